Background: an optimization exercise with open tools, aiming at small area. Do not read the settings as production practice. The RTL was checked by simulation tests, not by an equivalence proof against the original design. Order is by start time. A run may have started before the one above it ended, and the first run may already hold edits. The series may have gaps, and a smaller design here may also do less where the tests do not look. Power figures rest on the tool's default switching activity, not on a simulated workload.

`design/flow/design.v`:
```
`timescale 1ns / 1ps 
module data_scramler( 
    input               clk         ,
    input               ce          ,  
    input               rst_n       , 
    input               Scram_Din   ,  
    input               Scram_En    ,  
    input       [6:0]   Scram_Seed  , 
    input               Scram_Load  , 
    input               Signal_Flag_In,
    output reg          Signal_Flag_Out,
    output reg          Scram_Dout  ,
    output reg          Scram_Vld   
);
    reg     [6:0]   shift_reg;
    always@(posedge clk or negedge rst_n ) begin
        if(!rst_n) begin
            shift_reg <= 0;
            Scram_Dout <= 0;
            Scram_Vld  <= 0; 
        end
        else if (ce) begin if( Scram_Load ) begin 
            shift_reg <= Scram_Seed; 
            Scram_Vld <= 0; 
        end
        else if( Scram_En && ~Signal_Flag_In ) begin
            Scram_Dout <= shift_reg[6] + shift_reg[3] + Scram_Din;  
            Scram_Vld  <= 1; 
            shift_reg <= {shift_reg[5:0],(shift_reg[6]+shift_reg[3])};  
        end
        else if( Scram_En && Signal_Flag_In ) begin
            Scram_Dout <= Scram_Din; 
            Scram_Vld  <= 1; 
        end
        else begin  
            Scram_Vld  <= 0; 
        end
            end
    end
    always@(posedge clk or negedge rst_n ) begin
        if(!rst_n) begin 
            Signal_Flag_Out <= 0;
        end
        else if (ce) begin if( ~Signal_Flag_In ) begin 
            Signal_Flag_Out <= 0; 
        end
        else if(  Signal_Flag_In ) begin 
            Signal_Flag_Out <= 1;
        end 
            end
    end
endmodule   
`timescale 1ns / 1ps 
module data_conv_code( 
    input               clk         ,
    input               ce          ,  
    input               rst_n       , 
    input               Signal_Flag_In, 
    output reg         Signal_Flag_Out,
    input               Conv_Din   ,  
    input               Conv_En    , 
    output reg  [1:0]   Conv_Dout  ,
    output reg          Conv_Vld   
); 
    reg     [5:0]   shift_reg;
    always@(posedge clk or negedge rst_n ) begin
        if(!rst_n) begin
            shift_reg <= 0;
            Conv_Dout <= 0;
            Conv_Vld  <= 0; 
        end
        else if (ce) begin if( Conv_En ) begin
            Conv_Dout[0] <= shift_reg[5] + shift_reg[4] + shift_reg[2] + shift_reg[1] + Conv_Din; 
            Conv_Dout[1] <= shift_reg[5] + shift_reg[2] + shift_reg[1] + shift_reg[0] + Conv_Din; 
            Conv_Vld  <= 1;
            shift_reg <= {shift_reg[4:0],Conv_Din};  
        end
        else begin  
            Conv_Vld  <= 0; 
        end
            end
    end
    always@(posedge clk or negedge rst_n ) begin
        if(!rst_n) begin 
            Signal_Flag_Out <= 0;
        end
        else if (ce) begin if( Signal_Flag_In ) begin 
            Signal_Flag_Out <= 1'b1;
        end
        else if( ~Signal_Flag_In ) begin   
            Signal_Flag_Out <= 1'b0;
        end
            end
    end
endmodule   
`timescale 1ns / 1ps 
module data_puncturing( 
    input               clk            ,
    input               din_ce         , 
    input               cb_ce          , 
    input               rst_n          ,
    input   [3:0]       Rate_Con       ,
    input               Signal_Flag_In ,
    input   [1:0]       Punt_Din       ,  
    input               Punt_En        ,  
    output reg [1:0]    SymbolLen_Con  ,
    output reg          Signal_Flag_Out,
    output reg          Punt_Dout      ,
    output reg          Punt_Vld       
);
    reg [5:0]   Puncture_in;
    reg [5:0]   Puncture_reg1;
    reg [5:0]   Puncture_reg;
    reg [2:0]   Cnt_Index;  
    reg [2:0]   Cnt_Bit; 
    reg [2:0]   Cnt_Bit_Max;
    reg         Cache_Valid;
    reg         Cache_Valid_reg1; 
    reg         Cache_Valid_reg; 
    reg         Signal_Flag1,Signal_Flag2,Signal_Flag3,Signal_Flag4;
    wire [3:0]  RATE_CON ;
    assign      RATE_CON = Signal_Flag_In ? 4'b1101 : Rate_Con;
    always@(posedge clk or negedge rst_n ) begin
        if(!rst_n) begin
            Puncture_in <= 0; 
            Cnt_Index <= 0;
            Cache_Valid <= 0;
        end
        else if (din_ce) begin if( Punt_En ) begin   
            case ( RATE_CON )
			4'b1101,4'b0101,4'b1001: begin
                Puncture_in[1:0] <= Punt_Din;	 
                Cache_Valid <= 1'b1;
                Cnt_Index <= 0;
            end
            4'b1111,4'b0111,4'b1011,4'b0011: begin
                Puncture_in <= {Puncture_in[3:0],Punt_Din};	  
                if(Cnt_Index==2)  begin
                    Cnt_Index <= 0;
                    Cache_Valid <= 1'b1;
                    end
                else  begin
                    Cnt_Index <= Cnt_Index + 1'b1;
                    Cache_Valid <= 1'b0;
                  end
            end
            4'b0001: begin
                Puncture_in <= {Puncture_in[3:0],Punt_Din};			  
                if(Cnt_Index==1) begin
                    Cnt_Index <= 0;
                    Cache_Valid <= 1'b1;
                    end
                else  begin
                    Cnt_Index <= Cnt_Index + 1'b1;
                    Cache_Valid <= 1'b0;
                    end
            end  
            default:;
            endcase
        end 
        else begin
            Cache_Valid <= 1'b0;
        end
            end
    end
    always@(posedge clk or negedge rst_n ) begin
        if(!rst_n) begin
            Signal_Flag1 <= 0;
        end
        else if (din_ce) begin if( ~Signal_Flag_In ) begin
            Signal_Flag1 <= 1'b0;
        end
        else if( Signal_Flag_In ) begin
            Signal_Flag1 <= 1'b1;
        end
            end
    end
    always@(posedge clk or negedge rst_n ) begin
        if(!rst_n) begin
            Signal_Flag2 <= 0; 
            Signal_Flag3 <= 0;
            Signal_Flag4 <= 0;
            Puncture_reg <= 0; 
            Puncture_reg1 <= 0;
            Cache_Valid_reg <= 0;
            Cache_Valid_reg1 <= 0;
        end
        else if (cb_ce) begin  begin 
            Signal_Flag2 <= Signal_Flag1;
            Puncture_reg1 <= Puncture_in;
            Cache_Valid_reg1 <= Cache_Valid;
            Signal_Flag3 <= Signal_Flag2 ;
            Puncture_reg <= Puncture_reg1;
            Cache_Valid_reg <= ~Cache_Valid_reg && Cache_Valid_reg1; 
            Signal_Flag4 <= Signal_Flag3;
        end
            end
    end  
    always@( * ) begin    
        if( Signal_Flag3 || Signal_Flag4 ) begin 
            Cnt_Bit_Max <= 1;
        end
        else  begin 
            case ( RATE_CON )
			4'b1101,4'b0101,4'b1001: begin
                Cnt_Bit_Max <= 1;
            end
            4'b1111,4'b0111,4'b1011,4'b0011: begin
                Cnt_Bit_Max <= 3;
            end
            4'b0001: begin
                Cnt_Bit_Max <= 2;
            end 
            default: Cnt_Bit_Max <= 1;
            endcase
        end  
    end
    always@(posedge clk or negedge rst_n ) begin
        if(!rst_n) begin 
            Cnt_Bit <= 0; 
        end
        else if (cb_ce) begin if( Cnt_Bit>=Cnt_Bit_Max ) begin
            Cnt_Bit <= 1'b0;
        end  
        else if( Cnt_Bit>0 ) begin
            Cnt_Bit <= Cnt_Bit + 1'b1;
        end 
        else if( Cache_Valid_reg ) begin
            Cnt_Bit <= 1'b1;
        end  
            end
    end 
    always@(posedge clk or negedge rst_n ) begin
        if(!rst_n) begin
            Punt_Dout <= 0; 
            Punt_Vld <= 0; 
        end
        else if (cb_ce) begin if( Cache_Valid_reg || (Cnt_Bit>0) )  begin 
            case(Cnt_Bit_Max)
            1:begin
                case ( Cnt_Bit )
                    0: begin
                        Punt_Dout <= Puncture_reg[0];
                        Punt_Vld  <= 1'b1;
                    end
                    1: begin
                        Punt_Dout <= Puncture_reg[1];
                        Punt_Vld  <= 1'b1;
                    end
                default:;
                endcase
            end
            2:begin
                case ( Cnt_Bit )
                    0: begin
                        Punt_Dout <= Puncture_reg[0];
                        Punt_Vld  <= 1'b1;
                    end
                    1: begin
                        Punt_Dout <= Puncture_reg[1];
                        Punt_Vld  <= 1'b1;
                    end
                    2: begin
                        Punt_Dout <= Puncture_reg[2];
                        Punt_Vld  <= 1'b1;
                    end
                default:;
                endcase
            end
            3:begin
                case ( Cnt_Bit )
                    0: begin
                        Punt_Dout <= Puncture_reg[0];
                        Punt_Vld  <= 1'b1;
                    end
                    1: begin
                        Punt_Dout <= Puncture_reg[1];
                        Punt_Vld  <= 1'b1;
                    end
                    2: begin
                        Punt_Dout <= Puncture_reg[2];
                        Punt_Vld  <= 1'b1;
                    end
                    3: begin
                        Punt_Dout <= Puncture_reg[5];
                        Punt_Vld  <= 1'b1;
                    end
                default: Punt_Vld <= 0;
                endcase
            end
            default: Punt_Vld <= 0;
            endcase
        end
        else begin 
            Punt_Vld <= 1'b0;
        end
            end
    end
    always@(posedge clk or negedge rst_n ) begin
        if(!rst_n) begin
            SymbolLen_Con <= 0;   
        end
        else if (cb_ce) begin if( Signal_Flag3 || Signal_Flag4) begin 
            SymbolLen_Con <= 2'b00; 
        end
        else if( Cnt_Bit==0 ) begin 
            case ( RATE_CON )
			4'b1101,4'b1111: begin
                SymbolLen_Con <= 2'b00;   
            end
            4'b0101,4'b0111: begin
                SymbolLen_Con <= 2'b01;    
            end
            4'b1001,4'b1011: begin
                SymbolLen_Con <= 2'b10;   
            end 
            4'b0001,4'b0011: begin
                SymbolLen_Con <= 2'b11;   
            end
            default:SymbolLen_Con <= 2'b00;
            endcase
        end  
            end
    end
    always@(posedge clk or negedge rst_n ) begin
        if(!rst_n) begin
            Signal_Flag_Out <= 0;
        end
        else if (cb_ce) begin if( Signal_Flag3 || Signal_Flag4) begin 
            Signal_Flag_Out <= 1;
        end
        else begin 
            Signal_Flag_Out <= 0;
        end  
            end
    end
endmodule   
`timescale 1ns / 1ps 
module sync_buffer
(
    input           rst_n,
	input			clk,
	input			ce,
	input			wea,
	input [8:0]		addra,
	input    		dina,
	output      	douta,
	input			web,
	input [8:0]		addrb,
	input       	dinb,
	output      	doutb
);
    	integer i;
	reg  [575:0]	int_mem;
	reg  	out_mema;
	reg  	out_memb;
	always @ (posedge clk or negedge rst_n)
		begin
			if (!rst_n)
				int_mem <= 576'b0;
			else if (ce)
				begin
					if (wea)
						int_mem[addra] <= dina;
					if (web)
						int_mem[addrb] <= dinb;
				end
		end
	always @ (posedge clk)
		if (ce) begin
			if (!wea)
				out_mema <= int_mem[addra];
			if (!web)
				out_memb <= int_mem[addrb];
		end
	assign douta = (wea)? 0 : out_mema;
	assign doutb = (web)? 0 : out_memb;
endmodule
`timescale 1ns / 1ps 
module data_interleaver
#(
    parameter   SIGNAL_INTV_TO_QAM_FRE = 4  
)(    
    input               clk             ,
    input               ce              ,   
    input               rst_n           , 
    input               Intv_Din        ,   
    input               Intv_En         , 
    input       [1:0]   Intv_Con        , 
    input               Signal_Flag_In  ,
    output reg  [1:0]   Map_Type        , 
    output reg          Intv_Dout       ,
    output reg          Intv_Vld        
);            
    reg             i;
    reg             wea  ;
    reg     [8:0]   addra; 
    reg             dina ;  
    wire             web  ;
    reg     [8:0]   addrb;  
    wire            doutb;
    reg     [8:0]   Cnt_Index;
    wire            Add_Cnt_Index;
    wire            End_Cnt_Index;
    reg     [8:0]   Cnt_Index_Max;
    reg     [1:0]   Intv_Con1;
    reg         Buf_A_Flag;
    reg         Buf_B_Flag;
    reg  [8:0]  Data_Buf_Len; 
    reg         Signal_Flag_Reg; 
    reg             Back_12Bits;
    reg     [3:0]   Cnt_Bit_12; 
    reg     [8:0]   Cnt_Bit; 
    reg [2:0]   Signal_Interval_Time;
    reg [5:0]   Signal_Bit_Cnt;
    localparam  N_48 =2'b00,
                N_96 =2'b01,
                N_192=2'b10,
                N_288=2'b11;
    always@(posedge clk or negedge rst_n ) begin
        if(!rst_n) begin 
            Cnt_Index   <= 0;        
        end
        else if (ce) begin if( End_Cnt_Index ) begin
            Cnt_Index <= 0;
        end
        else if( Add_Cnt_Index ) begin
            Cnt_Index <= Cnt_Index + 1'b1;
        end
            end
    end
    assign Add_Cnt_Index = Intv_En;
    assign End_Cnt_Index = Add_Cnt_Index &&( Cnt_Index == Cnt_Index_Max-1);
    always@( * ) begin  
        case ( Intv_Con )
		N_48 :  Cnt_Index_Max = 48; 
        N_96 :  Cnt_Index_Max = 96;  
        N_192:  Cnt_Index_Max = 192;  
        N_288:  Cnt_Index_Max = 288;  
        default:Cnt_Index_Max = 48;
        endcase 
    end
    always@(posedge clk or negedge rst_n ) begin
        if(!rst_n) begin 
            wea   <= 0;
            addra <= 0;
            dina  <= 0;     
            i <= 0;
        end
        else if (ce) begin if( Add_Cnt_Index && (i==0) ) begin 
            case(Intv_Con)
            N_48:begin  
                wea   <= 1;
                addra <= Cnt_Index[3:0] + (Cnt_Index[3:0]<<1) + Cnt_Index[8:4] ;  
                dina  <= Intv_Din;   
            end 
            N_96:begin  
                wea   <= 1;
                addra <= (Cnt_Index[3:0]<<1)  + (Cnt_Index[3:0]<<2) + Cnt_Index[8:4] ;  
                dina  <= Intv_Din;   
            end
            N_192:begin  
                wea   <= 1;
                addra <= (Cnt_Index[3:0]<<3)  + (Cnt_Index[3:0]<<2) + Cnt_Index[8:4];  
                dina  <= Intv_Din;  
            end
            N_288:begin  
                wea   <= 1;
                addra <= (Cnt_Index[3:0]<<4)  + (Cnt_Index[3:0]<<1) + Cnt_Index[8:4];  
                dina  <= Intv_Din;  
            end 
            default:;
            endcase
            if(End_Cnt_Index)  i <= 1;
        end 
        else if( Add_Cnt_Index && (i==1) ) begin 
            case(Intv_Con)
            N_48:begin  
                wea   <= 1;
                addra <= Cnt_Index[3:0] + (Cnt_Index[3:0]<<1) + Cnt_Index[8:4] + 288;  
                dina  <= Intv_Din;  
            end
            N_96:begin  
                wea   <= 1;
                addra <= (Cnt_Index[3:0]<<1)  + (Cnt_Index[3:0]<<2) + Cnt_Index[8:4] + 288;  
                dina  <= Intv_Din; 
            end
            N_192:begin  
                wea   <= 1;
                addra <= (Cnt_Index[3:0]<<3)  + (Cnt_Index[3:0]<<2) + Cnt_Index[8:4] + 288;  
                dina  <= Intv_Din;  
            end
            N_288:begin  
                wea   <= 1;
                addra <= (Cnt_Index[3:0]<<4)  + (Cnt_Index[3:0]<<1) + Cnt_Index[8:4] + 288;  
                dina  <= Intv_Din;  
            end 
            default:;
            endcase
            if(End_Cnt_Index)  i <= 0;
        end 
        else begin
            wea <= 0; 
        end
            end
    end
    sync_buffer  spram(
        .rst_n          (rst_n          )  ,
	    .clk            (clk            )  ,
	    .ce             (ce             )  ,
	    .wea            (wea            )  ,
	    .addra          (addra          )  ,
	    .dina           (dina           )  ,
	    .douta          (               )  ,
	    .web            (web           )  ,
	    .addrb          (addrb          )  ,
	    .dinb           (               )  ,
	    .doutb          (doutb          )  
    );
    assign web =1'b0;
    always@(posedge clk or negedge rst_n ) begin
        if(!rst_n) begin 
            Buf_A_Flag   <= 0;       
        end
        else if (ce) begin if( Buf_A_Flag && (Cnt_Bit== Data_Buf_Len-1) ) begin
            Buf_A_Flag <= 0;  
        end
        else if( End_Cnt_Index && (i==0) ) begin
            Buf_A_Flag <= 1; 
        end 
            end
    end
    always@(posedge clk or negedge rst_n ) begin
        if(!rst_n) begin 
            Buf_B_Flag   <= 0;   
        end
        else if (ce) begin if( Buf_B_Flag && (Cnt_Bit== Data_Buf_Len-1)) begin
            Buf_B_Flag <= 0;  
        end
        else if( End_Cnt_Index && (i==1) ) begin
            Buf_B_Flag <= 1; 
        end 
            end
    end
    always@(posedge clk or negedge rst_n ) begin
        if(!rst_n) begin        
            Signal_Flag_Reg <=0;
            Data_Buf_Len <= 0;
        end
        else if (ce) begin if( Signal_Flag_Reg && (Signal_Bit_Cnt>=48-1 )&&(Signal_Interval_Time>=SIGNAL_INTV_TO_QAM_FRE-1 ) ) begin 
            Signal_Flag_Reg <= 0; 
        end
        else if( End_Cnt_Index    ) begin  
            Signal_Flag_Reg <= Signal_Flag_In; 
            Data_Buf_Len <= Cnt_Index_Max;
        end 
            end
    end
    always@(posedge clk or negedge rst_n ) begin
        if(!rst_n) begin 
            Intv_Con1 <= 0;        
        end
        else if (ce) begin if( End_Cnt_Index  ) begin 
            Intv_Con1 <= Intv_Con ; 
        end   
            end
    end 
    always@(posedge clk or negedge rst_n ) begin
        if(!rst_n) begin 
            Signal_Interval_Time <= 0;   
        end
        else if (ce) begin if( Signal_Flag_Reg  ) begin 
             if( (Signal_Interval_Time>=SIGNAL_INTV_TO_QAM_FRE-1 ) )  begin  
                Signal_Interval_Time  <= 0 ;   
            end 
            else begin
                Signal_Interval_Time <= Signal_Interval_Time + 1'b1;   
            end
        end
            end
    end 
    always@(posedge clk or negedge rst_n ) begin
        if(!rst_n) begin 
            Signal_Bit_Cnt <= 0;   
        end
        else if (ce) begin if( Signal_Flag_Reg &&(Signal_Interval_Time>=SIGNAL_INTV_TO_QAM_FRE-1)    ) begin 
             if( Signal_Bit_Cnt>=Data_Buf_Len-1  )  begin  
                Signal_Bit_Cnt  <= 0 ;   
            end 
            else begin
                Signal_Bit_Cnt <= Signal_Bit_Cnt + 1'b1;   
            end
        end
            end
    end 
    always@(posedge clk or negedge rst_n ) begin
        if(!rst_n) begin 
            Cnt_Bit   <= 0;    
            Back_12Bits <= 0;  
            Cnt_Bit_12 <= 0;    
        end
        else if (ce) begin if( Buf_A_Flag || Buf_B_Flag ) begin
            begin 
                if( Cnt_Bit == Data_Buf_Len-1 )
                    Cnt_Bit <= 0; 
                else  
                    Cnt_Bit <= Cnt_Bit + 1'b1; 
            end
            begin 
                if( (Back_12Bits==1)&& Cnt_Bit_12==11) 
                    Back_12Bits <= 1'b0; 
                else if( Cnt_Bit_12==11 )
                    Back_12Bits <=  1'b1;  
                end
            begin
                if( Cnt_Bit_12==11) 
                    Cnt_Bit_12 <= 0; 
                else 
                    Cnt_Bit_12 <= Cnt_Bit_12 + 1'b1; 
            end
        end 
            end
    end 
    reg  Rd_Buf_Vld;
     always@(posedge clk or negedge rst_n ) begin
        if(!rst_n) begin 
            addrb <= 0;   
            Rd_Buf_Vld <= 0;  
        end
        else if (ce) begin if( Buf_A_Flag && ~Signal_Flag_Reg  )  begin 
            Rd_Buf_Vld <= 1'b1; 
            if(Back_12Bits==0) 
                addrb <= Cnt_Bit;
            else if(Back_12Bits==1) begin
                case(Cnt_Bit[1:0])
                2'b00: addrb <= {Cnt_Bit[8:2],2'b10};
                2'b01: addrb <= {Cnt_Bit[8:2],2'b11};
                2'b10: addrb <= {Cnt_Bit[8:2],2'b00};
                2'b11: addrb <= {Cnt_Bit[8:2],2'b01};
                default:;
                endcase
            end
        end 
        else if( Buf_B_Flag && ~Signal_Flag_Reg)  begin 
            Rd_Buf_Vld <= 1'b1;
            if(Back_12Bits==0) 
                addrb <= 288 + Cnt_Bit;
            else if(Back_12Bits==1) begin
                case(Cnt_Bit[1:0])
                2'b00: addrb <= 288 + {Cnt_Bit[8:2],2'b10};
                2'b01: addrb <= 288 + {Cnt_Bit[8:2],2'b11};
                2'b10: addrb <= 288 + {Cnt_Bit[8:2],2'b00};
                2'b11: addrb <= 288 + {Cnt_Bit[8:2],2'b01};
                default:;
                endcase
            end
        end    
        else if( Signal_Flag_Reg && ((Signal_Interval_Time>=SIGNAL_INTV_TO_QAM_FRE-1 )) ) begin 
            addrb <= Signal_Bit_Cnt;   
            Rd_Buf_Vld <= 1; 
        end
        else begin 
            Rd_Buf_Vld <= 0;
        end
            end
    end 
    always@(posedge clk or negedge rst_n ) begin
        if(!rst_n) begin 
            Intv_Dout <= 0;
            Intv_Vld  <= 0;     
        end
        else if (ce) begin if( Rd_Buf_Vld ) begin 
            Intv_Dout <= doutb;
            Intv_Vld  <= 1'b1 ;  
        end  
        else    begin  
            Intv_Vld  <= 1'b0 ;   
        end 
            end
    end 
    always@(posedge clk or negedge rst_n ) begin
        if(!rst_n) begin 
            Map_Type <= 0;        
        end
        else if (ce) begin if((Buf_B_Flag || Buf_A_Flag) &&(Cnt_Bit==0)) begin 
            Map_Type <= Intv_Con1 ; 
        end   
            end
    end 
endmodule   
 `timescale 1ns / 1ps 
module data_maping( 
    input               clk         ,
    input               cb_ce       , 
    input               ce          ,  
    input               rst_n       , 
    input               Tx_Clr      ,
    input  [1:0]        Map_Type    ,
    input               Qam16_Din   ,  
    input               Qam16_En    ,    
    output reg  [7:0]   Qam16_Re    ,
    output reg  [7:0]   Qam16_Im    ,
    output reg          Qam16_Vld   ,
    output reg  [5:0]   Index_Out   
); 
    reg   [5:0]     Map_Bits;
    reg   [5:0]     Map_Bits_Reg;
    reg   [1:0]     Map_Type_Reg;
    reg             Map_Bits_Vld_80M; 
    wire            Map_Vld_80M_20M;
    reg   [2:0]     Cnt_Bits_Max;
    reg   [2:0]     Cnt_Bits;
    wire            Add_Cnt_Bits;
    wire            End_Cnt_Bits;
    reg             Map_Bits_Vld_20M;
    reg   [5:0]     Map_Bits_20M;
    reg   [1:0]     Map_Type_20M;
    always@(posedge clk or negedge rst_n ) begin
        if(!rst_n) begin 
            Cnt_Bits <= 0;  
        end
        else if (cb_ce) begin if( Tx_Clr ) begin
            Cnt_Bits <= 0;
        end
        else if( End_Cnt_Bits ) begin 
            Cnt_Bits <= 0;
        end
        else if( Add_Cnt_Bits ) begin   
            Cnt_Bits <= Cnt_Bits + 1'b1;
        end
            end
    end
    assign Add_Cnt_Bits = Qam16_En;
    assign End_Cnt_Bits = Add_Cnt_Bits &&(Cnt_Bits==Cnt_Bits_Max-1);
    always@( * ) begin
       case(Map_Type)
            2'b00:Cnt_Bits_Max = 1;  
            2'b01:Cnt_Bits_Max = 2;  
            2'b10:Cnt_Bits_Max = 4;  
            2'b11:Cnt_Bits_Max = 6;  
            default:Cnt_Bits_Max =1;
       endcase
    end
    always@(posedge clk or negedge rst_n ) begin
        if(!rst_n) begin 
            Map_Bits <= 0;  
        end
        else if (cb_ce) begin if( Add_Cnt_Bits ) begin 
            case(Map_Type)
            2'b00: 
                case(Cnt_Bits)
                0: Map_Bits[0] <= Qam16_Din;
                default:;
                endcase 
            2'b01:
                case(Cnt_Bits)
                0: Map_Bits[0] <= Qam16_Din;
                1: Map_Bits[1] <= Qam16_Din;
                default:;
                endcase 
            2'b10:
                case(Cnt_Bits)
                0: Map_Bits[0] <= Qam16_Din;
                1: Map_Bits[1] <= Qam16_Din;
                2: Map_Bits[2] <= Qam16_Din;
                3: Map_Bits[3] <= Qam16_Din;
                default:;
                endcase 
            2'b11:
                case(Cnt_Bits)
                0: Map_Bits[0] <= Qam16_Din;
                1: Map_Bits[1] <= Qam16_Din;
                2: Map_Bits[2] <= Qam16_Din;
                3: Map_Bits[3] <= Qam16_Din;
                4: Map_Bits[4] <= Qam16_Din;
                5: Map_Bits[5] <= Qam16_Din;
                default:;
                endcase 
            default:;
            endcase
        end 
            end
    end
    always@(posedge clk or negedge rst_n ) begin
        if(!rst_n) begin 
            Map_Bits_Reg <= 0;  
            Map_Type_Reg <= 0; 
            Map_Bits_Vld_80M <= 0; 
        end
        else if (cb_ce) begin if(  End_Cnt_Bits  ) begin 
            Map_Bits_Reg <= Map_Bits;  
            Map_Type_Reg <= Map_Type;
            Map_Bits_Vld_80M <= 1'b1; 
        end 
        else begin
            Map_Bits_Vld_80M <= 1'b0;
        end
            end
    end
    reg  Map_Bits_Vld_80M1,Map_Bits_Vld_80M2,Map_Bits_Vld_80M3;
    always@(posedge clk or negedge rst_n ) begin
        if(!rst_n) begin  
            Map_Bits_Vld_80M1 <= 0;
            Map_Bits_Vld_80M2 <= 0;
            Map_Bits_Vld_80M3 <= 0;
        end
        else if (cb_ce) begin  begin
            Map_Bits_Vld_80M1 <= Map_Bits_Vld_80M;
            Map_Bits_Vld_80M2 <= Map_Bits_Vld_80M1;
            Map_Bits_Vld_80M3 <= Map_Bits_Vld_80M2;
        end
            end
    end
    assign Map_Vld_80M_20M = Map_Bits_Vld_80M3 || Map_Bits_Vld_80M2 || Map_Bits_Vld_80M1 || Map_Bits_Vld_80M;
    always@(posedge clk or negedge rst_n ) begin
        if(!rst_n) begin 
            Map_Bits_Vld_20M <= 0;
            Map_Bits_20M <= 0;
            Map_Type_20M <= 0;
        end
        else if (ce) begin if(  Map_Vld_80M_20M  ) begin 
            Map_Bits_Vld_20M <= 1'b1;
            Map_Bits_20M <= Map_Bits_Reg;
            Map_Type_20M <= Map_Type_Reg;
        end 
        else begin
            Map_Bits_Vld_20M <= 1'b0;
        end
            end
    end
    always@(posedge clk or negedge rst_n ) begin
        if(!rst_n) begin 
            Qam16_Re  <= 0;
            Qam16_Im  <= 0;
            Qam16_Vld <= 0;
            Index_Out <= 6'b111_111;  
        end
        else if (ce) begin if( Tx_Clr ) begin
            Qam16_Re  <= 0;
            Qam16_Im  <= 0;
            Qam16_Vld <= 0;
            Index_Out <= 6'b111_111;
        end
        else if( Map_Bits_Vld_20M ) begin 
            case(Map_Type_20M) 
                2'b00: begin     
                    case(Map_Bits_20M[0])
                        1'b0: Qam16_Re <= 8'b1100_0000; 
                        1'b1: Qam16_Re <= 8'b0100_0000; 
                    default:Qam16_Re <= 0;
                    endcase
                    Qam16_Im <= 8'b00000000;
                    Qam16_Vld <= 1;
                    Index_Out <= Index_Out + 1;
                end
                2'b01: begin         
                    case(Map_Bits_20M[0])
                        1'b0: Qam16_Re <= 8'b1101_0011;   
                        1'b1: Qam16_Re <= 8'b0010_1101;   
                    default:Qam16_Re <= 0;
                    endcase
                    case(Map_Bits_20M[1])
                        1'b0: Qam16_Im <= 8'b1101_0011;
                        1'b1: Qam16_Im <= 8'b0010_1101; 
                    default: Qam16_Im <= 0;
                    endcase
                    Qam16_Vld <= 1;
                    Index_Out <= Index_Out + 1;
                end
                2'b10: begin        
                    case(Map_Bits_20M[1:0])
                        2'b00: Qam16_Re <= 8'b11000011;  
                        2'b10: Qam16_Re <= 8'b11101100;
                        2'b01: Qam16_Re <= 8'b00111101;
                        2'b11: Qam16_Re <= 8'b00010100;
                    default:Qam16_Re <= 0;
                    endcase
                    case(Map_Bits_20M[3:2])
                        2'b00: Qam16_Im <= 8'b11000011;
                        2'b10: Qam16_Im <= 8'b11101100;
                        2'b01: Qam16_Im <= 8'b00111101;
                        2'b11: Qam16_Im <= 8'b00010100;
                    default: Qam16_Im <= 0;
                    endcase
                    Qam16_Vld <= 1;
                    Index_Out <= Index_Out + 1;
                end
                2'b11: begin     
                    case(Map_Bits_20M[2:0])
                        3'b000: Qam16_Re <= 8'b1011_1011;  
                        3'b001: Qam16_Re <= 8'b1100_1111;  
                        3'b011: Qam16_Re <= 8'b1110_0011;  
                        3'b010: Qam16_Re <= 8'b1111_0111;  
                        3'b110: Qam16_Re <= 8'b0100_0101;  
                        3'b111: Qam16_Re <= 8'b0011_0001; 
                        3'b101: Qam16_Re <= 8'b0001_1101; 
                        3'b100: Qam16_Re <= 8'b0000_1001; 
                    default:Qam16_Re <= 0;
                    endcase
                    case(Map_Bits_20M[5:3])
                        3'b000: Qam16_Im <= 8'b1011_1011;  
                        3'b001: Qam16_Im <= 8'b1100_1111;  
                        3'b011: Qam16_Im <= 8'b1110_0011;  
                        3'b010: Qam16_Im <= 8'b1111_0111;  
                        3'b110: Qam16_Im <= 8'b0100_0101;  
                        3'b111: Qam16_Im <= 8'b0011_0001; 
                        3'b101: Qam16_Im <= 8'b0001_1101; 
                        3'b100: Qam16_Im <= 8'b0000_1001; 
                    default: Qam16_Im <= 0;
                    endcase
                    Qam16_Vld <= 1;
                    Index_Out <= Index_Out + 1;
                end
                default:;
            endcase
        end
        else   begin  
            Qam16_Vld  <= 0;
            Index_Out <= 6'b111_111;
        end 
            end
    end
endmodule   
`timescale 1ns / 1ps 
module spram_128
(
    input           rst_n,
	input			clk,
	input			ce,
	input			wea,
	input [6:0]		addra,
	input [7:0] 	dina,
	output[7:0] 	douta,
	input			web,
	input [6:0]		addrb,
	input [7:0]  	dinb,
	output[7:0] 	doutb
);
    integer i;
	reg [7:0]	int_mem [127:0]; 
	reg  [7:0]	out_mema;
	reg  [7:0]	out_memb;
	always @ (posedge clk)
		if (ce) begin
            if (wea)
				begin
					int_mem[addra] <= dina;
				end
			else
				begin
					out_mema <= int_mem[addra];
				end
		end
	always @ (posedge clk)
		if (ce) begin
			if (web)
				begin
					int_mem[addrb] <= dinb;
				end
			else
				begin
					out_memb <= int_mem[addrb];
				end
		end
	assign douta = (wea)? 8'b0 : out_mema;
	assign doutb = (web)? 8'b0 : out_memb;
endmodule
`timescale 1ns / 1ps 
module data_pilot( 
    input               clk         ,
    input               ce          ,  
    input               rst_n       , 
    input       [7:0]   Pilot_DinRe    ,
    input       [7:0]   Pilot_DinIm    ,
    input               Pilot_En    ,  
    input       [5:0]   Pilot_Index  , 
    input               pilot_start ,   
    output reg  [7:0]   Pilot_DoutRe      ,
    output reg  [7:0]   Pilot_DoutIm      ,
    output reg          Pilot_Vld      
);
    reg             Re_wea   ; 
    reg     [6:0]   Re_addra ; 
    reg     [7:0]   Re_dina  ; 
    reg             Im_wea   ; 
    reg     [6:0]   Im_addra ; 
    reg     [7:0]   Im_dina  ; 
    reg             wen_out  ;
    reg     [6:0]   out_addr ; 
    reg     [7:0]   din_b    ; 
    wire    [7:0]   Im_doutb ; 
    wire    [7:0]   Re_doutb ;
reg  [6:0]   Index_Out ;
    reg Pilot_En1;
    reg Pilot_En2;
    wire wr_done;
    always@(posedge clk  or negedge rst_n ) begin
        if(!rst_n) begin
            Pilot_En1 <= 0; 
            Pilot_En2 <= 0;
        end
        else if (ce) begin  begin 
            Pilot_En1 <= Pilot_En;
            Pilot_En2 <= Pilot_En1;
        end 
            end
    end
    assign wr_done = Pilot_En1 && ~Pilot_En;
    reg     [6:0]   shift_reg;
    wire            scram_out ;
    always@(posedge clk or negedge rst_n ) begin
        if(!rst_n) begin
            shift_reg <= 7'b111_1111; 
        end
        else if (ce) begin if( pilot_start ) begin 
            shift_reg <= 7'b111_1111; 
        end 
        else if( wr_done  ) begin  
            shift_reg <= {shift_reg[5:0],(shift_reg[6]+shift_reg[3])};  
        end 
            end
    end
    assign scram_out = (shift_reg[6]+shift_reg[3]);  
    reg     [6:0]   cnt_symbol;
    reg             insert;
    always@(posedge clk or negedge rst_n ) begin
        if(!rst_n) begin
            Re_addra <= 0; 
            Re_wea <= 0;
            Re_dina <= 0;
        end
        else if (ce) begin if( Pilot_En ) begin  
            Re_addra[6] <= cnt_symbol[0] ? 1 : 0;
            case(Pilot_Index)
                0,1,2,3,4 :						      
                    Re_addra[5:0] <= Pilot_Index+38 ; 					 
                5,6,7,8,9,10,11,12,13,14,15,16,17 :
                    Re_addra[5:0] <= Pilot_Index+39 ;
                18,19,20,21,22,23 : 
                    Re_addra[5:0] <= Pilot_Index+40 ;
                24,25,26,27,28,29 :
                    Re_addra[5:0] <= Pilot_Index-23 ; 
                30,31,32,33,34,35,36,37,38,39,40,41,42 :
                    Re_addra[5:0] <= Pilot_Index-22 ;
                43,44,45,46,47 : 
                    Re_addra[5:0] <= Pilot_Index-21 ;
            default:Re_addra[5:0] <= 0;
            endcase
            Re_dina <= Pilot_DinRe;
            Re_wea <= 1;
        end
        else  if( insert ) begin   
            case(Re_addra[5:0])   
                0  :begin
                    Re_addra[5:0] <= 7;
                    Re_dina <= scram_out ? 8'b11000000 : 8'b01000000;
                    Re_wea <= 1;
                end					 
                7  :begin
                    Re_addra[5:0] <= 21;
                    Re_dina <= scram_out ? 8'b01000000 : 8'b11000000;
                    Re_wea <= 1;
                end
                21 : begin
                    Re_addra[5:0] <= 43;
                    Re_dina <= scram_out ? 8'b11000000 : 8'b01000000;
                    Re_wea <= 1;
                end
                43 :begin
                    Re_addra[5:0] <= 57;
                    Re_dina <= scram_out ? 8'b11000000 : 8'b01000000;
                    Re_wea <= 1;
                end 
                57 :begin
                    Re_addra[5:0] <= 0; 
                    Re_wea <= 0;
                end 
            default: begin 
                    Re_addra[5:0] <= 0;
                    Re_wea <= 0;
            end
            endcase
        end
        else  begin
            Re_addra[6] <= cnt_symbol[0] ? 1 : 0;
            Re_wea <= 0;
            Re_addra[5:0] <= 0;
        end
            end
    end
    always@(posedge clk or negedge rst_n ) begin
        if(!rst_n) begin
            insert <= 1; 
        end
        else if (ce) begin if( Re_addra[5:0]==57 ) begin 
            insert <= 0; 
        end 
        else if( wr_done || pilot_start ) begin   
            insert <= 1;  
        end 
            end
    end
    always@(posedge clk or negedge rst_n ) begin
        if(!rst_n) begin
            cnt_symbol <= 0; 
        end
        else if (ce) begin if( pilot_start ) begin  
            cnt_symbol <= 0; 
        end 
        else if( wr_done ) begin   
            cnt_symbol <= cnt_symbol + 1;  
        end 
            end
    end
    always@(posedge clk or negedge rst_n ) begin
        if(!rst_n) begin
            Im_addra <= 0; 
            Im_wea <= 0;
            Im_dina <= 0;
        end
        else if (ce) begin if( Pilot_En ) begin  
            Im_addra[6] <= cnt_symbol[0] ? 1 : 0;
            case(Pilot_Index)
                0,1,2,3,4 :						      
                    Im_addra[5:0] <= Pilot_Index+38 ; 					 
                5,6,7,8,9,10,11,12,13,14,15,16,17 :
                    Im_addra[5:0] <= Pilot_Index+39 ;
                18,19,20,21,22,23 : 
                    Im_addra[5:0] <= Pilot_Index+40 ;
                24,25,26,27,28,29 :
                    Im_addra[5:0] <= Pilot_Index-23 ; 
                30,31,32,33,34,35,36,37,38,39,40,41,42 :
                    Im_addra[5:0] <= Pilot_Index-22 ;
                43,44,45,46,47 : 
                    Im_addra[5:0] <= Pilot_Index-21 ;
            default:Im_addra[5:0] <= 0;
            endcase
            Im_dina <= Pilot_DinIm;
            Im_wea <= 1;
        end
        else   begin   
            Im_wea <= 0; 
            Im_addra[6] <= cnt_symbol[0] ? 1 : 0; 
            Im_addra[5:0] <= 0;
        end
            end
    end
    reg   initialize ;
    always@(posedge clk or negedge rst_n ) begin
        if(!rst_n) begin
            initialize  <= 1; 
        end
        else if (ce) begin if( out_addr==127 ) begin    
            initialize <= 0 ;
        end 
            end
    end
    reg  rdy,rdy1,rdy2; 
    always@(posedge clk or negedge rst_n ) begin
        if(!rst_n) begin
            rdy  <= 0; 
        end
        else if (ce) begin if( out_addr[5:0]==63  ) begin      
            rdy <= 0;
        end 
        else if( ~Pilot_En &&  Pilot_En2  ) begin     
            rdy <= 1;
        end 
            end
    end
    always@(posedge clk or negedge rst_n ) begin
        if(!rst_n) begin
            wen_out  <= 0;
            out_addr <= 0;
            din_b    <= 0;
        end
        else if (ce) begin if( initialize ) begin    
            out_addr <= out_addr + 1; 
            wen_out <= 1; 
            din_b    <= 0;
        end 
        else if( rdy ) begin
            out_addr <= out_addr + 1; 
            wen_out <= 0;
        end
        else begin
            wen_out <= 0;
        end
            end
    end
    always@(posedge clk or negedge rst_n ) begin
        if(!rst_n) begin
            rdy1  <= 0; 
            rdy2  <= 0; 
        end
        else if (ce) begin  begin    
            rdy1  <= rdy; 
            rdy2  <= rdy1; 
        end 
            end
    end
    always@(posedge clk or negedge rst_n ) begin
        if(!rst_n) begin
            Pilot_DoutRe    <= 0;
            Pilot_DoutIm    <= 0;
            Pilot_Vld <= 0;  
        end
        else if (ce) begin  if( rdy1 ) begin     
            Pilot_DoutRe    <= Re_doutb;
            Pilot_DoutIm    <= Im_doutb;
            Pilot_Vld <= 1;  
        end 
        else 
            Pilot_Vld <= 0; 
            end
    end
    always@(posedge clk or negedge rst_n ) begin
        if(!rst_n) begin 
            Index_Out <= 0;
        end
        else if (ce) begin  if( rdy1 ) begin    
            Index_Out <= Index_Out + 1'b1;
        end 
        else  
            Index_Out <= 0;
            end
    end
    spram_128  spram_Re(
        .rst_n          (rst_n          )  ,
	    .clk            (clk          )  ,
	    .ce             (ce           )  ,
	    .wea            (Re_wea            )  ,
	    .addra          (Re_addra          )  ,
	    .dina           (Re_dina           )  ,
	    .douta          (               )  ,
	    .web            (wen_out              )  ,
	    .addrb          (out_addr          )  ,
	    .dinb           (din_b                )  ,
	    .doutb          (Re_doutb          )  
    );
    spram_128  spram_Im(
        .rst_n          (rst_n          )  ,
	    .clk            (clk          )  ,
	    .ce             (ce           )  ,
	    .wea            (Im_wea            )  ,
	    .addra          (Im_addra          )  ,
	    .dina           (Im_dina           )  ,
	    .douta          (               )  ,
	    .web            (wen_out              )  ,
	    .addrb          (out_addr          )  ,
	    .dinb           (din_b               )  ,
	    .doutb          (Im_doutb          )  
    );
endmodule   
`timescale 1ns / 1ps 
module   OFDM_Data_Modem
    #(
        parameter  SIGNAL_INTV_TO_QAM_FRE = 4
    )(  
    input               clk         , 
    input               rst_n       ,
    input               Tx_Clr      ,
    input [3:0]         Rate_Con    , 
    input               Signal_Flag ,
    input [6:0]         Scram_Seed  ,
    input               Data_Bit    ,
    input               Data_Bit_Vld,
    output[7:0]         Dout_Re     ,
    output[7:0]         Dout_Im     ,
    output              Dout_Vld      
);              
    reg  [3:0]  Phase;
    always@(posedge clk or negedge rst_n ) begin
        if(!rst_n)
            Phase <= 0;
        else if( Phase==11 )
            Phase <= 0;
        else
            Phase <= Phase + 1'b1;
    end
    wire din_ce = (Phase==0) || (Phase==4) || (Phase==8);
    wire cb_ce  = (Phase==0) || (Phase==3) || (Phase==6) || (Phase==9);
    wire sys_ce = (Phase==0);
    wire        Scram_Din   ;
    wire        Scram_En    ;
    wire        Scram_Dout  ;
    wire        Scram_Vld   ;
    wire        Signal_Scram_Out;
    assign Scram_Din = Data_Bit;
    assign Scram_En = Data_Bit_Vld ;
    data_scramler  u_scram(   
        .clk                (clk                ),
        .ce                 (din_ce             ),
        .rst_n              (rst_n              ), 
        .Scram_Din          (Scram_Din          ), 
        .Scram_En           (Scram_En           ), 
        .Scram_Seed         (Scram_Seed         ), 
        .Scram_Load         (Tx_Clr             ), 
        .Signal_Flag_In     (Signal_Flag        ),
        .Signal_Flag_Out    (Signal_Scram_Out   ),    
        .Scram_Dout         (Scram_Dout         ),
        .Scram_Vld          (Scram_Vld          ) 
    );
    wire        Conv_Din   ;
    wire        Conv_En    ;
    wire [1:0]  Conv_Dout  ;
    wire        Conv_Vld   ;
    wire        Signal_Conv_Out;
    assign Conv_Din = Scram_Dout;
    assign Conv_En  = Scram_Vld ;
    data_conv_code u_conv( 
        .clk                (clk                ),
        .ce                 (din_ce             ),  
        .rst_n              (rst_n              ),  
        .Conv_Din           (Conv_Din           ),  
        .Signal_Flag_In     (Signal_Scram_Out   ),
        .Signal_Flag_Out    (Signal_Conv_Out    ),
        .Conv_En            (Conv_En            ), 
        .Conv_Dout          (Conv_Dout          ),
        .Conv_Vld           (Conv_Vld           ) 
    );
    wire [1:0]  Punt_Din ;
    wire        Punt_En  ;
    wire        Punt_Dout;
    wire        Punt_Vld ;
    wire        Signal_Punt_Out;
    wire  [1:0] SymbolLen_Con;
    assign Punt_Din = Conv_Dout ;
    assign Punt_En  = Conv_Vld  ;
    data_puncturing  u_punt( 
        .clk                (clk                ),
        .din_ce             (din_ce             ), 
        .cb_ce              (cb_ce              ),  
        .rst_n              (rst_n              ) , 
        .Rate_Con           (Rate_Con           ),
        .Signal_Flag_In     (Signal_Conv_Out    ),
        .SymbolLen_Con      (SymbolLen_Con      ),
        .Signal_Flag_Out    (Signal_Punt_Out    ),
        .Punt_Din           (Punt_Din           ),  
        .Punt_En            (Punt_En            ),  
        .Punt_Dout          (Punt_Dout          ),
        .Punt_Vld           (Punt_Vld           )
    );
    wire        Intv_Din ;
    wire        Intv_En  ;
    wire        Intv_Dout;
    wire        Intv_Vld ;
    wire [1:0]  Map_Type;
    assign Intv_Din = Punt_Dout;
    assign Intv_En  = Punt_Vld ;
    data_interleaver 
    #(
        .SIGNAL_INTV_TO_QAM_FRE(SIGNAL_INTV_TO_QAM_FRE)
    )
    u_intv( 
        .clk                (clk                ),
        .ce                 (cb_ce              ), 
        .rst_n              (rst_n              ), 
        .Intv_Con           (SymbolLen_Con      ), 
        .Signal_Flag_In     (Signal_Punt_Out    ), 
        .Map_Type           (Map_Type           ), 
        .Intv_Din           (Intv_Din           ), 
        .Intv_En            (Intv_En            ), 
        .Intv_Dout          (Intv_Dout          ), 
        .Intv_Vld           (Intv_Vld           )
    );
    wire        Qam16_Din;
    wire        Qam16_En ;
    wire [7:0]  Qam16_Re ; 
    wire [7:0]  Qam16_Im ; 
    wire        Qam16_Vld; 
    wire [5:0]  Index_Out;
    assign Qam16_Din = Intv_Dout;
    assign Qam16_En  = Intv_Vld ;
    data_maping u_Qam16( 
        .cb_ce              (cb_ce              ), 
        .clk                (clk                ),
        .ce                 (sys_ce             ), 
        .Tx_Clr             (Tx_Clr             ), 
        .rst_n              (rst_n              ), 
        .Map_Type           (Map_Type           ), 
        .Qam16_Din          (Qam16_Din          ), 
        .Qam16_En           (Qam16_En           ), 
        .Index_Out          (Index_Out          ), 
        .Qam16_Re           (Qam16_Re           ), 
        .Qam16_Im           (Qam16_Im           ),
        .Qam16_Vld          (Qam16_Vld          ) 
    );
    wire [7:0]      Pilot_DinRe ;
    wire [7:0]      Pilot_DinIm ;
    wire            Pilot_En    ;
    wire [7:0]      Pilot_DoutRe;
    wire [7:0]      Pilot_DoutIm;
    wire            Pilot_Vld   ; 
    assign Pilot_DinRe = Qam16_Re ;
    assign Pilot_DinIm = Qam16_Im ;
    assign Pilot_En    = Qam16_Vld;
    data_pilot  u_pilot(     
        .clk                (clk                ),
        .ce                 (sys_ce             ), 
        .rst_n              (rst_n              ) , 
        .Pilot_Index        (Index_Out          ) , 
        .Pilot_DinRe        (Pilot_DinRe        ) , 
        .Pilot_DinIm        (Pilot_DinIm        ) , 
        .Pilot_En           (Pilot_En           ) , 
        .pilot_start        (Tx_Clr             ) , 
        .Pilot_DoutRe       (Pilot_DoutRe       ) , 
        .Pilot_DoutIm       (Pilot_DoutIm       ) ,
        .Pilot_Vld          (Pilot_Vld          )   
    );
    assign Dout_Re  = Pilot_DoutRe;
    assign Dout_Im  = Pilot_DoutIm;
    assign Dout_Vld = Pilot_Vld   ;
endmodule          
```
`design/flow/run.sh`:
```
#!/bin/bash
# synth_recipe.tcl (not shown) runs the flow's synth.tcl, then flattens the netlist and writes it again
# the make line also repeats each setting of config.mk as NAME=value (left out here)
make -C /OpenROAD-flow-scripts/flow DESIGN_CONFIG=/design/flow/config.mk WORK_HOME=/design/flow/orfs CLKGATE_MAP_FILE= SYNTH_SCRIPT=/design/flow/synth_recipe.tcl finish
```
`design/flow/config.mk`:
```
export PLATFORM = sky130hd
export DESIGN_NAME = OFDM_Data_Modem
export DESIGN_NICKNAME = OFDM_Data_Modem
export VERILOG_FILES = /design/flow/design.v
export SDC_FILE = /design/flow/constraint.sdc
export NUM_CORES = 4
export LEC_CHECK = 0
export CAP_MARGIN = 20
export CORE_MARGIN = 2
export CORE_UTILIZATION = 40
export SLEW_MARGIN = 20
```
`design/flow/constraint.sdc`:
```
create_clock -name core_clock -period 5.0 [get_ports {clk}]
set_input_delay 1.0000 -clock core_clock [delete_from_list [all_inputs] [get_ports {clk}]]
set_output_delay 1.0000 -clock core_clock [all_outputs]
set_load 0.01 [all_outputs]
```
==> results_dict.tcl, run 1 <==
set metrics [dict create \
    cts_buffers 314 \
    nets 10600 \
    cts.sinks 2823 \
    die_area_um2 333000 \
    hold_ws_ns 0.116 \
    seq_area_um2 81100 \
    clock_skew_ns 0.0733 \
    drt-total-wl_mm 440 \
    fin_util 0.452 \
    ys_types 86 \
    reg_top3 "u_pilot.spram_Im.int_mem (1024), u_pilot.spram_Re.int_mem (1024), u_intv.spram.int_mem (512)" \
    vias_per_cell 6.22 \
    grt.overflow.total 0 \
    worstSkewPairLatency_ns 0.93 \
    synth_seq_cells 2823 \
    synth.area.top_cells "edfxtp_1 47%, dfrtp_1 14%, and2_1 7.9%, a22o_1 3.7%, a22oi_1 3.6%" \
    grt_antenna_before_repair 17 \
    io_pins 34 \
    fin_tns_setup_ns 0 \
    grt_max_degree 136 \
    powerDensity_nw_per_um2 362 \
    rsz0062_at_grt "false" \
    crit_arrival_ns 4.68 \
    async_flop_share 0.269 \
    hold_violations 0 \
    ir_worst_vdd_uv 322 \
    initialDrtViolationCount 13300 \
    area_growth_pct 12.6 \
    syn-num-nets 10800 \
    cts_tree "yes" \
    ant_nets 0 \
    die_h_um 577 \
    drc 0 \
    p_leak_nw 48.0 \
    fillers 29400 \
    multi_input_area_um2 46600 \
    worstSetupStartpointType "register" \
    netlist_area_um2 131000 \
    ys.flop_type "edfxtp_1" \
    postCtsSetupBuffers 0 \
    drt_pass1_iterations 9 \
    avgSynthCellArea_um2 12.2 \
    ys_seq_area_frac 0.617 \
    slew_violations 0 \
    dr_total_vias 94200 \
    cts-resized-gates 0 \
    final_cell_mix "2065 x edfxtp_1, 1656 x and2_1, 828 x nand2_1" \
    worst_slew_pin_slew_ns 1.19 \
    rows 210 \
    fmax_ghz 0.252 \
    worstPathRequired_ns 5.71 \
    fin_crit_sh 0.793 \
    cp-end-kind "register" \
    die_w_um 577 \
    fin_crit_ns 3.96 \
    clkTransAtPathRegs_ns 0.06 \
    wire_per_inst_um 29.1 \
    drive_gt1_frac 0.122 \
    first_global_vias 92900 \
    start_util 0.401 \
    yosys.area.top_type "edfxtp_1" \
    cts_max_path_buffers 4 \
    grtUsageTotal 0.258 \
    cp_max_fo 9 \
    synth-edff-count 2065 \
    cap_violations 0 \
    cts_root_buffer "clkbuf_16" \
    io_buffers 33 \
    yosysTopAreaCellShare 0.473 \
    r2r_slack_ns 1.04 \
    hold_class "primary input to async pin" \
    synthCells 10700 \
    gp_congestion 0.922 \
    layout_commonest_cell "edfxtp_1" \
    grt_pass1_wl_mm 642 \
    maxSlewHeadroom 0.199 \
    h-tree-depth 5 \
    ys_warn_count 9 \
    crit_type "register to register" \
    outcome "no timing/DRC/antenna violations" \
    hold_buffers 0 \
    setup_violations 0 \
    core-area_um2 327000 \
    dp_hpwl_mm 268 \
]
==> metrics by stage <==
step                      power (mW)  area (µm²)  cells  setup WS (ns)
after CTS                       53.6      148000  15100           1.13
after detailed placement        30.2      137000  14600           1.12
after floorplan                 28.3      131000  10700           1.66
after global placement          30.2      137000  14600           1.00
after global routing            54.8      148000  15100          0.879
final                           53.4      148000  15100           1.04
==> metal layers <==
metal  part of all wire  GRT usage  up-vias
met5            0.00032          0        -
met4              0.031     0.0819       20
met3               0.11     0.0615      817
met2               0.45      0.400     5499
met1               0.40      0.356    48000
li1                   -          -    39900
==> final cells by class <==
class	count	share of cell area
clock inverter	150	0.0107
tap	4346	0.0368
clock buffer	413	0.0591
antenna	8	0.000136
multi-input combinational	6886	0.316
sequential	2823	0.549
timing repair buffer	437	0.0269
inverter	76	0.00195
==> Yosys cell counts, types with 179 or more instances <==
cell      count
a22o_1      560
a22oi_1     633
and2_1     1658
and3_1      294
clkbuf_1    815
dfrtp_1     743
edfxtp_1   2065
mux2_2      185
nand2_1     848
nor2_1      534
nor3_1      204
o21ai_0     179
o22ai_1     286
==> final timing paths <==
check                                   startpoint                   endpoint  depth (start not counted)
setup / recovery              u_Qam16.Index_Out[0]        u_pilot.Re_addra[2]                          8
hold / removal                               rst_n  u_intv.spram.int_mem[416]                          1
setup reg to reg              u_Qam16.Index_Out[0]        u_pilot.Re_addra[2]                          8
hold reg to reg            u_scram.Signal_Flag_Out     u_conv.Signal_Flag_Out                          2
max in group asynchronous                    rst_n        u_pilot.out_addr[2]                          2
min in group core_clock    u_scram.Signal_Flag_Out     u_conv.Signal_Flag_Out                          2
==> critical path, cell delays in order, from the launching register on <==
cell      delay, ns
dfstp_2        0.62
inv_1          0.15
ha_1           0.31
nor4_1         0.47
o22ai_1        0.17
a22oi_1        0.67
a21oi_1        0.16
o311ai_0       1.03
o211ai_1       0.21
==> report_power, final <==
| group | internal [mW] | switching [mW] |
|---|---|---|
| Combinational | 1.14 | 3.24 |
| Clock | 13.8 | 9.83 |
| Sequential | 25.1 | 0.413 |
==> kinds of logic after synthesis <==
group,share of synthesized area
simple gates,0.162
flops,0.617
compound gates,0.134
buf+inv,0.0297
mux,0.0427
fa+ha+maj,0.00921
xor+xnor,0.00535
==> run 2, diff against run 1 <==
==> design/flow/design.v (replaced) <==
`timescale 1ns / 1ps 
module data_scramler( 
    input               clk         ,
    input               ce          ,  
    input               rst_n       , 
    input               Scram_Din   ,  
    input               Scram_En    ,  
    input       [6:0]   Scram_Seed  , 
    input               Scram_Load  , 
    input               Signal_Flag_In,
    output reg          Signal_Flag_Out,
    output reg          Scram_Dout  ,
    output reg          Scram_Vld   
);
    reg     [6:0]   shift_reg;
    always@(posedge clk or negedge rst_n ) begin
        if(!rst_n) begin
            shift_reg <= 0;
            Scram_Dout <= 0;
            Scram_Vld  <= 0; 
        end
        else if (ce) begin if( Scram_Load ) begin 
            shift_reg <= Scram_Seed; 
            Scram_Vld <= 0; 
        end
        else if( Scram_En && ~Signal_Flag_In ) begin
            Scram_Dout <= shift_reg[6] + shift_reg[3] + Scram_Din;  
            Scram_Vld  <= 1; 
            shift_reg <= {shift_reg[5:0],(shift_reg[6]+shift_reg[3])};  
        end
        else if( Scram_En && Signal_Flag_In ) begin
            Scram_Dout <= Scram_Din; 
            Scram_Vld  <= 1; 
        end
        else begin  
            Scram_Vld  <= 0; 
        end
            end
    end
    always@(posedge clk or negedge rst_n ) begin
        if(!rst_n) begin 
            Signal_Flag_Out <= 0;
        end
        else if (ce) begin if( ~Signal_Flag_In ) begin 
            Signal_Flag_Out <= 0; 
        end
        else if(  Signal_Flag_In ) begin 
            Signal_Flag_Out <= 1;
        end 
            end
    end
endmodule   
`timescale 1ns / 1ps 
module data_conv_code( 
    input               clk         ,
    input               ce          ,  
    input               rst_n       , 
    input               Signal_Flag_In, 
    output reg         Signal_Flag_Out,
    input               Conv_Din   ,  
    input               Conv_En    , 
    output reg  [1:0]   Conv_Dout  ,
    output reg          Conv_Vld   
); 
    reg     [5:0]   shift_reg;
    always@(posedge clk or negedge rst_n ) begin
        if(!rst_n) begin
            shift_reg <= 0;
            Conv_Dout <= 0;
            Conv_Vld  <= 0; 
        end
        else if (ce) begin if( Conv_En ) begin
            Conv_Dout[0] <= shift_reg[5] + shift_reg[4] + shift_reg[2] + shift_reg[1] + Conv_Din; 
            Conv_Dout[1] <= shift_reg[5] + shift_reg[2] + shift_reg[1] + shift_reg[0] + Conv_Din; 
            Conv_Vld  <= 1;
            shift_reg <= {shift_reg[4:0],Conv_Din};  
        end
        else begin  
            Conv_Vld  <= 0; 
        end
            end
    end
    always@(posedge clk or negedge rst_n ) begin
        if(!rst_n) begin 
            Signal_Flag_Out <= 0;
        end
        else if (ce) begin if( Signal_Flag_In ) begin 
            Signal_Flag_Out <= 1'b1;
        end
        else if( ~Signal_Flag_In ) begin   
            Signal_Flag_Out <= 1'b0;
        end
            end
    end
endmodule   
`timescale 1ns / 1ps 
module data_puncturing( 
    input               clk            ,
    input               din_ce         , 
    input               cb_ce          , 
    input               rst_n          ,
    input   [3:0]       Rate_Con       ,
    input               Signal_Flag_In ,
    input   [1:0]       Punt_Din       ,  
    input               Punt_En        ,  
    output reg [1:0]    SymbolLen_Con  ,
    output reg          Signal_Flag_Out,
    output reg          Punt_Dout      ,
    output reg          Punt_Vld       
);
    reg [5:0]   Puncture_in;
    reg [5:0]   Puncture_reg1;
    reg [5:0]   Puncture_reg;
    reg [2:0]   Cnt_Index;  
    reg [2:0]   Cnt_Bit; 
    reg [2:0]   Cnt_Bit_Max;
    reg         Cache_Valid;
    reg         Cache_Valid_reg1; 
    reg         Cache_Valid_reg; 
    reg         Signal_Flag1,Signal_Flag2,Signal_Flag3,Signal_Flag4;
    wire [3:0]  RATE_CON ;
    assign      RATE_CON = Signal_Flag_In ? 4'b1101 : Rate_Con;
    always@(posedge clk or negedge rst_n ) begin
        if(!rst_n) begin
            Puncture_in <= 0; 
            Cnt_Index <= 0;
            Cache_Valid <= 0;
        end
        else if (din_ce) begin if( Punt_En ) begin   
            case ( RATE_CON )
			4'b1101,4'b0101,4'b1001: begin
                Puncture_in[1:0] <= Punt_Din;	 
                Cache_Valid <= 1'b1;
                Cnt_Index <= 0;
            end
            4'b1111,4'b0111,4'b1011,4'b0011: begin
                Puncture_in <= {Puncture_in[3:0],Punt_Din};	  
                if(Cnt_Index==2)  begin
                    Cnt_Index <= 0;
                    Cache_Valid <= 1'b1;
                    end
                else  begin
                    Cnt_Index <= Cnt_Index + 1'b1;
                    Cache_Valid <= 1'b0;
                  end
            end
            4'b0001: begin
                Puncture_in <= {Puncture_in[3:0],Punt_Din};			  
                if(Cnt_Index==1) begin
                    Cnt_Index <= 0;
                    Cache_Valid <= 1'b1;
                    end
                else  begin
                    Cnt_Index <= Cnt_Index + 1'b1;
                    Cache_Valid <= 1'b0;
                    end
            end  
            default:;
            endcase
        end 
        else begin
            Cache_Valid <= 1'b0;
        end
            end
    end
    always@(posedge clk or negedge rst_n ) begin
        if(!rst_n) begin
            Signal_Flag1 <= 0;
        end
        else if (din_ce) begin if( ~Signal_Flag_In ) begin
            Signal_Flag1 <= 1'b0;
        end
        else if( Signal_Flag_In ) begin
            Signal_Flag1 <= 1'b1;
        end
            end
    end
    always@(posedge clk or negedge rst_n ) begin
        if(!rst_n) begin
            Signal_Flag2 <= 0; 
            Signal_Flag3 <= 0;
            Signal_Flag4 <= 0;
            Puncture_reg <= 0; 
            Puncture_reg1 <= 0;
            Cache_Valid_reg <= 0;
            Cache_Valid_reg1 <= 0;
        end
        else if (cb_ce) begin  begin 
            Signal_Flag2 <= Signal_Flag1;
            Puncture_reg1 <= Puncture_in;
            Cache_Valid_reg1 <= Cache_Valid;
            Signal_Flag3 <= Signal_Flag2 ;
            Puncture_reg <= Puncture_reg1;
            Cache_Valid_reg <= ~Cache_Valid_reg && Cache_Valid_reg1; 
            Signal_Flag4 <= Signal_Flag3;
        end
            end
    end  
    always@( * ) begin    
        if( Signal_Flag3 || Signal_Flag4 ) begin 
            Cnt_Bit_Max <= 1;
        end
        else  begin 
            case ( RATE_CON )
			4'b1101,4'b0101,4'b1001: begin
                Cnt_Bit_Max <= 1;
            end
            4'b1111,4'b0111,4'b1011,4'b0011: begin
                Cnt_Bit_Max <= 3;
            end
            4'b0001: begin
                Cnt_Bit_Max <= 2;
            end 
            default: Cnt_Bit_Max <= 1;
            endcase
        end  
    end
    always@(posedge clk or negedge rst_n ) begin
        if(!rst_n) begin 
            Cnt_Bit <= 0; 
        end
        else if (cb_ce) begin if( Cnt_Bit>=Cnt_Bit_Max ) begin
            Cnt_Bit <= 1'b0;
        end  
        else if( Cnt_Bit>0 ) begin
            Cnt_Bit <= Cnt_Bit + 1'b1;
        end 
        else if( Cache_Valid_reg ) begin
            Cnt_Bit <= 1'b1;
        end  
            end
    end 
    always@(posedge clk or negedge rst_n ) begin
        if(!rst_n) begin
            Punt_Dout <= 0; 
            Punt_Vld <= 0; 
        end
        else if (cb_ce) begin if( Cache_Valid_reg || (Cnt_Bit>0) )  begin 
            case(Cnt_Bit_Max)
            1:begin
                case ( Cnt_Bit )
                    0: begin
                        Punt_Dout <= Puncture_reg[0];
                        Punt_Vld  <= 1'b1;
                    end
                    1: begin
                        Punt_Dout <= Puncture_reg[1];
                        Punt_Vld  <= 1'b1;
                    end
                default:;
                endcase
            end
            2:begin
                case ( Cnt_Bit )
                    0: begin
                        Punt_Dout <= Puncture_reg[0];
                        Punt_Vld  <= 1'b1;
                    end
                    1: begin
                        Punt_Dout <= Puncture_reg[1];
                        Punt_Vld  <= 1'b1;
                    end
                    2: begin
                        Punt_Dout <= Puncture_reg[2];
                        Punt_Vld  <= 1'b1;
                    end
                default:;
                endcase
            end
            3:begin
                case ( Cnt_Bit )
                    0: begin
                        Punt_Dout <= Puncture_reg[0];
                        Punt_Vld  <= 1'b1;
                    end
                    1: begin
                        Punt_Dout <= Puncture_reg[1];
                        Punt_Vld  <= 1'b1;
                    end
                    2: begin
                        Punt_Dout <= Puncture_reg[2];
                        Punt_Vld  <= 1'b1;
                    end
                    3: begin
                        Punt_Dout <= Puncture_reg[5];
                        Punt_Vld  <= 1'b1;
                    end
                default: Punt_Vld <= 0;
                endcase
            end
            default: Punt_Vld <= 0;
            endcase
        end
        else begin 
            Punt_Vld <= 1'b0;
        end
            end
    end
    always@(posedge clk or negedge rst_n ) begin
        if(!rst_n) begin
            SymbolLen_Con <= 0;   
        end
        else if (cb_ce) begin if( Signal_Flag3 || Signal_Flag4) begin 
            SymbolLen_Con <= 2'b00; 
        end
        else if( Cnt_Bit==0 ) begin 
            case ( RATE_CON )
			4'b1101,4'b1111: begin
                SymbolLen_Con <= 2'b00;   
            end
            4'b0101,4'b0111: begin
                SymbolLen_Con <= 2'b01;    
            end
            4'b1001,4'b1011: begin
                SymbolLen_Con <= 2'b10;   
            end 
            4'b0001,4'b0011: begin
                SymbolLen_Con <= 2'b11;   
            end
            default:SymbolLen_Con <= 2'b00;
            endcase
        end  
            end
    end
    always@(posedge clk or negedge rst_n ) begin
        if(!rst_n) begin
            Signal_Flag_Out <= 0;
        end
        else if (cb_ce) begin if( Signal_Flag3 || Signal_Flag4) begin 
            Signal_Flag_Out <= 1;
        end
        else begin 
            Signal_Flag_Out <= 0;
        end  
            end
    end
endmodule   
`timescale 1ns / 1ps
module sync_buffer
(
	input			clk,
	input			ce,
	input			we,        
	input [8:0]		addra,
	input    		dina,
	input [8:0]		addrb,
	output reg     	doutb
);
	reg  	int_mem [0:511];
	always @ (posedge clk)
		if (we)
			int_mem[addra] <= dina;
	always @ (posedge clk)
		if (ce)
			doutb <= int_mem[addrb];
endmodule
`timescale 1ns / 1ps 
module data_interleaver
#(
    parameter   SIGNAL_INTV_TO_QAM_FRE = 4  
)(
    input               clk             ,
    input               ce              ,   
    input               rst_n           ,
    input               Intv_Din        ,
    input               Intv_En         ,
    input       [1:0]   Intv_Con        , 
    input               Signal_Flag_In  ,
    output reg  [1:0]   Map_Type        ,
    output reg          Intv_Dout       ,
    output reg          Intv_Vld
);
    reg             i;
    reg             wea  ;
    reg     [8:0]   addra;
    reg             dina ;
    reg     [8:0]   addrb;
    wire            doutb;
    reg             clr;     
    reg     [8:0]   Cnt_Index;
    wire            Add_Cnt_Index;
    wire            End_Cnt_Index;
    reg     [8:0]   Cnt_Index_Max;
    reg     [1:0]   Intv_Con1;
    reg         Buf_A_Flag;
    reg         Buf_B_Flag;
    reg         Len_Vld;
    reg  [1:0]  Len_Con;
    reg  [8:0]  Len_M1;
    wire        Cnt_Bit_Last;
    reg         Signal_Flag_Reg;
    reg             Back_12Bits;
    reg     [3:0]   Cnt_Bit_12;
    reg     [8:0]   Cnt_Bit;
    reg [2:0]   Signal_Interval_Time;
    reg [5:0]   Signal_Bit_Cnt;
    localparam  N_48 =2'b00,
                N_96 =2'b01,
                N_192=2'b10,
                N_288=2'b11;
    always@( * ) begin
        case ( Len_Con )
        N_48 :  Len_M1 = 47;
        N_96 :  Len_M1 = 95;
        N_192:  Len_M1 = 191;
        default:Len_M1 = 287;
        endcase
    end
    assign Cnt_Bit_Last = Len_Vld && (Cnt_Bit == Len_M1);
    wire   Sig_Bit_Last = Len_Vld && (Signal_Bit_Cnt >= Len_M1);
    always@(posedge clk or negedge rst_n ) begin
        if(!rst_n) begin
            Cnt_Index   <= 0;
        end
        else if (ce) begin if( End_Cnt_Index ) begin
            Cnt_Index <= 0;
        end
        else if( Add_Cnt_Index ) begin
            Cnt_Index <= Cnt_Index + 1'b1;
        end
            end
    end
    assign Add_Cnt_Index = Intv_En;
    assign End_Cnt_Index = Add_Cnt_Index &&( Cnt_Index == Cnt_Index_Max-1);
    always@( * ) begin
        case ( Intv_Con )
        N_48 :  Cnt_Index_Max = 48;
        N_96 :  Cnt_Index_Max = 96;
        N_192:  Cnt_Index_Max = 192;
        default:Cnt_Index_Max = 288;
        endcase
    end
    reg [8:0] wr_addr;
    always@( * ) begin
        case(Intv_Con)
        N_48 : wr_addr = Cnt_Index[3:0] + (Cnt_Index[3:0]<<1) + Cnt_Index[8:4];
        N_96 : wr_addr = (Cnt_Index[3:0]<<1)  + (Cnt_Index[3:0]<<2) + Cnt_Index[8:4];
        N_192: wr_addr = (Cnt_Index[3:0]<<3)  + (Cnt_Index[3:0]<<2) + Cnt_Index[8:4];
        default: wr_addr = (Cnt_Index[3:0]<<4)  + (Cnt_Index[3:0]<<1) + Cnt_Index[8:4];
        endcase
    end
    always@(posedge clk or negedge rst_n ) begin
        if(!rst_n) begin
            clr   <= 1;
            wea   <= 0;
            addra <= 0;
            dina  <= 0;
            i <= 0;
        end
        else if (clr) begin
            addra <= addra + 1'b1;
            if (addra == 9'd511) clr <= 0;
        end
        else if (ce) begin if( Add_Cnt_Index ) begin
            wea   <= 1;
            addra <= i ? wr_addr + 9'd288 : wr_addr;
            dina  <= Intv_Din;
            if(End_Cnt_Index)  i <= ~i;
        end
        else begin
            wea <= 0;
        end
            end
    end
    sync_buffer  spram(
	    .clk            (clk            )  ,
	    .ce             (ce             )  ,
	    .we             (clr | (ce & wea))  ,
	    .addra          (addra          )  ,
	    .dina           (dina           )  ,
	    .addrb          (addrb          )  ,
	    .doutb          (doutb          )
    );
    always@(posedge clk or negedge rst_n ) begin
        if(!rst_n) begin
            Buf_A_Flag   <= 0;
        end
        else if (ce) begin if( Buf_A_Flag && Cnt_Bit_Last ) begin
            Buf_A_Flag <= 0;
        end
        else if( End_Cnt_Index && (i==0) ) begin
            Buf_A_Flag <= 1;
        end
            end
    end
    always@(posedge clk or negedge rst_n ) begin
        if(!rst_n) begin
            Buf_B_Flag   <= 0;
        end
        else if (ce) begin if( Buf_B_Flag && Cnt_Bit_Last ) begin
            Buf_B_Flag <= 0;
        end
        else if( End_Cnt_Index && (i==1) ) begin
            Buf_B_Flag <= 1;
        end
            end
    end
    always@(posedge clk or negedge rst_n ) begin
        if(!rst_n) begin
            Signal_Flag_Reg <=0;
            Len_Vld <= 0;
            Len_Con <= 0;
        end
        else if (ce) begin if( Signal_Flag_Reg && (Signal_Bit_Cnt>=48-1 )&&(Signal_Interval_Time>=SIGNAL_INTV_TO_QAM_FRE-1 ) ) begin
            Signal_Flag_Reg <= 0;
        end
        else if( End_Cnt_Index    ) begin
            Signal_Flag_Reg <= Signal_Flag_In;
            Len_Vld <= 1;
            Len_Con <= Intv_Con;
        end
            end
    end
    always@(posedge clk or negedge rst_n ) begin
        if(!rst_n) begin
            Intv_Con1 <= 0;
        end
        else if (ce) begin if( End_Cnt_Index  ) begin
            Intv_Con1 <= Intv_Con ;
        end
            end
    end
    always@(posedge clk or negedge rst_n ) begin
        if(!rst_n) begin
            Signal_Interval_Time <= 0;
        end
        else if (ce) begin if( Signal_Flag_Reg  ) begin
             if( (Signal_Interval_Time>=SIGNAL_INTV_TO_QAM_FRE-1 ) )  begin
                Signal_Interval_Time  <= 0 ;
            end
            else begin
                Signal_Interval_Time <= Signal_Interval_Time + 1'b1;
            end
        end
            end
    end
    always@(posedge clk or negedge rst_n ) begin
        if(!rst_n) begin
            Signal_Bit_Cnt <= 0;
        end
        else if (ce) begin if( Signal_Flag_Reg &&(Signal_Interval_Time>=SIGNAL_INTV_TO_QAM_FRE-1)    ) begin
             if( Sig_Bit_Last )  begin
                Signal_Bit_Cnt  <= 0 ;
            end
            else begin
                Signal_Bit_Cnt <= Signal_Bit_Cnt + 1'b1;
            end
        end
            end
    end
    always@(posedge clk or negedge rst_n ) begin
        if(!rst_n) begin
            Cnt_Bit   <= 0;
            Back_12Bits <= 0;
            Cnt_Bit_12 <= 0;
        end
        else if (ce) begin if( Buf_A_Flag || Buf_B_Flag ) begin
            begin
                if( Cnt_Bit_Last )
                    Cnt_Bit <= 0;
                else
                    Cnt_Bit <= Cnt_Bit + 1'b1;
            end
            begin
                if( (Back_12Bits==1)&& Cnt_Bit_12==11)
                    Back_12Bits <= 1'b0;
                else if( Cnt_Bit_12==11 )
                    Back_12Bits <=  1'b1;
                end
            begin
                if( Cnt_Bit_12==11)
                    Cnt_Bit_12 <= 0;
                else
                    Cnt_Bit_12 <= Cnt_Bit_12 + 1'b1;
            end
        end
            end
    end
    wire [8:0] rd_bit = Back_12Bits ? {Cnt_Bit[8:2], ~Cnt_Bit[1], Cnt_Bit[0]} : Cnt_Bit;
    reg  Rd_Buf_Vld;
     always@(posedge clk or negedge rst_n ) begin
        if(!rst_n) begin
            addrb <= 0;
            Rd_Buf_Vld <= 0;
        end
        else if (ce) begin if( (Buf_A_Flag || Buf_B_Flag) && ~Signal_Flag_Reg )  begin
            Rd_Buf_Vld <= 1'b1;
            addrb <= Buf_A_Flag ? rd_bit : rd_bit + 9'd288;
        end
        else if( Signal_Flag_Reg && ((Signal_Interval_Time>=SIGNAL_INTV_TO_QAM_FRE-1 )) ) begin
            addrb <= Signal_Bit_Cnt;
            Rd_Buf_Vld <= 1;
        end
        else begin
            Rd_Buf_Vld <= 0;
        end
            end
    end
    always@(posedge clk or negedge rst_n ) begin
        if(!rst_n) begin
            Intv_Dout <= 0;
            Intv_Vld  <= 0;
        end
        else if (ce) begin if( Rd_Buf_Vld ) begin
            Intv_Dout <= doutb;
            Intv_Vld  <= 1'b1 ;
        end
        else    begin
            Intv_Vld  <= 1'b0 ;
        end
            end
    end
    always@(posedge clk or negedge rst_n ) begin
        if(!rst_n) begin
            Map_Type <= 0;
        end
        else if (ce) begin if((Buf_B_Flag || Buf_A_Flag) &&(Cnt_Bit==0)) begin
            Map_Type <= Intv_Con1 ;
        end
            end
    end
endmodule
 `timescale 1ns / 1ps 
module data_maping(
    input               clk         ,
    input               cb_ce       , 
    input               ce          ,  
    input               rst_n       ,
    input               Tx_Clr      ,
    input  [1:0]        Map_Type    ,
    input               Qam16_Din   ,
    input               Qam16_En    ,
    output reg  [6:0]   Qam16_Code  ,
    output reg          Qam16_Vld   ,
    output reg  [5:0]   Index_Out
);
    reg   [5:0]     Map_Bits;
    reg   [6:0]     Map_Code_Reg;
    reg             Map_Bits_Vld_80M;
    wire            Map_Vld_80M_20M;
    reg   [2:0]     Cnt_Bits_Max;
    reg   [2:0]     Cnt_Bits;
    wire            Add_Cnt_Bits;
    wire            End_Cnt_Bits;
    reg             Map_Bits_Vld_20M;
    reg   [6:0]     Map_Code_20M;
    always@(posedge clk or negedge rst_n ) begin
        if(!rst_n) begin
            Cnt_Bits <= 0;
        end
        else if (cb_ce) begin if( Tx_Clr ) begin
            Cnt_Bits <= 0;
        end
        else if( End_Cnt_Bits ) begin
            Cnt_Bits <= 0;
        end
        else if( Add_Cnt_Bits ) begin
            Cnt_Bits <= Cnt_Bits + 1'b1;
        end
            end
    end
    assign Add_Cnt_Bits = Qam16_En;
    assign End_Cnt_Bits = Add_Cnt_Bits &&(Cnt_Bits==Cnt_Bits_Max-1);
    always@( * ) begin
       case(Map_Type)
            2'b00:Cnt_Bits_Max = 1;  
            2'b01:Cnt_Bits_Max = 2;  
            2'b10:Cnt_Bits_Max = 4;  
            default:Cnt_Bits_Max = 6;  
       endcase
    end
    always@(posedge clk or negedge rst_n ) begin
        if(!rst_n) begin
            Map_Bits <= 0;
        end
        else if (cb_ce) begin if( Add_Cnt_Bits && (Cnt_Bits < Cnt_Bits_Max) ) begin
            Map_Bits[Cnt_Bits] <= Qam16_Din;
        end
            end
    end
    wire [6:0] Map_Code;
    assign Map_Code[6]   = (Map_Type == 2'b11);
    assign Map_Code[5]   = (Map_Type == 2'b11) ? Map_Bits[5] : (Map_Type == 2'b10);
    assign Map_Code[4]   = (Map_Type == 2'b11) ? Map_Bits[4] : (Map_Type == 2'b01);
    assign Map_Code[3]   = Map_Type[1] ? Map_Bits[3] : ~Map_Type[0];
    assign Map_Code[2:0] = Map_Bits[2:0];
    always@(posedge clk or negedge rst_n ) begin
        if(!rst_n) begin
            Map_Code_Reg <= 7'b0001000;
            Map_Bits_Vld_80M <= 0;
        end
        else if (cb_ce) begin if(  End_Cnt_Bits  ) begin
            Map_Code_Reg <= Map_Code;
            Map_Bits_Vld_80M <= 1'b1;
        end
        else begin
            Map_Bits_Vld_80M <= 1'b0;
        end
            end
    end
    reg  Map_Bits_Vld_80M1,Map_Bits_Vld_80M2,Map_Bits_Vld_80M3;
    always@(posedge clk or negedge rst_n ) begin
        if(!rst_n) begin
            Map_Bits_Vld_80M1 <= 0;
            Map_Bits_Vld_80M2 <= 0;
            Map_Bits_Vld_80M3 <= 0;
        end
        else if (cb_ce) begin  begin
            Map_Bits_Vld_80M1 <= Map_Bits_Vld_80M;
            Map_Bits_Vld_80M2 <= Map_Bits_Vld_80M1;
            Map_Bits_Vld_80M3 <= Map_Bits_Vld_80M2;
        end
            end
    end
    assign Map_Vld_80M_20M = Map_Bits_Vld_80M3 || Map_Bits_Vld_80M2 || Map_Bits_Vld_80M1 || Map_Bits_Vld_80M;
    always@(posedge clk or negedge rst_n ) begin
        if(!rst_n) begin
            Map_Bits_Vld_20M <= 0;
            Map_Code_20M <= 7'b0001000;
        end
        else if (ce) begin if(  Map_Vld_80M_20M  ) begin
            Map_Bits_Vld_20M <= 1'b1;
            Map_Code_20M <= Map_Code_Reg;
        end
        else begin
            Map_Bits_Vld_20M <= 1'b0;
        end
            end
    end
    always@(posedge clk) begin
        if (ce && !Tx_Clr && Map_Bits_Vld_20M)
            Qam16_Code <= Map_Code_20M;
    end
    always@(posedge clk or negedge rst_n ) begin
        if(!rst_n) begin
            Qam16_Vld <= 0;
            Index_Out <= 6'b111_111;
        end
        else if (ce) begin if( Tx_Clr ) begin
            Qam16_Vld <= 0;
            Index_Out <= 6'b111_111;
        end
        else if( Map_Bits_Vld_20M ) begin
            Qam16_Vld <= 1;
            Index_Out <= Index_Out + 1;
        end
        else   begin
            Qam16_Vld  <= 0;
            Index_Out <= 6'b111_111;
        end
            end
    end
endmodule
`timescale 1ns / 1ps 
module spram_128
(
	input			clk,
	input			ce,
	input			wea,
	input [6:0]		addra,
	input [6:0] 	dina,
	input			web,
	input [6:0]		addrb,
	output reg [6:0] 	doutb
);
	function automatic is_null(input integer a);
		is_null = (a >= 27 && a <= 37);
	endfunction
	function automatic is_pilot(input integer a);
		is_pilot = (a == 7 || a == 21 || a == 43 || a == 57);
	endfunction
	wire [6:0] dw_addr = web ? addrb : addra;
	wire       dw_en   = ce & (web | wea);
	wire [6:0] dw_data = web ? 7'b0 : dina;
	wire [6:0] rd [0:127];
	genvar k;
	generate
		for (k = 0; k < 128; k = k + 1) begin : g_ent
			if (is_null(k % 64)) begin : g_null
				assign rd[k] = 7'b0;
			end else if (is_pilot(k % 64)) begin : g_pilot
				reg pv, ps;
				wire sa = ce & wea & (addra == k);
				wire sb = ce & web & (addrb == k);
				always @ (posedge clk) begin
					if (sa | sb)
						pv <= ~sb;
					if (sa)
						ps <= dina[0];
				end
				assign rd[k] = {3'b000, pv, 2'b00, ps};
			end else begin : g_data
				reg [6:0] d;
				always @ (posedge clk)
					if (dw_en && dw_addr == k)
						d <= dw_data;
				assign rd[k] = d;
			end
		end
	endgenerate
	wire [6:0] lv6 [0:63];
	wire [6:0] lv5 [0:31];
	wire [6:0] lv4 [0:15];
	wire [6:0] lv3 [0:7];
	wire [6:0] lv2 [0:3];
	wire [6:0] lv1 [0:1];
	generate
		for (k = 0; k < 64; k = k + 1) begin : g_l6
			assign lv6[k] = addrb[0] ? rd[2*k+1] : rd[2*k];
		end
		for (k = 0; k < 32; k = k + 1) begin : g_l5
			assign lv5[k] = addrb[1] ? lv6[2*k+1] : lv6[2*k];
		end
		for (k = 0; k < 16; k = k + 1) begin : g_l4
			assign lv4[k] = addrb[2] ? lv5[2*k+1] : lv5[2*k];
		end
		for (k = 0; k < 8; k = k + 1) begin : g_l3
			assign lv3[k] = addrb[3] ? lv4[2*k+1] : lv4[2*k];
		end
		for (k = 0; k < 4; k = k + 1) begin : g_l2
			assign lv2[k] = addrb[4] ? lv3[2*k+1] : lv3[2*k];
		end
		for (k = 0; k < 2; k = k + 1) begin : g_l1
			assign lv1[k] = addrb[5] ? lv2[2*k+1] : lv2[2*k];
		end
	endgenerate
	always @ (posedge clk)
		if (ce)
			doutb <= addrb[6] ? lv1[1] : lv1[0];
endmodule
`timescale 1ns / 1ps 
module data_pilot(
    input               clk         ,
    input               ce          ,  
    input               rst_n       ,
    input       [6:0]   Pilot_Din   ,   
    input               Pilot_En    ,
    input       [5:0]   Pilot_Index  ,
    input               pilot_start ,
    output      [7:0]   Pilot_DoutRe      ,
    output      [7:0]   Pilot_DoutIm      ,
    output reg          Pilot_Vld
);
    reg             Re_wea   ;
    reg     [6:0]   Re_addra ;
    reg     [6:0]   Re_dina  ;
    reg             wen_out  ;
    reg     [6:0]   out_addr ;
    wire    [6:0]   Code_doutb ;
    reg Pilot_En1;
    reg Pilot_En2;
    wire wr_done;
    always@(posedge clk  or negedge rst_n ) begin
        if(!rst_n) begin
            Pilot_En1 <= 0;
            Pilot_En2 <= 0;
        end
        else if (ce) begin  begin
            Pilot_En1 <= Pilot_En;
            Pilot_En2 <= Pilot_En1;
        end
            end
    end
    assign wr_done = Pilot_En1 && ~Pilot_En;
    reg     [6:0]   shift_reg;
    wire            scram_out ;
    always@(posedge clk or negedge rst_n ) begin
        if(!rst_n) begin
            shift_reg <= 7'b111_1111;
        end
        else if (ce) begin if( pilot_start ) begin
            shift_reg <= 7'b111_1111;
        end
        else if( wr_done  ) begin
            shift_reg <= {shift_reg[5:0],(shift_reg[6]+shift_reg[3])};
        end
            end
    end
    assign scram_out = (shift_reg[6]+shift_reg[3]);
    reg             cnt_symbol;    
    reg             insert;
    reg     [5:0]   data_addr;
    always@( * ) begin
        case(Pilot_Index)
            0,1,2,3,4 :
                data_addr = Pilot_Index+38 ;
            5,6,7,8,9,10,11,12,13,14,15,16,17 :
                data_addr = Pilot_Index+39 ;
            18,19,20,21,22,23 :
                data_addr = Pilot_Index+40 ;
            24,25,26,27,28,29 :
                data_addr = Pilot_Index-23 ;
            30,31,32,33,34,35,36,37,38,39,40,41,42 :
                data_addr = Pilot_Index-22 ;
            43,44,45,46,47 :
                data_addr = Pilot_Index-21 ;
        default:data_addr = 0;
        endcase
    end
    always@(posedge clk or negedge rst_n ) begin
        if(!rst_n) begin
            Re_addra <= 0;
            Re_wea <= 0;
        end
        else if (ce) begin if( Pilot_En ) begin
            Re_addra <= {cnt_symbol, data_addr};
            Re_wea <= 1;
        end
        else  if( insert ) begin
            case(Re_addra[5:0])
                0  :begin
                    Re_addra[5:0] <= 7;
                    Re_wea <= 1;
                end
                7  :begin
                    Re_addra[5:0] <= 21;
                    Re_wea <= 1;
                end
                21 : begin
                    Re_addra[5:0] <= 43;
                    Re_wea <= 1;
                end
                43 :begin
                    Re_addra[5:0] <= 57;
                    Re_wea <= 1;
                end
            default: begin
                    Re_addra[5:0] <= 0;
                    Re_wea <= 0;
            end
            endcase
        end
        else  begin
            Re_addra <= {cnt_symbol, 6'd0};
            Re_wea <= 0;
        end
            end
    end
    always@(posedge clk) begin
        if (ce) begin
            if (Pilot_En)
                Re_dina <= Pilot_Din;
            else
                Re_dina <= {6'b000100, (Re_addra[5:0] == 7) ? scram_out : ~scram_out};
        end
    end
    always@(posedge clk or negedge rst_n ) begin
        if(!rst_n) begin
            insert <= 1;
        end
        else if (ce) begin if( Re_addra[5:0]==57 ) begin
            insert <= 0;
        end
        else if( wr_done || pilot_start ) begin
            insert <= 1;
        end
            end
    end
    always@(posedge clk or negedge rst_n ) begin
        if(!rst_n) begin
            cnt_symbol <= 0;
        end
        else if (ce) begin if( pilot_start ) begin
            cnt_symbol <= 0;
        end
        else if( wr_done ) begin
            cnt_symbol <= ~cnt_symbol;
        end
            end
    end
    reg   initialize ;
    always@(posedge clk or negedge rst_n ) begin
        if(!rst_n) begin
            initialize  <= 1;
        end
        else if (ce) begin if( out_addr==127 ) begin
            initialize <= 0 ;
        end
            end
    end
    reg  rdy,rdy1;
    always@(posedge clk or negedge rst_n ) begin
        if(!rst_n) begin
            rdy  <= 0;
        end
        else if (ce) begin if( out_addr[5:0]==63  ) begin
            rdy <= 0;
        end
        else if( ~Pilot_En &&  Pilot_En2  ) begin
            rdy <= 1;
        end
            end
    end
    always@(posedge clk or negedge rst_n ) begin
        if(!rst_n) begin
            wen_out  <= 0;
            out_addr <= 0;
        end
        else if (ce) begin if( initialize ) begin
            out_addr <= out_addr + 1;
            wen_out <= 1;
        end
        else if( rdy ) begin
            out_addr <= out_addr + 1;
            wen_out <= 0;
        end
        else begin
            wen_out <= 0;
        end
            end
    end
    always@(posedge clk or negedge rst_n ) begin
        if(!rst_n) begin
            rdy1  <= 0;
        end
        else if (ce) begin
            rdy1  <= rdy;
        end
    end
    reg [6:0] Dout_Code;
    always@(posedge clk) begin
        if (ce)
            Dout_Code <= Code_doutb;
    end
    always@(posedge clk or negedge rst_n ) begin
        if(!rst_n) begin
            Pilot_Vld <= 0;
        end
        else if (ce) begin
            Pilot_Vld <= rdy1;
        end
    end
    function automatic [7:0] lvl64(input [2:0] b);
        case (b)
            3'b000: lvl64 = 8'b1011_1011;
            3'b001: lvl64 = 8'b1100_1111;
            3'b011: lvl64 = 8'b1110_0011;
            3'b010: lvl64 = 8'b1111_0111;
            3'b110: lvl64 = 8'b0100_0101;
            3'b111: lvl64 = 8'b0011_0001;
            3'b101: lvl64 = 8'b0001_1101;
            default: lvl64 = 8'b0000_1001;
        endcase
    endfunction
    function automatic [7:0] lvl16(input [1:0] b);
        case (b)
            2'b00: lvl16 = 8'b11000011;
            2'b10: lvl16 = 8'b11101100;
            2'b01: lvl16 = 8'b00111101;
            default: lvl16 = 8'b00010100;
        endcase
    endfunction
    reg [7:0] dec_re, dec_im;
    always@( * ) begin
        if (Dout_Code[6]) begin
            dec_re = lvl64(Dout_Code[2:0]);
            dec_im = lvl64(Dout_Code[5:3]);
        end else if (Dout_Code[5]) begin
            dec_re = lvl16(Dout_Code[1:0]);
            dec_im = lvl16(Dout_Code[3:2]);
        end else if (Dout_Code[4]) begin
            dec_re = Dout_Code[0] ? 8'b0010_1101 : 8'b1101_0011;
            dec_im = Dout_Code[1] ? 8'b0010_1101 : 8'b1101_0011;
        end else if (Dout_Code[3]) begin
            dec_re = Dout_Code[0] ? 8'b0100_0000 : 8'b1100_0000;
            dec_im = 8'b0;
        end else begin
            dec_re = 8'b0;
            dec_im = 8'b0;
        end
    end
    assign Pilot_DoutRe = dec_re;
    assign Pilot_DoutIm = dec_im;
    spram_128  spram_code(
	    .clk            (clk          )  ,
	    .ce             (ce           )  ,
	    .wea            (Re_wea       )  ,
	    .addra          (Re_addra     )  ,
	    .dina           (Re_dina      )  ,
	    .web            (wen_out      )  ,
	    .addrb          (out_addr     )  ,
	    .doutb          (Code_doutb   )
    );
endmodule
`timescale 1ns / 1ps 
module   OFDM_Data_Modem
    #(
        parameter  SIGNAL_INTV_TO_QAM_FRE = 4
    )(  
    input               clk         , 
    input               rst_n       ,
    input               Tx_Clr      ,
    input [3:0]         Rate_Con    , 
    input               Signal_Flag ,
    input [6:0]         Scram_Seed  ,
    input               Data_Bit    ,
    input               Data_Bit_Vld,
    output[7:0]         Dout_Re     ,
    output[7:0]         Dout_Im     ,
    output              Dout_Vld      
);              
    reg  [3:0]  Phase;
    always@(posedge clk or negedge rst_n ) begin
        if(!rst_n)
            Phase <= 0;
        else if( Phase==11 )
            Phase <= 0;
        else
            Phase <= Phase + 1'b1;
    end
    wire din_ce = (Phase==0) || (Phase==4) || (Phase==8);
    wire cb_ce  = (Phase==0) || (Phase==3) || (Phase==6) || (Phase==9);
    wire sys_ce = (Phase==0);
    wire        Scram_Din   ;
    wire        Scram_En    ;
    wire        Scram_Dout  ;
    wire        Scram_Vld   ;
    wire        Signal_Scram_Out;
    assign Scram_Din = Data_Bit;
    assign Scram_En = Data_Bit_Vld ;
    data_scramler  u_scram(   
        .clk                (clk                ),
        .ce                 (din_ce             ),
        .rst_n              (rst_n              ), 
        .Scram_Din          (Scram_Din          ), 
        .Scram_En           (Scram_En           ), 
        .Scram_Seed         (Scram_Seed         ), 
        .Scram_Load         (Tx_Clr             ), 
        .Signal_Flag_In     (Signal_Flag        ),
        .Signal_Flag_Out    (Signal_Scram_Out   ),    
        .Scram_Dout         (Scram_Dout         ),
        .Scram_Vld          (Scram_Vld          ) 
    );
    wire        Conv_Din   ;
    wire        Conv_En    ;
    wire [1:0]  Conv_Dout  ;
    wire        Conv_Vld   ;
    wire        Signal_Conv_Out;
    assign Conv_Din = Scram_Dout;
    assign Conv_En  = Scram_Vld ;
    data_conv_code u_conv( 
        .clk                (clk                ),
        .ce                 (din_ce             ),  
        .rst_n              (rst_n              ),  
        .Conv_Din           (Conv_Din           ),  
        .Signal_Flag_In     (Signal_Scram_Out   ),
        .Signal_Flag_Out    (Signal_Conv_Out    ),
        .Conv_En            (Conv_En            ), 
        .Conv_Dout          (Conv_Dout          ),
        .Conv_Vld           (Conv_Vld           ) 
    );
    wire [1:0]  Punt_Din ;
    wire        Punt_En  ;
    wire        Punt_Dout;
    wire        Punt_Vld ;
    wire        Signal_Punt_Out;
    wire  [1:0] SymbolLen_Con;
    assign Punt_Din = Conv_Dout ;
    assign Punt_En  = Conv_Vld  ;
    data_puncturing  u_punt( 
        .clk                (clk                ),
        .din_ce             (din_ce             ), 
        .cb_ce              (cb_ce              ),  
        .rst_n              (rst_n              ) , 
        .Rate_Con           (Rate_Con           ),
        .Signal_Flag_In     (Signal_Conv_Out    ),
        .SymbolLen_Con      (SymbolLen_Con      ),
        .Signal_Flag_Out    (Signal_Punt_Out    ),
        .Punt_Din           (Punt_Din           ),  
        .Punt_En            (Punt_En            ),  
        .Punt_Dout          (Punt_Dout          ),
        .Punt_Vld           (Punt_Vld           )
    );
    wire        Intv_Din ;
    wire        Intv_En  ;
    wire        Intv_Dout;
    wire        Intv_Vld ;
    wire [1:0]  Map_Type;
    assign Intv_Din = Punt_Dout;
    assign Intv_En  = Punt_Vld ;
    data_interleaver 
    #(
        .SIGNAL_INTV_TO_QAM_FRE(SIGNAL_INTV_TO_QAM_FRE)
    )
    u_intv( 
        .clk                (clk                ),
        .ce                 (cb_ce              ), 
        .rst_n              (rst_n              ), 
        .Intv_Con           (SymbolLen_Con      ), 
        .Signal_Flag_In     (Signal_Punt_Out    ), 
        .Map_Type           (Map_Type           ), 
        .Intv_Din           (Intv_Din           ), 
        .Intv_En            (Intv_En            ), 
        .Intv_Dout          (Intv_Dout          ), 
        .Intv_Vld           (Intv_Vld           )
    );
    wire        Qam16_Din;
    wire        Qam16_En ;
    wire [6:0]  Qam16_Code;
    wire        Qam16_Vld;
    wire [5:0]  Index_Out;
    assign Qam16_Din = Intv_Dout;
    assign Qam16_En  = Intv_Vld ;
    data_maping u_Qam16(
        .cb_ce              (cb_ce              ),
        .clk                (clk                ),
        .ce                 (sys_ce             ),
        .Tx_Clr             (Tx_Clr             ),
        .rst_n              (rst_n              ),
        .Map_Type           (Map_Type           ),
        .Qam16_Din          (Qam16_Din          ),
        .Qam16_En           (Qam16_En           ),
        .Index_Out          (Index_Out          ),
        .Qam16_Code         (Qam16_Code         ),
        .Qam16_Vld          (Qam16_Vld          )
    );
    data_pilot  u_pilot(
        .clk                (clk                ),
        .ce                 (sys_ce             ),
        .rst_n              (rst_n              ) ,
        .Pilot_Index        (Index_Out          ) ,
        .Pilot_Din          (Qam16_Code         ) ,
        .Pilot_En           (Qam16_Vld          ) ,
        .pilot_start        (Tx_Clr             ) ,
        .Pilot_DoutRe       (Dout_Re            ) ,
        .Pilot_DoutIm       (Dout_Im            ) ,
        .Pilot_Vld          (Dout_Vld           )
    );
endmodule          
==> run 2 against run 1 <==
Against the previous run: setup slack worse by 0.23 ns; largest power group unchanged; power down 50%; clock power is 54% lower; non-clock buffer count decreased by 328; clock skew is 0.047 ns lower; fmax down 5.5%; core utilization shrank 0.27 points; synthesized cell count down 60%.
==> results_dict.tcl, run 2 <==
set metrics [dict create \
    hold_class "primary input to async pin" \
    first_global_vias 35800 \
    drt-total-wl_mm 149 \
    p_leak_nw 24.0 \
    power.switching_mw 6.07 \
    synth-edff-count 1243 \
    cts_tree "yes" \
    yosys.area.top_type "edfxtp_1" \
    fin_crit_ns 4.20 \
    crit_path_start "u_pilot.Dout_Code[3]" \
    netlist_area_um2 62500 \
    vias_per_cell 5.56 \
    synth_most_common_cell "edfxtp_1" \
    die_h_um 399 \
    fillers 13700 \
    worstSkewPairLatency_ns 0.78 \
    p_int_mw 20.4 \
    area_growth_pct 11.9 \
    synthCells 4254 \
    syn-num-nets 4376 \
    clock_skew_ns 0.0267 \
    cts-resized-gates 0 \
    io_pins 34 \
    outcome "no timing/DRC/antenna violations" \
    avgSynthCellArea_um2 14.7 \
    n_antenna_cell 0 \
    comb_power_share 0.066 \
    switching_share 0.229 \
    hold_ws_ns 0.112 \
    ys.flop_type "edfxtp_1" \
    io_buffers 33 \
    worst_slew_pin_slew_ns 1.17 \
    r2r_slack_ns 0.91 \
    grt.overflow.total 0 \
    initialDrtViolationCount 3555 \
    hold_violations 0 \
    grt_antenna_before_repair 1 \
    clkTransAtPathRegs_ns 0.06 \
    synth.area.top_cells "edfxtp_1 60%, mux4_2 11%, dfrtp_1 6.8%, nor2_1 4.6%, nand2_1 2.1%" \
    cp-end-kind "primary output" \
    drt_pass1_iterations 5 \
    drive_gt1_frac 0.159 \
    final_cell_mix "1243 x edfxtp_1, 770 x nor2_1, 335 x nand2_1" \
    async_flop_share 0.131 \
    hold_buffers 0 \
    ant_nets 0 \
    seqPwrFrac 0.524 \
    worstSetupStartpointType "register" \
    ys_top_cells_by_count "1243 x edfxtp_1, 770 x nor2_1, 349 x nand2_1, 301 x mux4_2, 186 x clkbuf_1" \
    rr_startpoint "u_intv.Cnt_Index[2]" \
    pwr-share-clk 0.410 \
    maxSlewHeadroom 0.218 \
    cp_max_fo 8 \
    fin_tns_setup_ns 0 \
    die_area_um2 159000 \
    crit_arrival_ns 3.20 \
    postCtsSetupBuffers 0 \
    regMostFlops "u_pilot.spram_code.g_ent.genblk1.g_data.d" \
    yosysTopAreaCellShare 0.597 \
    ys_warn_count 9 \
    fmax_ghz 0.238 \
    dp_hpwl_mm 88.9 \
    dr_total_vias 35800 \
    start_util 0.401 \
    gp_congestion 0.850 \
    worstPathRequired_ns 4.00 \
    nets 4370 \
    cts_buffers 149 \
    largest_register_ffs 686 \
    reg_top3 "u_pilot.spram_code.g_ent.genblk1.g_data.d (686), u_intv.spram.int_mem (512)" \
    grtUsageTotal 0.188 \
    wire_per_inst_um 23.2 \
    synth_seq_cells 1431 \
    drc 0 \
    powerDensity_nw_per_um2 379 \
    die_w_um 399 \
    layout_commonest_cell "edfxtp_1" \
    core-area_um2 156000 \
    ys_types 80 \
    setup_violations 0 \
    crit_type "register to primary output" \
    grt_pass1_wl_mm 226 \
    rows 145 \
    slew_violations 0 \
    ir_worst_vdd_uv 391 \
    ys_seq_area_frac 0.673 \
    cts_root_buffer "clkbuf_16" \
    cap_violations 0 \
    h-tree-depth 4 \
    rsz0062_at_grt "false" \
    fin_crit_sh 0.839 \
    cts.sinks 1431 \
    cts_max_path_buffers 3 \
    grt_max_degree 180 \
]
[run 2: cell types whose count changed in the layout (fill, tap and decap cells not counted), moves of 247 or more]
cell | before | now
a22o_1 | 560 | 19
a22oi_1 | 632 | 29
and2_1 | 1656 | 15
and3_1 | 293 | 10
buf_4 | 355 | 59
dfrtp_1 | 720 | 163
edfxtp_1 | 2065 | 1243
nand2_1 | 828 | 335
nor2_1 | 523 | 770
o22ai_1 | 282 | 26
[run 2: per-layer routing]
layer	up-vias	GRT usage	wire, µm
li1	16000	-	-
met1	18500	0.265	65000
met2	1149	0.295	70400
met3	203	0.0395	10400
met4	2	0.0532	3370
met5	-	0	19
[run 2: cells by family after synthesis]
group,Yosys count,synth area share
flip-flops,1431,0.673
AND/OR/NAND/NOR,1342,0.0892
AO/OA/AOI/OAI,536,0.0541
multiplexers,434,0.131
buffers and inverters,341,0.0224
adder cells (fa/ha/maj),105,0.0217
XOR/XNOR,65,0.00911
[run 2: power by group through the flow]
stage	combinational (mW)	clock, mW	sequential, mW
after floorplan	0.938	0	14.4
after global placement	1.71	0	14.1
after detailed placement	1.74	0	14.1
after CTS	1.75	11.1	13.9
after global routing	1.97	11.5	13.9
final	1.75	10.9	13.9
[run 2: worst paths after layout]
kind	to	cells after the start
worst min-delay path	u_intv.addra[2]	1
worst min register to register	u_Qam16.Qam16_Code[6]	0
worst max register to register	u_intv.addra[6]	16
worst max-delay path	Dout_Im[1]	8
min in group core_clock	u_Qam16.Qam16_Code[6]	0
max in group asynchronous	u_intv.dina	2
[run 2: worst max-delay path, cell delays in order (launching register included)]
cell             delay (ns)
edfxtp_1               0.53
inv_1                  0.27
ha_1                   0.26
nor4_1                 0.06
o21ai_0                0.32
nand2_1                0.09
nor3_1                 0.23
or2_2                  0.14
clkdlybuf4s50_1        0.52
[run 2: final cells by class]
type                       count  area (µm²)  area share
clock buffer                 197        4030      0.0577
clock inverter                76         709      0.0101
inverter                      75         282     0.00403
multi-input combinational   2482       19200       0.274
sequential                  1431       42100       0.602
tap                         2058        2570      0.0368
timing repair buffer         109        1110      0.0159
[run 2: metrics by stage]
step	area (µm²)	utilization	power, mW	setup WS [ns]	std cells
final	69900	0.449	26.5	0.805	6428
after global routing	69900	0.449	27.4	0.497	6428
after CTS	69800	0.449	26.7	0.591	6425
after detailed placement	65100	0.418	15.9	0.950	6152
after global placement	65100	0.418	15.8	0.901	6151
after floorplan	62500	-	15.4	0.719	4254
==> run 3, diff against run 2 <==
--- a/design/flow/design.v
+++ b/design/flow/design.v
@@ -341,4 +341,7 @@
 	input			clk,
-	input			ce,
-	input			we,        
+	input			rst_n,
+	input			ce,        
+	input [1:0]		ph3,
+	input			clr,
+	input			wea,
 	input [8:0]		addra,
@@ -348,9 +351,45 @@
 );
-	reg  	int_mem [0:511];
+	reg			sw;
+	reg [8:0]	sa;
+	reg			sd;
+	always @ (posedge clk or negedge rst_n)
+		if (!rst_n)
+			sw <= 1'b0;
+		else if (ph3 == 2'd2)
+			sw <= wea | clr;
 	always @ (posedge clk)
-		if (we)
-			int_mem[addra] <= dina;
+		if (ph3 == 2'd2) begin
+			sa <= clr ? {2'b11, addra[6:0]} : addra;
+			sd <= dina & ~clr;
+		end
+	wire plain_w = (sa[8:7] == 2'b11);
+	wire fire    = sw & (plain_w ? (ph3 == 2'd0) : (sa[8:7] == 2'd2 - ph3));
+	wire		ring_d = sd & ~clr;
+	wire [127:0] ring_p0;
+	wire [127:0] plain_q;
+	genvar r;
+	generate
+		for (r = 0; r < 128; r = r + 1) begin : g_ring
+			reg [2:0]	q;    
+			reg			p;    
+			wire sel = fire & (sa[6:0] == r);
+			always @ (posedge clk) begin
+				q <= {q[1:0], (clr | (sel & ~plain_w)) ? ring_d : q[2]};
+				if (sel & plain_w)
+					p <= sd;
+			end
+			assign ring_p0[r] = q[0];
+			assign plain_q[r] = p;
+		end
+	endgenerate
+	wire [1:0]	rj = addrb[8:7];
+	wire		x  = ring_p0[addrb[6:0]];
+	reg			rd_hold;
+	always @ (posedge clk)
+		if ((rj == 2'd1 && ph3 == 2'd2) || (rj == 2'd2 && ph3 == 2'd1))
+			rd_hold <= x;
 	always @ (posedge clk)
 		if (ce)
-			doutb <= int_mem[addrb];
+			doutb <= (rj == 2'd3) ? plain_q[addrb[6:0]] :
+			         (rj == 2'd0) ? x : rd_hold;
 endmodule
@@ -363,2 +402,3 @@
     input               ce              ,   
+    input       [1:0]   ph3             ,   
     input               rst_n           ,
@@ -450,4 +490,6 @@
         else if (clr) begin
-            addra <= addra + 1'b1;
-            if (addra == 9'd511) clr <= 0;
+            if (ce) begin
+                addra[7:0] <= addra[7:0] + 1'b1;
+                if (addra[7:0] == 8'd255) clr <= 0;
+            end
         end
@@ -466,4 +508,7 @@
 	    .clk            (clk            )  ,
+	    .rst_n          (rst_n          )  ,
 	    .ce             (ce             )  ,
-	    .we             (clr | (ce & wea))  ,
+	    .ph3            (ph3            )  ,
+	    .clr            (clr            )  ,
+	    .wea            (wea            )  ,
 	    .addra          (addra          )  ,
@@ -757,5 +802,9 @@
 	input			clk,
+	input			rst_n,
 	input			ce,
+	input [1:0]		ph3,       
+	input [1:0]		ph4,       
 	input			wea,
-	input [6:0]		addra,
+	input			wh,
+	input [5:0]		wa,
 	input [6:0] 	dina,
@@ -765,24 +814,17 @@
 );
-	function automatic is_null(input integer a);
-		is_null = (a >= 27 && a <= 37);
-	endfunction
-	function automatic is_pilot(input integer a);
-		is_pilot = (a == 7 || a == 21 || a == 43 || a == 57);
-	endfunction
-	wire [6:0] dw_addr = web ? addrb : addra;
-	wire       dw_en   = ce & (web | wea);
-	wire [6:0] dw_data = web ? 7'b0 : dina;
-	wire [6:0] rd [0:127];
-	genvar k;
+	localparam [5:0] A0 = 6'd48, P7 = 6'd49, P21 = 6'd50, P43 = 6'd51, P57 = 6'd52;
+	wire [6:0]	pl_code [0:7];
+	wire [6:0]	a0_code [0:1];
+	genvar h, p;
 	generate
-		for (k = 0; k < 128; k = k + 1) begin : g_ent
-			if (is_null(k % 64)) begin : g_null
-				assign rd[k] = 7'b0;
-			end else if (is_pilot(k % 64)) begin : g_pilot
+		for (h = 0; h < 2; h = h + 1) begin : g_half
+			for (p = 0; p < 4; p = p + 1) begin : g_pil
+				localparam [5:0] PA = (p == 0) ? 6'd7 : (p == 1) ? 6'd21 : (p == 2) ? 6'd43 : 6'd57;
+				localparam [6:0] PADDR = 64 * h + PA;
 				reg pv, ps;
-				wire sa = ce & wea & (addra == k);
-				wire sb = ce & web & (addrb == k);
+				wire sa = ce & wea & (wh == h) & (wa == P7 + p);
+				wire sb = ce & web & (addrb == PADDR);
 				always @ (posedge clk) begin
 					if (sa | sb)
-						pv <= ~sb;
+						pv <= sa;
 					if (sa)
@@ -790,41 +832,110 @@
 				end
-				assign rd[k] = {3'b000, pv, 2'b00, ps};
-			end else begin : g_data
-				reg [6:0] d;
-				always @ (posedge clk)
-					if (dw_en && dw_addr == k)
-						d <= dw_data;
-				assign rd[k] = d;
+				assign pl_code[4*h+p] = {3'b000, pv, 2'b00, ps};
 			end
+			localparam [6:0] A0ADDR = 64 * h;
+			reg [6:0] a0;
+			wire e0 = ce & (web ? (addrb == A0ADDR) : (wea & (wh == h) & (wa == A0)));
+			always @ (posedge clk)
+				if (e0)
+					a0 <= web ? 7'b0 : dina;
+			assign a0_code[h] = a0;
 		end
 	endgenerate
-	wire [6:0] lv6 [0:63];
-	wire [6:0] lv5 [0:31];
-	wire [6:0] lv4 [0:15];
-	wire [6:0] lv3 [0:7];
-	wire [6:0] lv2 [0:3];
-	wire [6:0] lv1 [0:1];
-	generate
-		for (k = 0; k < 64; k = k + 1) begin : g_l6
-			assign lv6[k] = addrb[0] ? rd[2*k+1] : rd[2*k];
-		end
-		for (k = 0; k < 32; k = k + 1) begin : g_l5
-			assign lv5[k] = addrb[1] ? lv6[2*k+1] : lv6[2*k];
-		end
-		for (k = 0; k < 16; k = k + 1) begin : g_l4
-			assign lv4[k] = addrb[2] ? lv5[2*k+1] : lv5[2*k];
-		end
-		for (k = 0; k < 8; k = k + 1) begin : g_l3
-			assign lv3[k] = addrb[3] ? lv4[2*k+1] : lv4[2*k];
-		end
-		for (k = 0; k < 4; k = k + 1) begin : g_l2
-			assign lv2[k] = addrb[4] ? lv3[2*k+1] : lv3[2*k];
+	reg			sw;
+	reg			sh;
+	reg [5:0]	sn;
+	reg [6:0]	sd;
+	wire		ph11 = (ph3 == 2'd2) & (ph4 == 2'd3);
+	always @ (posedge clk or negedge rst_n)
+		if (!rst_n)
+			sw <= 1'b0;
+		else if (ph11)
+			sw <= wea & (wa < 6'd48);
+	always @ (posedge clk)
+		if (ph11) begin
+			sh <= wh;
+			sn <= wa;
+			sd <= dina;
 		end
-		for (k = 0; k < 2; k = k + 1) begin : g_l1
-			assign lv1[k] = addrb[5] ? lv2[2*k+1] : lv2[2*k];
+	wire		fire   = sw & (ph3 == 2'd2 - sn[5:4]) & (ph4 == ~sn[1:0]);
+	wire [6:0]	ring_d = web ? 7'b0 : sd;
+	wire [6:0]	ring_p0 [0:7];
+	genvar r;
+	generate
+		for (r = 0; r < 8; r = r + 1) begin : g_ring
+			localparam [2:0] RID = r;    
+			reg [83:0] q;    
+			wire sel = web | (fire & ({sh, sn[3:2]} == RID));
+			always @ (posedge clk)
+				q <= {q[76:0], sel ? ring_d : q[83:77]};
+			assign ring_p0[r] = q[6:0];
 		end
 	endgenerate
+	reg [5:0]	rd_idx;
+	always @ (*) begin
+		case (addrb[5:0])
+			6'd1: rd_idx = 6'd24;
+			6'd2: rd_idx = 6'd25;
+			6'd3: rd_idx = 6'd26;
+			6'd4: rd_idx = 6'd27;
+			6'd5: rd_idx = 6'd28;
+			6'd6: rd_idx = 6'd29;
+			6'd8: rd_idx = 6'd30;
+			6'd9: rd_idx = 6'd31;
+			6'd10: rd_idx = 6'd32;
+			6'd11: rd_idx = 6'd33;
+			6'd12: rd_idx = 6'd34;
+			6'd13: rd_idx = 6'd35;
+			6'd14: rd_idx = 6'd36;
+			6'd15: rd_idx = 6'd37;
+			6'd16: rd_idx = 6'd38;
+			6'd17: rd_idx = 6'd39;
+			6'd18: rd_idx = 6'd40;
+			6'd19: rd_idx = 6'd41;
+			6'd20: rd_idx = 6'd42;
+			6'd22: rd_idx = 6'd43;
+			6'd23: rd_idx = 6'd44;
+			6'd24: rd_idx = 6'd45;
+			6'd25: rd_idx = 6'd46;
+			6'd26: rd_idx = 6'd47;
+			6'd38: rd_idx = 6'd0;
+			6'd39: rd_idx = 6'd1;
+			6'd40: rd_idx = 6'd2;
+			6'd41: rd_idx = 6'd3;
+			6'd42: rd_idx = 6'd4;
+			6'd44: rd_idx = 6'd5;
+			6'd45: rd_idx = 6'd6;
+			6'd46: rd_idx = 6'd7;
+			6'd47: rd_idx = 6'd8;
+			6'd48: rd_idx = 6'd9;
+			6'd49: rd_idx = 6'd10;
+			6'd50: rd_idx = 6'd11;
+			6'd51: rd_idx = 6'd12;
+			6'd52: rd_idx = 6'd13;
+			6'd53: rd_idx = 6'd14;
+			6'd54: rd_idx = 6'd15;
+			6'd55: rd_idx = 6'd16;
+			6'd56: rd_idx = 6'd17;
+			6'd58: rd_idx = 6'd18;
+			6'd59: rd_idx = 6'd19;
+			6'd60: rd_idx = 6'd20;
+			6'd61: rd_idx = 6'd21;
+			6'd62: rd_idx = 6'd22;
+			6'd63: rd_idx = 6'd23;
+			default: rd_idx = 6'd63;
+		endcase
+	end
+	wire		rd_data = (rd_idx != 6'd63);
+	wire		rd_pil  = (addrb[5:0] == 6'd7) | (addrb[5:0] == 6'd21) | (addrb[5:0] == 6'd43) | (addrb[5:0] == 6'd57);
+	wire [1:0]	rd_pn   = (addrb[5:0] == 6'd7) ? 2'd0 : (addrb[5:0] == 6'd21) ? 2'd1 : (addrb[5:0] == 6'd43) ? 2'd2 : 2'd3;
+	wire [6:0]	x = ring_p0[{addrb[6], rd_idx[3:2]}];
+	reg  [6:0]	rd_hold;
+	always @ (posedge clk)
+		if ((ph3 == 2'd3 - rd_idx[5:4] || (rd_idx[5:4] == 2'd0 && ph3 == 2'd0)) && (ph4 == 2'd0 - rd_idx[1:0]))
+			rd_hold <= x;
 	always @ (posedge clk)
 		if (ce)
-			doutb <= addrb[6] ? lv1[1] : lv1[0];
+			doutb <= rd_data ? ((rd_idx[5:4] == 2'd0 && rd_idx[1:0] == 2'd0) ? x : rd_hold) :
+			         rd_pil  ? pl_code[{addrb[6], rd_pn}] :
+			         (addrb[5:0] == 6'd0) ? a0_code[addrb[6]] : 7'b0;
 endmodule
@@ -834,2 +945,4 @@
     input               ce          ,  
+    input       [1:0]   ph3         ,  
+    input       [1:0]   ph4         ,  
     input               rst_n       ,
@@ -844,3 +957,2 @@
     reg             Re_wea   ;
-    reg     [6:0]   Re_addra ;
     reg     [6:0]   Re_dina  ;
@@ -881,23 +993,9 @@
     reg             insert;
-    reg     [5:0]   data_addr;
-    always@( * ) begin
-        case(Pilot_Index)
-            0,1,2,3,4 :
-                data_addr = Pilot_Index+38 ;
-            5,6,7,8,9,10,11,12,13,14,15,16,17 :
-                data_addr = Pilot_Index+39 ;
-            18,19,20,21,22,23 :
-                data_addr = Pilot_Index+40 ;
-            24,25,26,27,28,29 :
-                data_addr = Pilot_Index-23 ;
-            30,31,32,33,34,35,36,37,38,39,40,41,42 :
-                data_addr = Pilot_Index-22 ;
-            43,44,45,46,47 :
-                data_addr = Pilot_Index-21 ;
-        default:data_addr = 0;
-        endcase
-    end
+    localparam [5:0] A0 = 6'd48, P7 = 6'd49, P21 = 6'd50, P43 = 6'd51, P57 = 6'd52;
+    reg             Re_h;
+    reg     [5:0]   Re_a;
     always@(posedge clk or negedge rst_n ) begin
         if(!rst_n) begin
-            Re_addra <= 0;
+            Re_h <= 0;
+            Re_a <= A0;
             Re_wea <= 0;
@@ -905,3 +1003,4 @@
         else if (ce) begin if( Pilot_En ) begin
-            Re_addra <= {cnt_symbol, data_addr};
+            Re_h <= cnt_symbol;
+            Re_a <= (Pilot_Index < 6'd48) ? Pilot_Index : A0;
             Re_wea <= 1;
@@ -909,17 +1008,17 @@
         else  if( insert ) begin
-            case(Re_addra[5:0])
-                0  :begin
-                    Re_addra[5:0] <= 7;
+            case(Re_a)
+                A0  :begin
+                    Re_a <= P7;
                     Re_wea <= 1;
                 end
-                7  :begin
-                    Re_addra[5:0] <= 21;
+                P7  :begin
+                    Re_a <= P21;
                     Re_wea <= 1;
                 end
-                21 : begin
-                    Re_addra[5:0] <= 43;
+                P21 : begin
+                    Re_a <= P43;
                     Re_wea <= 1;
                 end
-                43 :begin
-                    Re_addra[5:0] <= 57;
+                P43 :begin
+                    Re_a <= P57;
                     Re_wea <= 1;
@@ -927,3 +1026,3 @@
             default: begin
-                    Re_addra[5:0] <= 0;
+                    Re_a <= A0;
                     Re_wea <= 0;
@@ -933,3 +1032,4 @@
         else  begin
-            Re_addra <= {cnt_symbol, 6'd0};
+            Re_h <= cnt_symbol;
+            Re_a <= A0;
             Re_wea <= 0;
@@ -943,3 +1043,3 @@
             else
-                Re_dina <= {6'b000100, (Re_addra[5:0] == 7) ? scram_out : ~scram_out};
+                Re_dina <= {6'b000100, (Re_a == P7) ? scram_out : ~scram_out};
         end
@@ -950,3 +1050,3 @@
         end
-        else if (ce) begin if( Re_addra[5:0]==57 ) begin
+        else if (ce) begin if( Re_a==P57 ) begin
             insert <= 0;
@@ -1075,5 +1175,9 @@
 	    .clk            (clk          )  ,
+	    .rst_n          (rst_n        )  ,
 	    .ce             (ce           )  ,
+	    .ph3            (ph3          )  ,
+	    .ph4            (ph4          )  ,
 	    .wea            (Re_wea       )  ,
-	    .addra          (Re_addra     )  ,
+	    .wh             (Re_h         )  ,
+	    .wa             (Re_a         )  ,
 	    .dina           (Re_dina      )  ,
@@ -1101,14 +1205,17 @@
 );              
-    reg  [3:0]  Phase;
+    reg  [1:0]  P3;
+    reg  [1:0]  P4;
     always@(posedge clk or negedge rst_n ) begin
-        if(!rst_n)
-            Phase <= 0;
-        else if( Phase==11 )
-            Phase <= 0;
-        else
-            Phase <= Phase + 1'b1;
-    end
-    wire din_ce = (Phase==0) || (Phase==4) || (Phase==8);
-    wire cb_ce  = (Phase==0) || (Phase==3) || (Phase==6) || (Phase==9);
-    wire sys_ce = (Phase==0);
+        if(!rst_n) begin
+            P3 <= 0;
+            P4 <= 0;
+        end
+        else begin
+            P3 <= (P3 == 2) ? 2'd0 : P3 + 1'b1;
+            P4 <= P4 + 1'b1;
+        end
+    end
+    wire din_ce = (P4 == 0);
+    wire cb_ce  = (P3 == 0);
+    wire sys_ce = (P3 == 0) && (P4 == 0);
     wire        Scram_Din   ;
@@ -1187,2 +1294,3 @@
         .ce                 (cb_ce              ), 
+        .ph3                (P3                 ),
         .rst_n              (rst_n              ), 
@@ -1219,2 +1327,4 @@
         .ce                 (sys_ce             ),
+        .ph3                (P3                 ),
+        .ph4                (P4                 ),
         .rst_n              (rst_n              ) ,
==> run 3 against run 2 <==
Against the previous run: critical endpoint is now u_intv.addra[6]; largest power group unchanged; combinational power is 47% lower; worst hold slack improved by 0.20 ns; sequential share of layout area down 0.47 points; power fell by 7.5%; via count shrank 23%; flip-flop and latch count is 34 higher; die area is 24% lower; clock skew fell by 0.0064 ns; still clean.
==> results_dict.tcl, run 3 <==
set metrics [dict create \
    hold_start "u_pilot.spram_code.g_ring[2].q[56]" \
    cp-end-kind "register" \
    hold_class "register to register" \
    fmax_ghz 0.244 \
    grt.overflow.total 0 \
    async_flop_share 0.130 \
    ant_nets 0 \
    p_total_mw 24.5 \
    regMostFlops "u_pilot.spram_code.g_ring.q" \
    ys_seq_area_frac 0.685 \
    synth_seq_cells 1465 \
    r2r_end "u_intv.addra[6]" \
    synthCells 3859 \
    drc 0 \
    cp_slowest_cell "a221oi_1" \
    cts-resized-gates 0 \
    setup_violations 0 \
    ys.flop_type "dfxtp_1" \
    netlist_area_um2 47500 \
    worst_slew_pin_slew_ns 1.17 \
    crit_type "register to register" \
    cts_tree "yes" \
    rr_startpoint "u_intv.Cnt_Index[0]" \
    grt_max_degree 257 \
    cp_max_fo 8 \
    reg_top3 "u_pilot.spram_code.g_ring.q (672), u_intv.spram.g_ring.q (384), u_intv.spram.g_ring.p (128)" \
    ys_types 88 \
    drt_pass1_iterations 5 \
    largest_register_ffs 672 \
    rows 126 \
    grtUsageTotal 0.158 \
    fin_tns_setup_ns 0 \
    nets 3990 \
    postCtsSetupBuffers 0 \
    drt-total-wl_mm 95.7 \
    n_antenna_cell 0 \
    hold_buffers 0 \
    io_buffers 33 \
    dr_total_vias 27600 \
    avgSynthCellArea_um2 12.3 \
    worstPathRequired_ns 5.60 \
    drive_gt1_frac 0.120 \
    yosysTopAreaCellShare 0.445 \
    ys_warn_count 9 \
    powerDensity_nw_per_um2 450 \
    numPlacedInstances 5255 \
    vias_per_cell 4.99 \
    worstSetupStartpointType "register" \
    outcome "no timing/DRC/antenna violations" \
    worstSkewPairLatency_ns 0.73 \
    first_global_vias 27100 \
    crit_path_frequent_cell "ha_1" \
    clkTransAtPathRegs_ns 0.06 \
    gp_congestion 0.860 \
    max_stage_delay_ns 0.54 \
    fin_crit_ns 4.11 \
    core-area_um2 118000 \
    ir_worst_vdd_uv 298 \
    die_w_um 348 \
    area_growth_pct 14.7 \
    cts_root_buffer "clkbuf_16" \
    maxSlewHeadroom 0.219 \
    slew_violations 0 \
    cts_max_path_buffers 3 \
    fin_crit_sh 0.821 \
    layout_commonest_cell "dfxtp_1" \
    syn-num-nets 3983 \
    synth-edff-count 219 \
    r2r_slack_ns 0.89 \
    ys_top_cells_by_count "1056 x dfxtp_1, 315 x nand2_1, 311 x nor2_1, 219 x edfxtp_1, 212 x a21oi_1" \
    fin_cells 5523 \
    path_cells "ha_1 -> fa_1 -> xor2_1 -> inv_1 -> ha_1 -> and2_1 -> a311o_1 -> nand3_1 -> xnor2_1 -> a221oi_1 -> nor2_1 -> ha_1 -> nand2_1 -> o31a_1 -> a21oi_1" \
    initialDrtViolationCount 1882 \
    grt_pass1_wl_mm 153 \
    wire_per_inst_um 17.3 \
    crit_arrival_ns 4.70 \
    reg2reg_depth 15 \
    hold_violations 0 \
    min_to "u_pilot.spram_code.g_ring[2].q[63]" \
    cap_violations 0 \
    die_area_um2 121000 \
    cts.sinks 1465 \
    hold_ws_ns 0.315 \
    die_h_um 348 \
    yosys.area.top_type "dfxtp_1" \
    start_util 0.403 \
    cts_buffers 144 \
    synth.area.top_cells "dfxtp_1 45%, edfxtp_1 14%, dfrtp_1 9.0%, ha_1 2.7%, mux2i_1 2.6%" \
    p_leak_nw 20.7 \
    io_pins 34 \
    synth_most_common_cell "dfxtp_1" \
    grt_antenna_before_repair 0 \
    hold_depth 0 \
    clock_skew_ns 0.0203 \
    rsz0062_at_grt "false" \
    dp_hpwl_mm 59.0 \
    final_cell_mix "1056 x dfxtp_1, 315 x nand2_1, 309 x nor2_1" \
    h-tree-depth 4 \
]
[run 3: worst max-delay path by stage]
stage	to	startpoint	cells past startpoint	slack [ns]
finish	u_intv.addra[6]	u_intv.Cnt_Index[0]	15	0.89
global route	u_intv.addra[7]	u_intv.Cnt_Index[2]	15	0.64
CTS	Dout_Im[1]	u_pilot.Dout_Code[3]	8	0.85
detailed placement	u_intv.addra[6]	u_intv.Cnt_Index[0]	15	0.96
global placement	u_intv.addra[6]	u_intv.Cnt_Index[0]	15	0.94
floorplan	u_intv.addra[8]	u_intv.Cnt_Index[2]	13	1.30
[run 3: cell families (layout without fill, tap and decap cells)]
logic type	after synthesis	in the layout	share of synthesized area
compound gates	624	624	0.0808
xor+xnor	70	70	0.0129
fa+ha+maj	107	107	0.0292
buf+inv	302	430	0.0252
flops	1465	1465	0.685
mux	245	245	0.0660
simple gates	1046	1046	0.101
[run 3: stage by stage]
stage,util,setup WS [ns],area (µm²)
finish,0.462,0.893,54500
CTS,0.462,0.848,54400
floorplan,-,1.30,47500
global route,0.462,0.640,54500
detailed placement,0.418,0.959,49300
global placement,0.418,0.940,49300
[run 3: worst max-delay path: cells and delay by family, from the launching register on]
kind,cells,cell delay [ns]
compound gates,4,1.04
xor+xnor,2,0.38
fa+ha+maj,4,1.46
buf+inv,1,0.15
flops,1,0.48
simple gates,4,0.44
[run 3: area by class of cell]
type	count	area [µm²]
inverter	88	330
clock buffer	202	4210
sequential	1465	32500
fill	10500	63500
tap	1536	1920
clock inverter	65	930
multi-input combinational	2092	13900
timing repair buffer	75	707
[run 3: layer usage]
| layer | vias to the layer above | GRT usage | wire length (µm) |
|---|---|---|---|
| met5 | - | 0 | 0 |
| met4 | 0 | 0.0502 | 2140 |
| met3 | 150 | 0.0278 | 3650 |
| met2 | 465 | 0.250 | 43800 |
| met1 | 13500 | 0.220 | 46100 |
| li1 | 13400 | - | - |
[run 3: report_power, final]
group | switching [mW] | internal [mW] | leakage [nW]
clock network | 4.56 | 6.79 | 2.54
logic | 0.512 | 0.408 | 5.31
registers | 0.176 | 12.1 | 12.9
==> run 4, diff against run 3 <==
--- a/design/flow/design.v
+++ b/design/flow/design.v
@@ -361,27 +361,41 @@
 		if (ph3 == 2'd2) begin
-			sa <= clr ? {2'b11, addra[6:0]} : addra;
+			sa <= clr ? {4'b1111, addra[4:0]} : addra;
 			sd <= dina & ~clr;
 		end
-	wire plain_w = (sa[8:7] == 2'b11);
-	wire fire    = sw & (plain_w ? (ph3 == 2'd0) : (sa[8:7] == 2'd2 - ph3));
+	wire		w_l1  = (sa[8:7] != 2'b11);
+	wire		w_l2  = (sa[8:7] == 2'b11) & (sa[6:5] != 2'b11);
+	wire		w_pl  = (sa[8:5] == 4'b1111);
+	wire [1:0]	w_j   = w_l1 ? sa[8:7] : sa[6:5];
+	wire		fire  = sw & (w_pl ? (ph3 == 2'd0) : (w_j == 2'd2 - ph3));
 	wire		ring_d = sd & ~clr;
-	wire [127:0] ring_p0;
-	wire [127:0] plain_q;
+	wire [127:0] ring1_p0;
+	wire [31:0]	ring2_p0;
+	wire [31:0]	plain_q;
 	genvar r;
 	generate
-		for (r = 0; r < 128; r = r + 1) begin : g_ring
+		for (r = 0; r < 128; r = r + 1) begin : g_ring1
 			reg [2:0]	q;    
+			wire sel = fire & w_l1 & (sa[6:0] == r);
+			always @ (posedge clk)
+				q <= {q[1:0], (clr | sel) ? ring_d : q[2]};
+			assign ring1_p0[r] = q[0];
+		end
+		for (r = 0; r < 32; r = r + 1) begin : g_ring2
+			reg [2:0]	q;
 			reg			p;    
-			wire sel = fire & (sa[6:0] == r);
+			wire sel2 = fire & w_l2 & (sa[4:0] == r);
+			wire selp = fire & w_pl & (sa[4:0] == r);
 			always @ (posedge clk) begin
-				q <= {q[1:0], (clr | (sel & ~plain_w)) ? ring_d : q[2]};
-				if (sel & plain_w)
+				q <= {q[1:0], (clr | sel2) ? ring_d : q[2]};
+				if (selp)
 					p <= sd;
 			end
-			assign ring_p0[r] = q[0];
-			assign plain_q[r] = p;
+			assign ring2_p0[r] = q[0];
+			assign plain_q[r]  = p;
 		end
 	endgenerate
-	wire [1:0]	rj = addrb[8:7];
-	wire		x  = ring_p0[addrb[6:0]];
+	wire		r_l1 = (addrb[8:7] != 2'b11);
+	wire		r_pl = (addrb[8:5] == 4'b1111);
+	wire [1:0]	rj   = r_l1 ? addrb[8:7] : addrb[6:5];
+	wire		x    = r_l1 ? ring1_p0[addrb[6:0]] : ring2_p0[addrb[4:0]];
 	reg			rd_hold;
@@ -392,3 +406,3 @@
 		if (ce)
-			doutb <= (rj == 2'd3) ? plain_q[addrb[6:0]] :
+			doutb <= r_pl ? plain_q[addrb[4:0]] :
 			         (rj == 2'd0) ? x : rd_hold;
@@ -491,4 +505,4 @@
             if (ce) begin
-                addra[7:0] <= addra[7:0] + 1'b1;
-                if (addra[7:0] == 8'd255) clr <= 0;
+                addra[5:0] <= addra[5:0] + 1'b1;
+                if (addra[5:0] == 6'd63) clr <= 0;
             end
@@ -645,3 +659,2 @@
         if(!rst_n) begin
-            Intv_Dout <= 0;
             Intv_Vld  <= 0;
@@ -649,3 +662,2 @@
         else if (ce) begin if( Rd_Buf_Vld ) begin
-            Intv_Dout <= doutb;
             Intv_Vld  <= 1'b1 ;
@@ -657,2 +669,5 @@
     end
+    always@(posedge clk)
+        if (ce)
+            Intv_Dout <= doutb;
     always@(posedge clk or negedge rst_n ) begin
@@ -733,3 +748,2 @@
         if(!rst_n) begin
-            Map_Code_Reg <= 7'b0001000;
             Map_Bits_Vld_80M <= 0;
@@ -737,3 +751,2 @@
         else if (cb_ce) begin if(  End_Cnt_Bits  ) begin
-            Map_Code_Reg <= Map_Code;
             Map_Bits_Vld_80M <= 1'b1;
@@ -760,2 +773,8 @@
     assign Map_Vld_80M_20M = Map_Bits_Vld_80M3 || Map_Bits_Vld_80M2 || Map_Bits_Vld_80M1 || Map_Bits_Vld_80M;
+    always@(posedge clk) begin
+        if (cb_ce && End_Cnt_Bits)
+            Map_Code_Reg <= Map_Code;
+        if (ce && Map_Vld_80M_20M)
+            Map_Code_20M <= Map_Code_Reg;
+    end
     always@(posedge clk or negedge rst_n ) begin
@@ -763,3 +782,2 @@
             Map_Bits_Vld_20M <= 0;
-            Map_Code_20M <= 7'b0001000;
         end
@@ -767,3 +785,2 @@
             Map_Bits_Vld_20M <= 1'b1;
-            Map_Code_20M <= Map_Code_Reg;
         end
--- a/design/flow/config.mk
+++ b/design/flow/config.mk
@@ -9,3 +9,5 @@
 export CORE_MARGIN = 2
-export CORE_UTILIZATION = 40
+export CORE_UTILIZATION = 60
+export CTS_BUF_LIST = sky130_fd_sc_hd__clkbuf_4
+export CTS_CLUSTER_SIZE = 20
 export SLEW_MARGIN = 20
==> run 4 against run 3 <==
Against the previous run: still clean; final area is 4.7% lower; fmax down 10%; die area shrank 35%; core utilization is 22 points higher; clock power decreased by 15%; flip-flop and latch count stayed put; first-iteration DRC count is 11% lower; worst hold slack got worse by 0.092 ns; via count is 2.0% higher; register-to-register slack improved by 0.097 ns; critical endpoint is now Dout_Im[7]; largest cell class unchanged; largest power group unchanged; highest routed layer unchanged.
==> results_dict.tcl, run 4 <==
set metrics [dict create \
    fin_tns_setup_ns 0 \
    p_total_mw 22.9 \
    setup_violations 0 \
    regMostFlops "u_pilot.spram_code.g_ring.q" \
    r2r_end "u_intv.addra[7]" \
    outcome "no timing/DRC/antenna violations" \
    avgSynthCellArea_um2 12.4 \
    syn-num-nets 3836 \
    io_pins 34 \
    rr_startpoint "u_intv.Cnt_Index[2]" \
    cts_root_buffer "clkbuf_4" \
    cts_max_path_buffers 4 \
    cp_max_fo 8 \
    hold_start "u_pilot.spram_code.g_ring[1].q[65]" \
    cts_buffers 360 \
    yosysTopAreaCellShare 0.500 \
    nets 4075 \
    die_area_um2 79100 \
    ys_types 86 \
    powerDensity_nw_per_um2 442 \
    ys_seq_area_frac 0.685 \
    ys_top_cells_by_count "1152 x dfxtp_1, 356 x nor2_1, 257 x nand2_1, 184 x mux2i_1, 157 x dfrtp_1" \
    core-area_um2 76100 \
    initialDrtViolationCount 1670 \
    reg_top3 "u_pilot.spram_code.g_ring.q (672), u_intv.spram.g_ring1.q (384), u_intv.spram.g_ring2.q (96)" \
    crit_type "register to primary output" \
    timing.final.ws_setup_ns 0.424 \
    io_buffers 33 \
    fin_cells 5247 \
    numPlacedInstances 4619 \
    grt.overflow.total 0 \
    fmax_ghz 0.219 \
    gp_congestion 0.854 \
    synth.area.top_cells "dfxtp_1 50%, edfxtp_1 9.0%, dfrtp_1 8.5%, mux2i_1 4.0%, nor2_1 2.9%" \
    hold_class "register to register" \
    grt_max_degree 101 \
    die_h_um 281 \
    grt_pass1_wl_mm 154 \
    hold_violations 0 \
    cts-resized-gates 0 \
    ant_nets 0 \
    clkTransAtPathRegs_ns 0.07 \
    slew_violations 0 \
    wire_per_inst_um 18.3 \
    min_to "u_pilot.spram_code.g_ring[1].q[72]" \
    synth_most_common_cell "dfxtp_1" \
    netlist_area_um2 46100 \
    worst_slew_pin_slew_ns 1.10 \
    r2r_slack_ns 0.99 \
    drive_gt1_frac 0.177 \
    dr_total_vias 28100 \
    yosys.area.top_type "dfxtp_1" \
    cp-end-kind "primary output" \
    start_util 0.607 \
    hold_depth 0 \
    post-place-ws_ns 0.967 \
    fin_crit_ns 4.58 \
    hold_buffers 1 \
    worstSetupStartpointType "register" \
    async_flop_share 0.119 \
    cts.sinks 1465 \
    final_cell_mix "1152 x dfxtp_1, 537 x clkbuf_4, 354 x nor2_1" \
    ys.flop_type "dfxtp_1" \
    vias_per_cell 5.36 \
    maxSlewHeadroom 0.264 \
    first_global_vias 29000 \
    synth_seq_cells 1465 \
    drt_pass1_iterations 5 \
    synthCells 3713 \
    clock_skew_ns 0.151 \
    layout_commonest_cell "dfxtp_1" \
    area_growth_pct 12.5 \
    cap_violations 0 \
    dp_hpwl_mm 59.9 \
    drc 0 \
    postCtsSetupBuffers 0 \
    reg2reg_depth 15 \
    ir_worst_vdd_uv 271 \
    synth-edff-count 138 \
    crit_arrival_ns 3.58 \
    p_leak_nw 20.7 \
    worstSkewPairLatency_ns 1.16 \
    rsz0062_at_grt "false" \
    drt-total-wl_mm 96.1 \
    rows 101 \
    h-tree-depth 5 \
    worstPathRequired_ns 4.00 \
    ys_warn_count 9 \
    largest_register_ffs 672 \
    fillers 5691 \
    die_w_um 281 \
    grt_antenna_before_repair 2 \
    fin_crit_sh 0.915 \
    cts_tree "yes" \
    grtUsageTotal 0.248 \
]
[run 4: cell types whose count changed after synthesis, moves of 45 or more]
cell,before,now
mux2i_1,123,184
nand2_1,315,257
nor3_1,35,85
a21oi_1,212,114
nand3_1,180,75
nor2_1,311,356
edfxtp_1,219,138
dfxtp_1,1056,1152
[run 4: cell families (layout without fill, tap and decap cells)]
| logic type | count (synthesis) | in the layout | synth area share |
|---|---|---|---|
| compound gates | 537 | 537 | 0.0771 |
| flops | 1465 | 1465 | 0.685 |
| buf+inv | 275 | 772 | 0.0233 |
| other cells | 0 | 7 | 0 |
| xor+xnor | 69 | 69 | 0.0131 |
| fa+ha+maj | 106 | 106 | 0.0297 |
| simple gates | 974 | 974 | 0.0959 |
| mux | 287 | 287 | 0.0759 |
[run 4: cell type report]
cell class	instances	area (µm²)	area share
antenna	7	17.5	0.000338
sequential	1465	31600	0.609
inverter	81	304	0.00586
timing repair buffer	71	632	0.0122
tap	1030	1290	0.0248
multi-input combinational	1973	13500	0.260
clock inverter	83	523	0.0101
clock buffer	537	4030	0.0777
[run 4: how the worst max path moves through the flow]
stage,start,endpoint,slack [ns],cells past startpoint
3_5_place_dp,u_intv.Cnt_Index[2],u_intv.addra[7],0.97,15
3_3_place_gp,u_intv.Cnt_Index[2],u_intv.addra[7],0.92,15
6_report,u_pilot.Dout_Code[3],Dout_Im[7],0.42,8
5_1_grt,u_pilot.Dout_Code[3],Dout_Im[1],0.02,8
4_1_cts,u_pilot.Dout_Code[3],Dout_Im[1],0.31,8
2_1_floorplan,u_intv.Cnt_Index[2],u_intv.addra[6],1.29,15
[run 4: layer usage]
| metal | GRT usage | vias to the layer above | wire length, µm |
|---|---|---|---|
| met5 | 0 | - | 0 |
| met4 | 0.116 | 0 | 3120 |
| met3 | 0.0447 | 195 | 3940 |
| met2 | 0.411 | 732 | 46800 |
| met1 | 0.317 | 13600 | 42200 |
| li1 | - | 13600 | - |
[run 4: where the power goes]
part	leakage, nW	switching, mW	total (mW)	internal (mW)
Clock	2.71	4.39	9.64	5.25
Sequential	12.8	0.166	12.2	12.0
Combinational	5.21	0.636	1.11	0.473
Total	20.7	5.19	22.9	17.7
[run 4: per-stage QoR]
stage               hold slack (ns)  utilization  area, µm²
global route                  0.224        0.682      51900
CTS                           0.224        0.682      51900
global placement              0.310        0.622      47300
detailed placement            0.312        0.622      47300
finish                        0.223        0.682      51900
floorplan                     0.310            -      46100
[run 4: worst max-delay path: stages, from the launching register on]
cell	delay [ns]
edfxtp_1	0.51
inv_1	0.26
ha_1	0.25
nor4_1	0.07
o21ai_0	0.23
nand2_1	0.11
nor3_1	0.31
or3_1	0.17
clkdlybuf4s50_1	0.53
==> run 5, diff against run 4 <==
--- a/design/flow/config.mk
+++ b/design/flow/config.mk
@@ -10,4 +10,5 @@
 export CORE_UTILIZATION = 60
-export CTS_BUF_LIST = sky130_fd_sc_hd__clkbuf_4
-export CTS_CLUSTER_SIZE = 20
+export CTS_BUF_LIST = sky130_fd_sc_hd__clkbuf_8
+export CTS_CLUSTER_DIAMETER = 60
+export CTS_CLUSTER_SIZE = 15
 export SLEW_MARGIN = 20
==> run 5 against run 4 <==
Against the previous run: highest routed layer unchanged; still clean on timing, DRC and antenna; core utilization decreased by 3.5 points; die area unchanged; synthesized area unchanged.
==> results_dict.tcl, run 5 <==
set metrics [dict create \
    rsz0062_at_grt "false" \
    grt_antenna_before_repair 2 \
    cts_max_path_buffers 3 \
    ir_worst_vdd_uv 246 \
    layout_commonest_cell "dfxtp_1" \
    ant_nets 0 \
    synth_most_common_cell "dfxtp_1" \
    crit_arrival_ns 3.22 \
    drc 0 \
    fin_util 0.647 \
    die_w_um 281 \
    rows 101 \
    fin_crit_ns 4.22 \
    vias_per_cell 5.54 \
    first_global_vias 26600 \
    synth-simple-area-share 0.0959 \
    ys_types 86 \
    grt_pass1_wl_mm 148 \
    die_area_um2 79100 \
    cap_violations 0 \
    h-tree-depth 3 \
    grt_max_degree 101 \
    cp-end-kind "primary output" \
    clkTransAtPathRegs_ns 0.09 \
    synth.area.top_cells "dfxtp_1 50%, edfxtp_1 9.0%, dfrtp_1 8.5%, mux2i_1 4.0%, nor2_1 2.9%" \
    grt.overflow.total 0 \
    die_h_um 281 \
    post-place-ws_ns 0.967 \
    avgSynthCellArea_um2 12.4 \
    powerDensity_nw_per_um2 389 \
    initialDrtViolationCount 1649 \
    drt-total-wl_mm 92.6 \
    synthCells 3713 \
    synth_seq_cells 1465 \
    core-area_um2 76100 \
    synth_xor_area_frac 0.0131 \
    ys_warn_count 9 \
    syn-num-nets 3836 \
    synth_top_family_by_area "simple AND/OR/NAND/NOR gates" \
    postCtsSetupBuffers 0 \
    cts.sinks 1465 \
    netlist_area_um2 46100 \
    cts_tree "yes" \
    final_cell_mix "1152 x dfxtp_1, 354 x nor2_1, 255 x nand2_1" \
    hold_violations 0 \
    wire_per_inst_um 19.4 \
    crit_type "register to primary output" \
    timing.final.ws_setup_ns 0.781 \
    worstPathRequired_ns 4.00 \
    fillers 5841 \
    drt_pass1_iterations 6 \
    ys_seq_area_frac 0.685 \
    synth_compound_area_frac 0.0771 \
    reg_top3 "u_pilot.spram_code.g_ring.q (672), u_intv.spram.g_ring1.q (384), u_intv.spram.g_ring2.q (96)" \
    clock_skew_ns 0.0596 \
    dr_total_vias 26500 \
    slew_violations 0 \
    hold_buffers 0 \
    area_growth_pct 6.71 \
    fin_tns_setup_ns 0 \
    grtUsageTotal 0.237 \
    io_buffers 33 \
    async_flop_share 0.119 \
    start_util 0.607 \
    dp_hpwl_mm 59.9 \
    gp_congestion 0.854 \
    hold_class "register to register" \
    cts_root_buffer "clkbuf_8" \
    io_pins 34 \
    p_leak_nw 19.0 \
    cp_max_fo 8 \
    ys_top_cells_by_count "1152 x dfxtp_1, 356 x nor2_1, 257 x nand2_1, 184 x mux2i_1, 157 x dfrtp_1" \
    yosys.area.top_type "dfxtp_1" \
    outcome "no timing/DRC/antenna violations" \
    worst_slew_pin_slew_ns 1.18 \
    worstSkewPairLatency_ns 0.79 \
    maxSlewHeadroom 0.208 \
    fmax_ghz 0.237 \
    yosysTopAreaCellShare 0.500 \
    synth_fa_ha_area_frac 0.0297 \
    cts-resized-gates 0 \
    setup_violations 0 \
    ys.flop_type "dfxtp_1" \
    worstSetupStartpointType "register" \
    drive_gt1_frac 0.0870 \
    fin_crit_sh 0.844 \
    synthMuxAreaShare 0.0759 \
    regMostFlops "u_pilot.spram_code.g_ring.q" \
    synth-edff-count 138 \
    nets 3828 \
    cts_buffers 114 \
    largest_register_ffs 672 \
]
[run 5: cell counts after synthesis]
No cell type changed its count.
[run 5: final cells by class]
| type | count | area (µm²) | area share |
|---|---|---|---|
| multi-input cells | 1973 | 13500 | 0.274 |
| well taps | 1030 | 1290 | 0.0262 |
| inverters | 81 | 304 | 0.00617 |
| clock inverters | 43 | 338 | 0.00686 |
| clock buffers | 115 | 1580 | 0.0321 |
| repair buffers | 70 | 622 | 0.0126 |
| flip-flops and latches | 1465 | 31600 | 0.642 |
| diodes | 2 | 5.00 | 0.000102 |
[run 5: final timing paths]
kind | start | endpoint | slack (ns) | cells past startpoint
max in group asynchronous | rst_n | u_Qam16.Index_Out[1] | 3.54 | 2
min reg2reg | u_pilot.spram_code.g_ring[2].q[70] | u_pilot.spram_code.g_ring[2].q[77] | 0.29 | 0
max | u_pilot.Dout_Code[3] | Dout_Im[7] | 0.78 | 8
min | u_pilot.spram_code.g_ring[2].q[70] | u_pilot.spram_code.g_ring[2].q[77] | 0.29 | 0
min in group asynchronous | rst_n | u_Qam16.Map_Bits[2] | 0.34 | 1
max reg2reg | u_intv.Cnt_Index[2] | u_intv.addra[7] | 1.00 | 15
[run 5: cell families (layout without fill, tap and decap cells)]
family | after synthesis | in the layout
AOI/OAI and AO/OA | 537 | 537
muxes | 287 | 287
adders and majority gates | 106 | 106
xor gates and xnor gates | 69 | 69
buffers and inverters | 275 | 309
other | 0 | 2
DFF | 1465 | 1465
and+or+nand+nor | 974 | 974
[run 5: worst max-delay path: stages, from the launching register on]
cell and delay (ns):
edfxtp_1 0.52, inv_1 0.26, ha_1 0.25, nor4_1 0.07, o21ai_0 0.24, nand2_1 0.11
nor3_1 0.31, or3_1 0.17, clkdlybuf4s50_1 0.53
[run 5: routing by layer]
metal,global-route usage,part of all wire,up-vias
li1,-,-,12800
met1,0.317,0.44,13000
met2,0.399,0.48,563
met3,0.0312,0.041,174
met4,0.0840,0.033,0
met5,0,0,-
[run 5: where the power goes]
group | leakage [nW] | switching (mW) | internal [mW] | total (mW)
clock | 1.07 | 3.64 | 2.23 | 5.87
sequential | 12.8 | 0.166 | 12.0 | 12.2
combinational | 5.21 | 0.635 | 0.472 | 1.11
[run 5: per-stage QoR]
stage	instance area (µm²)	hold slack, ns	std cells	power (mW)
after floorplan	46100	0.310	3713	13.2
after global placement	47300	0.310	4619	13.5
after detailed placement	47300	0.312	4619	13.5
after CTS	49200	0.292	4777	19.3
after global routing	49200	0.316	4779	20.0
final	49200	0.293	4779	19.1
==> run 6, diff against run 5 <==
--- a/design/flow/design.v
+++ b/design/flow/design.v
@@ -344,3 +344,3 @@
 	input [1:0]		ph3,
-	input			clr,
+	input			clr,       
 	input			wea,
@@ -361,4 +361,4 @@
 		if (ph3 == 2'd2) begin
-			sa <= clr ? {4'b1111, addra[4:0]} : addra;
-			sd <= dina & ~clr;
+			sa <= addra;
+			sd <= dina;
 		end
@@ -369,3 +369,2 @@
 	wire		fire  = sw & (w_pl ? (ph3 == 2'd0) : (w_j == 2'd2 - ph3));
-	wire		ring_d = sd & ~clr;
 	wire [127:0] ring1_p0;
@@ -379,3 +378,3 @@
 			always @ (posedge clk)
-				q <= {q[1:0], (clr | sel) ? ring_d : q[2]};
+				q <= {q[1:0], sel ? sd : q[2]};
 			assign ring1_p0[r] = q[0];
@@ -388,3 +387,3 @@
 			always @ (posedge clk) begin
-				q <= {q[1:0], (clr | sel2) ? ring_d : q[2]};
+				q <= {q[1:0], sel2 ? sd : q[2]};
 				if (selp)
@@ -504,5 +503,5 @@
         else if (clr) begin
-            if (ce) begin
-                addra[5:0] <= addra[5:0] + 1'b1;
-                if (addra[5:0] == 6'd63) clr <= 0;
+            if (ph3 == 2'd2) begin
+                addra <= addra + 1'b1;
+                if (addra == 9'd511) clr <= 0;
             end
==> run 6 against run 5 <==
Against the previous run: final area is 0.85% lower; count of clock-buffer cells in the layout is 2 lower; setup slack worse by 0.058 ns; die area is 1.1% lower; first-iteration DRC count is 3.6% lower; flip-flop and latch count stayed put; synthesized cell count is 6.1% lower; core utilization is 0.23 points lower; sequential share of layout area is 0.54 points higher; non-clock buffer count is 10 lower; sequential power hardly changed; critical path depth stayed put; critical path type unchanged.
==> results_dict.tcl, run 6 <==
set metrics [dict create \
    outcome "no timing/DRC/antenna violations" \
    yosysTopAreaCellShare 0.505 \
    ant_nets 0 \
    grt.overflow.total 0 \
    grtUsageTotal 0.220 \
    die_w_um 280 \
    comb_power_share 0.061 \
    ys_seq_area_frac 0.692 \
    p_leak_nw 19.4 \
    rsz0062_at_grt "false" \
    worstSkewPairLatency_ns 0.79 \
    yosys.area.top_type "dfxtp_1" \
    async_flop_share 0.119 \
    vias_per_cell 5.45 \
    grt_pass1_wl_mm 137 \
    hold_buffers 0 \
    syn-num-nets 3609 \
    layout_commonest_cell "dfxtp_1" \
    grt_max_degree 193 \
    cts_tree "yes" \
    dp_hpwl_mm 56.1 \
    synth_seq_cells 1465 \
    cts-resized-gates 0 \
    worstPathRequired_ns 4.00 \
    min_to "u_pilot.spram_code.g_ring[7].q[49]" \
    start_util 0.603 \
    maxSlewHeadroom 0.362 \
    fin_cells 4542 \
    fin_util 0.645 \
    die_area_um2 78300 \
    hold_start "u_pilot.spram_code.g_ring[7].q[42]" \
    synth.area.top_cells "dfxtp_1 51%, edfxtp_1 9.1%, dfrtp_1 8.6%, mux2_2 4.6%, ha_1 2.7%" \
    hold_violations 0 \
    drt-total-wl_mm 85.6 \
    synth_most_common_cell "dfxtp_1" \
    fillers 5717 \
    r2r_slack_ns 1.00 \
    synthCells 3486 \
    rows 101 \
    io_pins 34 \
    clock_skew_ns 0.0350 \
    seqPwrFrac 0.633 \
    netlist_area_um2 45700 \
    first_global_vias 25000 \
    cts_root_buffer "clkbuf_8" \
    nets 3643 \
    crit_arrival_ns 3.28 \
    postCtsSetupBuffers 0 \
    fin_tns_setup_ns 0 \
    ys_types 93 \
    area_growth_pct 6.94 \
    drive_gt1_frac 0.126 \
    rr_startpoint "u_intv.Cnt_Index[2]" \
    die_h_um 280 \
    cts_buffers 112 \
    powerDensity_nw_per_um2 396 \
    ys_top_cells_by_count "1152 x dfxtp_1, 314 x nand2_1, 276 x nor2_1, 186 x mux2_2, 157 x dfrtp_1" \
    initialDrtViolationCount 1590 \
    seq_area_um2 31600 \
    switching_share 0.232 \
    cp-end-kind "primary output" \
    grt_antenna_before_repair 1 \
    ir_worst_vdd_uv 300 \
    drc 0 \
    reg_top3 "u_pilot.spram_code.g_ring.q (672), u_intv.spram.g_ring1.q (384), u_intv.spram.g_ring2.q (96)" \
    pwr-share-clk 0.306 \
    largest_register_ffs 672 \
    avgSynthCellArea_um2 13.1 \
    fin_crit_ns 4.28 \
    cts.sinks 1465 \
    wire_per_inst_um 18.8 \
    multi_input_area_um2 13100 \
    synth-edff-count 138 \
    final_cell_mix "1152 x dfxtp_1, 314 x nand2_1, 274 x nor2_1" \
    drt_pass1_iterations 5 \
    p_int_mw 14.8 \
    cp_max_fo 11 \
    fin_crit_sh 0.855 \
    gp_congestion 0.870 \
    hold_class "register to register" \
    regMostFlops "u_pilot.spram_code.g_ring.q" \
    slew_violations 0 \
    reg2reg_depth 14 \
    h-tree-depth 3 \
    cap_violations 0 \
    worstSetupStartpointType "register" \
    crit_path_start "u_pilot.Dout_Code[0]" \
    core-area_um2 75700 \
    hold_depth 0 \
    fmax_ghz 0.234 \
    ys_warn_count 9 \
    setup_violations 0 \
    dr_total_vias 24700 \
    cts_max_path_buffers 3 \
    crit_type "register to primary output" \
    numPlacedInstances 4383 \
    power.switching_mw 4.49 \
    clkTransAtPathRegs_ns 0.08 \
    worst_slew_pin_slew_ns 0.950 \
    io_buffers 33 \
    ys.flop_type "dfxtp_1" \
    r2r_end "u_intv.addra[7]" \
]
[run 6: worst max-delay path, cell delays in order (launching register included)]
cell and delay, ns:
edfxtp_1 0.56, inv_1 0.23, ha_1 0.28, nor3_1 0.09
o21ai_0 0.24, nand2_1 0.11, a211o_1 0.33, o21ai_0 0.09
clkdlybuf4s50_1 0.58
[run 6: cell type report]
| cell class | count | share of cell area |
|---|---|---|
| clock buffers | 113 | 0.0319 |
| flip-flops and latches | 1465 | 0.647 |
| multi-input cells | 1798 | 0.269 |
| diodes | 2 | 0.000103 |
| repair buffers | 60 | 0.0118 |
| inverters | 83 | 0.00638 |
| well taps | 978 | 0.0251 |
| clock inverters | 43 | 0.00823 |
[run 6: worst max-delay path by stage]
| stage | end | slack [ns] |
|---|---|---|
| final | Dout_Re[7] | 0.72 |
| after global routing | Dout_Im[7] | 0.38 |
| after CTS | Dout_Im[7] | 0.65 |
| after detailed placement | u_intv.addra[7] | 1.02 |
| after global placement | u_intv.addra[7] | 0.99 |
| after floorplan | u_intv.addra[6] | 1.27 |
[run 6: stage by stage]
stage	hold slack (ns)	setup slack (ns)	instance area, µm²	power [mW]
2_1_floorplan	0.310	1.27	45700	13.3
3_3_place_gp	0.310	0.991	46800	13.7
3_5_place_dp	0.312	1.02	46800	13.7
4_1_cts	0.303	0.652	48800	19.5
5_1_grt	0.310	0.381	48800	20.2
6_report	0.309	0.724	48800	19.3
[run 6: logic make-up (layout without fill, tap and decap cells)]
kind of cell / after synthesis / in the layout / synth area share
mux: 374 / 374 / 0.101
flops: 1465 / 1465 / 0.692
compound gates: 385 / 385 / 0.0571
fa+ha+maj: 106 / 106 / 0.0300
other cells: 0 / 2 / 0
simple gates: 867 / 867 / 0.0865
buf+inv: 223 / 299 / 0.0205
xor+xnor: 66 / 66 / 0.0127
[run 6: power by group through the flow]
| stage | registers (mW) | logic (mW) | clock network, mW |
|---|---|---|---|
| 3_3_place_gp | 12.5 | 1.17 | 0 |
| 4_1_cts | 12.2 | 1.19 | 6.11 |
| 3_5_place_dp | 12.5 | 1.19 | 0 |
| 5_1_grt | 12.3 | 1.34 | 6.54 |
| 6_report | 12.2 | 1.18 | 5.91 |
| 2_1_floorplan | 12.4 | 0.886 | 0 |
[run 6: layer usage]
metal	vias to the layer above	wire, µm	GRT usage
met5	-	0	0
met1	12200	39900	0.303
met4	0	2340	0.0687
met3	149	2510	0.0306
li1	12000	-	-
met2	390	40900	0.363
==> run 7, diff against run 6 <==
--- a/design/flow/config.mk
+++ b/design/flow/config.mk
@@ -9,3 +9,3 @@
 export CORE_MARGIN = 2
-export CORE_UTILIZATION = 60
+export CORE_UTILIZATION = 75
 export CTS_BUF_LIST = sky130_fd_sc_hd__clkbuf_8
==> run 7 against run 6 <==
Against the previous run: flip-flop and latch count stayed put; sequential share of layout area is 0.61 points higher; cell count is 4.5% lower; largest power group unchanged.
==> results_dict.tcl, run 7 <==
set metrics [dict create \
    h-tree-depth 3 \
    switching_share 0.235 \
    regMostFlops "u_pilot.spram_code.g_ring.q" \
    io_buffers 33 \
    largest_register_ffs 672 \
    final_cell_mix "1152 x dfxtp_1, 314 x nand2_1, 274 x nor2_1" \
    hold_ws_ns 0.267 \
    worst_slew_pin_slew_ns 1.10 \
    ant_nets 0 \
    dp_hpwl_mm 59.1 \
    fin_util 0.803 \
    max_stage_delay_ns 0.54 \
    fmax_ghz 0.227 \
    first_global_vias 27000 \
    path_cells "inv_1 -> ha_1 -> nor3_1 -> o21ai_0 -> nand2_1 -> o31ai_1 -> nand2b_1 -> clkdlybuf4s50_1" \
    fin_crit_ns 4.40 \
    cap_violations 0 \
    syn-num-nets 3609 \
    seqPwrFrac 0.641 \
    fin_tns_setup_ns 0 \
    cts_tree "yes" \
    io_pins 34 \
    grt_antenna_before_repair 2 \
    rows 90 \
    fin_crit_sh 0.879 \
    p_total_mw 19.1 \
    use_met2 0.515 \
    worstSetupStartpointType "register" \
    comb_power_share 0.063 \
    die_area_um2 62900 \
    yosys.area.top_type "dfxtp_1" \
    die_h_um 251 \
    vias_per_cell 5.94 \
    synth_seq_cells 1465 \
    area_growth_pct 5.94 \
    postCtsSetupBuffers 0 \
    cp-end-kind "primary output" \
    cp_max_fo 8 \
    p_int_mw 14.6 \
    use_met1 0.388 \
    drt_pass1_iterations 6 \
    netlist_area_um2 45700 \
    cp_slowest_cell "edfxtp_1" \
    grt_max_degree 193 \
    dr_total_vias 25800 \
    hold_violations 0 \
    clkTransAtPathRegs_ns 0.09 \
    layout_commonest_cell "dfxtp_1" \
    synth.area.top_cells "dfxtp_1 51%, edfxtp_1 9.1%, dfrtp_1 8.6%, mux2_2 4.6%, ha_1 2.7%" \
    async_flop_share 0.119 \
    worstSkewPairLatency_ns 0.77 \
    die_w_um 251 \
    synth-edff-count 138 \
    post-place-ws_ns 1.05 \
    drive_gt1_frac 0.123 \
    outcome "no timing/DRC/antenna violations" \
    crit_arrival_ns 3.40 \
    ir_worst_vdd_uv 332 \
    cts-resized-gates 0 \
    ys_seq_area_frac 0.692 \
    fin_area_um2 48400 \
    grtUsageTotal 0.298 \
    nets 3637 \
    drt-total-wl_mm 92.9 \
    reg_top3 "u_pilot.spram_code.g_ring.q (672), u_intv.spram.g_ring1.q (384), u_intv.spram.g_ring2.q (96)" \
    pwr-share-clk 0.296 \
    cts_root_buffer "clkbuf_8" \
    hold_buffers 0 \
    numPlacedInstances 4185 \
    crit_type "register to primary output" \
    grt.overflow.total 0 \
    synthCells 3486 \
    reg2reg_depth 14 \
    timing.final.ws_setup_ns 0.603 \
    detailed_place.area_um2 46600 \
    worstPathRequired_ns 4.00 \
    clock_skew_ns 0.0642 \
    wire_per_inst_um 21.4 \
    power.switching_mw 4.48 \
    ys_warn_count 9 \
    fin_cells 4338 \
    maxSlewHeadroom 0.262 \
    r2r_slack_ns 0.98 \
    ys_top_cells_by_count "1152 x dfxtp_1, 314 x nand2_1, 276 x nor2_1, 186 x mux2_2, 157 x dfrtp_1" \
    ys.flop_type "dfxtp_1" \
    cts.sinks 1465 \
    powerDensity_nw_per_um2 395 \
    grt_pass1_wl_mm 147 \
    synth_most_common_cell "dfxtp_1" \
    drc 0 \
    setup_violations 0 \
    ys_types 93 \
    rsz0062_at_grt "false" \
    start_util 0.758 \
    p_leak_nw 19.3 \
    core-area_um2 60200 \
    cts_max_path_buffers 3 \
    hold_class "primary input to async pin" \
    yosysTopAreaCellShare 0.505 \
    grtUsageMet3 0.0387 \
    cts_buffers 109 \
    slew_violations 0 \
    grt.busiest_layer "met2" \
    avgSynthCellArea_um2 13.1 \
    initialDrtViolationCount 2286 \
    gp_congestion 0.877 \
]
## run 7: cell type report
cell class / count / area [µm²]
Multi-Input combinational cell: 1798 / 13100
Antenna cell: 2 / 5.00
Timing Repair Buffer: 57 / 549
Clock buffer: 110 / 1510
Clock inverter: 41 / 254
Fill cell: 3126 / 11900
Sequential cell: 1465 / 31600
Tap cell: 782 / 978
Inverter: 83 / 312
## run 7: critical path: cells and delay by family (launching register included)
kind,cells,cell delay [ns]
compound gates,2,0.61
simple gates,3,0.38
flops,1,0.54
fa+ha+maj,1,0.28
buf+inv,2,0.82
## run 7: cell families (layout without fill, tap and decap cells)
group,count (synthesis),after routing,share of synthesized area
flops,1465,1465,0.692
compound gates,385,385,0.0571
mux,374,374,0.101
fa+ha+maj,106,106,0.0300
simple gates,867,867,0.0865
buf+inv,223,291,0.0205
xor+xnor,66,66,0.0127
other cells,0,2,0
## run 7: per-layer routing
metal,wire length [µm],up-vias,part of all wire
li1,-,11900,-
met1,38700,12700,0.42
met2,46700,881,0.50
met3,4330,225,0.047
met4,3170,0,0.034
met5,0,-,0
## run 7: final timing paths
check | startpoint | end
worst max-delay path | u_pilot.Dout_Code[3] | Dout_Im[7]
worst min-delay path | rst_n | u_pilot.out_addr[0]
worst max register to register | u_intv.Cnt_Index[0] | u_intv.addra[6]
worst min register to register | u_intv.spram.g_ring2[2].q[1] | u_intv.spram.g_ring2[2].q[2]
max in group asynchronous | rst_n | u_intv.Cnt_Index[1]
min in group core_clock | u_intv.spram.g_ring2[2].q[1] | u_intv.spram.g_ring2[2].q[2]
## run 7: power by group through the flow
| stage | Sequential, mW | Clock (mW) | Combinational, mW |
|---|---|---|---|
| CTS | 12.2 | 5.72 | 1.20 |
| floorplan | 12.4 | 0 | 0.886 |
| detailed placement | 12.5 | 0 | 1.19 |
| global placement | 12.5 | 0 | 1.16 |
| finish | 12.2 | 5.65 | 1.20 |
| global route | 12.3 | 6.12 | 1.34 |
==> run 8, diff against run 7 <==
--- a/design/flow/config.mk
+++ b/design/flow/config.mk
@@ -9,6 +9,6 @@
 export CORE_MARGIN = 2
-export CORE_UTILIZATION = 75
-export CTS_BUF_LIST = sky130_fd_sc_hd__clkbuf_8
-export CTS_CLUSTER_DIAMETER = 60
-export CTS_CLUSTER_SIZE = 15
+export CORE_UTILIZATION = 80
+export CTS_BUF_LIST = sky130_fd_sc_hd__clkbuf_16
+export CTS_CLUSTER_DIAMETER = 80
+export CTS_CLUSTER_SIZE = 25
 export SLEW_MARGIN = 20
==> run 8 against run 7 <==
Against the previous run: die area fell by 6.2%; worst hold slack improved by 0.052 ns; flip-flop and latch count did not move; fmax fell by 2.4%; still clean on timing, DRC and antenna; critical endpoint unchanged; synthesized area did not move; power rose by 3.5%; core utilization rose by 5.8 points.
==> results_dict.tcl, run 8 <==
set metrics [dict create \
    fillers 2415 \
    hold_class "register to register" \
    maxSlewHeadroom 0.173 \
    fin_crit_ns 4.50 \
    synthCells 3486 \
    cts_buffers 69 \
    postCtsSetupBuffers 0 \
    avgSynthCellArea_um2 13.1 \
    ys_seq_area_frac 0.692 \
    wire_per_inst_um 24.9 \
    multi_input_area_um2 13100 \
    ir_worst_vdd_uv 397 \
    max_stage_delay_ns 0.56 \
    crit_type "register to primary output" \
    drc 0 \
    first_global_vias 28200 \
    worstSetupStartpointType "register" \
    powerDensity_nw_per_um2 407 \
    cts-resized-gates 0 \
    hold_violations 0 \
    area_growth_pct 6.33 \
    timing.final.ws_setup_ns 0.496 \
    ant_nets 0 \
    cp.buffers_inverters 2 \
    synth-edff-count 138 \
    reg_top3 "u_pilot.spram_code.g_ring.q (672), u_intv.spram.g_ring1.q (384), u_intv.spram.g_ring2.q (96)" \
    h-tree-depth 3 \
    fin_cells 4258 \
    rsz0062_at_grt "false" \
    synthMuxAreaShare 0.101 \
    rows 87 \
    outcome "no timing/DRC/antenna violations" \
    synth_seq_cells 1465 \
    yosys.area.top_type "dfxtp_1" \
    synth_compound_area_frac 0.0571 \
    worstPathRequired_ns 4.00 \
    initialDrtViolationCount 3347 \
    gp_congestion 0.895 \
    layout_commonest_cell "dfxtp_1" \
    grt_max_degree 193 \
    post-place-ws_ns 1.02 \
    cp_slowest_cell "edfxtp_1" \
    r2r_slack_ns 0.80 \
    clkTransAtPathRegs_ns 0.11 \
    async_flop_share 0.119 \
    setup_violations 0 \
    synth_fa_ha_area_frac 0.0300 \
    vias_per_cell 6.36 \
    core-area_um2 56400 \
    synth_top_family_by_area "multiplexers" \
    die_h_um 243 \
    p_leak_nw 19.3 \
    cts_max_path_buffers 3 \
    syn-num-nets 3609 \
    grt_antenna_before_repair 2 \
    fmax_ghz 0.222 \
    die_w_um 243 \
    cp-end-kind "primary output" \
    nets 3595 \
    yosysTopAreaCellShare 0.505 \
    netlist_area_um2 45700 \
    io_buffers 33 \
    fin_crit_sh 0.901 \
    dr_total_vias 27100 \
    clock_skew_ns 0.0301 \
    cts_tree "yes" \
    seq_area_um2 31600 \
    start_util 0.810 \
    drt-total-wl_mm 106 \
    worst_slew_pin_slew_ns 1.23 \
    cts_root_buffer "clkbuf_16" \
    dp_hpwl_mm 62.3 \
    fin_tns_setup_ns 0 \
    cts.sinks 1465 \
    path_cells "inv_1 -> ha_1 -> nor3_1 -> o21ai_0 -> nand2_1 -> o31ai_1 -> nand2b_1 -> clkdlybuf4s50_1" \
    worstSkewPairLatency_ns 0.66 \
    ys.flop_type "dfxtp_1" \
    die_area_um2 59000 \
    grt.overflow.total 0 \
    cp_max_fo 8 \
    hold_buffers 0 \
    final_cell_mix "1152 x dfxtp_1, 314 x nand2_1, 274 x nor2_1" \
    ys_warn_count 9 \
    grt_pass1_wl_mm 164 \
    drive_gt1_frac 0.112 \
    synth-simple-area-share 0.0865 \
    largest_register_ffs 672 \
    ys_types 93 \
    synth_most_common_cell "dfxtp_1" \
    ys_top_cells_by_count "1152 x dfxtp_1, 314 x nand2_1, 276 x nor2_1, 186 x mux2_2, 157 x dfrtp_1" \
    io_pins 34 \
    regMostFlops "u_pilot.spram_code.g_ring.q" \
    synth.area.top_cells "dfxtp_1 51%, edfxtp_1 9.1%, dfrtp_1 8.6%, mux2_2 4.6%, ha_1 2.7%" \
    numPlacedInstances 4157 \
    synth_xor_area_frac 0.0127 \
    slew_violations 0 \
    cap_violations 0 \
    critPathTopFamily "buffers and inverters" \
    grtUsageTotal 0.363 \
    drt_pass1_iterations 14 \
    crit_arrival_ns 3.50 \
]
==> run 8: cell counts after synthesis <==
No cell type changed its count.
==> run 8: final timing paths <==
kind                                                from                            end  depth (start not counted)
max                                 u_pilot.Dout_Code[3]                     Dout_Im[7]                          8
min                        u_intv.spram.g_ring2[11].q[1]  u_intv.spram.g_ring2[11].q[2]                          0
max reg2reg                          u_pilot.out_addr[1]    u_pilot.spram_code.doutb[1]                         11
min reg2reg                u_intv.spram.g_ring2[11].q[1]  u_intv.spram.g_ring2[11].q[2]                          0
max in group asynchronous                          rst_n                     u_intv.clr                          2
min in group asynchronous                          rst_n            u_pilot.out_addr[0]                          1
==> run 8: where the power goes <==
group	internal [mW]	switching, mW	leakage, nW	total (mW)
logic	0.509	0.689	5.54	1.20
registers	12.0	0.200	12.7	12.2
clock network	2.64	3.67	1.04	6.30
total	15.2	4.55	19.3	19.7
==> run 8: cell families after synthesis <==
logic type	Yosys count
compound gates	385
mux	374
xor+xnor	66
flops	1465
simple gates	867
buf+inv	223
fa+ha+maj	106
==> run 8: per-stage QoR <==
step	hold WS, ns	util	instance area (µm²)	power, mW
floorplan	0.310	-	45700	13.3
global placement	0.310	0.826	46600	13.6
detailed placement	0.312	0.826	46600	13.7
CTS	0.324	0.861	48500	19.7
global route	0.326	0.861	48500	20.3
finish	0.319	0.861	48500	19.7
==> run 8: layer usage <==
| layer | up-vias | track usage | share of wire |
|---|---|---|---|
| met1 | 13200 | 0.440 | 0.37 |
| met4 | 2 | 0.188 | 0.061 |
| met3 | 481 | 0.0621 | 0.071 |
| met5 | - | 0 | 0.000085 |
| li1 | 11800 | - | - |
| met2 | 1544 | 0.626 | 0.50 |
==> run 8: final cells by class <==
type,count,share of cell area
sequential,1465,0.651
multi-input combinational,1798,0.271
clock buffer,71,0.0366
tap,756,0.0195
timing repair buffer,55,0.0113
inverter,83,0.00642
clock inverter,29,0.00441
antenna,1,0.0000515
==> run 9, diff against run 8 <==
--- a/design/flow/config.mk
+++ b/design/flow/config.mk
@@ -9,6 +9,6 @@
 export CORE_MARGIN = 2
-export CORE_UTILIZATION = 80
+export CORE_UTILIZATION = 75
 export CTS_BUF_LIST = sky130_fd_sc_hd__clkbuf_16
-export CTS_CLUSTER_DIAMETER = 80
-export CTS_CLUSTER_SIZE = 25
+export CTS_CLUSTER_DIAMETER = 100
+export CTS_CLUSTER_SIZE = 30
 export SLEW_MARGIN = 20
==> run 9 against run 8 <==
Against the previous run: still clean; power fell by 4.3%; synthesized area did not move; sequential power barely moved; non-clock buffer count rose by 2; clock power fell by 13%; sequential share of layout area rose by 0.55 points; clock skew rose by 0.020 ns; largest cell class unchanged; highest routed layer is now met4.
==> results_dict.tcl, run 9 <==
set metrics [dict create \
    outcome "no timing/DRC/antenna violations" \
    slew_violations 0 \
    p_leak_nw 19.1 \
    vias_per_cell 6.04 \
    worstSkewPairLatency_ns 0.69 \
    powerDensity_nw_per_um2 393 \
    fillers 3182 \
    final_cell_mix "1152 x dfxtp_1, 314 x nand2_1, 274 x nor2_1" \
    h-tree-depth 2 \
    crit_type "register to primary output" \
    cts_max_path_buffers 3 \
    switching_share 0.227 \
    drive_gt1_frac 0.109 \
    ys_top_cells_by_count "1152 x dfxtp_1, 314 x nand2_1, 276 x nor2_1, 186 x mux2_2, 157 x dfrtp_1" \
    synth_most_common_cell "dfxtp_1" \
    n_antenna_cell 0 \
    layout_commonest_cell "dfxtp_1" \
    cts.sinks 1465 \
    nets 3583 \
    setup_violations 0 \
    synth_compound_area_frac 0.0571 \
    die_w_um 251 \
    netlist_area_um2 45700 \
    die_h_um 251 \
    area_growth_pct 5.44 \
    gp_congestion 0.877 \
    comb_power_share 0.063 \
    hold_class "register to register" \
    ys.flop_type "dfxtp_1" \
    rows 90 \
    avgSynthCellArea_um2 13.1 \
    pwr-share-clk 0.288 \
    rsz0062_at_grt "false" \
    io_pins 34 \
    io_buffers 33 \
    maxSlewHeadroom 0.298 \
    cp_max_fo 8 \
    multi_input_area_um2 13100 \
    dr_total_vias 25800 \
    ys_seq_area_frac 0.692 \
    grtUsageTotal 0.304 \
    critPathTopFamily "buffers and inverters" \
    postCtsSetupBuffers 0 \
    grt_max_degree 193 \
    clkTransAtPathRegs_ns 0.11 \
    path_cells "inv_1 -> ha_1 -> nor3_1 -> o21ai_0 -> nand2_1 -> o31ai_1 -> nand2b_1 -> clkdlybuf4s50_1" \
    initialDrtViolationCount 2337 \
    fmax_ghz 0.233 \
    synth.area.top_cells "dfxtp_1 51%, edfxtp_1 9.1%, dfrtp_1 8.6%, mux2_2 4.6%, ha_1 2.7%" \
    synth-edff-count 138 \
    cp_slowest_cell "edfxtp_1" \
    hold_ws_ns 0.305 \
    syn-num-nets 3609 \
    cts-resized-gates 0 \
    seq_area_um2 31600 \
    power.switching_mw 4.29 \
    seqPwrFrac 0.648 \
    cts_buffers 55 \
    synth_top_family_by_area "multiplexers" \
    crit_arrival_ns 3.29 \
    core-area_um2 60200 \
    ys_types 93 \
    worst_slew_pin_slew_ns 1.04 \
    cp.buffers_inverters 2 \
    clock_skew_ns 0.0505 \
    worstPathRequired_ns 4.00 \
    drt_pass1_iterations 6 \
    ir_worst_vdd_uv 404 \
    fin_tns_setup_ns 0 \
    yosys.area.top_type "dfxtp_1" \
    async_flop_share 0.119 \
    synth_seq_cells 1465 \
    first_global_vias 26500 \
    yosysTopAreaCellShare 0.505 \
    hold_buffers 0 \
    fin_crit_ns 4.29 \
    cp-end-kind "primary output" \
    grt.overflow.total 0 \
    synth_fa_ha_area_frac 0.0300 \
    drt-total-wl_mm 95.0 \
    worstSetupStartpointType "register" \
    ant_nets 0 \
    hold_violations 0 \
    p_int_mw 14.6 \
    synth_xor_area_frac 0.0127 \
    grt_pass1_wl_mm 149 \
    cap_violations 0 \
    ys_warn_count 9 \
    grt_antenna_before_repair 0 \
    largest_register_ffs 672 \
    cts_tree "yes" \
    synth-simple-area-share 0.0865 \
    start_util 0.758 \
    drc 0 \
    cts_root_buffer "clkbuf_16" \
    dp_hpwl_mm 59.1 \
    die_area_um2 62900 \
    max_stage_delay_ns 0.55 \
    wire_per_inst_um 22.3 \
    synthCells 3486 \
    fin_crit_sh 0.857 \
    reg_top3 "u_pilot.spram_code.g_ring.q (672), u_intv.spram.g_ring1.q (384), u_intv.spram.g_ring2.q (96)" \
    regMostFlops "u_pilot.spram_code.g_ring.q" \
    p_total_mw 18.9 \
    synthMuxAreaShare 0.101 \
]
-- run 9: cell counts after synthesis --
No cell type changed its count.
-- run 9: worst reg2reg max path, cell delays in order, from the launching register on --
cell and delay, ns:
dfrtp_1 0.51, inv_1 0.15, ha_1 0.35, and3b_1 0.20, or4_1 0.52, and2_1 0.27
ha_1 0.27, or4_1 0.52, mux2_2 0.27, nand4_1 0.12, a2bb2oi_2 0.19, ha_1 0.26
a21oi_1 0.16, a22oi_1 0.09
-- run 9: layout make-up --
| type | instances | area share |
|---|---|---|
| inverters | 83 | 0.00647 |
| well taps | 782 | 0.0203 |
| multi-input cells | 1798 | 0.273 |
| repair buffers | 57 | 0.0114 |
| flip-flops and latches | 1465 | 0.657 |
| clock inverters | 23 | 0.00338 |
| clock buffers | 55 | 0.0286 |
-- run 9: path summary, 6_finish.rpt --
| path | from | to | slack (ns) | cells after the start |
|---|---|---|---|---|
| hold / removal | u_intv.spram.g_ring2[31].q[1] | u_intv.spram.g_ring2[31].q[2] | 0.31 | 0 |
| max in group asynchronous | rst_n | u_intv.Rd_Buf_Vld | 3.62 | 2 |
| hold reg to reg | u_intv.spram.g_ring2[31].q[1] | u_intv.spram.g_ring2[31].q[2] | 0.31 | 0 |
| setup reg to reg | u_intv.Cnt_Index[2] | u_intv.addra[6] | 1.02 | 13 |
| setup / recovery | u_pilot.Dout_Code[3] | Dout_Im[7] | 0.71 | 8 |
| min in group asynchronous | rst_n | u_pilot.out_addr[0] | 0.38 | 1 |
-- run 9: kinds of logic (layout without fill, tap and decap cells) --
logic type,Yosys count,count (layout)
AO/OA/AOI/OAI,385,385
AND/OR/NAND/NOR,867,867
flip-flops,1465,1465
buffers and inverters,223,218
adder cells (fa/ha/maj),106,106
XOR/XNOR,66,66
multiplexers,374,374
-- run 9: power by group through the flow --
| stage | Sequential (mW) | Combinational, mW | Clock (mW) |
|---|---|---|---|
| after detailed placement | 12.5 | 1.19 | 0 |
| after floorplan | 12.4 | 0.886 | 0 |
| after CTS | 12.2 | 1.20 | 5.48 |
| final | 12.3 | 1.20 | 5.45 |
| after global placement | 12.5 | 1.16 | 0 |
| after global routing | 12.3 | 1.34 | 5.85 |
-- run 9: metrics by stage --
stage	area (µm²)	utilization	std cells	setup WS (ns)
4_1_cts	48100	0.799	4263	0.744
3_3_place_gp	46600	0.773	4185	1.06
3_5_place_dp	46600	0.773	4185	1.05
2_1_floorplan	45700	-	3486	1.27
6_report	48100	0.799	4263	0.714
5_1_grt	48100	0.799	4263	0.580
-- run 9: layer usage --
metal / vias up / GRT usage / routed length, µm
met1: 12800 / 0.397 / 38800
met2: 903 / 0.533 / 48300
met3: 250 / 0.0271 / 4220
met5: - / 0 / 0
met4: 0 / 0.114 / 3620
li1: 11800 / - / -
==> run 10, diff against run 9 <==
--- a/design/flow/config.mk
+++ b/design/flow/config.mk
@@ -9,6 +9,6 @@
 export CORE_MARGIN = 2
-export CORE_UTILIZATION = 75
+export CORE_UTILIZATION = 70
 export CTS_BUF_LIST = sky130_fd_sc_hd__clkbuf_16
-export CTS_CLUSTER_DIAMETER = 100
-export CTS_CLUSTER_SIZE = 30
+export CTS_CLUSTER_DIAMETER = 90
+export CTS_CLUSTER_SIZE = 28
 export SLEW_MARGIN = 20
==> run 10 against run 9 <==
Against the previous run: die area increased by 7.0%; core utilization decreased by 4.8 points; worst hold slack improved by 0.016 ns; count of clock-buffer cells in the layout increased by 5; setup slack got worse by 0.13 ns; critical endpoint unchanged; highest routed layer unchanged.
==> results_dict.tcl, run 10 <==
set metrics [dict create \
    fin_cells 4346 \
    first_global_vias 25700 \
    max_stage_delay_ns 0.55 \
    p_int_mw 14.8 \
    powerDensity_nw_per_um2 396 \
    ys_top_cells_by_count "1152 x dfxtp_1, 314 x nand2_1, 276 x nor2_1, 186 x mux2_2, 157 x dfrtp_1" \
    numPlacedInstances 4260 \
    drt_pass1_iterations 5 \
    largest_register_ffs 672 \
    highest_layer "met4" \
    nets 3590 \
    yosys.area.top_type "dfxtp_1" \
    power.switching_mw 4.36 \
    ir_worst_vdd_uv 365 \
    cts_tree "yes" \
    setup_violations 0 \
    grt_antenna_before_repair 0 \
    postCtsSetupBuffers 0 \
    grt_pass1_wl_mm 142 \
    hold_ws_ns 0.321 \
    critPathTopFamily "buffers and inverters" \
    area_growth_pct 6.02 \
    synth_seq_cells 1465 \
    layout_commonest_cell "dfxtp_1" \
    worst_slew_pin_slew_ns 1.12 \
    fmax_ghz 0.226 \
    cts.sinks 1465 \
    pwr-share-clk 0.298 \
    hold_buffers 0 \
    p_total_mw 19.2 \
    ant_nets 0 \
    rsz0062_at_grt "false" \
    die_h_um 259 \
    ys.flop_type "dfxtp_1" \
    reg_top3 "u_pilot.spram_code.g_ring.q (672), u_intv.spram.g_ring1.q (384), u_intv.spram.g_ring2.q (96)" \
    fin_util 0.751 \
    clock_skew_ns 0.0304 \
    drc 0 \
    switching_share 0.227 \
    synth_most_common_cell "dfxtp_1" \
    drive_gt1_frac 0.111 \
    n_antenna_cell 0 \
    cap_violations 0 \
    final_cell_mix "1152 x dfxtp_1, 314 x nand2_1, 274 x nor2_1" \
    slew_violations 0 \
    synth-edff-count 138 \
    clkTransAtPathRegs_ns 0.10 \
    die_w_um 259 \
    rows 93 \
    wire_per_inst_um 20.7 \
    path_cells "inv_1 -> ha_1 -> nor3_1 -> o21ai_0 -> nand2_1 -> o31ai_1 -> nand2b_1 -> clkdlybuf4s50_1" \
    hold_class "register to register" \
    hold_violations 0 \
    cp-end-kind "primary output" \
    cts-resized-gates 0 \
    fin_crit_sh 0.884 \
    cp_max_fo 8 \
    grt_max_degree 93 \
    grtUsageTotal 0.268 \
    vias_per_cell 5.78 \
    io_buffers 33 \
    cts_buffers 60 \
    routed-wl-met3_mm 3.80 \
    worstPathRequired_ns 4.00 \
    ys_types 93 \
    outcome "no timing/DRC/antenna violations" \
    ys_seq_area_frac 0.692 \
    cp_slowest_cell "edfxtp_1" \
    seqPwrFrac 0.639 \
    worstSkewPairLatency_ns 0.68 \
    core-area_um2 64500 \
    async_flop_share 0.119 \
    cts_max_path_buffers 3 \
    synthCells 3486 \
    die_area_um2 67300 \
    crit_arrival_ns 3.42 \
    start_util 0.708 \
    cp.buffers_inverters 2 \
    syn-num-nets 3609 \
    ys_warn_count 9 \
    regMostFlops "u_pilot.spram_code.g_ring.q" \
    initialDrtViolationCount 1946 \
    fin_crit_ns 4.42 \
    avgSynthCellArea_um2 13.1 \
    cts_root_buffer "clkbuf_16" \
    wl_met1_mm 38.6 \
    crit_type "register to primary output" \
    met2_length_mm 44.9 \
    io_pins 34 \
    h-tree-depth 2 \
    yosysTopAreaCellShare 0.505 \
    comb_power_share 0.063 \
    maxSlewHeadroom 0.250 \
    worstSetupStartpointType "register" \
    dr_total_vias 25100 \
    grt.overflow.total 0 \
    synth.area.top_cells "dfxtp_1 51%, edfxtp_1 9.1%, dfrtp_1 8.6%, mux2_2 4.6%, ha_1 2.7%" \
    drt-total-wl_mm 90.0 \
    p_leak_nw 19.2 \
    fin_tns_setup_ns 0 \
    gp_congestion 0.894 \
    dp_hpwl_mm 58.3 \
    netlist_area_um2 45700 \
]
==> run 10: cell counts after synthesis <==
No cell type changed its count.
==> run 10: worst reg2reg max path, cell delays in order, from the launching register on <==
cell and delay (ns):
dfrtp_1 0.48, ha_1 0.34, fa_1 0.51, xor2_1 0.32, inv_1 0.12, ha_1 0.37, and2_1 0.18, a311o_1 0.32
nand3_1 0.10, xnor2_1 0.09, a221oi_1 0.40, a21oi_1 0.09, ha_1 0.33, a21oi_1 0.16, a22oi_1 0.09
==> run 10: cell families after synthesis <==
family | count (synthesis) | share of synthesized area
adders and majority gates | 106 | 0.0300
and+or+nand+nor | 867 | 0.0865
buffers and inverters | 223 | 0.0205
muxes | 374 | 0.101
xor gates and xnor gates | 66 | 0.0127
AOI/OAI and AO/OA | 385 | 0.0571
DFF | 1465 | 0.692
==> run 10: worst paths after layout <==
path | from | end | slack, ns | depth (start not counted)
min | u_intv.spram.g_ring1[100].q[1] | u_intv.spram.g_ring1[100].q[2] | 0.32 | 0
max reg2reg | u_intv.Cnt_Index[0] | u_intv.addra[6] | 0.99 | 14
max | u_pilot.Dout_Code[3] | Dout_Im[7] | 0.58 | 8
min in group asynchronous | rst_n | u_pilot.out_addr[2] | 0.38 | 1
max in group asynchronous | rst_n | u_intv.clr | 3.56 | 2
min reg2reg | u_intv.spram.g_ring1[100].q[1] | u_intv.spram.g_ring1[100].q[2] | 0.32 | 0
==> run 10: layer usage <==
layer | vias up | GRT usage
met5 | - | 0
met4 | 0 | 0.0833
met3 | 167 | 0.0319
met2 | 629 | 0.459
met1 | 12500 | 0.360
li1 | 11900 | -
==> run 10: power by group through the flow <==
stage,combinational [mW],clock (mW),sequential (mW)
5_1_grt,1.32,6.19,12.3
3_3_place_gp,1.16,0,12.5
2_1_floorplan,0.886,0,12.4
3_5_place_dp,1.19,0,12.5
4_1_cts,1.20,5.79,12.2
6_report,1.20,5.70,12.2
==> run 10: through the flow <==
| stage | cell area [µm²] | setup slack (ns) |
|---|---|---|
| after floorplan | 45700 | 1.27 |
| after global placement | 46700 | 1.07 |
| after detailed placement | 46700 | 1.06 |
| after CTS | 48400 | 0.562 |
| after global routing | 48400 | 0.411 |
| final | 48400 | 0.580 |
==> run 10: final cells by class <==
cell class / instances / area, µm²
clock buffers: 60 / 1500
well taps: 855 / 1070
clock inverters: 26 / 218
fillers: 3961 / 16100
multi-input cells: 1798 / 13100
repair buffers: 59 / 552
inverters: 83 / 312
flip-flops and latches: 1465 / 31600

## static timing again, ports no longer ideal
In the flow no input, the clock included, has a driving cell. The finished layouts below were timed again as built, in two steps.
Step 1 assumes that a clkbuf_16 drives the clock port and a buf_2 every other input.
Step 2 moves the port delays by t, midway between the first and last clock arrival at a register: inputs arrive t later, outputs are due t later. That takes back most of the time a late clock gives input paths.
a / b / c = no drivers / after step 1 / after step 2; a / b = the first two.
run	t, ns	setup WS [ns]	worst data-port slew with drivers (ns)
run 1	0.995	1.036 / 1.036 / 1.036	0.08
run 2	0.841	0.805 / 0.732 / 0.908	0.09
run 3	0.795	0.893 / 0.833 / 0.893	0.07
run 4	1.143	0.424 / 0.365 / 0.987	0.04
run 5	0.825	0.781 / 0.717 / 0.996	0.04
run 6	0.834	0.724 / 0.664 / 0.995	0.04
run 7	0.803	0.603 / 0.538 / 0.981	0.04
run 8	0.714	0.496 / 0.430 / 0.796	0.04
run 9	0.725	0.714 / 0.649 / 1.020	0.04
run 10	0.731	0.580 / 0.513 / 0.994	0.04
After both steps setup and hold are still met in every run listed.
